This design comes from an exercise in tuning for small area on the open sky130 flow, not from production work.
At most, simulation tests tie the RTL to the original design; equivalence was not proved.
Runs are listed by start time; runs that overlapped did not see each other's results, and the first one shown may already differ from the original design.
Some runs may be left out. An edit can pass the tests and still lose a function that they never use.
No functional check of the RTL was part of run 13.
No driver is modelled on the clock port, so clocking that relies on it looks cheaper here than on a real chip.
Power figures rest on the tool's default switching activity, not on a simulated workload.

==> flow/design.v <==
module counter_and_display(clk,rst,SEC_low,SEC_high,MIN_low,MIN_high,HOUR_low,HOUR_high,key0,key1,key2,key3);
input clk;
input rst;
integer count;
input key0,key1,key2,key3;
output reg[6:0] SEC_low;
output reg[6:0] SEC_high;
output reg[6:0] MIN_low;
output reg[6:0] MIN_high;
output reg[6:0] HOUR_low;
output reg[6:0] HOUR_high;
reg[6:0] second;
reg[6:0] min;
reg[6:0] hour;
reg key0_r0;
reg key0_r1;
reg key1_r0;
reg key1_r1;
reg key2_r0;
reg key2_r1;
reg key3_r0;
reg key3_r1;
always@(posedge clk)begin
	if(rst)begin
		count<=0;
		second<=0;
		min<=0;
		hour<=0;
		key0_r0<=1;
		key0_r1<=1;
		key1_r0<=1;
		key1_r1<=1;
		key2_r0<=1;
		key2_r1<=1;
		key3_r0<=1;
		key3_r1<=1;
	end
	else begin
	if(count==1000-1)begin
		count<=0;
		if(second<59)begin
			second<= second + 1;
		end
		else
			begin
			second <= 0;
			if(min<59)begin
				min <= min +1;
			end
			else
				begin
				min<=0;
				if(hour<23)begin
					hour<=hour + 1;
					end
				else
					hour<=0;
				end
			end
		end
	else
		count=count+1;
	key0_r0<= key0;
	key0_r1<= key0_r0;
	key1_r0<= key1;
	key1_r1<= key1_r0;
	key2_r0<= key2;
	key2_r1<= key2_r0;
	key3_r0<= key3;
	key3_r1<= key3_r0;
	if(key0_r0==0 && key0_r1==1)begin
		if(min==59)begin
			min<=0;
			if(hour ==23)begin
				hour<= 0;
				end
			else
				hour<=hour+1;
			end
		else
			min<= min + 1;
	end
	if(key1_r0==0 && key1_r1==1)begin
		if(min == 0)begin
			if(hour==0)begin
				hour<=23;
				end
			else
				hour<= hour -1;
			min<=59;
			end
		else
			min <= min - 1;
	end
	if(key2_r0==0 && key2_r1==1)begin
		if(hour == 23)begin
			hour<=0;
			end
		else
			hour<= hour +1;
	end
	if(key3_r0==0 && key3_r1==1)begin
		if(hour==00)begin
				hour<=23;
			end
		else
			hour<= hour - 1;
	end
	end
end
always@(second)begin
	SEC_low=second%10;
	case(SEC_low)
	4'd0:SEC_low=7'b1000000;
	4'd1:SEC_low=7'b1111001;
	4'd2:SEC_low=7'b0100100;
	4'd3:SEC_low=7'b0110000;
	4'd4:SEC_low=7'b0011001;
	4'd5:SEC_low=7'b0010010;
	4'd6:SEC_low=7'b0000010;
	4'd7:SEC_low=7'b1111000;
	4'd8:SEC_low=7'b0000000;
	4'd9:SEC_low=7'b0010000;
	default: SEC_low=7'b1001000;
	endcase
end
always@(second)begin
	SEC_high=second/10;
	case(SEC_high)
	4'd0:SEC_high=7'b1000000;
	4'd1:SEC_high=7'b1111001;
	4'd2:SEC_high=7'b0100100;
	4'd3:SEC_high=7'b0110000;
	4'd4:SEC_high=7'b0011001;
	4'd5:SEC_high=7'b0010010;
	4'd6:SEC_high=7'b0000010;
	4'd7:SEC_high=7'b1111000;
	4'd8:SEC_high=7'b0000000;
	4'd9:SEC_high=7'b0010000;
	default: SEC_high=7'b1001000;
	endcase
end
always@(min)begin
	MIN_low=min%10;
	case(MIN_low)
	4'd0:MIN_low=7'b1000000;
	4'd1:MIN_low=7'b1111001;
	4'd2:MIN_low=7'b0100100;
	4'd3:MIN_low=7'b0110000;
	4'd4:MIN_low=7'b0011001;
	4'd5:MIN_low=7'b0010010;
	4'd6:MIN_low=7'b0000010;
	4'd7:MIN_low=7'b1111000;
	4'd8:MIN_low=7'b0000000;
	4'd9:MIN_low=7'b0010000;
	default: MIN_low=7'b1001000;
	endcase
	end
always@(min)begin
	MIN_high=min/10;
	case(MIN_high)
	4'd0:MIN_high=7'b1000000;
	4'd1:MIN_high=7'b1111001;
	4'd2:MIN_high=7'b0100100;
	4'd3:MIN_high=7'b0110000;
	4'd4:MIN_high=7'b0011001;
	4'd5:MIN_high=7'b0010010;
	4'd6:MIN_high=7'b0000010;
	4'd7:MIN_high=7'b1111000;
	4'd8:MIN_high=7'b0000000;
	4'd9:MIN_high=7'b0010000;
	default: MIN_high=7'b1001000;
	endcase
end
always@(hour)begin
	HOUR_low=hour%10;
	case(HOUR_low)
	4'd0:HOUR_low=7'b1000000;
	4'd1:HOUR_low=7'b1111001;
	4'd2:HOUR_low=7'b0100100;
	4'd3:HOUR_low=7'b0110000;
	4'd4:HOUR_low=7'b0011001;
	4'd5:HOUR_low=7'b0010010;
	4'd6:HOUR_low=7'b0000010;
	4'd7:HOUR_low=7'b1111000;
	4'd8:HOUR_low=7'b0000000;
	4'd9:HOUR_low=7'b0010000;
	default: HOUR_low=7'b1001000;
	endcase
end
always@(hour)begin
	HOUR_high=hour/10;
	case(HOUR_high)
	4'd0:HOUR_high=7'b1000000;
	4'd1:HOUR_high=7'b1111001;
	4'd2:HOUR_high=7'b0100100;
	4'd3:HOUR_high=7'b0110000;
	4'd4:HOUR_high=7'b0011001;
	4'd5:HOUR_high=7'b0010010;
	4'd6:HOUR_high=7'b0000010;
	4'd7:HOUR_high=7'b1111000;
	4'd8:HOUR_high=7'b0000000;
	4'd9:HOUR_high=7'b0010000;
	default: HOUR_high=7'b1001000;
	endcase
end
endmodule
==> flow/run.sh <==
#!/bin/bash
# synth_recipe.tcl (not shown) runs the flow's synth.tcl, then flattens the netlist and writes it again
# the make line also repeats each setting of config.mk as NAME=value (left out here)
make -C /OpenROAD-flow-scripts/flow DESIGN_CONFIG=/design/flow/config.mk WORK_HOME=/design/flow/orfs CLKGATE_MAP_FILE= SYNTH_SCRIPT=/design/flow/synth_recipe.tcl finish
==> flow/config.mk <==
export PLATFORM = sky130hd
export DESIGN_NAME = counter_and_display
export DESIGN_NICKNAME = counter_and_display
export VERILOG_FILES = /design/flow/design.v
export SDC_FILE = /design/flow/constraint.sdc
export NUM_CORES = 4
export LEC_CHECK = 0
export CAP_MARGIN = 20
export CORE_MARGIN = 2
export CORE_UTILIZATION = 40
export SLEW_MARGIN = 20
==> flow/constraint.sdc <==
create_clock -name core_clock -period 10.0 [get_ports {clk}]
set_input_delay 2.0000 -clock core_clock [delete_from_list [all_inputs] [get_ports {clk}]]
set_output_delay 2.0000 -clock core_clock [all_outputs]
set_load 0.01 [all_outputs]
==> impl_metrics.ini, run 1 <==
[critical_path]
critPathSlowestCell = dfxtp_1
timing.rr.start = min[3]
r2r-end = hour[1]
reg2regPathDepth = 8
arrival_ns = 6.04
worstPathMaxFanout = 19
start_kind = flop
cp_cell_sequence = nor2_1 -> inv_1 -> ha_1 -> nand2b_1 -> o21ai_1 -> a21boi_1 -> mux2_2 -> a211oi_2 -> nand2_1 -> nor2b_1 -> nand2_1 -> xnor2_1 -> ha_1 -> inv_1 -> o31ai_1 -> nand2_1 -> nand4_1 -> a21bo_2 -> clkdlybuf4s50_1
cp_common_cell = nand2_1
critPathBufInv = 3
crit_type = reg -> out
required_ns = 8.00
cp_slowest_stage_delay_ns = 0.69
cp-end-kind = primary output
rrSetupSlack_ns = 6.40
cp_top_family = simple AND/OR/NAND/NOR gates

[pwr]
worst_ir_drop_vdd_mv = 0.115
power_density_nw_per_um2 = 149
p_leak_uw = 0.00278

[route]
drc = 0
drt_first_iter_violations = 488
wl_um = 16300
drt_pass1_iterations = 5
ant_nets = 0
wl_per_cell_um = 14.2
routed_via_density = 5.72
detailroute.via_count = 6570

[clock_tree]
cts_buffers = 9
cts_sinks = 61
cts_tree = done
htreeDepth = 3
path_clk_slew_ns = 0.06
hold_buffers = 0
post-cts-setup-buffer-count = 0
root_buffer = clkbuf_16
ctsResizeCount = 0
clock_path_buffers = 2
clk_latency_ns = 0.33

[min_path]
whs_path_depth = 1
min_to = key0_r1
hold_start = key0_r0
hold_class = reg -> reg

[synthesis]
synthAdderAreaFrac_pct = 10.2
synthFlopType = dfxtp_1
synthSimpleGateAreaFrac_pct = 29.3
synth_compound_area_share_pct = 26.6
synthXorXnorAreaFrac_pct = 6.71
avgSynthCellArea_sq_um = 7.28
ys_seq_area_share_pct = 18.4
ys_types = 97
synth_top_family_by_area = simple AND/OR/NAND/NOR gates
synth_top_area_cell = dfxtp_1
netlist_area_sq_um = 6620
ys_warn_count = 1
synth_edf_count = 0
syn_nets = 964
synth_top_area_share_pct = 18.4
synthCells = 909
ys_async_sr_fraction_pct = 0
synthTopCellsByArea = dfxtp_1 18%, ha_1 9.3%, nor2_1 6.0%
synth.area.mux_share_pct = 2.76
ys_ff_latch = 61

[finish]
seq_area_sq_um = 1220
syn_to_final_growth_pct = 12.6
postLayoutCoreUtil_pct = 45.6
stdcell_count = 1148
multi_input_area_sq_um = 5000
drive_above_1_share_pct = 6.90
insertedDiodeCount = 0
nets = 978
fill_cells = 1744

[sta]
rsz0062_at_grt = false
fin_skew_ns = 0.00502
finalHoldViolations = 0
tns_ns = 0
tightest_slew_ns = 0.944
setup_viol = 0
fin_crit_sh_pct = 80.4
min_period_ns = 8.04
finalMaxSlewViolations = 0
fmax_mhz = 124
slew_headroom_pct = 37.0

[floorplan]
die_x_um = 133
die_h_um = 133
ios = 48
rows = 47
die_area_sq_um = 17600
start_util_pct = 40.5
core_area_sq_um = 16300

[job]
drv_cap = 0

[grt]
antenna_found_initial = 0
grt_pass1_wl_um = 28000
grt_use_total_pct = 18.3
grt_max_degree = 34
overflow = 0
grt_pass1_vias = 5867

[placed_design]
portBuffers = 47
finalWeightedCongestion = 0.864
dp_hpwl_um = 11900
dpl.cell_count = 1132

[outcome]
outcome = complete, no violations
## per-layer routing
metal	up-vias	part of all wire, %	GRT usage, %
li1	3320	-	-
met5	-	0	0
met3	20	5.0	3.03
met1	3050	49	26.3
met2	180	45	28.7
met4	0	1.3	3.76
## flip-flops by register name, summed over array words and instances (netlist names)
name     cells
count       32
hour         7
key0_r0      1
key0_r1      1
key1_r0      1
key1_r1      1
key2_r0      1
key2_r1      1
key3_r0      1
key3_r1      1
min          7
second       7
## metrics by stage
| step | hold slack [ns] | worst slack, ns | power, uW | area, sq um |
|---|---|---|---|---|
| detailed placement | 0.423 | 2.35 | 797 | 7150 |
| global placement | 0.417 | 2.52 | 800 | 7150 |
| finish | 0.435 | 1.96 | 1110 | 7450 |
| CTS | 0.438 | 1.98 | 1120 | 7450 |
| global route | 0.468 | 1.25 | 1190 | 7450 |
| floorplan | 0.408 | 3.95 | 637 | 6620 |
## layout by cell type (no fill, tap or decap), types with 5 or more instances in the layout
cell type / instances
nand2b_1: 18
a31oi_1: 11
a22oi_1: 5
xor2_1: 20
nor2b_1: 17
or3_1: 9
clkbuf_16: 9
a21o_1: 5
o211ai_1: 7
and3_1: 11
inv_1: 40
o22ai_1: 9
nor2_1: 106
dfxtp_1: 61
nor3b_1: 6
a21oi_1: 71
nand3_1: 35
o31ai_1: 8
a211oi_1: 12
o21ai_1: 6
mux2i_1: 10
maj3_1: 5
nor3_1: 31
or2_2: 12
nand4_1: 16
ha_1: 49
a22o_1: 5
nand2_1: 79
xnor2_1: 27
and2_1: 6
o21a_1: 9
o221ai_1: 8
clkdlybuf4s50_1: 47
o21ai_0: 47
nor4_1: 8
## cell usage after synthesis, types with 6 or more instances
master and n:
o221ai_1 8, xnor2_1 27, nand3_1 35, nor4_1 8
buf_4 7, nor3b_1 6, o21ai_1 6, nand2_1 79
nand2b_1 18, o31ai_1 8, nor3_1 31, and2_1 6
inv_1 40, dfxtp_1 61, mux2i_1 10, a211oi_1 12
a21oi_1 71, o21a_1 9, ha_1 49, nor2b_1 17
o22ai_1 9, o211ai_1 7, a31oi_1 11, buf_2 12
xor2_1 20, nor2_1 106, nand4_1 16, or3_1 9
o21ai_0 47, and3_1 11, clkbuf_1 20, or2_2 12
## worst register-to-register path, cell delays in order (launching register included)
cell	delay [ns]
dfxtp_1	0.83
clkinv_1	0.51
o41ai_1	0.78
nand3_1	0.34
nor2_1	0.28
a31oi_1	0.17
o221ai_1	0.20
o211ai_1	0.11
a221oi_1	0.28
## layout make-up
cell class              instances  share of cell area [%]
multi-input cells             758                    67.1
clock buffers                   9                    3.02
flip-flops and latches         61                    16.4
well taps                     220                    3.69
inverters                      45                    2.27
repair buffers                 48                    6.41
clock inverters                 7                    1.11
## worst max-delay path by stage
stage / from / endpoint / slack, ns / cells after the start
global route: hour[4] / HOUR_low[6] / 1.25 / 19
CTS: hour[4] / HOUR_low[6] / 1.98 / 19
finish: hour[4] / HOUR_low[6] / 1.96 / 19
detailed placement: hour[4] / HOUR_low[6] / 2.35 / 19
global placement: min[4] / MIN_low[4] / 2.52 / 19
floorplan: min[0] / MIN_low[4] / 3.95 / 20
## cells by family after synthesis
family / after synthesis
AO/OA/AOI/OAI: 256
XOR/XNOR: 49
adder cells (fa/ha/maj): 55
buffers and inverters: 90
flip-flops: 61
multiplexers: 17
AND/OR/NAND/NOR: 381
## power breakdown
part | internal [uW] | switching (uW)
Clock | 197 | 122
Combinational | 241 | 273
Sequential | 251 | 27.7
Total | 689 | 423
==> inputs of run 2 (changes only) <==
==> flow/design.v (replaced) <==
module counter_and_display(clk,rst,SEC_low,SEC_high,MIN_low,MIN_high,HOUR_low,HOUR_high,key0,key1,key2,key3);
input clk;
input rst;
input key0,key1,key2,key3;
output [6:0] SEC_low;
output [6:0] SEC_high;
output [6:0] MIN_low;
output [6:0] MIN_high;
output [6:0] HOUR_low;
output [6:0] HOUR_high;
reg [9:0] pre;
reg [3:0] ks;
reg [3:0] kp;
reg [3:0] s_lo;
reg [2:0] s_hi;
reg [3:0] m_lo;
reg [2:0] m_hi;
reg [3:0] h_lo;
reg [1:0] h_hi;
wire [3:0] s_lo_d; wire [2:0] s_hi_d; wire [3:0] m_lo_d; wire [2:0] m_hi_d; wire [3:0] h_lo_d; wire [1:0] h_hi_d;
wire tc, s9, s5, sc, m9, m0, m5, mh0, mz, m59, mdn, mup, mcu, mcd, hdn, hup, hz, h23, hl9, hl0, hcu, hcd, h2, hh0;
wire s_hi_en;
assign tc = (~pre[0] & pre[1] & ~pre[2] & ~pre[3] & pre[4] & pre[5] & ~pre[6] & pre[7] & ~pre[8] & pre[9]);
assign s9 = (s_lo[0] & s_lo[3]);
assign s5 = (s_hi[0] & s_hi[2]);
assign sc = tc & s9 & s5;
assign m9 = (m_lo[0] & m_lo[3]);
assign m0 = (~m_lo[0] & ~m_lo[1] & ~m_lo[2] & ~m_lo[3]);
assign m5 = (m_hi[0] & m_hi[2]);
assign mh0 = (~m_hi[0] & ~m_hi[1] & ~m_hi[2]);
assign mz = m0 & mh0;
assign m59 = m9 & m5;
assign mdn = kp[1];
assign mup = kp[0] | sc;
assign hdn = kp[3] | (~kp[2] & kp[1] & mz);
assign hup = ~kp[3] & (kp[2] | (mup & m59));
assign mcd = mdn & m0;
assign mcu = ~mdn & mup & m9;
assign s_lo_d[0] = (~s_lo[0] & ~rst & tc) | (s_lo[0] & ~rst & ~tc);
assign s_lo_d[1] = ~((~s_lo[1] & ~tc) | (rst) | (~s_lo[0] & ~s_lo[1]) | (s_lo[3]) | (s_lo[0] & s_lo[1] & tc));
assign s_lo_d[2] = ~((~s_lo[2] & ~tc) | (rst) | (~s_lo[1] & ~s_lo[2]) | (~s_lo[0] & ~s_lo[2]) | (s_lo[0] & s_lo[1] & s_lo[2] & tc));
assign s_lo_d[3] = (s_lo[3] & ~rst & ~tc) | (~s_lo[0] & s_lo[3] & ~rst) | (s_lo[0] & s_lo[1] & s_lo[2] & ~rst & tc);
assign s_hi_en = tc & s9;
assign s_hi_d[0] = (~s_hi[0] & ~rst & s_hi_en) | (s_hi[0] & ~rst & ~s_hi_en);
assign s_hi_d[1] = ~((~s_hi[1] & ~s_hi_en) | (rst) | (~s_hi[0] & ~s_hi[1]) | (s_hi[0] & s_hi[1] & s_hi_en) | (s_hi[2]));
assign s_hi_d[2] = ~((rst) | (~s_hi[2] & ~s_hi_en) | (~s_hi[0] & ~s_hi[2]) | (s_hi[0] & ~s_hi[1] & s_hi_en));
assign m_lo_d[0] = ~((~m_lo[0] & ~mdn & ~mup) | (rst) | (m_lo[0] & mdn) | (m_lo[0] & mup));
assign m_lo_d[1] = ~((rst) | (~m_lo[0] & m_lo[1] & mdn) | (m_lo[0] & m_lo[1] & ~mdn & mup) | (~m_lo[0] & ~m_lo[1] & ~mdn) | (m_lo[0] & ~m_lo[1] & mdn) | (~m_lo[1] & ~mdn & ~mup) | (~m_lo[0] & ~m_lo[2] & ~m_lo[3] & mdn) | (m_lo[0] & m_lo[3]));
assign m_lo_d[2] = ~((rst) | (m_lo[0] & m_lo[1] & m_lo[2] & ~mdn & mup) | (~m_lo[1] & ~m_lo[2] & ~mdn) | (~m_lo[2] & ~m_lo[3] & mdn) | (m_lo[0] & m_lo[3]) | (~m_lo[0] & ~m_lo[2] & ~mdn) | (~m_lo[0] & ~m_lo[1] & m_lo[2] & mdn) | (m_lo[0] & ~m_lo[2] & ~mup));
assign m_lo_d[3] = ~((rst) | (~m_lo[0] & m_lo[3] & mdn) | (m_lo[2] & ~mup) | (m_lo[1] & ~m_lo[2]) | (m_lo[0] & ~m_lo[1] & ~m_lo[3]) | (~m_lo[0] & m_lo[2]) | (~m_lo[0] & ~m_lo[3] & ~mdn) | (m_lo[2] & mdn) | (m_lo[0] & ~m_lo[2] & ~mdn & mup));
assign m_hi_d[0] = ~((~m_hi[0] & ~mcd & ~mcu) | (rst) | (m_hi[0] & mcu) | (m_hi[0] & mcd));
assign m_hi_d[1] = ~((rst) | (m_hi[0] & m_hi[1] & ~mcd & mcu) | (m_hi[0] & m_hi[2]) | (~m_hi[0] & ~m_hi[2] & mcd) | (~m_hi[0] & ~m_hi[1] & ~mcd) | (m_hi[0] & ~m_hi[1] & mcd) | (~m_hi[1] & ~m_hi[2] & ~mcu));
assign m_hi_d[2] = ~((rst) | (~m_hi[0] & m_hi[2] & mcd) | (m_hi[1] & mcd) | (m_hi[0] & ~m_hi[1] & ~m_hi[2]) | (~m_hi[0] & ~m_hi[2] & ~mcd) | (m_hi[1] & ~mcu) | (m_hi[0] & ~m_hi[1] & ~mcd & mcu));
assign h_lo_d[0] = ~((~h_lo[0] & ~hdn & ~hup) | (rst) | (h_lo[0] & hdn) | (h_lo[0] & hup));
assign h_lo_d[1] = ~((rst) | (~h_lo[0] & h_lo[1] & hdn) | (~h_lo[0] & ~h_lo[1] & ~hdn) | (h_lo[0] & h_lo[1] & ~hdn & hup) | (h_lo[0] & ~h_lo[1] & hdn) | (h_lo[0] & ~h_lo[1] & ~hup) | (h_lo[3] & ~hdn) | (~h_lo[0] & h_hi[1] & hdn) | (~h_lo[0] & ~h_lo[2] & ~h_lo[3] & h_hi[0] & hdn));
assign h_lo_d[2] = ~((rst) | (h_lo[0] & h_lo[1] & h_lo[2] & ~hdn & hup) | (h_hi[1]) | (~h_lo[1] & ~h_lo[2] & ~hdn) | (~h_lo[2] & ~h_lo[3] & hdn) | (h_lo[0] & h_lo[3]) | (~h_lo[2] & ~hdn & ~hup) | (~h_lo[0] & ~h_lo[1] & h_lo[2] & hdn) | (~h_lo[0] & ~h_lo[2] & ~h_lo[3]));
assign h_lo_d[3] = ~((rst) | (~h_lo[0] & h_lo[3] & hdn) | (h_lo[1] & ~h_lo[2]) | (~h_lo[1] & ~h_lo[3] & ~hdn) | (h_lo[2] & hdn) | (h_lo[0] & ~h_lo[3] & hdn) | (~h_lo[0] & h_lo[2]) | (h_lo[2] & ~hup) | (~h_lo[3] & ~h_hi[0] & ~h_hi[1] & hdn) | (h_lo[0] & h_lo[3] & ~hdn & hup));
assign h_hi_d[0] = ~((rst) | (h_lo[0] & h_lo[3] & h_hi[0] & ~hdn & hup) | (~h_lo[3] & ~h_hi[0] & ~h_hi[1]) | (h_hi[1] & ~hdn) | (h_lo[0] & ~h_hi[0] & hdn) | (~h_lo[0] & ~h_hi[0] & ~h_hi[1]) | (h_lo[1] & h_hi[1]) | (~h_lo[0] & ~h_lo[1] & ~h_lo[2] & ~h_lo[3] & h_hi[0] & hdn) | (~h_hi[0] & ~hdn & ~hup));
assign h_hi_d[1] = ~((rst) | (h_lo[1] & ~h_hi[1]) | (h_lo[2]) | (~h_lo[0] & ~h_lo[1] & h_hi[1] & hdn) | (h_lo[0] & h_lo[1] & ~hdn & hup) | (h_hi[0] & ~hup) | (h_lo[3] & ~h_hi[0]) | (h_lo[0] & ~h_lo[3] & ~h_hi[1]) | (~h_lo[0] & h_hi[0]) | (~h_lo[0] & ~h_hi[1] & ~hdn) | (h_hi[0] & hdn));
assign SEC_low[0] = (s_lo[0] & ~s_lo[1] & ~s_lo[2] & ~s_lo[3]) | (~s_lo[0] & ~s_lo[1] & s_lo[2]);
assign SEC_low[1] = (s_lo[0] & ~s_lo[1] & s_lo[2]) | (~s_lo[0] & s_lo[1] & s_lo[2]);
assign SEC_low[2] = (~s_lo[0] & s_lo[1] & ~s_lo[2]);
assign SEC_low[3] = (s_lo[0] & ~s_lo[1] & ~s_lo[2] & ~s_lo[3]) | (~s_lo[0] & ~s_lo[1] & s_lo[2]) | (s_lo[0] & s_lo[1] & s_lo[2]);
assign SEC_low[4] = (s_lo[0]) | (~s_lo[1] & s_lo[2]);
assign SEC_low[5] = (s_lo[0] & ~s_lo[2] & ~s_lo[3]) | (s_lo[1] & ~s_lo[2]) | (s_lo[0] & s_lo[1]);
assign SEC_low[6] = (~s_lo[1] & ~s_lo[2] & ~s_lo[3]) | (s_lo[0] & s_lo[1] & s_lo[2]);
assign SEC_high[0] = (s_hi[0] & ~s_hi[1] & ~s_hi[2]) | (~s_hi[0] & s_hi[2]);
assign SEC_high[1] = (s_hi[0] & s_hi[2]);
assign SEC_high[2] = (~s_hi[0] & s_hi[1]);
assign SEC_high[3] = (s_hi[0] & ~s_hi[1] & ~s_hi[2]) | (~s_hi[0] & s_hi[2]);
assign SEC_high[4] = (s_hi[0]) | (s_hi[2]);
assign SEC_high[5] = (s_hi[0] & ~s_hi[2]) | (s_hi[1]);
assign SEC_high[6] = (~s_hi[1] & ~s_hi[2]);
assign MIN_low[0] = (m_lo[0] & ~m_lo[1] & ~m_lo[2] & ~m_lo[3]) | (~m_lo[0] & ~m_lo[1] & m_lo[2]);
assign MIN_low[1] = (m_lo[0] & ~m_lo[1] & m_lo[2]) | (~m_lo[0] & m_lo[1] & m_lo[2]);
assign MIN_low[2] = (~m_lo[0] & m_lo[1] & ~m_lo[2]);
assign MIN_low[3] = (m_lo[0] & ~m_lo[1] & ~m_lo[2] & ~m_lo[3]) | (~m_lo[0] & ~m_lo[1] & m_lo[2]) | (m_lo[0] & m_lo[1] & m_lo[2]);
assign MIN_low[4] = (m_lo[0]) | (~m_lo[1] & m_lo[2]);
assign MIN_low[5] = (m_lo[0] & ~m_lo[2] & ~m_lo[3]) | (m_lo[1] & ~m_lo[2]) | (m_lo[0] & m_lo[1]);
assign MIN_low[6] = (~m_lo[1] & ~m_lo[2] & ~m_lo[3]) | (m_lo[0] & m_lo[1] & m_lo[2]);
assign MIN_high[0] = (m_hi[0] & ~m_hi[1] & ~m_hi[2]) | (~m_hi[0] & m_hi[2]);
assign MIN_high[1] = (m_hi[0] & m_hi[2]);
assign MIN_high[2] = (~m_hi[0] & m_hi[1]);
assign MIN_high[3] = (m_hi[0] & ~m_hi[1] & ~m_hi[2]) | (~m_hi[0] & m_hi[2]);
assign MIN_high[4] = (m_hi[0]) | (m_hi[2]);
assign MIN_high[5] = (m_hi[0] & ~m_hi[2]) | (m_hi[1]);
assign MIN_high[6] = (~m_hi[1] & ~m_hi[2]);
assign HOUR_low[0] = (h_lo[0] & ~h_lo[1] & ~h_lo[2] & ~h_lo[3]) | (~h_lo[0] & ~h_lo[1] & h_lo[2]);
assign HOUR_low[1] = (h_lo[0] & ~h_lo[1] & h_lo[2]) | (~h_lo[0] & h_lo[1] & h_lo[2]);
assign HOUR_low[2] = (~h_lo[0] & h_lo[1] & ~h_lo[2]);
assign HOUR_low[3] = (h_lo[0] & ~h_lo[1] & ~h_lo[2] & ~h_lo[3]) | (~h_lo[0] & ~h_lo[1] & h_lo[2]) | (h_lo[0] & h_lo[1] & h_lo[2]);
assign HOUR_low[4] = (h_lo[0]) | (~h_lo[1] & h_lo[2]);
assign HOUR_low[5] = (h_lo[0] & ~h_lo[2] & ~h_lo[3]) | (h_lo[1] & ~h_lo[2]) | (h_lo[0] & h_lo[1]);
assign HOUR_low[6] = (~h_lo[1] & ~h_lo[2] & ~h_lo[3]) | (h_lo[0] & h_lo[1] & h_lo[2]);
assign HOUR_high[0] = (h_hi[0]);
assign HOUR_high[1] = 1'b0;
assign HOUR_high[2] = (h_hi[1]);
assign HOUR_high[3] = (h_hi[0]);
assign HOUR_high[4] = (h_hi[0]);
assign HOUR_high[5] = (h_hi[0]) | (h_hi[1]);
assign HOUR_high[6] = (~h_hi[1]);
always @(posedge clk) begin
	if (rst | tc) pre <= 10'd0;
	else pre <= {pre[8:0], ~(pre[9] ^ pre[6])};
	if (rst) begin
		ks <= 4'hf;
		kp <= 4'h0;
	end else begin
		ks <= {key3,key2,key1,key0};
		kp <= ~{key3,key2,key1,key0} & ks;
	end
	s_lo <= s_lo_d; s_hi <= s_hi_d;
	m_lo <= m_lo_d; m_hi <= m_hi_d;
	h_lo <= h_lo_d; h_hi <= h_hi_d;
end
endmodule
==> impl_metrics.ini, run 2 <==
[finish]
largest_register_ffs = 10
drive_above_1_share_pct = 9.18
stdcell_count = 377
layout_common_cells = 46 x clkdlybuf4s50_1, 38 x dfxtp_1, 28 x nor2_1
final_common_cell = clkdlybuf4s50_1
postLayoutCoreUtil_pct = 49.9
nets = 310
syn_to_final_growth_pct = 21.1
largest_register = pre
insertedDiodeCount = 0

[sta]
slew_headroom_pct = 60.4
finalMaxSlewViolations = 0
fin_crit_sh_pct = 42.6
fin_skew_ns = 0.00585
finalHoldViolations = 0
fmax_mhz = 235
setup_viol = 0
tns_ns = 0
tightest_slew_ns = 0.579
fin_hold_ws_ns = 0.409
min_period_ns = 4.26
rsz0062_at_grt = false

[floorplan]
ios = 48
die_area_sq_um = 6290
die_h_um = 79.3
die_x_um = 79.3
core_area_sq_um = 5510
start_util_pct = 41.2
rows = 27

[critical_path]
cp-end-kind = primary output
critPathSlowestCell = clkdlybuf4s50_1
cp_cell_sequence = clkinv_1 -> or3_1 -> mux2i_1 -> clkdlybuf4s50_1
crit_path_start = m_lo[0]
critPathBufInv = 2
timing.rr.start = s_lo[0]
required_ns = 8.00
start_kind = flop
crit_type = reg -> out
cp_top_family = buffers and inverters
arrival_ns = 2.26
cp_slowest_stage_delay_ns = 0.55
worstPathMaxFanout = 9

[route]
ant_nets = 0
routed_via_density = 5.10
wl_per_cell_um = 12.0
wl_um = 4540
drt_first_iter_violations = 180
drt_pass1_iterations = 4
detailroute.via_count = 1923
drc = 0

[pwr]
p_total_uw = 387
p_leak_uw = 0.00109
power_density_nw_per_um2 = 141
worst_ir_drop_vdd_mv = 0.0843

[synthesis]
synth_top_area_cell = dfxtp_1
synth_most_common_cell = dfxtp_1
synth_edf_count = 0
yosys-top-cells-count = 38 x dfxtp_1, 28 x nor2_1, 18 x nand2_1
avgSynthCellArea_sq_um = 8.25
syn_nets = 281
ys_warn_count = 1
synthCells = 275
synthFlopType = dfxtp_1
ys_seq_area_share_pct = 33.5
netlist_area_sq_um = 2270
ys_types = 54
ys_ff_latch = 38
ys_async_sr_fraction_pct = 0
synthTopCellsByArea = dfxtp_1 34%, nor2_1 4.6%, mux2i_1 3.1%
synth_top_area_share_pct = 33.5

[grt]
grt_pass1_vias = 1663
overflow = 0
grt_pass1_wl_um = 7620
grt_max_degree = 34
grt_use_total_pct = 15.1
antenna_found_initial = 0

[min_path]
hold_start = ks[0]
hold_class = reg -> reg

[clock_tree]
clock_path_buffers = 2
cts_tree = done
path_clk_slew_ns = 0.07
root_buffer = clkbuf_8
clk_latency_ns = 0.28
hold_buffers = 0
post-cts-setup-buffer-count = 0
ctsResizeCount = 0
cts_buffers = 5
htreeDepth = 2
cts_sinks = 38

[placed_design]
portBuffers = 46
dp_hpwl_um = 3150
dpl.cell_count = 369
finalWeightedCongestion = 0.832

[job]
drv_cap = 0

[outcome]
outcome = complete, no violations
-- run 2: cell types whose count changed after synthesis, sizes merged, moves of 12 or more --
| cell | previous run | this run |
|---|---|---|
| a21oi | 75 | 13 |
| clkbuf | 20 | 8 |
| dfxtp | 61 | 38 |
| ha | 49 | 0 |
| inv | 42 | 17 |
| nand2 | 79 | 18 |
| nand2b | 18 | 6 |
| nand3 | 36 | 4 |
| nor2 | 106 | 28 |
| nor3 | 32 | 14 |
| o21ai | 55 | 11 |
| xnor2 | 28 | 5 |
| xor2 | 21 | 7 |
-- run 2: power breakdown --
group	switching, uW	internal, uW	leakage (uW)	total, uW
Sequential	18.4	159	0.000311	178
Clock	52.5	55.6	0.0000482	108
Combinational	46.8	54.6	0.000735	101
Total	118	270	0.00109	387
-- run 2: final timing paths --
kind | end | slack, ns | cells past startpoint
max | MIN_low[3] | 5.74 | 4
max reg2reg | h_hi[0] | 7.96 | 5
min reg2reg | kp[0] | 0.41 | 2
min | kp[0] | 0.41 | 2
-- run 2: worst min-delay path, cell delays in order (launching register included) --
cell     delay [ns]
dfxtp_1        0.30
inv_1          0.04
nor2_1         0.03
-- run 2: cell type report --
type | count | area, sq um
tap | 72 | 90.1
multi-input combinational | 194 | 1270
sequential | 38 | 761
timing repair buffer | 47 | 468
clock buffer | 7 | 86.3
clock inverter | 1 | 5.00
fill | 538 | 2760
inverter | 18 | 67.6
-- run 2: through the flow --
step	area, sq um	worst slack (ns)
floorplan	2270	6.75
global placement	2660	6.09
detailed placement	2660	6.05
CTS	2750	5.73
global route	2750	5.61
finish	2750	5.74
-- run 2: cells by family after synthesis --
logic type,count (synthesis),synth area share (%)
compound gates,58,19.3
xor+xnor,12,4.63
buf+inv,43,10.5
flops,38,33.5
mux,7,3.09
other cells,1,0.165
simple gates,116,28.7
-- run 2: metal layers --
metal / global-route usage, % / part of all wire (%) / vias up
met4: 5.34 / 0.93 / 0
met2: 22.6 / 46 / 37
met3: 3.07 / 3.6 / 4
li1: - / - / 999
met1: 21.5 / 50 / 883
met5: 0 / 0 / -
==> inputs of run 3 (changes only) <==
--- a/flow/config.mk
+++ b/flow/config.mk
@@ -6,6 +6,8 @@
 export NUM_CORES = 4
 export LEC_CHECK = 0
+export ABC_AREA = 1
 export CAP_MARGIN = 20
 export CORE_MARGIN = 2
 export CORE_UTILIZATION = 40
+export CTS_BUF_LIST = sky130_fd_sc_hd__clkbuf_4
 export SLEW_MARGIN = 20
==> impl_metrics.ini, run 3 <==
[outcome]
outcome = complete, no violations

[synthesis]
syn_nets = 351
synth_most_common_cell = nor2_1
ys_async_sr_fraction_pct = 0
synth_top_area_cell = dfxtp_1
netlist_area_sq_um = 2160
ys_warn_count = 1
avgSynthCellArea_sq_um = 6.26
ys_seq_area_share_pct = 35.2
ys_types = 34
synth_edf_count = 0
synthTopCellsByArea = dfxtp_1 35%, nor2_1 13%, nand2_1 12%
yosys-top-cells-count = 74 x nor2_1, 68 x nand2_1, 53 x inv_1
synth_top_area_share_pct = 35.2
ys_ff_latch = 38
synthCells = 345
synthFlopType = dfxtp_1

[sta]
tns_ns = 0
fmax_mhz = 249
fin_crit_sh_pct = 40.2
min_period_ns = 4.02
finalHoldViolations = 0
setup_ws_ns = 5.98
rsz0062_at_grt = false
setup_viol = 0
tightest_slew_ns = 0.507
fin_skew_ns = 0.0118
finalMaxSlewViolations = 0
slew_headroom_pct = 66.1

[placed_design]
dp_hpwl_um = 3650
pre_cts_slack_ns = 6.10
finalWeightedCongestion = 0.864
portBuffers = 46

[clock_tree]
cts_tree = done
hold_buffers = 0
clk_latency_ns = 0.34
root_buffer = clkbuf_4
post-cts-setup-buffer-count = 0
clock_path_buffers = 2
cts_sinks = 38
ctsResizeCount = 0
htreeDepth = 2
cts_buffers = 5
path_clk_slew_ns = 0.12

[grt]
overflow = 0
grt_pass1_wl_um = 8660
grt_max_degree = 16
grt_pass1_vias = 1995
grt_use_total_pct = 17.3
antenna_found_initial = 0

[finish]
fill_cells = 544
final_common_cell = nor2_1
largest_register = pre
largest_register_ffs = 10
syn_to_final_growth_pct = 23.9
nets = 391
seq_area_sq_um = 761
layout_common_cells = 74 x nor2_1, 68 x nand2_1, 53 x inv_1
drive_above_1_share_pct = 6.99
insertedDiodeCount = 0
multi_input_area_sq_um = 1090

[route]
routed_via_density = 4.81
drc = 0
ant_nets = 0
wl_um = 4940
detailroute.via_count = 2193
drt_first_iter_violations = 122
drt_pass1_iterations = 4
wl_per_cell_um = 10.8

[critical_path]
timing.rr.start = m_lo[0]
required_ns = 8.00
cp_cell_sequence = nand2_1 -> o22ai_1 -> o21bai_1 -> clkdlybuf4s50_1
rrSetupSlack_ns = 8.34
crit_type = reg -> out
cp-end-kind = primary output
reg2regPathDepth = 11
cp_slowest_stage_delay_ns = 0.65
arrival_ns = 2.02
worstPathMaxFanout = 15
start_kind = flop
r2r-end = h_hi[1]
critPathSlowestCell = dfxtp_1

[pwr]
worst_ir_drop_vdd_mv = 0.0711
power_frac_seq_pct = 49.2
p_leak_uw = 0.00116
p_sw_share_pct = 33.2
pwr-share-clk_pct = 22.5
power.internal_uw = 232
power_density_nw_per_um2 = 130
comb_power_share_pct = 28.3
p_switching_uw = 115

[floorplan]
rows = 26
die_area_sq_um = 6000
die_x_um = 77.5
ios = 48
start_util_pct = 41.7
die_h_um = 77.5
core_area_sq_um = 5170

[job]
drv_cap = 0

[min_path]
whs_path_depth = 2
hold_start = ks[0]
hold_class = reg -> reg
min_to = kp[0]
run 3: power groups by stage:
stage	registers [uW]	logic, uW	clock network [uW]
final	171	98.1	78.1
after global routing	172	110	87.8
after CTS	170	98.6	82.9
after detailed placement	174	98.0	0
after global placement	174	98.1	0
after floorplan	169	64.4	0
run 3: how the worst max path moves through the flow:
stage / start / to / slack (ns) / cells after the start
floorplan: h_lo[0] / HOUR_low[3] / 6.77 / 4
global route: h_lo[0] / HOUR_low[3] / 5.85 / 4
CTS: h_lo[0] / HOUR_low[3] / 5.98 / 4
finish: h_lo[0] / HOUR_low[3] / 5.98 / 4
global placement: rst / h_hi[1] / 6.12 / 8
detailed placement: rst / h_hi[1] / 6.10 / 8
run 3: cell families (layout without fill, tap and decap cells):
logic type / count (synthesis) / in the layout / synth area share (%)
AO/OA/AOI/OAI: 45 / 45 / 12.5
flip-flops: 38 / 38 / 35.2
buffers and inverters: 70 / 111 / 14.0
other: 1 / 1 / 0.174
AND/OR/NAND/NOR: 191 / 191 / 38.0
run 3: layout make-up:
class	count	area share, %
Multi-Input combinational cell	237	40.9
Sequential cell	38	28.5
Timing Repair Buffer	46	17.2
Inverter	57	8.10
Tap cell	70	3.28
Clock buffer	5	1.40
Clock inverter	3	0.608
run 3: layer usage:
layer	up-vias	global-route usage, %	share of wire, %
li1	1156	-	-
met1	974	22.3	47
met2	55	27.9	47
met3	8	4.53	4.6
met4	0	5.89	1.3
met5	-	0	0
run 3: worst max-delay path: cells and delay by family (launching register included):
family	cells	cell delay, ns
AO/OA/AOI/OAI	2	0.31
buffers and inverters	1	0.55
flip-flops	1	0.65
AND/OR/NAND/NOR	1	0.17
run 3: per-stage QoR:
| stage | util (%) | area (sq um) | std cells | power [uW] | hold WS [ns] |
|---|---|---|---|---|---|
| floorplan | - | 2160 | 345 | 233 | 0.392 |
| global placement | 50.7 | 2620 | 448 | 272 | 0.396 |
| detailed placement | 50.7 | 2620 | 448 | 272 | 0.400 |
| CTS | 51.7 | 2670 | 456 | 352 | 0.402 |
| global route | 51.7 | 2670 | 456 | 370 | 0.424 |
| finish | 51.7 | 2670 | 456 | 347 | 0.401 |
==> inputs of run 4 (changes only) <==
==> flow/flow/run.sh (new file) <==
#!/bin/bash
set -o pipefail
export BUFFER_PORTS_ARGS="-buffer_cell sky130_fd_sc_hd__buf_1"
export CTS_ARGS="-sink_clustering_enable -repair_clock_nets -dont_use_dummy_load -buf_list {sky130_fd_sc_hd__clkbuf_4}"
bash standard.sh > standard.log 2>&1
==> flow/standard.sh (new file) <==
#!/bin/bash
# synth_recipe.tcl (not shown) runs the flow's synth.tcl, then flattens the netlist and writes it again
# the make line also repeats each setting of config.mk as NAME=value (left out here)
make -C /OpenROAD-flow-scripts/flow DESIGN_CONFIG=/design/flow/config.mk WORK_HOME=/design/flow/orfs CLKGATE_MAP_FILE= SYNTH_SCRIPT=/design/flow/synth_recipe.tcl "${@:-finish}"
--- a/flow/config.mk
+++ b/flow/config.mk
@@ -10,4 +10,3 @@
 export CORE_MARGIN = 2
 export CORE_UTILIZATION = 40
-export CTS_BUF_LIST = sky130_fd_sc_hd__clkbuf_4
 export SLEW_MARGIN = 20
removed: flow/run.sh
==> impl_metrics.ini, run 4 <==
[outcome]
outcome = complete, no violations

[synthesis]
netlist_area_sq_um = 2160
synthAdderAreaFrac_pct = 0
synth_compound_area_share_pct = 12.5
syn_nets = 351
ys_warn_count = 1
synth_top_area_share_pct = 35.2
synth_top_family_by_area = simple AND/OR/NAND/NOR gates
synth_most_common_cell = nor2_1
synthFlopType = dfxtp_1
synth_edf_count = 0
synth_top_area_cell = dfxtp_1
synthTopCellsByArea = dfxtp_1 35%, nor2_1 13%, nand2_1 12%
synth.area.mux_share_pct = 0
synthXorXnorAreaFrac_pct = 0
ys_types = 34
ys_ff_latch = 38
avgSynthCellArea_sq_um = 6.26
synthSimpleGateAreaFrac_pct = 38.0
ys_async_sr_fraction_pct = 0
yosys-top-cells-count = 74 x nor2_1, 68 x nand2_1, 53 x inv_1
ys_seq_area_share_pct = 35.2
synthCells = 345

[clock_tree]
post-cts-setup-buffer-count = 0
cts_buffers = 5
root_buffer = clkbuf_4
hold_buffers = 0
ctsResizeCount = 0
cts_sinks = 38
clk_latency_ns = 0.35
cts_tree = done
path_clk_slew_ns = 0.10
clock_path_buffers = 2
htreeDepth = 2

[pwr]
pwr-share-clk_pct = 21.8
p_switching_uw = 109
power_density_nw_per_um2 = 135
p_leak_uw = 0.00105
p_total_uw = 319
comb_power_share_pct = 24.7
power.internal_uw = 210
worst_ir_drop_vdd_mv = 0.0906
power_frac_seq_pct = 53.5
p_sw_share_pct = 34.2

[critical_path]
cp_cell_sequence = nand2_1 -> o22ai_1 -> o21bai_1 -> buf_1
critPathBufInv = 1
cp_top_family = flip-flops
arrival_ns = 1.64
cp_slowest_stage_delay_ns = 0.63
crit_type = reg -> out
cp-end-kind = primary output
required_ns = 8.00
worstPathMaxFanout = 15
start_kind = flop
critPathSlowestCell = dfxtp_1

[finish]
drive_above_1_share_pct = 6.53
stdcell_count = 453
largest_register = pre
nets = 391
syn_to_final_growth_pct = 9.80
fill_cells = 597
fin_area_sq_um = 2370
final_common_cell = nor2_1
largest_register_ffs = 10
layout_common_cells = 74 x nor2_1, 68 x nand2_1, 53 x inv_1
insertedDiodeCount = 0

[floorplan]
die_area_sq_um = 6000
core_area_sq_um = 5170
rows = 26
start_util_pct = 41.7
die_h_um = 77.5
die_x_um = 77.5
ios = 48

[grt]
grt_max_degree = 16
grt_pass1_vias = 1980
grt_pass1_wl_um = 8700
grt_use_total_pct = 17.4
overflow = 0
antenna_found_initial = 0

[sta]
fin_crit_sh_pct = 36.4
rsz0062_at_grt = false
fmax_mhz = 275
tns_ns = 0
min_period_ns = 3.64
fin_hold_ws_ns = 0.405
finalHoldViolations = 0
setup_viol = 0
fin_skew_ns = 0.0282
slew_headroom_pct = 58.4
tightest_slew_ns = 0.624
finalMaxSlewViolations = 0

[route]
detailroute.via_count = 2201
wl_um = 4820
drt_pass1_iterations = 4
drt_first_iter_violations = 110
routed_via_density = 4.86
ant_nets = 0
wl_per_cell_um = 10.6
drc = 0

[placed_design]
placed_area_sq_um = 2330
dp_hpwl_um = 3650
finalWeightedCongestion = 0.847
dpl.cell_count = 448
portBuffers = 46

[min_path]
hold_class = reg -> reg

[job]
drv_cap = 0
## run 4: cell count changes in the layout (fill, tap and decap cells not counted), sizes merged
cell           before  now
clkinv              2    0
buf                 0   46
clkdlybuf4s50      46    0
clkinvlp            1    0
## run 4: worst paths after layout
check,from,end,slack [ns],depth (start not counted)
worst min-delay path,ks[0],kp[0],0.41,2
worst max-delay path,h_lo[0],HOUR_low[3],6.36,4
worst min register to register,ks[0],kp[0],0.41,2
worst max register to register,m_hi[0],h_hi[1],8.36,11
## run 4: layout make-up
type | instances | area [sq um] | area share, %
Timing Repair Buffer | 46 | 173 | 7.29
Tap cell | 70 | 87.6 | 3.70
Multi-Input combinational cell | 237 | 1090 | 46.2
Sequential cell | 38 | 761 | 32.1
Inverter | 57 | 216 | 9.13
Clock buffer | 5 | 37.5 | 1.58
## run 4: worst register-to-register path: stages (launching register included)
cell and delay [ns]:
dfxtp_1 0.39, inv_2 0.11, nand2_1 0.08, nor2_1 0.15, nand3_2 0.12, nand2_2 0.22, inv_1 0.15, nand2_1 0.08
nand2_1 0.05, nor2_1 0.08, nand2_1 0.05, nor2_1 0.08
## run 4: logic make-up (layout without fill, tap and decap cells)
kind of cell / count (synthesis) / count (layout)
AO/OA/AOI/OAI: 45 / 45
other: 1 / 1
buffers and inverters: 70 / 108
flip-flops: 38 / 38
AND/OR/NAND/NOR: 191 / 191
## run 4: metal layers
metal	vias to the layer above	routed length (um)	part of all wire, %	track usage (%)
met2	51	2250	47	28.6
met4	0	61	1.3	3.75
met5	-	0	0	0
met3	6	262	5.4	5.23
li1	1163	-	-	-
met1	981	2250	47	22.5
## run 4: metrics by stage
stage | setup slack (ns) | util [%]
global route | 6.16 | 45.8
CTS | 6.37 | 45.8
floorplan | 6.77 | -
detailed placement | 6.57 | 45.1
finish | 6.36 | 45.8
global placement | 6.57 | 45.1
## run 4: power by group through the flow
stage	sequential [uW]	combinational [uW]	clock, uW
floorplan	169	64.4	0
global route	172	91.5	78.3
detailed placement	174	78.7	0
finish	171	78.8	69.6
CTS	170	79.2	73.7
global placement	174	78.7	0
==> inputs of run 5 (changes only) <==
==> flow/flow/run.sh (replaced) <==
#!/bin/bash
set -o pipefail
export BUFFER_PORTS_ARGS="-buffer_cell sky130_fd_sc_hd__buf_1"
export CTS_ARGS="-sink_clustering_enable -repair_clock_nets -dont_use_dummy_load -buf_list {sky130_fd_sc_hd__clkbuf_8}"
bash standard.sh > standard.log 2>&1
==> impl_metrics.ini, run 5 <==
[outcome]
outcome = complete, no violations

[clock_tree]
clock_path_buffers = 2
hold_buffers = 0
path_clk_slew_ns = 0.07
root_buffer = clkbuf_8
cts_buffers = 5
htreeDepth = 2
cts_sinks = 38
cts_tree = done
ctsResizeCount = 0
post-cts-setup-buffer-count = 0
clk_latency_ns = 0.29

[route]
drt_first_iter_violations = 125
detailroute.via_count = 2194
routed_via_density = 4.84
ant_nets = 0
drt_pass1_iterations = 4
wl_um = 4850
drc = 0
wl_per_cell_um = 10.7

[critical_path]
timing.rr.start = m_hi[0]
crit_path_start = h_lo[0]
worstPathMaxFanout = 15
rrSetupSlack_ns = 8.37
crit_type = reg -> out
reg2regPathDepth = 11
cp-end-kind = primary output
r2r-end = h_hi[1]
required_ns = 8.00
start_kind = flop
arrival_ns = 1.57

[pwr]
worst_ir_drop_vdd_mv = 0.108
power_density_nw_per_um2 = 143
p_leak_uw = 0.00106

[finish]
insertedDiodeCount = 0
final_common_cell = nor2_1
syn_to_final_growth_pct = 11.2
drive_above_1_share_pct = 6.53
fill_cells = 594
largest_register = pre
fin_area_sq_um = 2400
layout_common_cells = 74 x nor2_1, 68 x nand2_1, 53 x inv_1
largest_register_ffs = 10
nets = 391

[grt]
grt_pass1_vias = 1984
grt_max_degree = 16
overflow = 0
grt_pass1_wl_um = 8710
grt_use_total_pct = 17.5
antenna_found_initial = 0

[sta]
min_period_ns = 3.57
tightest_slew_ns = 0.621
fmax_mhz = 280
tns_ns = 0
fin_skew_ns = 0.0181
slew_headroom_pct = 58.6
finalHoldViolations = 0
fin_crit_sh_pct = 35.7
setup_viol = 0
finalMaxSlewViolations = 0
fin_hold_ws_ns = 0.403
setup_ws_ns = 6.43
rsz0062_at_grt = false

[synthesis]
synth_top_area_share_pct = 35.2
yosys-top-cells-count = 74 x nor2_1, 68 x nand2_1, 53 x inv_1
avgSynthCellArea_sq_um = 6.26
synth_edf_count = 0
ys_warn_count = 1
netlist_area_sq_um = 2160
ys_ff_latch = 38
ys_types = 34
synth_most_common_cell = nor2_1
synthFlopType = dfxtp_1
synth_top_area_cell = dfxtp_1
synthTopCellsByArea = dfxtp_1 35%, nor2_1 13%, nand2_1 12%
syn_nets = 351
synthCells = 345
ys_async_sr_fraction_pct = 0
ys_seq_area_share_pct = 35.2

[placed_design]
portBuffers = 46
finalWeightedCongestion = 0.847
dp_hpwl_um = 3650
pre_cts_slack_ns = 6.57
placed_area_sq_um = 2330

[min_path]
hold_start = ks[0]
hold_class = reg -> reg
min_to = kp[0]
whs_path_depth = 2

[floorplan]
rows = 26
die_x_um = 77.5
die_h_um = 77.5
start_util_pct = 41.7
core_area_sq_um = 5170
ios = 48
die_area_sq_um = 6000

[job]
drv_cap = 0
run 5: cell counts after synthesis:
No cell type changed its count.
run 5: cell families (layout without fill, tap and decap cells):
kind of cell | after synthesis | in the layout | synth area share [%]
AND/OR/NAND/NOR | 191 | 191 | 38.0
buffers and inverters | 70 | 108 | 14.0
AO/OA/AOI/OAI | 45 | 45 | 12.5
flip-flops | 38 | 38 | 35.2
other | 1 | 1 | 0.174
run 5: metrics by stage:
stage / power [uW] / util [%] / std cells
6_report: 344 / 46.4 / 453
5_1_grt: 367 / 46.4 / 453
4_1_cts: 347 / 46.4 / 453
2_1_floorplan: 233 / - / 345
3_5_place_dp: 253 / 45.1 / 448
3_3_place_gp: 253 / 45.1 / 448
run 5: worst max-delay path, stage by stage, from the launching register on:
cell and delay [ns]:
dfxtp_1 0.62, nand2_1 0.18, o22ai_1 0.19, o21bai_1 0.13
buf_1 0.16
run 5: final cells by class:
| cell class | count | area, sq um | share of cell area [%] |
|---|---|---|---|
| clock buffers | 5 | 68.8 | 2.87 |
| inverters | 57 | 216 | 9.02 |
| multi-input cells | 237 | 1090 | 45.6 |
| flip-flops and latches | 38 | 761 | 31.7 |
| well taps | 70 | 87.6 | 3.65 |
| repair buffers | 46 | 173 | 7.19 |
run 5: how the worst max path moves through the flow:
stage | endpoint | slack, ns
6_report | HOUR_low[3] | 6.43
5_1_grt | HOUR_low[3] | 6.23
4_1_cts | HOUR_low[3] | 6.44
3_5_place_dp | h_hi[1] | 6.57
3_3_place_gp | h_hi[1] | 6.57
2_1_floorplan | HOUR_low[3] | 6.77
run 5: power breakdown:
group	switching, uW	total [uW]	internal, uW
sequential	11.6	171	159
combinational	51.6	78.9	27.3
clock	49.5	94.5	45.0
run 5: layer usage:
metal | share of wire (%) | up-vias | GRT usage, %
met3 | 5.3 | 6 | 5.23
met4 | 1.3 | 0 | 4.29
met5 | 0 | - | 0
li1 | - | 1159 | -
met1 | 47 | 981 | 22.5
met2 | 46 | 48 | 28.8
==> inputs of run 6 (changes only) <==
==> flow/flow/run.sh (replaced) <==
#!/bin/bash
set -o pipefail
export BUFFER_PORTS_ARGS="-buffer_cell sky130_fd_sc_hd__buf_1"
export CTS_ARGS="-sink_clustering_enable -repair_clock_nets -dont_use_dummy_load -buf_list {sky130_fd_sc_hd__clkbuf_2 sky130_fd_sc_hd__clkbuf_4 sky130_fd_sc_hd__clkbuf_8}"
bash standard.sh > standard.log 2>&1
==> impl_metrics.ini, run 6 <==
[outcome]
outcome = complete, no violations

[route]
routed_via_density = 4.84
wl_um = 4850
drt_first_iter_violations = 125
drc = 0
wl_per_cell_um = 10.7
drt_pass1_iterations = 4
ant_nets = 0
detailroute.via_count = 2194

[clock_tree]
cts_buffers = 5
cts_sinks = 38
path_clk_slew_ns = 0.07
post-cts-setup-buffer-count = 0
cts_tree = done
htreeDepth = 2
hold_buffers = 0
ctsResizeCount = 0
clk_latency_ns = 0.29
root_buffer = clkbuf_8
clock_path_buffers = 2

[finish]
layout_common_cells = 74 x nor2_1, 68 x nand2_1, 53 x inv_1
stdcell_count = 453
postLayoutCoreUtil_pct = 46.4
fill_cells = 594
final_common_cell = nor2_1
largest_register_ffs = 10
drive_above_1_share_pct = 6.53
multi_input_area_sq_um = 1090
insertedDiodeCount = 0
seq_area_sq_um = 761
largest_register = pre
syn_to_final_growth_pct = 11.2
nets = 391

[grt]
grt_use_total_pct = 17.5
grt_pass1_vias = 1984
grt_pass1_wl_um = 8710
antenna_found_initial = 0
grt_max_degree = 16
overflow = 0

[pwr]
p_total_uw = 344
p_leak_uw = 0.00106
power_density_nw_per_um2 = 143
worst_ir_drop_vdd_mv = 0.108

[synthesis]
synth_top_area_share_pct = 35.2
synth_most_common_cell = nor2_1
synthCells = 345
synthTopCellsByArea = dfxtp_1 35%, nor2_1 13%, nand2_1 12%
synthFlopType = dfxtp_1
syn_nets = 351
ys_async_sr_fraction_pct = 0
avgSynthCellArea_sq_um = 6.26
yosys-top-cells-count = 74 x nor2_1, 68 x nand2_1, 53 x inv_1
netlist_area_sq_um = 2160
ys_types = 34
ys_ff_latch = 38
synth_top_area_cell = dfxtp_1
ys_seq_area_share_pct = 35.2
synth_edf_count = 0
ys_warn_count = 1

[critical_path]
start_kind = flop
r2r-end = h_hi[1]
timing.rr.start = m_hi[0]
arrival_ns = 1.57
cp-end-kind = primary output
required_ns = 8.00
rrSetupSlack_ns = 8.37
crit_type = reg -> out
worstPathMaxFanout = 15
reg2regPathDepth = 11

[job]
drv_cap = 0

[floorplan]
die_x_um = 77.5
die_area_sq_um = 6000
start_util_pct = 41.7
core_area_sq_um = 5170
rows = 26
die_h_um = 77.5
ios = 48

[min_path]
whs_path_depth = 2
hold_start = ks[0]
hold_class = reg -> reg
min_to = kp[0]

[sta]
rsz0062_at_grt = false
slew_headroom_pct = 58.6
fin_skew_ns = 0.0181
tightest_slew_ns = 0.621
tns_ns = 0
finalMaxSlewViolations = 0
fin_crit_sh_pct = 35.7
finalHoldViolations = 0
min_period_ns = 3.57
fmax_mhz = 280
setup_viol = 0

[placed_design]
dpl.cell_count = 448
portBuffers = 46
dp_hpwl_um = 3650
finalWeightedCongestion = 0.847
run 6: cell counts after synthesis:
No cell type changed its count.
run 6: cell families after synthesis:
group | count (synthesis) | share of synthesized area [%]
flip-flops | 38 | 35.2
AND/OR/NAND/NOR | 191 | 38.0
AO/OA/AOI/OAI | 45 | 12.5
buffers and inverters | 70 | 14.0
other | 1 | 0.174
run 6: through the flow:
step	setup slack [ns]	area, sq um	hold WS, ns
CTS	6.44	2400	0.405
detailed placement	6.57	2330	0.400
finish	6.43	2400	0.403
floorplan	6.77	2160	0.392
global placement	6.57	2330	0.396
global route	6.23	2400	0.422
run 6: worst max path at each step:
stage | startpoint | to | slack [ns] | cells past startpoint
floorplan | h_lo[0] | HOUR_low[3] | 6.77 | 4
global placement | rst | h_hi[1] | 6.57 | 8
detailed placement | rst | h_hi[1] | 6.57 | 8
CTS | h_lo[0] | HOUR_low[3] | 6.44 | 4
global route | h_lo[0] | HOUR_low[3] | 6.23 | 4
finish | h_lo[0] | HOUR_low[3] | 6.43 | 4
run 6: report_power, final:
group | switching (uW) | leakage, uW | internal, uW
Sequential | 11.6 | 0.000311 | 159
Combinational | 51.6 | 0.000711 | 27.3
Clock | 49.5 | 0.0000359 | 45.0
run 6: routing by layer:
layer	vias to the layer above	share of wire [%]	GRT usage, %
met2	48	46	28.8
li1	1159	-	-
met5	-	0	0
met1	981	47	22.5
met4	0	1.3	4.29
met3	6	5.3	5.23
run 6: area by class of cell:
| class | instances | area share, % |
|---|---|---|
| Timing Repair Buffer | 46 | 7.19 |
| Clock buffer | 5 | 2.87 |
| Tap cell | 70 | 3.65 |
| Multi-Input combinational cell | 237 | 45.6 |
| Inverter | 57 | 9.02 |
| Sequential cell | 38 | 31.7 |
run 6: worst max-delay path: stages, from the launching register on:
cell and delay (ns):
dfxtp_1 0.62, nand2_1 0.18, o22ai_1 0.19, o21bai_1 0.13
buf_1 0.16
==> inputs of run 7 (changes only) <==
==> flow/flow/run.sh (replaced) <==
#!/bin/bash
set -o pipefail
export BUFFER_PORTS_ARGS="-buffer_cell sky130_fd_sc_hd__buf_1"
export CTS_ARGS="-sink_clustering_enable -sink_clustering_size 40 -sink_clustering_max_diameter 500 -repair_clock_nets -dont_use_dummy_load -buf_list {sky130_fd_sc_hd__clkbuf_16}"
bash standard.sh > standard.log 2>&1
==> impl_metrics.ini, run 7 <==
[outcome]
outcome = complete, no violations

[pwr]
p_switching_uw = 116
worst_ir_drop_vdd_mv = 0.0963
p_sw_share_pct = 29.7
p_leak_uw = 0.00108
power_density_nw_per_um2 = 159
power.internal_uw = 275
pwr-share-clk_pct = 36.1
comb_power_share_pct = 20.2
power_frac_seq_pct = 43.8

[synthesis]
synth_top_family_by_area = simple AND/OR/NAND/NOR gates
synth_edf_count = 0
netlist_area_sq_um = 2160
synth_most_common_cell = nor2_1
synth_top_area_share_pct = 35.2
ys_warn_count = 1
synth_compound_area_share_pct = 12.5
synth.area.mux_share_pct = 0
synthAdderAreaFrac_pct = 0
ys_types = 34
avgSynthCellArea_sq_um = 6.26
synth_top_area_cell = dfxtp_1
synthCells = 345
ys_async_sr_fraction_pct = 0
synthSimpleGateAreaFrac_pct = 38.0
synthXorXnorAreaFrac_pct = 0
ys_ff_latch = 38
synthTopCellsByArea = dfxtp_1 35%, nor2_1 13%, nand2_1 12%
yosys-top-cells-count = 74 x nor2_1, 68 x nand2_1, 53 x inv_1
ys_seq_area_share_pct = 35.2
synthFlopType = dfxtp_1
syn_nets = 351

[min_path]
hold_class = reg -> reg

[route]
detailroute.via_count = 2184
drc = 0
dr_wl_met2_um = 2240
drt-met1-wl_um = 2330
routed.top_layer = met4
routed_via_density = 4.82
drt_first_iter_violations = 83
wl_um = 4860
ant_nets = 0
drt_pass1_iterations = 4
wl_per_cell_um = 10.7
met3WireLength_um = 232

[sta]
fin_crit_sh_pct = 35.7
rsz0062_at_grt = false
tightest_slew_ns = 0.621
finalMaxSlewViolations = 0
min_period_ns = 3.57
fin_hold_ws_ns = 0.405
fmax_mhz = 280
fin_skew_ns = 0.00893
slew_headroom_pct = 58.6
tns_ns = 0
finalHoldViolations = 0
setup_viol = 0

[clock_tree]
clk_latency_ns = 0.28
root_buffer = clkbuf_16
clock_path_buffers = 2
post-cts-setup-buffer-count = 0
cts_buffers = 5
htreeDepth = 2
cts_sinks = 38
cts_tree = done
hold_buffers = 0
path_clk_slew_ns = 0.05
ctsResizeCount = 0

[finish]
seq_area_sq_um = 761
multi_input_area_sq_um = 1090
fin_area_sq_um = 2460
largest_register_ffs = 10
insertedDiodeCount = 0
drive_above_1_share_pct = 6.53
fill_cells = 584
layout_common_cells = 74 x nor2_1, 68 x nand2_1, 53 x inv_1
largest_register = pre
nets = 391
final_common_cell = nor2_1
syn_to_final_growth_pct = 13.9

[floorplan]
rows = 26
die_area_sq_um = 6000
start_util_pct = 41.7
die_h_um = 77.5
ios = 48
core_area_sq_um = 5170
die_x_um = 77.5

[critical_path]
required_ns = 8.00
worstPathMaxFanout = 15
start_kind = flop
cp-end-kind = primary output
crit_type = reg -> out
arrival_ns = 1.57

[job]
drv_cap = 0

[placed_design]
finalWeightedCongestion = 0.847
portBuffers = 46
dp_hpwl_um = 3650
placed_area_sq_um = 2330

[grt]
grt_pass1_wl_um = 8720
grt_max_degree = 16
overflow = 0
antenna_found_initial = 0
grt_pass1_vias = 1974
grt_use_total_pct = 17.7
[run 7: power by group through the flow]
stage	combinational, uW	clock [uW]	sequential (uW)
global placement	78.7	0	174
global route	91.5	152	172
detailed placement	78.7	0	174
floorplan	64.4	0	169
finish	78.8	141	171
CTS	79.3	146	171
[run 7: layer usage]
| layer | track usage, % | vias to the layer above |
|---|---|---|
| met3 | 5.23 | 6 |
| li1 | - | 1169 |
| met2 | 28.8 | 41 |
| met5 | 0 | - |
| met4 | 5.36 | 0 |
| met1 | 22.6 | 968 |
[run 7: critical path, stage by stage (launching register included)]
cell and delay [ns]:
dfxtp_1 0.62, nand2_1 0.18, o22ai_1 0.19, o21bai_1 0.13, buf_1 0.16
[run 7: cell type report]
type	count	area share (%)
multi-input combinational	237	44.6
sequential	38	31.0
inverter	57	8.81
timing repair buffer	46	7.03
clock buffer	5	5.09
tap	70	3.56
[run 7: per-stage QoR]
stage / setup WS, ns / instances / total power [uW] / util (%)
after floorplan: 6.77 / 345 / 233 / -
after global placement: 6.57 / 448 / 253 / 45.1
after detailed placement: 6.57 / 448 / 253 / 45.1
after CTS: 6.46 / 453 / 396 / 47.5
after global routing: 6.25 / 453 / 416 / 47.5
final: 6.43 / 453 / 391 / 47.5
[run 7: logic make-up (layout without fill, tap and decap cells)]
family          Yosys count  count (layout)
other cells               1               1
buf+inv                  70             108
flops                    38              38
compound gates           45              45
simple gates            191             191
[run 7: path summary, 6_finish.rpt]
kind | depth (start not counted) | slack, ns | to | startpoint
worst max-delay path | 4 | 6.43 | HOUR_low[3] | h_lo[0]
worst min-delay path | 2 | 0.41 | kp[0] | ks[0]
worst max register to register | 11 | 8.39 | h_hi[1] | m_hi[0]
worst min register to register | 2 | 0.41 | kp[0] | ks[0]
==> inputs of run 8 (changes only) <==
==> flow/design.v (replaced) <==
module counter_and_display(clk,rst,SEC_low,SEC_high,MIN_low,MIN_high,HOUR_low,HOUR_high,key0,key1,key2,key3);
input clk;
input rst;
input key0,key1,key2,key3;
output [6:0] SEC_low;
output [6:0] SEC_high;
output [6:0] MIN_low;
output [6:0] MIN_high;
output [6:0] HOUR_low;
output [6:0] HOUR_high;
reg [9:0] pre;
reg [3:0] ks;
reg [3:0] kp;
reg [3:0] s_lo;
reg [2:0] s_hi;
reg [3:0] m_lo;
reg [2:0] m_hi;
reg [5:0] h;
wire [3:0] s_lo_d; wire [2:0] s_hi_d; wire [3:0] m_lo_d; wire [2:0] m_hi_d; wire [5:0] h_d;
wire tc, s9, s5, sc, s_hi_en, m9, m0, m5, mh0, mz, m59, mdn, mup, mcu, mcd, hdn, hup;
wire [9:0] prel = pre ^ 10'd0;
wire [3:0] ksl = ks ^ 4'd0;
wire [3:0] kpl = kp ^ 4'd0;
assign tc = (~pre[0] & ~pre[1] & pre[2] & ~pre[3] & ~pre[4] & pre[5] & ~pre[6] & pre[7] & ~pre[8] & pre[9]);
assign s9 = (s_lo[0] & ~s_lo[1] & ~s_lo[3]);
assign s5 = (~s_hi[0] & ~s_hi[1]);
assign sc = tc & s9 & s5;
assign s_hi_en = tc & s9;
assign m9 = (~m_lo[0] & m_lo[3]);
assign m0 = (~m_lo[2] & m_lo[3]);
assign m5 = (m_hi[0] & ~m_hi[2]);
assign mh0 = (~m_hi[0] & m_hi[1]);
assign mz = m0 & mh0;
assign m59 = m9 & m5;
assign mdn = kpl[1];
assign mup = kpl[0] | sc;
assign hdn = kpl[3] | (~kpl[2] & kpl[1] & mz);
assign hup = ~kpl[3] & (kpl[2] | (mup & m59));
assign mcd = mdn & m0;
assign mcu = ~mdn & mup & m9;
assign s_lo_d[0] = (s_lo[0] & ~tc) | (rst) | (s_lo[0] & ~s_lo[2]) | (~s_lo[0] & s_lo[2] & tc);
assign s_lo_d[1] = (~s_lo[0] & ~rst & tc) | (s_lo[1] & ~s_lo[2] & ~s_lo[3] & ~rst) | (s_lo[1] & ~rst & ~tc);
assign s_lo_d[2] = (s_lo[2] & ~tc) | (rst) | (~s_lo[2] & ~s_lo[3] & tc) | (~s_lo[1] & s_lo[3]) | (s_lo[0] & s_lo[2] & s_lo[3]);
assign s_lo_d[3] = (s_lo[3] & ~tc) | (rst) | (~s_lo[2] & ~s_lo[3] & tc) | (s_lo[0] & ~s_lo[1] & tc) | (~s_lo[1] & ~s_lo[3] & tc);
assign s_hi_d[0] = (rst) | (~s_hi[1] & s_hi_en) | (s_hi[0] & s_hi[2]) | (~s_hi[2] & ~s_hi_en);
assign s_hi_d[1] = ~((~s_hi[1] & ~s_hi_en) | (rst) | (s_hi[1] & s_hi[2] & s_hi_en) | (~s_hi[0] & s_hi_en));
assign s_hi_d[2] = (s_hi[2] & ~s_hi_en) | (rst) | (s_hi[1] & ~s_hi[2] & s_hi_en) | (~s_hi[1] & s_hi[2]) | (~s_hi[0]);
assign m_lo_d[0] = (m_lo[0] & ~mdn & ~mup) | (rst) | (~m_lo[0] & mdn) | (~m_lo[0] & mup);
assign m_lo_d[1] = (rst) | (m_lo[0] & ~m_lo[1] & mdn) | (~m_lo[0] & ~m_lo[1] & ~mdn & mup) | (m_lo[0] & m_lo[1] & ~m_lo[3] & ~mdn) | (~m_lo[0] & m_lo[1] & mdn) | (m_lo[1] & ~mdn & ~mup) | (~m_lo[0] & m_lo[2] & ~m_lo[3] & mdn);
assign m_lo_d[2] = ~((~m_lo[2] & ~mdn & ~mup) | (rst) | (~m_lo[0] & ~m_lo[1] & ~m_lo[2] & ~mdn) | (m_lo[0] & m_lo[1] & ~m_lo[2] & ~m_lo[3] & mdn) | (~m_lo[0] & m_lo[2] & mdn) | (m_lo[2] & m_lo[3] & mup) | (m_lo[1] & m_lo[2] & ~mdn & mup) | (~m_lo[1] & m_lo[3] & mdn));
assign m_lo_d[3] = (rst) | (~m_lo[0] & m_lo[1] & ~m_lo[2] & ~mdn & mup) | (~m_lo[0] & m_lo[3] & ~mdn) | (~m_lo[0] & ~m_lo[1] & ~m_lo[3] & mdn) | (~m_lo[2] & m_lo[3] & ~mup) | (~m_lo[2] & m_lo[3] & mdn) | (m_lo[3] & ~mdn & ~mup) | (m_lo[0] & ~m_lo[1] & ~m_lo[2] & ~mdn & mup);
assign m_hi_d[0] = ~((~m_hi[0] & ~mcd & ~mcu) | (rst) | (m_hi[0] & mcu) | (m_hi[0] & mcd));
assign m_hi_d[1] = (rst) | (~m_hi[2] & ~mcd & mcu) | (~m_hi[0] & m_hi[1]) | (~m_hi[0] & m_hi[2] & mcd) | (m_hi[1] & m_hi[2] & mcd) | (m_hi[1] & ~mcd & ~mcu);
assign m_hi_d[2] = ~((rst) | (~m_hi[1] & ~m_hi[2] & ~mcd) | (m_hi[0] & ~m_hi[2]) | (m_hi[0] & ~m_hi[1] & ~mcd & mcu) | (m_hi[1] & mcd) | (~m_hi[2] & ~mcd & ~mcu));
assign h_d[0] = ~((~h[0] & ~hdn & ~hup) | (rst) | (h[0] & hdn) | (h[0] & hup));
assign h_d[1] = (rst) | (h[0] & ~h[1] & ~hdn & hup) | (~h[0] & ~h[1] & hdn) | (~h[0] & h[1] & ~h[3] & ~hdn) | (h[0] & h[1] & hdn) | (h[1] & ~hdn & ~hup) | (h[1] & ~h[5] & hdn) | (h[0] & h[3] & hdn) | (h[3] & h[4] & ~hdn);
assign h_d[2] = (rst) | (~h[5]) | (h[0] & ~h[1] & ~h[2] & ~hdn & hup) | (~h[0] & h[2] & ~h[3]) | (h[0] & h[2] & hdn) | (h[1] & h[2] & ~hdn) | (~h[0] & h[1] & ~h[3] & hdn) | (~h[1] & h[2] & ~hup) | (~h[1] & h[3]);
assign h_d[3] = ~((rst) | (~h[0] & h[3] & hdn) | (~h[1] & h[2] & ~h[3]) | (h[1] & ~h[3] & ~hdn) | (~h[2] & hdn) | (h[0] & h[2] & ~h[3]) | (~h[0] & ~h[1]) | (~h[2] & ~hup) | (h[1] & ~h[3] & ~h[4] & h[5]) | (h[0] & h[3] & ~hdn & hup));
assign h_d[4] = ~((rst) | (~h[3] & ~h[4] & h[5]) | (~h[5] & ~hdn) | (h[0] & ~h[4] & hdn) | (~h[0] & ~h[4] & h[5]) | (~h[1] & ~h[5]) | (~h[0] & h[1] & h[2] & ~h[3] & h[4] & hdn) | (~h[4] & ~hdn & ~hup) | (h[0] & h[1] & h[3] & ~hdn & hup));
assign h_d[5] = (rst) | (~h[0] & h[1] & ~h[5] & hdn) | (~h[2]) | (h[0] & ~h[1] & ~hdn & hup) | (~h[1] & h[5]) | (h[4] & ~hup) | (~h[0] & h[3]) | (h[0] & ~h[3] & h[5]) | (~h[0] & h[5] & ~hdn) | (h[4] & hdn);
assign SEC_low[0] = (~s_lo[0] & s_lo[3]);
assign SEC_low[1] = (s_lo[1] & ~s_lo[2] & ~s_lo[3]) | (s_lo[0] & s_lo[1] & s_lo[2] & s_lo[3]);
assign SEC_low[2] = (s_lo[1] & s_lo[2] & ~s_lo[3]);
assign SEC_low[3] = (~s_lo[0] & s_lo[2]);
assign SEC_low[4] = (~s_lo[2] & ~s_lo[3]) | (~s_lo[0]);
assign SEC_low[5] = (~s_lo[0] & ~s_lo[1]) | (s_lo[2] & ~s_lo[3]);
assign SEC_low[6] = (~s_lo[1] & s_lo[2]);
assign SEC_high[0] = (s_hi[1] & s_hi[2]);
assign SEC_high[1] = (~s_hi[0] & ~s_hi[1]);
assign SEC_high[2] = (~s_hi[1] & ~s_hi[2]);
assign SEC_high[3] = (s_hi[1] & s_hi[2]);
assign SEC_high[4] = (s_hi[1]) | (~s_hi[0]);
assign SEC_high[5] = (~s_hi[2]) | (s_hi[0] & s_hi[1]);
assign SEC_high[6] = (s_hi[0] & s_hi[2]);
assign MIN_low[0] = ~((~m_lo[2]) | (~m_lo[0] & m_lo[3]) | (m_lo[1]));
assign MIN_low[1] = (~m_lo[0] & ~m_lo[1] & ~m_lo[2]) | (m_lo[0] & m_lo[1] & ~m_lo[2] & ~m_lo[3]);
assign MIN_low[2] = (m_lo[0] & m_lo[1] & m_lo[2]);
assign MIN_low[3] = (~m_lo[0] & m_lo[2] & ~m_lo[3]) | (m_lo[0] & ~m_lo[1] & m_lo[3]);
assign MIN_low[4] = (~m_lo[0]) | (m_lo[2] & m_lo[3]);
assign MIN_low[5] = (~m_lo[0] & m_lo[1]) | (m_lo[2] & ~m_lo[3]);
assign MIN_low[6] = (~m_lo[0] & m_lo[2] & ~m_lo[3]) | (m_lo[1] & m_lo[3]);
assign MIN_high[0] = (~m_hi[1] & ~m_hi[2]) | (m_hi[1] & m_hi[2]);
assign MIN_high[1] = (m_hi[0] & ~m_hi[2]);
assign MIN_high[2] = (~m_hi[0] & m_hi[2]);
assign MIN_high[3] = (~m_hi[1] & ~m_hi[2]) | (m_hi[1] & m_hi[2]);
assign MIN_high[4] = (~m_hi[1] & ~m_hi[2]) | (m_hi[0]);
assign MIN_high[5] = (m_hi[2]);
assign MIN_high[6] = (~m_hi[0] & m_hi[1]) | (m_hi[1] & m_hi[2]);
assign HOUR_low[0] = (~h[0] & h[1] & ~h[2]) | (h[0] & h[1] & h[2] & ~h[3]);
assign HOUR_low[1] = (~h[0] & ~h[1] & ~h[2]) | (h[0] & h[1] & ~h[2]);
assign HOUR_low[2] = (~h[0] & ~h[1] & h[2]);
assign HOUR_low[3] = (h[0] & ~h[1] & ~h[2]) | (~h[0] & h[1] & ~h[2]) | (h[0] & h[1] & h[2] & ~h[3]);
assign HOUR_low[4] = (h[0]) | (h[1] & ~h[2]);
assign HOUR_low[5] = ~((~h[0] & ~h[2]) | (h[1] & ~h[2]) | (~h[0] & h[1]) | (h[3]));
assign HOUR_low[6] = (h[0] & ~h[1] & ~h[2]) | (h[1] & h[2] & ~h[3]);
assign HOUR_high[0] = (h[4]);
assign HOUR_high[1] = 1'b0;
assign HOUR_high[2] = (~h[5]);
assign HOUR_high[3] = (h[4]);
assign HOUR_high[4] = (h[4]);
assign HOUR_high[5] = (~h[5]) | (h[4]);
assign HOUR_high[6] = (h[5]);
always @(posedge clk) begin
	if (rst | tc) pre <= 10'd453;
	else pre <= {prel[8:0], ~(prel[6] ^ prel[9])} ^ 10'd0;
	if (rst) begin
		ks <= 4'd15;
		kp <= 4'd0;
	end else begin
		ks <= {key3,key2,key1,key0} ^ 4'd0;
		kp <= (~{key3,key2,key1,key0} & ksl) ^ 4'd0;
	end
	s_lo <= s_lo_d; s_hi <= s_hi_d;
	m_lo <= m_lo_d; m_hi <= m_hi_d;
	h <= h_d;
end
endmodule
==> flow/flow/run.sh (replaced) <==
#!/bin/bash
set -o pipefail
export BUFFER_PORTS_ARGS="-buffer_cell sky130_fd_sc_hd__buf_1"
export CTS_ARGS="-sink_clustering_enable -repair_clock_nets -dont_use_dummy_load -buf_list {sky130_fd_sc_hd__clkbuf_8}"
bash standard.sh > standard.log 2>&1
==> impl_metrics.ini, run 8 <==
[outcome]
outcome = complete, no violations

[clock_tree]
htreeDepth = 2
root_buffer = clkbuf_8
path_clk_slew_ns = 0.07
cts_sinks = 38
clk_latency_ns = 0.28
clock_path_buffers = 2
cts_buffers = 5
cts_tree = done
ctsResizeCount = 0
hold_buffers = 0
post-cts-setup-buffer-count = 0

[grt]
antenna_found_initial = 0
grt_pass1_vias = 1748
grt_use_total_pct = 16.4
grt_max_degree = 18
overflow = 0
grt_pass1_wl_um = 7860

[route]
ant_nets = 0
detailroute.via_count = 2049
routed_via_density = 4.88
wl_um = 4640
wl_per_cell_um = 11.1
drc = 0
drt_pass1_iterations = 4
drt_first_iter_violations = 114

[pwr]
power.internal_uw = 233
p_switching_uw = 110
p_leak_uw = 0.00111
p_total_uw = 343
power_density_nw_per_um2 = 146
worst_ir_drop_vdd_mv = 0.0746
comb_power_share_pct = 22.8
power_frac_seq_pct = 50.1
p_sw_share_pct = 32.0
pwr-share-clk_pct = 27.1

[critical_path]
arrival_ns = 1.49
required_ns = 8.00
cp-end-kind = primary output
worstPathMaxFanout = 10
crit_type = reg -> out
start_kind = flop

[synthesis]
syn_nets = 322
synth_top_area_share_pct = 36.0
synthTopCellsByArea = dfxtp_1 36%, nand2_1 9.4%, nor2_1 8.3%
netlist_area_sq_um = 2110
synthCells = 314
yosys-top-cells-count = 53 x nand2_1, 47 x nor2_1, 41 x inv_1
ys_warn_count = 1
ys_types = 38
avgSynthCellArea_sq_um = 6.73
synth_most_common_cell = nand2_1
synth_edf_count = 0
synth_top_area_cell = dfxtp_1
ys_ff_latch = 38
synthFlopType = dfxtp_1
ys_seq_area_share_pct = 36.0
ys_async_sr_fraction_pct = 0

[sta]
rsz0062_at_grt = false
fin_hold_ws_ns = 0.399
finalHoldViolations = 0
setup_viol = 0
min_period_ns = 3.49
fin_crit_sh_pct = 34.9
tns_ns = 0
fmax_mhz = 286
fin_skew_ns = 0.0126
finalMaxSlewViolations = 0

[placed_design]
placed_area_sq_um = 2270
portBuffers = 46
dp_hpwl_um = 3460
finalWeightedCongestion = 0.838

[finish]
reg.largest.list = pre: 10 flops, h: 6 flops
postLayoutCoreUtil_pct = 45.8
largest_register = pre
fin_area_sq_um = 2340
nets = 360
drive_above_1_share_pct = 9.71
syn_to_final_growth_pct = 10.7
layout_common_cells = 53 x nand2_1, 47 x nor2_1, 46 x buf_1
insertedDiodeCount = 0
final_common_cell = nand2_1
largest_register_ffs = 10

[min_path]
hold_class = reg -> reg

[floorplan]
core_area_sq_um = 5110
start_util_pct = 41.4
ios = 48
die_x_um = 76.7
rows = 26
die_h_um = 76.7
die_area_sq_um = 5880

[job]
drv_cap = 0
==> run 8: cell types whose count changed after synthesis, sizes merged, moves of 4 or more <==
cell	change
nor3	+9
a21oi	+7
or2	+5
nand3	-13
inv	-11
a211oi	-4
o21ai	+7
nor2	-27
nand2	-14
==> run 8: power groups by stage <==
stage	combinational, uW	clock [uW]	sequential [uW]
floorplan	65.9	0	170
global placement	77.9	0	175
detailed placement	77.6	0	175
CTS	78.1	97.2	171
global route	89.1	105	174
finish	78.3	92.8	172
==> run 8: cell families (layout without fill, tap and decap cells) <==
logic type	Yosys count	in the layout	synth area share [%]
AO/OA/AOI/OAI	57	57	15.0
adder cells (fa/ha/maj)	2	2	1.18
buffers and inverters	63	99	13.6
flip-flops	38	38	36.0
other	1	1	0.177
AND/OR/NAND/NOR	152	152	33.7
XOR/XNOR	1	1	0.414
==> run 8: metrics by stage <==
| step | cells | setup slack [ns] |
|---|---|---|
| 6_report | 420 | 6.51 |
| 5_1_grt | 420 | 6.42 |
| 4_1_cts | 420 | 6.53 |
| 3_5_place_dp | 415 | 6.79 |
| 3_3_place_gp | 415 | 6.83 |
| 2_1_floorplan | 314 | 6.96 |
==> run 8: layer usage <==
layer / vias to the layer above / wire length (um) / share of wire [%] / GRT usage, %
li1: 1080 / - / - / -
met1: 888 / 2210 / 48 / 23.1
met2: 74 / 2050 / 44 / 24.1
met3: 7 / 318 / 6.9 / 3.88
met4: 0 / 63 / 1.4 / 6.18
met5: - / 0 / 0 / 0
==> run 8: path summary, 6_finish.rpt <==
path / start / to / slack, ns / depth (start not counted)
setup reg to reg: m_lo[3] / h[3] / 8.34 / 9
hold / removal: ks[1] / kp[1] / 0.40 / 2
hold reg to reg: ks[1] / kp[1] / 0.40 / 2
setup / recovery: h[1] / HOUR_low[3] / 6.51 / 5
==> run 8: area by class of cell <==
| class | count | area [sq um] |
|---|---|---|
| multi-input cells | 213 | 1070 |
| clock buffers | 5 | 68.8 |
| flip-flops and latches | 38 | 761 |
| well taps | 70 | 87.6 |
| fillers | 540 | 2770 |
| inverters | 47 | 176 |
| repair buffers | 47 | 180 |
==> run 8: worst max-delay path, cell delays in order (launching register included) <==
cell and delay (ns):
dfxtp_1 0.53, inv_2 0.14, nor2_2 0.21, nand2_1 0.10, nand3_1 0.09, buf_1 0.15
==> inputs of run 9 (changes only) <==
==> flow/flow/run.sh (replaced) <==
#!/bin/bash
set -o pipefail
export BUFFER_PORTS_ARGS="-buffer_cell sky130_fd_sc_hd__buf_1"
export CLK_TREE_N=2
export CLK_TREE_BUF=sky130_fd_sc_hd__clkbuf_8
export PRE_CTS_TCL=$PWD/flow/clk_tree.tcl
export CTS_ARGS="-clk_nets clk -dont_use_dummy_load -buf_list {sky130_fd_sc_hd__clkbuf_8}"
bash standard.sh > standard.log 2>&1
==> flow/flow/clk_tree.tcl (new file) <==
# Drive the register clock pins from CLK_TREE_N clock buffers (each placed at the
# centre of its group of registers), all fed from the clock port. Runs before
# clock_tree_synthesis, which then finds the clock already buffered.
set block [ord::get_db_block]
set dbu [$block getDbUnitsPerMicron]
set k $::env(CLK_TREE_N)
set pins {}
foreach pin [get_pins -of_objects [get_nets clk]] {
  if {[get_property $pin direction] ne "input"} { continue }
  set inst [[sta::sta_to_db_pin $pin] getInst]
  set bb [$inst getBBox]
  lappend pins [list $pin [expr {([$bb xMin] + [$bb xMax]) / 2.0 / $dbu}] [expr {([$bb yMin] + [$bb yMax]) / 2.0 / $dbu}]]
}
set n [llength $pins]
# k-means on the pin locations, seeded along x
set sorted [lsort -real -index 1 $pins]
set cent {}
for {set i 0} {$i < $k} {incr i} {
  set p [lindex $sorted [expr {int(($i + 0.5) * $n / $k)}]]
  lappend cent [list [lindex $p 1] [lindex $p 2]]
}
for {set iter 0} {$iter < 50} {incr iter} {
  set groups [lrepeat $k {}]
  foreach p $pins {
    set best 0; set bd 1e30
    for {set i 0} {$i < $k} {incr i} {
      set c [lindex $cent $i]
      set d [expr {pow([lindex $p 1] - [lindex $c 0], 2) + pow([lindex $p 2] - [lindex $c 1], 2)}]
      if {$d < $bd} { set bd $d; set best $i }
    }
    lset groups $best [concat [lindex $groups $best] [list $p]]
  }
  set cent {}
  foreach g $groups {
    set sx 0; set sy 0
    foreach p $g { set sx [expr {$sx + [lindex $p 1]}]; set sy [expr {$sy + [lindex $p 2]}] }
    set m [llength $g]
    if {$m == 0} { set m 1 }
    lappend cent [list [expr {$sx / $m}] [expr {$sy / $m}]]
  }
}
set i 0
foreach g $groups c $cent {
  if {[llength $g] == 0} { continue }
  set loads {}
  foreach p $g { lappend loads [lindex $p 0] }
  puts "clk_tree: buffer $i drives [llength $g] clock pins at ($c)"
  insert_buffer -buffer_cell $::env(CLK_TREE_BUF) -net clk -load_pins $loads -location $c -buffer_name clkleaf_buf$i -net_name clknet_leaf$i
  incr i
}
==> impl_metrics.ini, run 9 <==
[critical_path]
cp_slowest_stage_delay_ns = 0.55
rrSetupSlack_ns = 8.36
cp-end-kind = primary output
cp_cell_sequence = inv_2 -> nor2_2 -> nand2_1 -> nand3_1 -> buf_1
critPathSlowestCell = dfxtp_1
reg2regPathDepth = 9
cp_top_family = flip-flops
critPathBufInv = 2
r2r-end = h[3]
timing.rr.start = m_lo[3]
worstPathMaxFanout = 10
start_kind = flop
crit_type = reg -> out
required_ns = 8.00
arrival_ns = 1.39

[sta]
min_period_ns = 3.39
setup_ws_ns = 6.61
finalMaxSlewViolations = 0
fin_crit_sh_pct = 33.9
tns_ns = 0
fin_skew_ns = 0.00134
fmax_mhz = 295
setup_viol = 0
finalHoldViolations = 0
rsz0062_at_grt = false

[synthesis]
avgSynthCellArea_sq_um = 6.73
ys_warn_count = 1
syn_nets = 322
synth_most_common_cell = nand2_1
synthFlopType = dfxtp_1
synthCells = 314
synthSimpleGateAreaFrac_pct = 33.7
synthXorXnorAreaFrac_pct = 0.414
synthTopCellsByArea = dfxtp_1 36%, nand2_1 9.4%, nor2_1 8.3%
synth_top_family_by_area = simple AND/OR/NAND/NOR gates
ys_types = 38
synthAdderAreaFrac_pct = 1.18
yosys-top-cells-count = 53 x nand2_1, 47 x nor2_1, 41 x inv_1
synth_edf_count = 0
netlist_area_sq_um = 2110
ys_async_sr_fraction_pct = 0
synth_top_area_share_pct = 36.0
synth_top_area_cell = dfxtp_1
synth_compound_area_share_pct = 15.0
synth.area.mux_share_pct = 0
ys_ff_latch = 38
ys_seq_area_share_pct = 36.0

[pwr]
power_density_nw_per_um2 = 133
power_frac_seq_pct = 56.2
p_total_uw = 305
p_switching_uw = 98.4
p_sw_share_pct = 32.2
p_leak_uw = 0.00109
worst_ir_drop_vdd_mv = 0.0860
power.internal_uw = 207
comb_power_share_pct = 25.4
pwr-share-clk_pct = 18.4

[clock_tree]
hold_buffers = 0
path_clk_slew_ns = 0.11
post-cts-setup-buffer-count = 0
ctsResizeCount = 0
clk_latency_ns = 0.16

[floorplan]
rows = 26
die_h_um = 76.7
ios = 48
die_area_sq_um = 5880
core_area_sq_um = 5110
die_x_um = 76.7
start_util_pct = 41.4

[finish]
largest_register_ffs = 10
layout_common_cells = 53 x nand2_1, 47 x nor2_1, 46 x buf_1
reg.largest.list = pre: 10 flops, h: 6 flops
nets = 357
postLayoutCoreUtil_pct = 45.0
final_common_cell = nand2_1
syn_to_final_growth_pct = 8.76
largest_register = pre
insertedDiodeCount = 0
drive_above_1_share_pct = 8.93

[route]
wl_um = 4490
ant_nets = 0
wl_per_cell_um = 10.8
drc = 0
detailroute.via_count = 2004
routed_via_density = 4.81
drt_pass1_iterations = 4
drt_first_iter_violations = 94

[outcome]
outcome = complete, no violations

[grt]
grt_use_total_pct = 15.0
grt_pass1_vias = 1725
overflow = 0
antenna_found_initial = 0
grt_pass1_wl_um = 7670
grt_max_degree = 21

[min_path]
min_to = kp[3]
hold_class = reg -> reg
hold_start = ks[3]
whs_path_depth = 2

[placed_design]
dp_hpwl_um = 3460
finalWeightedCongestion = 0.838
pre_cts_slack_ns = 6.79
portBuffers = 46

[job]
drv_cap = 0
[run 9: tightest hold or removal path: cells and delay by family, from the launching register on]
kind                   cells  cell delay, ns
flip-flops                 1            0.31
AND/OR/NAND/NOR            1            0.03
buffers and inverters      1            0.04
[run 9: cell type report, without the clock buffers]
type | instances | area, sq um
fillers | 541 | 2810
inverters | 47 | 176
repair buffers | 47 | 180
well taps | 70 | 87.6
flip-flops and latches | 38 | 761
multi-input cells | 213 | 1070
[run 9: worst max-delay path by stage]
stage	end	start	cells after the start	slack [ns]
2_1_floorplan	HOUR_low[5]	h[0]	3	6.96
3_3_place_gp	h[3]	rst	9	6.83
3_5_place_dp	h[3]	rst	9	6.79
4_1_cts	h[3]	rst	9	6.78
5_1_grt	HOUR_low[3]	h[1]	5	6.50
6_report	HOUR_low[3]	h[1]	5	6.61
[run 9: power by group through the flow]
stage | logic [uW] | clock network, uW | registers (uW)
CTS | 77.9 | 41.4 | 175
global placement | 77.9 | 0 | 175
global route | 88.9 | 65.1 | 174
detailed placement | 77.6 | 0 | 175
floorplan | 65.9 | 0 | 170
finish | 77.7 | 56.1 | 172
[run 9: metal layers]
layer  GRT usage [%]  routed length (um)
met3            1.29                 263
met2            24.7                2000
met4            1.64                  40
met5               0                   0
met1            22.0                2190
[run 9: cell families after synthesis]
family                   Yosys count
flip-flops                        38
adder cells (fa/ha/maj)            2
XOR/XNOR                           1
AND/OR/NAND/NOR                  152
buffers and inverters             63
other                              1
AO/OA/AOI/OAI                     57
[run 9: through the flow]
| step | cells | cell area (sq um) | hold WS, ns |
|---|---|---|---|
| 2_1_floorplan | 314 | 2110 | 0.392 |
| 3_3_place_gp | 415 | 2270 | 0.395 |
| 3_5_place_dp | 415 | 2270 | 0.397 |
| 4_1_cts | 417 | 2300 | 0.397 |
| 5_1_grt | 417 | 2300 | 0.437 |
| 6_report | 417 | 2300 | 0.412 |
==> inputs of run 10 (changes only) <==
==> flow/flow/run.sh (replaced) <==
#!/bin/bash
set -o pipefail
export BUFFER_PORTS_ARGS="-buffer_cell sky130_fd_sc_hd__buf_1"
export CLK_TREE_N=4
export CLK_TREE_BUF=sky130_fd_sc_hd__clkbuf_4
export PRE_CTS_TCL=$PWD/flow/clk_tree.tcl
export CTS_ARGS="-clk_nets clk -dont_use_dummy_load -buf_list {sky130_fd_sc_hd__clkbuf_4}"
bash standard.sh > standard.log 2>&1
==> impl_metrics.ini, run 10 <==
[outcome]
outcome = complete, no violations

[finish]
syn_to_final_growth_pct = 8.88
largest_register = pre
drive_above_1_share_pct = 9.46
nets = 359
layout_common_cells = 53 x nand2_1, 47 x nor2_1, 46 x buf_1
reg.largest.list = pre: 10 flops, h: 6 flops
fill_cells = 542
largest_register_ffs = 10
stdcell_count = 419
insertedDiodeCount = 0
final_common_cell = nand2_1

[synthesis]
synthFlopType = dfxtp_1
synth_most_common_cell = nand2_1
avgSynthCellArea_sq_um = 6.73
syn_nets = 322
synth_top_area_share_pct = 36.0
synth_edf_count = 0
yosys-top-cells-count = 53 x nand2_1, 47 x nor2_1, 41 x inv_1
ys_seq_area_share_pct = 36.0
ys_ff_latch = 38
synthTopCellsByArea = dfxtp_1 36%, nand2_1 9.4%, nor2_1 8.3%
ys_types = 38
synthCells = 314
synth_top_area_cell = dfxtp_1
netlist_area_sq_um = 2110
ys_warn_count = 1
ys_async_sr_fraction_pct = 0

[pwr]
p_sw_share_pct = 32.3
power_frac_seq_pct = 56.1
pwr-share-clk_pct = 18.6
p_leak_uw = 0.00109
comb_power_share_pct = 25.4
power_density_nw_per_um2 = 133
power.internal_uw = 207
p_switching_uw = 98.8
worst_ir_drop_vdd_mv = 0.0796
p_total_uw = 306

[sta]
fin_skew_ns = 0.0243
tns_ns = 0
fin_hold_ws_ns = 0.410
rsz0062_at_grt = false
fmax_mhz = 293
fin_crit_sh_pct = 34.2
setup_viol = 0
finalHoldViolations = 0
min_period_ns = 3.42
finalMaxSlewViolations = 0

[placed_design]
dp_hpwl_um = 3460
dpl.cell_count = 415
portBuffers = 46
finalWeightedCongestion = 0.838

[floorplan]
die_h_um = 76.7
rows = 26
ios = 48
die_area_sq_um = 5880
start_util_pct = 41.4
core_area_sq_um = 5110
die_x_um = 76.7

[clock_tree]
post-cts-setup-buffer-count = 0
clk_latency_ns = 0.17
path_clk_slew_ns = 0.12
hold_buffers = 0
ctsResizeCount = 0

[critical_path]
r2r-end = h[3]
crit_path_end = HOUR_low[3]
reg2regPathDepth = 9
crit_type = reg -> out
arrival_ns = 1.42
start_kind = flop
worstPathMaxFanout = 10
cp-end-kind = primary output
required_ns = 8.00
timing.rr.start = kp[1]
rrSetupSlack_ns = 8.36
crit_path_start = h[1]

[grt]
top_usage_layer = met2
grt_pass1_wl_um = 7730
grt_max_degree = 18
antenna_found_initial = 0
overflow = 0
met1_usage_pct = 22.3
grt_pass1_vias = 1732
grt_use_met3_pct = 1.88
globalRouteMet2Util_pct = 24.4
grt_use_total_pct = 15.2

[job]
drv_cap = 0

[route]
ant_nets = 0
drt_pass1_iterations = 4
routed_via_density = 4.84
wl_per_cell_um = 10.9
drt_first_iter_violations = 106
detailroute.via_count = 2027
wl_um = 4560
drc = 0

[min_path]
hold_class = reg -> reg
==> run 10: cell count changes in the layout (fill, tap and decap cells not counted) <==
cell      delta
clkbuf_4     +4
clkbuf_8     -2
==> run 10: area by class of cell, without the clock buffers <==
cell class	count	area, sq um	area share (%)
inverters	47	176	7.66
well taps	70	87.6	3.80
repair buffers	47	180	7.83
multi-input cells	213	1070	46.4
flip-flops and latches	38	761	33.0
==> run 10: layer usage <==
layer | share of wire, % | vias to the layer above
li1 | - | 1079
met1 | 49 | 884
met2 | 44 | 59
met3 | 5.8 | 5
met4 | 1.3 | 0
met5 | 0 | -
==> run 10: how the worst min path moves through the flow <==
stage | cells after the start | slack, ns | endpoint | from
2_1_floorplan | 2 | 0.39 | kp[1] | ks[1]
3_3_place_gp | 2 | 0.40 | kp[3] | ks[3]
3_5_place_dp | 2 | 0.40 | kp[3] | ks[3]
4_1_cts | 2 | 0.40 | kp[3] | ks[3]
5_1_grt | 2 | 0.44 | kp[1] | ks[1]
6_report | 2 | 0.41 | kp[3] | ks[3]
==> run 10: cell families after synthesis <==
family | after synthesis | share of synthesized area, %
simple gates | 152 | 33.7
buf+inv | 63 | 13.6
compound gates | 57 | 15.0
flops | 38 | 36.0
fa+ha+maj | 2 | 1.18
xor+xnor | 1 | 0.414
other cells | 1 | 0.177
==> run 10: power by group through the flow <==
stage	Combinational, uW	Sequential [uW]	Clock [uW]
floorplan	65.9	170	0
global placement	77.9	175	0
detailed placement	77.6	175	0
CTS	77.9	175	42.1
global route	88.9	174	66.2
finish	77.7	172	56.9
==> run 10: stage by stage <==
stage | instance area, sq um | setup slack [ns] | util, %
2_1_floorplan | 2110 | 6.96 | -
3_3_place_gp | 2270 | 6.83 | 44.5
3_5_place_dp | 2270 | 6.79 | 44.5
4_1_cts | 2300 | 6.78 | 45.1
5_1_grt | 2300 | 6.49 | 45.1
6_report | 2300 | 6.58 | 45.1
==> run 10: critical path, stage by stage, from the launching register on <==
cell     delay, ns
dfxtp_1       0.56
inv_2         0.14
nor2_2        0.20
nand2_1       0.10
nand3_1       0.09
buf_1         0.15
==> inputs of run 11 (changes only) <==
==> flow/flow/run.sh (replaced) <==
#!/bin/bash
# The standard layout (standard.sh: standard synthesis, floorplan, placement,
# routing) with three changes, made through ORFS's own hooks:
#  - the port buffers are the smallest buffer cell (buf_1);
#  - after floorplan, logic cells are swapped for the smallest drive strength of
#    their family (flow/downsize.tcl);
#  - the clock port drives 2 clock buffers, each feeding the registers of one half
#    of the core (flow/clk_tree.tcl, run just before clock tree synthesis, which
#    then finds the clock already buffered).
# Each tool's output goes to standard.log here and to ORFS's logs under orfs/.
set -o pipefail
export BUFFER_PORTS_ARGS="-buffer_cell sky130_fd_sc_hd__buf_1"
export POST_FLOORPLAN_TCL=$PWD/flow/downsize.tcl
export CLK_TREE_N=2
export CLK_TREE_BUF=sky130_fd_sc_hd__clkbuf_8
export PRE_CTS_TCL=$PWD/flow/clk_tree.tcl
export CTS_ARGS="-clk_nets clk -dont_use_dummy_load -buf_list {sky130_fd_sc_hd__clkbuf_8}"
bash standard.sh > standard.log 2>&1
==> flow/flow/downsize.tcl (new file) <==
# Swap every logic cell for the smallest cell of its family (same function, other
# drive strength): synthesis upsizes gates for a speed the 10 ns clock does not need.
# Registers, buffers, tie cells and physical cells are left alone.
set block [ord::get_db_block]
set db [ord::get_db]
set area {}
foreach lib [$db getLibs] {
  foreach m [$lib getMasters] {
    set name [$m getName]
    if {[regexp {^(sky130_fd_sc_hd__[a-z0-9]+)_([0-9]+)$} $name -> fam drive]} {
      if {[llength [get_lib_cells -quiet $name]] == 0} { continue }
      if {[get_property [get_lib_cells $name] dont_use]} { continue }
      dict lappend area $fam [list $name [expr {[$m getWidth] * [$m getHeight]}]]
    }
  }
}
set n 0
foreach inst [$block getInsts] {
  set name [[$inst getMaster] getName]
  if {![regexp {^(sky130_fd_sc_hd__([a-z0-9]+))_([0-9]+)$} $name -> fam base drive]} { continue }
  if {[regexp {^(df|sdf|edf|dl|buf|clkbuf|clkdly|dlygate|dlymetal|conb|tap|fill|decap|diode|probe|lpflow|macro|bufbuf|bufinv)} $base]} { continue }
  if {![dict exists $area $fam]} { continue }
  set best [lindex [lsort -integer -index 1 [dict get $area $fam]] 0]
  set cur [expr {[[$inst getMaster] getWidth] * [[$inst getMaster] getHeight]}]
  if {[lindex $best 1] < $cur} {
    replace_cell [$inst getName] [lindex $best 0]
    incr n
  }
}
puts "downsize: $n cells swapped for a smaller drive strength"
==> impl_metrics.ini, run 11 <==
[outcome]
outcome = complete, no violations

[sta]
tns_ns = 0
fin_crit_sh_pct = 34.7
rsz0062_at_grt = false
finalHoldViolations = 0
min_period_ns = 3.47
fin_skew_ns = 0.0114
fmax_mhz = 289
setup_viol = 0
finalMaxSlewViolations = 0
setup_ws_ns = 6.53

[route]
drc = 0
drt_first_iter_violations = 96
wl_um = 4390
ant_nets = 0
drt_pass1_iterations = 4
wl_per_cell_um = 10.5
detailroute.via_count = 2029
routed_via_density = 4.87

[critical_path]
timing.rr.start = s_lo[0]
cp-end-kind = primary output
rrSetupSlack_ns = 8.13
start_kind = flop
reg2regPathDepth = 9
r2r-end = h[5]
required_ns = 8.00
crit_type = reg -> out
arrival_ns = 1.47
worstPathMaxFanout = 10

[placed_design]
pre_cts_slack_ns = 6.76
portBuffers = 46
placed_area_sq_um = 2200
dp_hpwl_um = 3350
finalWeightedCongestion = 0.861

[synthesis]
netlist_area_sq_um = 2110
synthFlopType = dfxtp_1
synth_compound_area_share_pct = 15.0
avgSynthCellArea_sq_um = 6.73
ys_warn_count = 1
synth_top_area_cell = dfxtp_1
synth_most_common_cell = nand2_1
yosys-top-cells-count = 53 x nand2_1, 47 x nor2_1, 41 x inv_1
synthTopCellsByArea = dfxtp_1 36%, nand2_1 9.4%, nor2_1 8.3%
ys_types = 38
synthXorXnorAreaFrac_pct = 0.414
syn_nets = 322
ys_seq_area_share_pct = 36.0
synth_edf_count = 0
synth_top_family_by_area = simple AND/OR/NAND/NOR gates
synthAdderAreaFrac_pct = 1.18
ys_ff_latch = 38
synthCells = 314
synthSimpleGateAreaFrac_pct = 33.7
synth_top_area_share_pct = 36.0
synth.area.mux_share_pct = 0
ys_async_sr_fraction_pct = 0

[finish]
final_common_cell = nand2_1
syn_to_final_growth_pct = 5.33
insertedDiodeCount = 0
multi_input_area_sq_um = 995
largest_register = pre
layout_common_cells = 59 x nand2_1, 50 x nor2_1, 46 x buf_1
seq_area_sq_um = 761
drive_above_1_share_pct = 4.61
nets = 357
reg.largest.list = pre: 10 flops, h: 6 flops
largest_register_ffs = 10
fin_area_sq_um = 2230
fill_cells = 542

[pwr]
p_total_uw = 302
p_sw_share_pct = 32.0
pwr-share-clk_pct = 18.6
worst_ir_drop_vdd_mv = 0.0833
power_density_nw_per_um2 = 136
comb_power_share_pct = 24.7
p_switching_uw = 96.8
p_leak_uw = 0.00106
power_frac_seq_pct = 56.7
power.internal_uw = 206

[grt]
grt_use_total_pct = 14.2
grt_max_degree = 21
grt_use_met3_pct = 0.824
grt_pass1_vias = 1681
antenna_found_initial = 0
globalRouteMet2Util_pct = 23.4
top_usage_layer = met2
overflow = 0
met1_usage_pct = 20.9
grt_pass1_wl_um = 7400

[clock_tree]
path_clk_slew_ns = 0.12
ctsResizeCount = 0
clk_latency_ns = 0.17
hold_buffers = 0
post-cts-setup-buffer-count = 0

[floorplan]
die_area_sq_um = 5880
start_util_pct = 41.4
ios = 48
die_x_um = 76.7
rows = 26
die_h_um = 76.7
core_area_sq_um = 5110

[job]
drv_cap = 0

[min_path]
whs_path_depth = 2
hold_start = ks[2]
min_to = kp[2]
hold_class = reg -> reg
-- run 11: cell count changes in the layout (fill, tap and decap cells not counted), sizes merged --
cell,previous run,this run
clkbuf,4,2
-- run 11: power by group through the flow --
stage                     Clock (uW)  Sequential (uW)  Combinational [uW]
after global routing            64.6              173                85.8
after floorplan                    0              170                65.9
after CTS                       41.4              175                74.9
after global placement             0              175                75.0
final                           56.2              172                74.7
after detailed placement           0              175                74.5
-- run 11: critical path: stages (launching register included) --
cell and delay (ns):
dfxtp_1 0.54, inv_2 0.13, nor2_1 0.26, nand2_1 0.11
nand3_1 0.09, buf_1 0.15
-- run 11: logic make-up (layout without fill, tap and decap cells) --
kind of cell | count (synthesis) | after routing
other cells | 1 | 1
simple gates | 152 | 152
flops | 38 | 38
compound gates | 57 | 57
fa+ha+maj | 2 | 2
xor+xnor | 1 | 1
buf+inv | 63 | 96
-- run 11: cell type report, without the clock buffers --
class / count / share of cell area (%)
Timing Repair Buffer: 47 / 8.09
Inverter: 47 / 7.92
Multi-Input combinational cell: 213 / 44.7
Sequential cell: 38 / 34.2
Tap cell: 70 / 3.93
-- run 11: metal layers --
layer,part of all wire [%],wire [um],vias up
met4,0.80,35,0
met2,44,1920,71
li1,-,-,1073
met3,7.0,306,4
met1,48,2130,881
met5,0,0,-
-- run 11: per-stage QoR --
stage	hold slack, ns	util [%]	cells
2_1_floorplan	0.392	-	314
3_3_place_gp	0.396	43.1	415
3_5_place_dp	0.401	43.1	415
4_1_cts	0.401	43.6	417
5_1_grt	0.419	43.6	417
6_report	0.404	43.6	417
-- run 11: worst max-delay path by stage --
stage / depth (start not counted) / start / endpoint
after floorplan: 3 / h[0] / HOUR_low[5]
after global placement: 5 / h[1] / HOUR_low[3]
after detailed placement: 9 / rst / h[3]
after CTS: 9 / rst / h[3]
after global routing: 5 / h[1] / HOUR_low[3]
final: 5 / h[1] / HOUR_low[3]
==> inputs of run 12 (changes only) <==
==> flow/design.v (replaced) <==
module counter_and_display(clk,rst,SEC_low,SEC_high,MIN_low,MIN_high,HOUR_low,HOUR_high,key0,key1,key2,key3);
input clk;
input rst;
input key0,key1,key2,key3;
output [6:0] SEC_low;
output [6:0] SEC_high;
output [6:0] MIN_low;
output [6:0] MIN_high;
output [6:0] HOUR_low;
output [6:0] HOUR_high;
reg [9:0] pre;
reg [3:0] ks;
reg [3:0] kp;
reg [3:0] s_lo;
reg [2:0] s_hi;
reg [3:0] m_lo;
reg [2:0] m_hi;
reg [5:0] h;
wire [3:0] s_lo_d; wire [2:0] s_hi_d; wire [3:0] m_lo_d; wire [2:0] m_hi_d; wire [5:0] h_d;
wire tc, s9, s5, sc, s_hi_en, m9, m0, m5, mh0, mz, m59, mdn, mup, mcu, mcd, hdn, hup;
wire [9:0] prel = pre ^ 10'd64;
wire [3:0] ksl = ks ^ 4'd0;
wire [3:0] kpl = kp ^ 4'd7;
assign tc = (~pre[0] & ~pre[1] & pre[2] & pre[3] & pre[4] & pre[6] & ~pre[7] & ~pre[8] & ~pre[9]);
assign s9 = (s_lo[1] & s_lo[2] & ~s_lo[3]);
assign s5 = (s_hi[0] & ~s_hi[1] & s_hi[2]);
assign sc = tc & s9 & s5;
assign s_hi_en = tc & s9;
assign m9 = (~m_lo[0] & m_lo[3]);
assign m0 = (m_lo[0] & m_lo[2] & ~m_lo[3]);
assign m5 = (m_hi[0] & m_hi[1] & m_hi[2]);
assign mh0 = (~m_hi[0] & ~m_hi[1]);
assign mz = m0 & mh0;
assign m59 = m9 & m5;
assign mdn = kpl[1];
assign mup = kpl[0] | sc;
assign hdn = kpl[3] | (~kpl[2] & kpl[1] & mz);
assign hup = ~kpl[3] & (kpl[2] | (mup & m59));
assign mcd = mdn & m0;
assign mcu = ~mdn & mup & m9;
assign s_lo_d[0] = (s_lo[0] & ~rst & ~tc) | (~s_lo[0] & s_lo[1] & ~rst & tc) | (~s_lo[1] & s_lo[2] & ~rst & tc);
assign s_lo_d[1] = ~((~s_lo[1] & ~tc) | (rst) | (~s_lo[0] & ~s_lo[1]) | (s_lo[0] & s_lo[1] & ~s_lo[3] & tc));
assign s_lo_d[2] = ~((~s_lo[2] & ~tc) | (rst) | (~s_lo[0] & s_lo[3] & tc) | (s_lo[1] & s_lo[2] & tc) | (s_lo[0] & ~s_lo[1] & ~s_lo[3]));
assign s_lo_d[3] = (~s_lo[0] & ~s_lo[3] & ~rst & tc) | (s_lo[3] & ~rst & ~tc) | (s_lo[1] & s_lo[2] & s_lo[3] & ~rst);
assign s_hi_d[0] = (s_hi[0] & ~s_hi_en) | (rst) | (s_hi[1] & ~s_hi[2]) | (~s_hi[0] & s_hi_en) | (s_hi[0] & ~s_hi[1] & s_hi[2]);
assign s_hi_d[1] = ~((~s_hi[1] & ~s_hi_en) | (rst) | (s_hi[0] & ~s_hi[1]) | (~s_hi[0] & s_hi[1] & s_hi_en));
assign s_hi_d[2] = ~((~s_hi[2] & ~s_hi_en) | (rst) | (~s_hi[1] & s_hi[2] & s_hi_en));
assign m_lo_d[0] = (m_lo[0] & ~mdn & ~mup) | (rst) | (~m_lo[0] & mdn) | (~m_lo[0] & mup);
assign m_lo_d[1] = (m_lo[1] & ~mdn & ~mup) | (rst) | (~m_lo[1] & ~m_lo[3] & mdn) | (~m_lo[0] & m_lo[1] & ~m_lo[2]) | (~m_lo[2] & mdn) | (m_lo[3] & ~mdn & mup) | (~m_lo[1] & m_lo[2] & ~m_lo[3] & mup);
assign m_lo_d[2] = (rst) | (~m_lo[0] & m_lo[1] & mdn) | (~m_lo[1] & ~mdn & mup) | (m_lo[0] & m_lo[2] & ~m_lo[3]) | (m_lo[2] & ~mdn & ~mup) | (m_lo[2] & ~m_lo[3] & mdn) | (m_lo[1] & m_lo[2] & mdn) | (m_lo[0] & ~m_lo[1] & ~m_lo[2] & mdn);
assign m_lo_d[3] = ~((rst) | (m_lo[3] & mdn) | (m_lo[3] & mup) | (~m_lo[1] & mdn) | (m_lo[1] & ~m_lo[3] & ~mdn) | (~m_lo[3] & ~mdn & ~mup) | (m_lo[0] & m_lo[1] & ~m_lo[2]));
assign m_hi_d[0] = ~((~m_hi[0] & ~mcd & ~mcu) | (rst) | (m_hi[0] & mcu) | (m_hi[0] & mcd));
assign m_hi_d[1] = ~((~m_hi[1] & ~mcd & ~mcu) | (rst) | (m_hi[1] & m_hi[2] & ~mcd & mcu) | (~m_hi[2] & mcd));
assign m_hi_d[2] = (rst) | (~m_hi[2] & mcd) | (~m_hi[1] & mcd) | (m_hi[2] & ~mcd & ~mcu) | (m_hi[1] & ~mcd & mcu);
assign h_d[0] = (h[0] & ~hdn & ~hup) | (rst) | (~h[0] & hdn) | (~h[0] & hup);
assign h_d[1] = (rst) | (~h[0] & ~h[1] & ~hdn & hup) | (h[0] & ~h[1] & hdn) | (h[0] & h[1] & ~hdn) | (~h[0] & h[1] & hdn) | (h[1] & ~hdn & ~hup) | (~h[4] & h[5]) | (h[0] & ~h[2] & ~h[3] & ~h[4] & hdn) | (~h[0] & h[3]);
assign h_d[2] = ~((rst) | (~h[0] & ~h[1] & h[2] & ~hdn & hup) | (h[5]) | (h[0] & ~h[2] & ~h[3]) | (~h[0] & h[1] & ~h[2]) | (h[3] & ~hdn) | (~h[1] & ~h[2] & hdn) | (h[0] & h[1] & ~h[3] & hdn) | (~h[2] & ~hdn & ~hup));
assign h_d[3] = (h[0] & h[1] & ~h[2] & ~h[3] & ~h[4] & ~rst & hdn) | (~h[0] & ~h[1] & h[2] & ~rst & ~hdn & hup) | (h[3] & ~h[5] & ~rst & ~hdn) | (h[1] & h[5] & ~rst & hdn) | (~h[0] & h[3] & ~rst & hdn) | (h[3] & h[5] & ~rst & ~hup);
assign h_d[4] = (rst) | (h[0] & h[5] & ~hdn & hup) | (~h[3] & h[4] & ~h[5]) | (~h[1] & h[4]) | (h[4] & h[5] & ~hdn) | (h[0] & h[4] & ~hup) | (~h[0] & h[3] & h[5] & hdn) | (h[4] & ~h[5] & hdn);
assign h_d[5] = ~((rst) | (~h[1] & ~h[5]) | (h[2]) | (h[3] & hdn) | (~h[0] & ~h[1] & ~hdn & hup) | (~h[0] & ~h[3] & ~h[5]) | (~h[5] & ~hdn & ~hup) | (~h[3] & ~h[5] & ~hdn) | (h[0] & ~h[4] & ~h[5] & ~hdn) | (~h[0] & h[3] & h[5] & hup));
assign SEC_low[0] = ~((~s_lo[3]) | (s_lo[0] & ~s_lo[1]) | (~s_lo[2]));
assign SEC_low[1] = (s_lo[0] & s_lo[1] & ~s_lo[2]) | (~s_lo[2] & s_lo[3]);
assign SEC_low[2] = (s_lo[0] & ~s_lo[1] & ~s_lo[3]);
assign SEC_low[3] = (~s_lo[0] & s_lo[2]) | (s_lo[1] & s_lo[2] & s_lo[3]);
assign SEC_low[4] = ~((~s_lo[1] & ~s_lo[2]) | (s_lo[0] & ~s_lo[2]) | (s_lo[0] & ~s_lo[1]));
assign SEC_low[5] = (~s_lo[0] & s_lo[1] & ~s_lo[3]) | (~s_lo[0] & s_lo[2]) | (s_lo[0] & ~s_lo[1] & ~s_lo[3]);
assign SEC_low[6] = (~s_lo[0] & ~s_lo[1]);
assign SEC_high[0] = (~s_hi[0]);
assign SEC_high[1] = (s_hi[0] & ~s_hi[1] & s_hi[2]);
assign SEC_high[2] = (s_hi[1] & ~s_hi[2]);
assign SEC_high[3] = (~s_hi[0]);
assign SEC_high[4] = (s_hi[2]);
assign SEC_high[5] = (~s_hi[0] & ~s_hi[1]) | (s_hi[0] & s_hi[1]);
assign SEC_high[6] = (~s_hi[1] & ~s_hi[2]) | (~s_hi[0] & ~s_hi[1]);
assign MIN_low[0] = (m_lo[0] & m_lo[1] & ~m_lo[2]) | (~m_lo[1] & m_lo[2] & ~m_lo[3]);
assign MIN_low[1] = (~m_lo[0] & ~m_lo[1] & ~m_lo[2]) | (m_lo[0] & ~m_lo[1] & m_lo[2]);
assign MIN_low[2] = (m_lo[1] & m_lo[3]);
assign MIN_low[3] = (m_lo[0] & m_lo[1] & ~m_lo[2]) | (~m_lo[0] & m_lo[2] & ~m_lo[3]);
assign MIN_low[4] = (~m_lo[0]) | (m_lo[1] & ~m_lo[2]);
assign MIN_low[5] = (~m_lo[0] & m_lo[1]) | (m_lo[1] & m_lo[3]) | (~m_lo[0] & m_lo[2] & ~m_lo[3]);
assign MIN_low[6] = (m_lo[2] & ~m_lo[3]);
assign MIN_high[0] = (~m_hi[2]);
assign MIN_high[1] = (m_hi[0] & m_hi[1] & m_hi[2]);
assign MIN_high[2] = (~m_hi[0] & m_hi[1] & m_hi[2]);
assign MIN_high[3] = (~m_hi[2]);
assign MIN_high[4] = (~m_hi[2]) | (m_hi[0]);
assign MIN_high[5] = (m_hi[0] & ~m_hi[2]) | (m_hi[0] & ~m_hi[1]) | (~m_hi[0] & m_hi[1] & m_hi[2]);
assign MIN_high[6] = (m_hi[0] & ~m_hi[2]) | (~m_hi[0] & ~m_hi[1]);
assign HOUR_low[0] = (~h[0] & h[1] & ~h[2] & ~h[3]) | (h[0] & h[1] & h[2]);
assign HOUR_low[1] = (h[0] & ~h[1] & h[2]) | (~h[0] & h[1] & h[2]);
assign HOUR_low[2] = (h[0] & ~h[1] & ~h[2]);
assign HOUR_low[3] = (~h[0] & h[1] & ~h[2] & ~h[3]) | (h[0] & h[1] & h[2]) | (~h[0] & ~h[1] & h[2]);
assign HOUR_low[4] = (~h[0]) | (h[1] & h[2]);
assign HOUR_low[5] = (~h[1] & ~h[2]) | (~h[0] & ~h[2] & ~h[3]) | (~h[0] & ~h[1]);
assign HOUR_low[6] = (h[1] & ~h[2] & ~h[3]) | (~h[0] & ~h[1] & h[2]) | (h[0] & h[1] & h[5]);
assign HOUR_high[0] = (~h[4] & ~h[5]);
assign HOUR_high[1] = 1'b0;
assign HOUR_high[2] = (h[0] & h[5]) | (~h[3] & h[5]);
assign HOUR_high[3] = (~h[4] & ~h[5]);
assign HOUR_high[4] = (~h[4] & ~h[5]);
assign HOUR_high[5] = (~h[4] & ~h[5]) | (~h[3] & h[5]) | (h[0] & ~h[4]);
assign HOUR_high[6] = (~h[5]) | (~h[0] & ~h[4]);
always @(posedge clk) begin
	if (rst | tc) pre <= 10'd120;
	else pre <= {prel[8:0], ~(prel[2] ^ prel[9])} ^ 10'd64;
	if (rst) begin
		ks <= 4'd15;
		kp <= 4'd7;
	end else begin
		ks <= {key3,key2,key1,key0} ^ 4'd0;
		kp <= (~{key3,key2,key1,key0} & ksl) ^ 4'd7;
	end
	s_lo <= s_lo_d; s_hi <= s_hi_d;
	m_lo <= m_lo_d; m_hi <= m_hi_d;
	h <= h_d;
end
endmodule
==> impl_metrics.ini, run 12 <==
[sta]
fin_crit_sh_pct = 34.8
slew_headroom_pct = 64.5
tns_ns = 0
fmax_mhz = 287
tightest_slew_ns = 0.532
min_period_ns = 3.48
setup_viol = 0
fin_skew_ns = 0.00631
finalMaxSlewViolations = 0
rsz0062_at_grt = false
finalHoldViolations = 0

[finish]
largest_register = pre
reg.largest.list = pre: 10 flops, h: 6 flops
syn_to_final_growth_pct = 6.36
nets = 351
final_common_cell = nand2_1
largest_register_ffs = 10
multi_input_area_sq_um = 975
layout_common_cells = 53 x nand2_1, 51 x nor2_1, 50 x inv_1
drive_above_1_share_pct = 2.06
insertedDiodeCount = 0
postLayoutCoreUtil_pct = 43.7
seq_area_sq_um = 761
fill_cells = 584

[synthesis]
avgSynthCellArea_sq_um = 6.79
ys_types = 38
synth_top_area_share_pct = 36.5
synth_most_common_cell = inv_1
ys_ff_latch = 38
synth_edf_count = 0
ys_warn_count = 1
synth.area.mux_share_pct = 0
netlist_area_sq_um = 2090
synthTopCellsByArea = dfxtp_1 36%, inv_1 8.8%, nand2_1 8.6%
synthSimpleGateAreaFrac_pct = 30.1
synth_top_family_by_area = simple AND/OR/NAND/NOR gates
synthFlopType = dfxtp_1
ys_seq_area_share_pct = 36.5
synth_compound_area_share_pct = 17.2
ys_async_sr_fraction_pct = 0
synthAdderAreaFrac_pct = 1.80
synth_top_area_cell = dfxtp_1
syn_nets = 316
yosys-top-cells-count = 49 x inv_1, 48 x nand2_1, 48 x nor2_1
synthCells = 307
synthXorXnorAreaFrac_pct = 0

[grt]
top_usage_layer = met2
grt_max_degree = 21
grt_pass1_vias = 1786
globalRouteMet2Util_pct = 26.9
grt_use_total_pct = 14.8
grt_use_met3_pct = 1.07
antenna_found_initial = 0
grt_pass1_wl_um = 7690
met1_usage_pct = 20.1
overflow = 0

[floorplan]
ios = 48
die_x_um = 76.2
die_area_sq_um = 5810
start_util_pct = 41.1
core_area_sq_um = 5070
die_h_um = 76.2
rows = 26

[min_path]
whs_path_depth = 1
min_to = pre[6]
hold_start = pre[5]
hold_class = reg -> reg

[placed_design]
finalWeightedCongestion = 0.861
portBuffers = 46
dp_hpwl_um = 3400

[critical_path]
arrival_ns = 1.48
worstPathMaxFanout = 12
rrSetupSlack_ns = 7.97
cp-end-kind = primary output
timing.rr.start = m_lo[2]
start_kind = flop
crit_type = reg -> out
required_ns = 8.00
reg2regPathDepth = 12
r2r-end = h[2]

[route]
drt_pass1_iterations = 4
drt_first_iter_violations = 98
wl_um = 4410
drc = 0
wl_per_cell_um = 10.8
ant_nets = 0
routed_via_density = 4.82
detailroute.via_count = 1977

[clock_tree]
post-cts-setup-buffer-count = 0
clk_latency_ns = 0.17
hold_buffers = 0
ctsResizeCount = 0
path_clk_slew_ns = 0.12

[outcome]
outcome = complete, no violations

[pwr]
power_density_nw_per_um2 = 128
worst_ir_drop_vdd_mv = 0.0708
p_leak_uw = 0.00109

[job]
drv_cap = 0
-- run 12: changes by cell type in the layout (fill, tap and decap cells not counted), sizes merged, moves of 5 or more --
| cell | before | now |
|---|---|---|
| a21oi | 20 | 15 |
| nor3 | 13 | 6 |
| nand2 | 59 | 53 |
| nand3 | 14 | 21 |
| or2 | 9 | 4 |
| inv | 46 | 51 |
-- run 12: cells by family (layout without fill, tap and decap cells) --
logic type	Yosys count	in the layout
adders and majority gates	3	3
other	1	1
and+or+nand+nor	139	139
AOI/OAI and AO/OA	59	59
buffers and inverters	67	100
DFF	38	38
-- run 12: through the flow --
stage | area (sq um) | hold slack, ns | std cells | setup WS (ns) | total power, uW
2_1_floorplan | 2090 | 0.351 | 307 | 6.77 | 218
3_3_place_gp | 2190 | 0.364 | 408 | 6.50 | 230
3_5_place_dp | 2190 | 0.363 | 408 | 6.49 | 230
4_1_cts | 2220 | 0.365 | 410 | 6.48 | 272
5_1_grt | 2220 | 0.416 | 410 | 6.38 | 303
6_report | 2220 | 0.390 | 410 | 6.52 | 283
-- run 12: layer usage --
layer / wire [um] / share of wire, % / vias up
met3: 188 / 4.3 / 2
met2: 2080 / 47 / 36
met1: 2120 / 48 / 886
met5: 0 / 0 / -
met4: 27 / 0.61 / 0
li1: - / - / 1053
-- run 12: critical path, cell delays in order, from the launching register on --
cell and delay, ns:
dfxtp_1 0.56, nor2_1 0.15, inv_1 0.13, nor2_1 0.07, or2_2 0.29, buf_1 0.13
-- run 12: area by class of cell, without the clock buffers --
| type | count | area share, % |
|---|---|---|
| Inverter | 52 | 8.80 |
| Timing Repair Buffer | 46 | 7.78 |
| Sequential cell | 38 | 34.3 |
| Multi-Input combinational cell | 202 | 43.9 |
| Tap cell | 70 | 3.95 |
-- run 12: worst max path at each step --
stage	startpoint	endpoint	slack (ns)	cells after the start
2_1_floorplan	h[0]	HOUR_low[3]	6.77	4
3_3_place_gp	rst	m_lo[2]	6.50	4
3_5_place_dp	rst	s_lo[2]	6.49	4
4_1_cts	rst	s_lo[2]	6.48	4
5_1_grt	h[0]	HOUR_low[3]	6.38	5
6_report	h[0]	HOUR_low[3]	6.52	5
-- run 12: where the power goes --
part	switching, uW	internal (uW)	total [uW]
clock	38.7	18.8	57.4
sequential	7.90	159	167
combinational	38.9	20.0	58.9
==> inputs of run 13 (changes only) <==
==> flow/design.v (replaced) <==
module counter_and_display(clk,rst,SEC_low,SEC_high,MIN_low,MIN_high,HOUR_low,HOUR_high,key0,key1,key2,key3);
input clk;
input rst;
input key0,key1,key2,key3;
output [6:0] SEC_low;
output [6:0] SEC_high;
output [6:0] MIN_low;
output [6:0] MIN_high;
output [6:0] HOUR_low;
output [6:0] HOUR_high;
reg [9:0] pre;
reg [3:0] ks;
reg [3:0] kp;
reg [3:0] s_lo;
reg [2:0] s_hi;
reg [3:0] m_lo;
reg [2:0] m_hi;
wire [3:0] s_lo_d; wire [2:0] s_hi_d; wire [3:0] m_lo_d; wire [2:0] m_hi_d; reg [3:0] h_lo; reg [1:0] h_hi; wire [3:0] h_lo_d; wire [1:0] h_hi_d; wire hl9, hl0, hl3, hh2, hh0, hcu, hcd;
wire tc, s9, s5, sc, s_hi_en, m9, m0, m5, mh0, mz, m59, mdn, mup, mcu, mcd, hdn, hup;
wire [9:0] prel = pre ^ 10'd64;
wire [3:0] ksl = ks ^ 4'd0;
wire [3:0] kpl = kp ^ 4'd15;
assign tc = (~pre[0] & ~pre[1] & pre[2] & pre[3] & pre[4] & pre[6] & ~pre[7] & ~pre[8] & ~pre[9]);
assign s9 = (s_lo[1] & s_lo[2] & ~s_lo[3]);
assign s5 = (s_hi[1] & ~s_hi[2]);
assign sc = tc & s9 & s5;
assign s_hi_en = tc & s9;
assign m9 = (~m_lo[0] & m_lo[3]);
assign m0 = (m_lo[0] & m_lo[2] & ~m_lo[3]);
assign m5 = (m_hi[0] & m_hi[1] & m_hi[2]);
assign mh0 = (~m_hi[0] & ~m_hi[1]);
assign mz = m0 & mh0;
assign m59 = m9 & m5;
assign mdn = kpl[1];
assign mup = kpl[0] | sc;
assign hdn = kpl[3] | (~kpl[2] & kpl[1] & mz);
assign hup = ~kpl[3] & (kpl[2] | (mup & m59));
assign mcd = mdn & m0;
assign mcu = ~mdn & mup & m9;
assign s_lo_d[0] = (s_lo[0] & ~rst & ~tc) | (~s_lo[0] & s_lo[1] & ~rst & tc) | (~s_lo[1] & s_lo[2] & ~rst & tc);
assign s_lo_d[1] = ~((~s_lo[1] & ~tc) | (rst) | (~s_lo[0] & ~s_lo[1]) | (s_lo[0] & s_lo[1] & ~s_lo[3] & tc));
assign s_lo_d[2] = ~((~s_lo[2] & ~tc) | (rst) | (~s_lo[0] & s_lo[3] & tc) | (s_lo[1] & s_lo[2] & tc) | (s_lo[0] & ~s_lo[1] & ~s_lo[3]));
assign s_lo_d[3] = (~s_lo[0] & ~s_lo[3] & ~rst & tc) | (s_lo[3] & ~rst & ~tc) | (s_lo[1] & s_lo[2] & s_lo[3] & ~rst);
assign s_hi_d[0] = (s_hi[0] & ~s_hi_en) | (rst) | (s_hi[1] & ~s_hi[2]) | (~s_hi[0] & s_hi_en) | (s_hi[0] & ~s_hi[1] & s_hi[2]);
assign s_hi_d[1] = ~((~s_hi[1] & ~s_hi_en) | (rst) | (~s_hi[2] & s_hi_en) | (~s_hi[0] & ~s_hi[1]));
assign s_hi_d[2] = (~s_hi[1] & ~rst & s_hi_en) | (s_hi[0] & s_hi[2] & ~rst) | (~s_hi[0] & ~rst & ~s_hi_en);
assign m_lo_d[0] = (m_lo[0] & ~mdn & ~mup) | (rst) | (~m_lo[0] & mdn) | (~m_lo[0] & mup);
assign m_lo_d[1] = (m_lo[1] & ~mdn & ~mup) | (rst) | (~m_lo[1] & ~m_lo[3] & mdn) | (~m_lo[0] & m_lo[1] & ~m_lo[2]) | (~m_lo[2] & mdn) | (m_lo[3] & ~mdn & mup) | (~m_lo[1] & m_lo[2] & ~m_lo[3] & mup);
assign m_lo_d[2] = (rst) | (~m_lo[0] & m_lo[1] & mdn) | (~m_lo[1] & ~mdn & mup) | (m_lo[0] & m_lo[2] & ~m_lo[3]) | (m_lo[2] & ~mdn & ~mup) | (m_lo[2] & ~m_lo[3] & mdn) | (m_lo[1] & m_lo[2] & mdn) | (m_lo[0] & ~m_lo[1] & ~m_lo[2] & mdn);
assign m_lo_d[3] = ~((rst) | (m_lo[3] & mdn) | (m_lo[3] & mup) | (~m_lo[1] & mdn) | (m_lo[1] & ~m_lo[3] & ~mdn) | (~m_lo[3] & ~mdn & ~mup) | (m_lo[0] & m_lo[1] & ~m_lo[2]));
assign m_hi_d[0] = ~((~m_hi[0] & ~mcd & ~mcu) | (rst) | (m_hi[0] & mcu) | (m_hi[0] & mcd));
assign m_hi_d[1] = ~((~m_hi[1] & ~mcd & ~mcu) | (rst) | (m_hi[1] & m_hi[2] & ~mcd & mcu) | (~m_hi[2] & mcd));
assign m_hi_d[2] = (rst) | (~m_hi[2] & mcd) | (~m_hi[1] & mcd) | (m_hi[2] & ~mcd & ~mcu) | (m_hi[1] & ~mcd & mcu);
assign hl9 = (h_lo[0] & ~h_lo[2] & h_lo[3]);
assign hl0 = (~h_lo[0] & ~h_lo[1] & ~h_lo[2] & ~h_lo[3]);
assign hl3 = (h_lo[2] & h_lo[3]);
assign hh2 = (~h_hi[1]);
assign hh0 = (~h_hi[0] & h_hi[1]);
assign hcu = hup & (hl9 | (hh2 & hl3));
assign hcd = hdn & hl0;
assign h_hi_d[0] = ~rst & (hcd ? ((~h_hi[1])) : (hcu ? ((~h_hi[0] & h_hi[1])) : h_hi[0]));
assign h_hi_d[1] = rst | (hcd ? ((~h_hi[1]) | (h_hi[0])) : (hcu ? ((~h_hi[0])) : h_hi[1]));
assign h_lo_d[0] = ~((~h_lo[0] & ~hdn & ~hup) | (rst) | (h_lo[0] & hdn) | (h_lo[0] & hup));
assign h_lo_d[1] = ~((rst) | (h_lo[0] & h_lo[1] & hup) | (~h_lo[1] & ~h_lo[3] & ~hup) | (h_lo[3] & ~hdn) | (~h_lo[0] & ~h_lo[2] & hup) | (~h_lo[0] & ~h_lo[3] & hdn) | (h_lo[0] & ~h_lo[2] & ~hup) | (~h_lo[0] & ~h_lo[1] & h_lo[2]));
assign h_lo_d[2] = ~((rst) | (h_lo[0] & ~h_lo[2]) | (h_lo[0] & h_lo[1] & hup) | (~h_lo[1] & ~h_lo[2] & ~hdn) | (h_lo[1] & ~h_lo[2] & ~hup) | (h_lo[2] & h_lo[3] & hdn) | (~h_lo[2] & ~h_lo[3] & hdn & ~hh0) | (h_lo[3] & hup & hh2));
assign h_lo_d[3] = ~((rst) | (~h_lo[0] & h_lo[3] & hdn) | (~h_lo[1] & ~h_lo[3] & ~hdn) | (h_lo[1] & ~hup) | (h_lo[0] & ~h_lo[1] & hup) | (h_lo[0] & ~h_lo[3] & ~hup) | (h_lo[2] & h_lo[3] & hdn) | (~h_lo[0] & h_lo[2] & hup));
assign SEC_low[0] = ~((~s_lo[3]) | (s_lo[0] & ~s_lo[1]) | (~s_lo[2]));
assign SEC_low[1] = (s_lo[0] & s_lo[1] & ~s_lo[2]) | (~s_lo[2] & s_lo[3]);
assign SEC_low[2] = (s_lo[0] & ~s_lo[1] & ~s_lo[3]);
assign SEC_low[3] = (~s_lo[0] & s_lo[2]) | (s_lo[1] & s_lo[2] & s_lo[3]);
assign SEC_low[4] = ~((~s_lo[1] & ~s_lo[2]) | (s_lo[0] & ~s_lo[2]) | (s_lo[0] & ~s_lo[1]));
assign SEC_low[5] = (~s_lo[0] & s_lo[1] & ~s_lo[3]) | (~s_lo[0] & s_lo[2]) | (s_lo[0] & ~s_lo[1] & ~s_lo[3]);
assign SEC_low[6] = (~s_lo[0] & ~s_lo[1]);
assign SEC_high[0] = (~s_hi[0]);
assign SEC_high[1] = (s_hi[1] & ~s_hi[2]);
assign SEC_high[2] = (s_hi[0] & ~s_hi[1] & s_hi[2]);
assign SEC_high[3] = (~s_hi[0]);
assign SEC_high[4] = (s_hi[1]) | (~s_hi[0]);
assign SEC_high[5] = (s_hi[0] & s_hi[2]) | (~s_hi[1] & s_hi[2]);
assign SEC_high[6] = (~s_hi[1] & ~s_hi[2]) | (~s_hi[0] & ~s_hi[1]);
assign MIN_low[0] = (m_lo[0] & m_lo[1] & ~m_lo[2]) | (~m_lo[1] & m_lo[2] & ~m_lo[3]);
assign MIN_low[1] = (~m_lo[0] & ~m_lo[1] & ~m_lo[2]) | (m_lo[0] & ~m_lo[1] & m_lo[2]);
assign MIN_low[2] = (m_lo[1] & m_lo[3]);
assign MIN_low[3] = (m_lo[0] & m_lo[1] & ~m_lo[2]) | (~m_lo[0] & m_lo[2] & ~m_lo[3]);
assign MIN_low[4] = (~m_lo[0]) | (m_lo[1] & ~m_lo[2]);
assign MIN_low[5] = (~m_lo[0] & m_lo[1]) | (m_lo[1] & m_lo[3]) | (~m_lo[0] & m_lo[2] & ~m_lo[3]);
assign MIN_low[6] = (m_lo[2] & ~m_lo[3]);
assign MIN_high[0] = (~m_hi[2]);
assign MIN_high[1] = (m_hi[0] & m_hi[1] & m_hi[2]);
assign MIN_high[2] = (~m_hi[0] & m_hi[1] & m_hi[2]);
assign MIN_high[3] = (~m_hi[2]);
assign MIN_high[4] = (~m_hi[2]) | (m_hi[0]);
assign MIN_high[5] = (m_hi[0] & ~m_hi[2]) | (m_hi[0] & ~m_hi[1]) | (~m_hi[0] & m_hi[1] & m_hi[2]);
assign MIN_high[6] = (m_hi[0] & ~m_hi[2]) | (~m_hi[0] & ~m_hi[1]);
assign HOUR_low[0] = (h_lo[0] & ~h_lo[2] & ~h_lo[3]) | (~h_lo[0] & ~h_lo[1] & h_lo[2]);
assign HOUR_low[1] = (h_lo[0] & ~h_lo[1] & h_lo[2] & ~h_lo[3]) | (~h_lo[0] & h_lo[1] & h_lo[2]);
assign HOUR_low[2] = (h_lo[1] & ~h_lo[2]);
assign HOUR_low[3] = (h_lo[0] & ~h_lo[2] & ~h_lo[3]) | (~h_lo[0] & ~h_lo[1] & h_lo[2]) | (h_lo[0] & h_lo[1]);
assign HOUR_low[4] = (h_lo[0]) | (~h_lo[1] & h_lo[2]);
assign HOUR_low[5] = (h_lo[0] & ~h_lo[2] & ~h_lo[3]) | (h_lo[1] & ~h_lo[2]) | (h_lo[2] & h_lo[3]) | (h_lo[0] & h_lo[1]);
assign HOUR_low[6] = (~h_lo[1] & ~h_lo[2] & ~h_lo[3]) | (h_lo[0] & h_lo[1]);
assign HOUR_high[0] = (h_hi[0]);
assign HOUR_high[1] = 1'b0;
assign HOUR_high[2] = (~h_hi[1]);
assign HOUR_high[3] = (h_hi[0]);
assign HOUR_high[4] = (h_hi[0]);
assign HOUR_high[5] = (~h_hi[1]) | (h_hi[0]);
assign HOUR_high[6] = (h_hi[1]);
always @(posedge clk) begin
	if (rst | tc) pre <= 10'd120;
	else pre <= {prel[8:0], ~(prel[2] ^ prel[9])} ^ 10'd64;
	if (rst) begin
		ks <= 4'd15;
		kp <= 4'd15;
	end else begin
		ks <= {key3,key2,key1,key0} ^ 4'd0;
		kp <= (~{key3,key2,key1,key0} & ksl) ^ 4'd15;
	end
	s_lo <= s_lo_d; s_hi <= s_hi_d;
	m_lo <= m_lo_d; m_hi <= m_hi_d;
	h_lo <= h_lo_d; h_hi <= h_hi_d;
end
endmodule
==> flow/flow/run.sh (replaced) <==
#!/bin/bash
# The standard layout (standard.sh) with these changes, made through ORFS's hooks:
#  - synthesis is the standard one except that ABC maps the logic with
#    flow/abc_area.script (flow/synth_abc.tcl wraps synth_recipe.tcl);
#  - the port buffers are the smallest buffer cell (buf_1);
#  - after floorplan, logic cells are swapped for the smallest drive strength of
#    their family (flow/downsize.tcl);
#  - the clock port drives 2 clock buffers, each feeding the registers of one half
#    of the core (flow/clk_tree.tcl, run just before clock tree synthesis, which
#    then finds the clock already buffered).
# The tools' output goes to standard.log here and to ORFS's logs under orfs/.
set -o pipefail
export FLOW_STD_SYNTH=$PWD/synth_recipe.tcl
export FLOW_ABC_SCRIPT=$PWD/flow/abc_area.script
sed "s#SYNTH_SCRIPT=[^ ]*#SYNTH_SCRIPT=$PWD/flow/synth_abc.tcl#" standard.sh > standard_abc.sh
grep -q "SYNTH_SCRIPT=$PWD/flow/synth_abc.tcl" standard_abc.sh || { echo "could not set SYNTH_SCRIPT" >&2; exit 1; }
export BUFFER_PORTS_ARGS="-buffer_cell sky130_fd_sc_hd__buf_1"
export POST_FLOORPLAN_TCL=$PWD/flow/downsize.tcl
export CLK_TREE_N=2
export CLK_TREE_BUF=sky130_fd_sc_hd__clkbuf_8
export PRE_CTS_TCL=$PWD/flow/clk_tree.tcl
export CTS_ARGS="-clk_nets clk -dont_use_dummy_load -buf_list {sky130_fd_sc_hd__clkbuf_8}"
bash standard_abc.sh > standard.log 2>&1
==> flow/flow/abc_area.script (new file) <==
strash
&get -n
&deepsyn -T 60
&put
dch -f
map -a
topo
dnsize -c
==> flow/flow/synth_abc.tcl (new file) <==
# The standard synthesis (synth_recipe.tcl, which sources ORFS's synth.tcl) with one
# change: the combinational logic is mapped by ABC with flow/abc_area.script, an
# area-only mapping, instead of ORFS's abc_area.script. Registers are untouched: they
# are mapped by dfflibmap before ABC runs, exactly as in the standard synthesis.
proc abc {args} {
  set i [lsearch -exact $args -script]
  if {$i >= 0} { lset args [expr {$i + 1}] $::env(FLOW_ABC_SCRIPT) }
  yosys abc {*}$args
}
source $::env(FLOW_STD_SYNTH)
==> impl_metrics.ini, run 13 <==
[critical_path]
cp_slowest_stage_delay_ns = 0.42
reg2regPathDepth = 15
worstPathMaxFanout = 6
cp_cell_sequence = clkinv_1 -> nor3_1 -> clkinv_1 -> o21ai_0 -> buf_1
crit_type = reg -> out
arrival_ns = 1.57
cp-end-kind = primary output
start_kind = flop
critPathBufInv = 3
cp_top_family = buffers and inverters
cp_common_cell = clkinv_1
required_ns = 8.00
crit_cells = 5
critPathSlowestCell = dfxtp_1

[pwr]
p_leak_uw = 0.000763
power.internal_uw = 205
p_sw_share_pct = 31.2
comb_power_share_pct = 23.9
worst_ir_drop_vdd_mv = 0.125
p_switching_uw = 92.9
pwr-share-clk_pct = 19.0
power_frac_seq_pct = 57.1
p_total_uw = 298
power_density_nw_per_um2 = 149

[clock_tree]
path_clk_slew_ns = 0.12
ctsResizeCount = 0
clk_latency_ns = 0.17
hold_buffers = 0
post-cts-setup-buffer-count = 0

[placed_design]
dp_hpwl_um = 2860
portBuffers = 46
finalWeightedCongestion = 0.858

[route]
detailroute.via_count = 1716
drt_first_iter_violations = 59
wl_um = 3700
drt_pass1_iterations = 4
ant_nets = 0
wl_per_cell_um = 10.7
routed_via_density = 4.96
drc = 0

[synthesis]
avgSynthCellArea_sq_um = 7.05
synthTopCellsByArea = dfxtp_1 43%, clkinv_1 9.5%, nor2_1 8.2%
yosys-top-cells-count = 45 x clkinv_1, 39 x nor2_1, 38 x dfxtp_1
ys_warn_count = 1
syn_nets = 259
ys_ff_latch = 38
synth_top_area_cell = dfxtp_1
synth_most_common_cell = clkinv_1
synthCells = 253
synth_edf_count = 0
ys_types = 26
netlist_area_sq_um = 1780
ys_seq_area_share_pct = 42.7
synthFlopType = dfxtp_1
synth_top_area_share_pct = 42.7
ys_async_sr_fraction_pct = 0

[sta]
finalMaxSlewViolations = 0
fin_skew_ns = 0.0186
slew_headroom_pct = 58.7
tightest_slew_ns = 0.618
tns_ns = 0
min_period_ns = 3.57
fin_crit_sh_pct = 35.7
finalHoldViolations = 0
fmax_mhz = 280
setup_viol = 0
rsz0062_at_grt = false

[grt]
grt_max_degree = 21
antenna_found_initial = 0
grt_use_total_pct = 14.2
grt_pass1_wl_um = 6240
overflow = 0
grt_pass1_vias = 1483

[floorplan]
die_area_sq_um = 5010
rows = 24
core_area_sq_um = 4320
die_h_um = 70.8
ios = 48
die_x_um = 70.8
start_util_pct = 41.2

[finish]
largest_register_ffs = 10
postLayoutCoreUtil_pct = 46.2
insertedDiodeCount = 0
final_common_cell = buf_1
layout_common_cells = 46 x buf_1, 45 x clkinv_1, 39 x nor2_1
largest_register = pre
nets = 302
syn_to_final_growth_pct = 11.9
drive_above_1_share_pct = 2.72

[outcome]
outcome = complete, no violations

[min_path]
hold_class = reg -> reg
whs_path_depth = 1

[job]
drv_cap = 0
-- run 13: routing by layer --
metal	vias up	track usage (%)	share of wire, %
met5	-	0	0
met4	0	0.839	0.73
met3	2	1.14	4.3
met2	25	25.9	48
met1	772	19.3	47
li1	917	-	-
-- run 13: worst paths after layout --
check | from | slack [ns] | endpoint
max reg2reg | pre[7] | 6.82 | h_hi[0]
min | ks[1] | 0.38 | kp[1]
min reg2reg | ks[1] | 0.38 | kp[1]
max | m_lo[0] | 6.43 | MIN_low[0]
-- run 13: final cells by class, without the clock buffers --
type	instances	area, sq um
multi-input cells	162	793
repair buffers	47	180
fillers	477	2330
flip-flops and latches	38	761
inverters	45	169
well taps	52	65.1
-- run 13: cell families (layout without fill, tap and decap cells) --
logic type      Yosys count  after routing  share of synthesized area [%]
flops                    38             38                           42.7
simple gates             94             94                           22.2
compound gates           66             66                           21.6
xor+xnor                  1              1                          0.491
buf+inv                  53             94                           12.8
other cells               1              1                          0.210
-- run 13: stage by stage --
| stage | hold WS (ns) | setup WS [ns] | instances | instance area (sq um) |
|---|---|---|---|---|
| final | 0.376 | 6.43 | 346 | 2000 |
| after global routing | 0.391 | 6.25 | 346 | 2000 |
| after CTS | 0.374 | 6.57 | 346 | 2000 |
| after detailed placement | 0.374 | 6.57 | 344 | 1970 |
| after global placement | 0.369 | 6.59 | 344 | 1970 |
| after floorplan | 0.367 | 6.84 | 253 | 1780 |
-- run 13: power by group through the flow --
stage | clock, uW | combinational [uW] | sequential, uW
after floorplan | 0 | 52.9 | 172
after global placement | 0 | 71.8 | 173
after detailed placement | 0 | 71.4 | 174
after CTS | 41.4 | 71.6 | 174
after global routing | 63.9 | 81.4 | 172
final | 56.6 | 71.0 | 170
==> inputs of run 14 (changes only) <==
==> flow/design.v (replaced) <==
module counter_and_display(clk,rst,SEC_low,SEC_high,MIN_low,MIN_high,HOUR_low,HOUR_high,key0,key1,key2,key3);
input clk;
input rst;
input key0,key1,key2,key3;
output [6:0] SEC_low;
output [6:0] SEC_high;
output [6:0] MIN_low;
output [6:0] MIN_high;
output [6:0] HOUR_low;
output [6:0] HOUR_high;
reg [9:0] pre;
reg [3:0] ks;
reg [3:0] kp;
reg [3:0] s_lo;
reg [2:0] s_hi;
reg [3:0] m_lo;
reg [2:0] m_hi;
wire [3:0] s_lo_d; wire [2:0] s_hi_d; wire [3:0] m_lo_d; wire [2:0] m_hi_d; reg [3:0] h_lo; reg [1:0] h_hi; wire [3:0] h_lo_d; wire [1:0] h_hi_d; wire hl9, hl0, hl3, hh2, hh0, hcu, hcd;
wire tc, s9, s5, sc, s_hi_en, m9, m0, m5, mh0, mz, m59, mdn, mup, mcu, mcd, hdn, hup;
wire [9:0] prel = pre ^ 10'd341;
wire [3:0] ksl = ks ^ 4'd15;
wire [3:0] kpl = kp ^ 4'd0;
assign tc = (pre[0] & pre[1] & pre[2] & pre[3] & pre[4] & pre[5] & ~pre[6] & ~pre[7] & ~pre[8] & ~pre[9]);
assign s9 = (s_lo[0] & s_lo[1] & s_lo[2] & s_lo[3]);
assign s5 = (s_hi[1] & ~s_hi[2]);
assign sc = tc & s9 & s5;
assign s_hi_en = tc & s9;
assign m9 = (~m_lo[0] & m_lo[3]);
assign m0 = (m_lo[1] & m_lo[3]);
assign m5 = (~m_hi[0] & m_hi[1] & m_hi[2]);
assign mh0 = (m_hi[0] & ~m_hi[1]);
assign mz = m0 & mh0;
assign m59 = m9 & m5;
assign mdn = kpl[1];
assign mup = kpl[0] | sc;
assign hdn = kpl[3] | (~kpl[2] & kpl[1] & mz);
assign hup = ~kpl[3] & (kpl[2] | (mup & m59));
assign mcd = mdn & m0;
assign mcu = ~mdn & mup & m9;
assign s_lo_d[0] = ~rst & (s_lo[0] ^ ((~s_lo[1] & tc) | (s_lo[3] & tc)));
assign s_lo_d[1] = ~rst & (s_lo[1] ^ (~((~tc) | (~s_lo[2] & s_lo[3]) | (~s_lo[1] & ~s_lo[2]) | (s_lo[1] & s_lo[2] & ~s_lo[3]))));
assign s_lo_d[2] = ~rst & (s_lo[2] ^ ((~s_lo[2] & tc) | (s_lo[0] & tc)));
assign s_lo_d[3] = ~rst & (s_lo[3] ^ ((~s_lo[3] & tc) | (s_lo[2] & tc)));
assign s_hi_d[0] = (s_hi[0] & ~s_hi_en) | (rst) | (s_hi[1] & ~s_hi[2] & s_hi_en) | (s_hi[0] & s_hi[2]);
assign s_hi_d[1] = (rst) | (~s_hi[0] & ~s_hi[2] & s_hi_en) | (~s_hi[0] & s_hi[1]) | (s_hi[1] & ~s_hi_en);
assign s_hi_d[2] = (s_hi[2] & ~s_hi_en) | (rst) | (~s_hi[2] & s_hi_en);
assign m_lo_d[0] = (m_lo[0] & ~mdn & ~mup) | (rst) | (~m_lo[0] & mdn) | (~m_lo[0] & mup);
assign m_lo_d[1] = (m_lo[1] & ~mdn & ~mup) | (rst) | (~m_lo[1] & ~m_lo[3] & mdn) | (~m_lo[0] & m_lo[1] & ~m_lo[2]) | (~m_lo[2] & mdn) | (m_lo[0] & m_lo[2] & ~m_lo[3] & ~mdn) | (~m_lo[1] & m_lo[2] & ~mdn & mup);
assign m_lo_d[2] = (rst) | (~m_lo[0] & m_lo[1] & mdn) | (~m_lo[1] & ~mdn & mup) | (m_lo[2] & ~mdn & ~mup) | (m_lo[2] & ~m_lo[3] & mdn) | (m_lo[1] & m_lo[3]) | (m_lo[0] & ~m_lo[1] & ~m_lo[3] & mdn);
assign m_lo_d[3] = (rst) | (~m_lo[1] & ~m_lo[2] & ~mdn & mup) | (~m_lo[0] & m_lo[3] & ~mdn) | (m_lo[1] & m_lo[3] & mdn) | (~m_lo[0] & m_lo[2] & ~m_lo[3] & mdn) | (m_lo[3] & ~mdn & ~mup);
assign m_hi_d[0] = (m_hi[0] & ~mcd & ~mcu) | (rst) | (~m_hi[0] & mcu) | (~m_hi[0] & mcd);
assign m_hi_d[1] = ~((~m_hi[1] & ~mcd & ~mcu) | (rst) | (m_hi[1] & m_hi[2] & ~mcd & mcu) | (~m_hi[2] & mcd));
assign m_hi_d[2] = (rst) | (~m_hi[2] & mcd) | (~m_hi[1] & mcd) | (m_hi[2] & ~mcd & ~mcu) | (m_hi[1] & ~mcd & mcu);
assign hl9 = (h_lo[0] & h_lo[1] & h_lo[2]);
assign hl0 = (~h_lo[0] & ~h_lo[1] & ~h_lo[2] & h_lo[3]);
assign hl3 = (h_lo[2] & ~h_lo[3]);
assign hh2 = (~h_hi[0] & h_hi[1]);
assign hh0 = (~h_hi[1]);
assign hcu = hup & (hl9 | (hh2 & hl3));
assign hcd = hdn & hl0;
assign h_hi_d[0] = ~rst & (hcd ? ((~h_hi[0] & h_hi[1])) : (hcu ? ((~h_hi[1])) : h_hi[0]));
assign h_hi_d[1] = ~rst & (hcd ? ((~h_hi[0])) : (hcu ? ((~h_hi[1]) | (h_hi[0])) : h_hi[1]));
assign h_lo_d[0] = ~((~h_lo[0] & ~hdn & ~hup) | (rst) | (h_lo[0] & hdn) | (h_lo[0] & hup));
assign h_lo_d[1] = ~((rst) | (~h_lo[1] & ~hdn & ~hup) | (h_lo[2] & h_lo[3] & hdn) | (h_lo[1] & h_lo[2] & hup) | (h_lo[0] & ~h_lo[3] & hup) | (h_lo[0] & h_lo[3] & hdn) | (~h_lo[0] & ~h_lo[2] & h_lo[3] & hup) | (~h_lo[0] & ~h_lo[3] & hdn) | (~h_lo[0] & ~h_lo[1] & ~hup & hh0));
assign h_lo_d[2] = ~((rst) | (h_lo[0] & ~h_lo[2] & ~hup) | (~h_lo[0] & ~h_lo[2] & ~hdn) | (~h_lo[0] & h_lo[2] & hdn) | (h_lo[0] & h_lo[2] & hup) | (h_lo[1] & ~h_lo[2]));
assign h_lo_d[3] = (rst) | (h_lo[3] & ~hdn & ~hup) | (~h_lo[1] & ~h_lo[2] & hup) | (h_lo[0] & ~h_lo[1] & hdn) | (h_lo[1] & h_lo[2] & ~hup) | (h_lo[0] & h_lo[3] & ~hdn) | (~h_lo[0] & ~h_lo[2] & h_lo[3] & ~hup & ~hh0) | (~h_lo[1] & h_lo[3] & ~hdn) | (~h_lo[1] & hup & hh2) | (~h_lo[0] & h_lo[1] & ~hup);
assign SEC_low[0] = (s_lo[0] & ~s_lo[1] & s_lo[3]) | (s_lo[1] & s_lo[2] & ~s_lo[3]);
assign SEC_low[1] = (s_lo[0] & ~s_lo[2]) | (~s_lo[0] & s_lo[1] & s_lo[2]);
assign SEC_low[2] = (~s_lo[0] & s_lo[1] & ~s_lo[3]);
assign SEC_low[3] = (s_lo[0] & ~s_lo[1]) | (s_lo[2] & ~s_lo[3]);
assign SEC_low[4] = (s_lo[0]) | (~s_lo[1] & s_lo[2]);
assign SEC_low[5] = (~s_lo[1] & s_lo[2]) | (~s_lo[0] & s_lo[1] & ~s_lo[3]);
assign SEC_low[6] = (s_lo[0] & ~s_lo[1]) | (~s_lo[1] & ~s_lo[3]);
assign SEC_high[0] = (~s_hi[0] & s_hi[1] & s_hi[2]) | (s_hi[0] & ~s_hi[1]);
assign SEC_high[1] = (s_hi[1] & ~s_hi[2]);
assign SEC_high[2] = (~s_hi[1] & s_hi[2]);
assign SEC_high[3] = (~s_hi[0] & s_hi[1] & s_hi[2]) | (s_hi[0] & ~s_hi[1]);
assign SEC_high[4] = (~s_hi[2]) | (~s_hi[0] & s_hi[1]);
assign SEC_high[5] = (~s_hi[1]);
assign SEC_high[6] = (s_hi[0]);
assign MIN_low[0] = (m_lo[0] & m_lo[1] & ~m_lo[2]) | (~m_lo[1] & m_lo[2] & ~m_lo[3]);
assign MIN_low[1] = (~m_lo[0] & ~m_lo[1] & ~m_lo[2]) | (m_lo[0] & ~m_lo[1] & m_lo[2]);
assign MIN_low[2] = (m_lo[0] & m_lo[2] & ~m_lo[3]);
assign MIN_low[3] = (m_lo[0] & m_lo[1] & ~m_lo[2]) | (~m_lo[0] & m_lo[2] & ~m_lo[3]);
assign MIN_low[4] = (~m_lo[0]) | (m_lo[1] & ~m_lo[2]);
assign MIN_low[5] = (~m_lo[0] & m_lo[1]) | (m_lo[2] & ~m_lo[3]);
assign MIN_low[6] = (m_lo[1] & m_lo[3]) | (~m_lo[0] & m_lo[2] & ~m_lo[3]);
assign MIN_high[0] = (~m_hi[2]);
assign MIN_high[1] = (~m_hi[0] & m_hi[1] & m_hi[2]);
assign MIN_high[2] = (m_hi[0] & m_hi[1] & m_hi[2]);
assign MIN_high[3] = (~m_hi[2]);
assign MIN_high[4] = (~m_hi[2]) | (~m_hi[0]);
assign MIN_high[5] = (~m_hi[0] & ~m_hi[2]) | (~m_hi[0] & ~m_hi[1]) | (m_hi[0] & m_hi[1] & m_hi[2]);
assign MIN_high[6] = (~m_hi[0] & ~m_hi[2]) | (m_hi[0] & ~m_hi[1]);
assign HOUR_low[0] = (~h_lo[0] & ~h_lo[3]) | (h_lo[0] & ~h_lo[1] & h_lo[3]);
assign HOUR_low[1] = (h_lo[1] & ~h_lo[2]);
assign HOUR_low[2] = (~h_lo[0] & h_lo[1] & h_lo[2]);
assign HOUR_low[3] = (~h_lo[2] & ~h_lo[3]) | (h_lo[0] & ~h_lo[1] & ~h_lo[2]);
assign HOUR_low[4] = (~h_lo[3]) | (h_lo[0]);
assign HOUR_low[5] = (h_lo[0] & ~h_lo[1]) | (~h_lo[0] & h_lo[1] & h_lo[2]);
assign HOUR_low[6] = ~((~h_lo[0] & ~h_lo[3]) | (h_lo[2]) | (h_lo[1]));
assign HOUR_high[0] = (h_hi[0]);
assign HOUR_high[1] = 1'b0;
assign HOUR_high[2] = (~h_hi[0] & h_hi[1]);
assign HOUR_high[3] = (h_hi[0]);
assign HOUR_high[4] = (h_hi[0]);
assign HOUR_high[5] = (h_hi[1]);
assign HOUR_high[6] = (~h_hi[1]) | (h_hi[0]);
always @(posedge clk) begin
	if (rst | tc) pre <= 10'd0;
	else pre <= {prel[8:0], ~(prel[2] ^ prel[9])} ^ 10'd341;
	if (rst) begin
		ks <= 4'd0;
		kp <= 4'd0;
	end else begin
		ks <= {key3,key2,key1,key0} ^ 4'd15;
		kp <= (~{key3,key2,key1,key0} & ksl) ^ 4'd0;
	end
	s_lo <= s_lo_d; s_hi <= s_hi_d;
	m_lo <= m_lo_d; m_hi <= m_hi_d;
	h_lo <= h_lo_d; h_hi <= h_hi_d;
end
endmodule
--- a/flow/flow/run.sh
+++ b/flow/flow/run.sh
@@ -6,5 +6,5 @@
 #  - after floorplan, logic cells are swapped for the smallest drive strength of
 #    their family (flow/downsize.tcl);
-#  - the clock port drives 2 clock buffers, each feeding the registers of one half
+#  - the clock port drives 3 clock buffers, each feeding the registers of one part
 #    of the core (flow/clk_tree.tcl, run just before clock tree synthesis, which
 #    then finds the clock already buffered).
@@ -17,5 +17,5 @@
 export BUFFER_PORTS_ARGS="-buffer_cell sky130_fd_sc_hd__buf_1"
 export POST_FLOORPLAN_TCL=$PWD/flow/downsize.tcl
-export CLK_TREE_N=2
+export CLK_TREE_N=3
 export CLK_TREE_BUF=sky130_fd_sc_hd__clkbuf_8
 export PRE_CTS_TCL=$PWD/flow/clk_tree.tcl
==> impl_metrics.ini, run 14 <==
[pwr]
worst_ir_drop_vdd_mv = 0.107
p_total_uw = 302
power_frac_seq_pct = 57.6
comb_power_share_pct = 20.9
power.internal_uw = 211
pwr-share-clk_pct = 21.6
p_leak_uw = 0.000717
p_sw_share_pct = 30.0
power_density_nw_per_um2 = 154
p_switching_uw = 90.5

[min_path]
hold_class = reg -> reg
min_to = kp[2]
whs_path_depth = 1
hold_start = ks[2]

[critical_path]
cp_cell_sequence = clkinv_1 -> o22ai_1 -> clkinv_1 -> a21oi_1 -> buf_1
required_ns = 8.00
start_kind = flop
rrSetupSlack_ns = 7.30
cp_common_cell = clkinv_1
reg2regPathDepth = 13
cp_top_family = buffers and inverters
critPathBufInv = 3
timing.rr.start = pre[4]
arrival_ns = 1.49
r2r-end = h_hi[1]
cp-end-kind = primary output
crit_path_start = s_lo[0]
critPathSlowestCell = dfxtp_1
worstPathMaxFanout = 7
cp_slowest_stage_delay_ns = 0.41
crit_type = reg -> out

[finish]
final_common_cell = nor2_1
largest_register = pre
largest_register_ffs = 10
fill_cells = 445
seq_area_sq_um = 761
nets = 294
drive_above_1_share_pct = 1.75
insertedDiodeCount = 0
layout_common_cells = 47 x nor2_1, 46 x buf_1, 43 x clkinv_1
multi_input_area_sq_um = 749
syn_to_final_growth_pct = 12.4

[clock_tree]
path_clk_slew_ns = 0.09
clk_latency_ns = 0.15
ctsResizeCount = 0
hold_buffers = 0
post-cts-setup-buffer-count = 0

[placed_design]
portBuffers = 46
dp_hpwl_um = 2760
finalWeightedCongestion = 0.899

[synthesis]
avgSynthCellArea_sq_um = 7.10
ys_async_sr_fraction_pct = 0
synth_top_area_cell = dfxtp_1
synthFlopType = dfxtp_1
netlist_area_sq_um = 1740
synth_top_area_share_pct = 43.7
ys_seq_area_share_pct = 43.7
synth_edf_count = 0
yosys-top-cells-count = 47 x nor2_1, 43 x clkinv_1, 38 x dfxtp_1
ys_types = 25
syn_nets = 251
ys_warn_count = 1
synthTopCellsByArea = dfxtp_1 44%, nor2_1 10%, clkinv_1 9.3%
ys_ff_latch = 38
synth_most_common_cell = nor2_1
synthCells = 245

[sta]
fin_crit_sh_pct = 34.9
fin_skew_ns = 0.0134
finalHoldViolations = 0
fmax_mhz = 286
tns_ns = 0
setup_viol = 0
min_period_ns = 3.49
rsz0062_at_grt = false
finalMaxSlewViolations = 0

[grt]
antenna_found_initial = 0
grt_max_degree = 28
grt_pass1_vias = 1435
grt_use_total_pct = 14.0
grt_pass1_wl_um = 6080
overflow = 0

[floorplan]
die_x_um = 69.9
die_h_um = 69.9
ios = 48
core_area_sq_um = 4090
die_area_sq_um = 4890
rows = 23
start_util_pct = 42.6

[route]
detailroute.via_count = 1699
drt_first_iter_violations = 74
routed_via_density = 5.06
ant_nets = 0
drc = 0
drt_pass1_iterations = 4
wl_um = 3660
wl_per_cell_um = 10.9

[outcome]
outcome = complete, no violations

[job]
drv_cap = 0
run 14: cell families (layout without fill, tap and decap cells):
kind of cell | count (synthesis) | in the layout | synth area share [%]
XOR/XNOR | 1 | 1 | 0.504
other | 1 | 1 | 0.216
flip-flops | 38 | 38 | 43.7
buffers and inverters | 52 | 93 | 13.2
AND/OR/NAND/NOR | 89 | 89 | 21.2
AO/OA/AOI/OAI | 64 | 64 | 21.2
run 14: power groups by stage:
stage	clock [uW]	combinational (uW)	sequential, uW
finish	65.1	62.9	174
global route	72.7	72.1	175
CTS	50.2	63.6	177
detailed placement	0	63.4	177
global placement	0	63.7	177
floorplan	0	46.2	174
run 14: worst reg2reg max path: cells and delay by family (launching register included):
kind / cells / cell delay [ns]
compound gates: 4 / 0.81
simple gates: 7 / 1.31
flops: 1 / 0.34
buf+inv: 2 / 0.16
run 14: per-stage QoR:
stage | instance area (sq um) | instances | hold slack, ns | util, % | worst slack (ns)
2_1_floorplan | 1740 | 245 | 0.367 | - | 6.78
3_3_place_gp | 1910 | 333 | 0.375 | 46.8 | 6.77
3_5_place_dp | 1910 | 333 | 0.377 | 46.8 | 6.71
4_1_cts | 1960 | 336 | 0.377 | 47.9 | 6.70
5_1_grt | 1960 | 336 | 0.407 | 47.9 | 6.34
6_report | 1960 | 336 | 0.388 | 47.9 | 6.51
run 14: layout make-up, without the clock buffers:
class                   count  area share [%]
well taps                  50            3.20
multi-input cells         155            38.3
flip-flops and latches     38            38.9
repair buffers             47            9.21
inverters                  43            8.25
run 14: routing by layer:
metal	wire (um)	vias to the layer above	GRT usage, %
met5	0	-	0
met4	43	0	1.50
met3	179	5	1.01
met2	1580	39	22.9
met1	1860	754	20.9
li1	-	901	-
run 14: worst max-delay path by stage:
stage                   to  slack, ns  cells after the start
3_3_place_gp   HOUR_low[3]       6.77                      5
4_1_cts         SEC_low[0]       6.70                      5
3_5_place_dp    SEC_low[0]       6.71                      5
6_report        SEC_low[0]       6.51                      5
2_1_floorplan   SEC_low[0]       6.78                      4
5_1_grt         SEC_low[0]       6.34                      5
==> inputs of run 15 (changes only) <==
==> flow/flow/abc_area.script (replaced) <==
strash
dch -f
amap
mfs -a
strash
dch -f
amap
topo
==> impl_metrics.ini, run 15 <==
[outcome]
outcome = complete, no violations

[synthesis]
ys_types = 27
ys_async_sr_fraction_pct = 0
synthXorXnorAreaFrac_pct = 0
ys_ff_latch = 38
ys_warn_count = 1
synth_most_common_cell = nor2_1
netlist_area_sq_um = 1720
synth_compound_area_share_pct = 20.8
synth_edf_count = 0
synthSimpleGateAreaFrac_pct = 23.3
avgSynthCellArea_sq_um = 7.40
synthCells = 232
synth_top_family_by_area = simple AND/OR/NAND/NOR gates
ys_seq_area_share_pct = 44.3
synth_top_area_cell = dfxtp_1
synthFlopType = dfxtp_1
synthTopCellsByArea = dfxtp_1 44%, nor2_1 13%, clkinv_1 7.4%
synth_top_area_share_pct = 44.3
syn_nets = 238
synth.area.mux_share_pct = 0
synthAdderAreaFrac_pct = 0
yosys-top-cells-count = 61 x nor2_1, 38 x dfxtp_1, 34 x clkinv_1

[finish]
postLayoutCoreUtil_pct = 47.6
largest_register_ffs = 10
multi_input_area_sq_um = 761
drive_above_1_share_pct = 1.47
final_common_cell = nor2_1
largest_register = pre
fill_cells = 438
insertedDiodeCount = 0
syn_to_final_growth_pct = 12.6
seq_area_sq_um = 761
layout_common_cells = 61 x nor2_1, 46 x buf_1, 38 x dfxtp_1
fin_area_sq_um = 1930
nets = 281

[floorplan]
start_util_pct = 42.3
core_area_sq_um = 4060
die_h_um = 69.5
rows = 23
die_x_um = 69.5
ios = 48
die_area_sq_um = 4830

[route]
detailroute.via_count = 1622
wl_per_cell_um = 10.8
routed_via_density = 5.02
drt_first_iter_violations = 40
drc = 0
drt_pass1_iterations = 4
ant_nets = 0
wl_um = 3500

[critical_path]
worstPathMaxFanout = 10
cp_slowest_stage_delay_ns = 0.52
cp_common_cell = clkinv_1
crit_type = reg -> out
required_ns = 8.00
critPathSlowestCell = dfxtp_1
cp_cell_sequence = clkinv_1 -> nor2_1 -> clkinv_1 -> a21oi_1 -> buf_1
start_kind = flop
arrival_ns = 1.49
cp-end-kind = primary output

[grt]
grt_use_total_pct = 13.8
grt_pass1_vias = 1370
grt_pass1_wl_um = 5960
overflow = 0
antenna_found_initial = 0
grt_max_degree = 21

[pwr]
p_total_uw = 299
p_leak_uw = 0.000718
power_density_nw_per_um2 = 155
worst_ir_drop_vdd_mv = 0.0918

[sta]
fin_crit_sh_pct = 34.9
setup_viol = 0
min_period_ns = 3.49
finalMaxSlewViolations = 0
fmax_mhz = 286
finalHoldViolations = 0
rsz0062_at_grt = false
fin_skew_ns = 0.0103
tns_ns = 0

[job]
drv_cap = 0

[placed_design]
finalWeightedCongestion = 0.885
placed_area_sq_um = 1890
dp_hpwl_um = 2670
portBuffers = 46

[clock_tree]
path_clk_slew_ns = 0.08
hold_buffers = 0
clk_latency_ns = 0.14
ctsResizeCount = 0
post-cts-setup-buffer-count = 0

[min_path]
hold_class = reg -> reg
[run 15: cell count changes after synthesis, sizes merged, moves of 3 or more]
cell / previous run / this run
a211oi: 4 / 9
a21oi: 21 / 6
a22oi: 0 / 3
clkinv: 43 / 34
nand2: 20 / 14
nor2: 47 / 61
o2111ai: 0 / 3
o21ai: 25 / 11
o22ai: 4 / 9
[run 15: logic make-up after synthesis]
| logic type | after synthesis |
|---|---|
| AO/OA/AOI/OAI | 53 |
| buffers and inverters | 43 |
| flip-flops | 38 |
| other | 1 |
| AND/OR/NAND/NOR | 97 |
[run 15: layout make-up, without the clock buffers]
| class | instances | area share [%] |
|---|---|---|
| Inverter | 34 | 6.60 |
| Tap cell | 50 | 3.24 |
| Multi-Input combinational cell | 151 | 39.4 |
| Sequential cell | 38 | 39.4 |
| Timing Repair Buffer | 47 | 9.32 |
[run 15: worst max-delay path, delay by kind of cell, from the launching register on]
family | cells | cell delay [ns]
AND/OR/NAND/NOR | 1 | 0.18
AO/OA/AOI/OAI | 1 | 0.15
buffers and inverters | 3 | 0.51
flip-flops | 1 | 0.52
[run 15: worst paths after layout]
path | slack (ns) | startpoint | cells past startpoint | end
hold reg to reg | 0.38 | ks[1] | 1 | kp[1]
setup / recovery | 6.51 | h_lo[0] | 5 | HOUR_low[3]
setup reg to reg | 6.95 | pre[2] | 15 | h_hi[0]
hold / removal | 0.38 | ks[1] | 1 | kp[1]
[run 15: stage by stage]
| stage | cells | hold WS, ns | setup WS, ns |
|---|---|---|---|
| floorplan | 232 | 0.371 | 6.86 |
| global placement | 320 | 0.374 | 6.72 |
| detailed placement | 320 | 0.379 | 6.69 |
| CTS | 323 | 0.379 | 6.67 |
| global route | 323 | 0.398 | 6.27 |
| finish | 323 | 0.382 | 6.51 |
[run 15: power by group]
| group | switching [uW] | leakage [uW] | internal (uW) |
|---|---|---|---|
| logic | 40.5 | 0.000382 | 22.0 |
| clock network | 36.1 | 0.0000216 | 27.5 |
| registers | 11.0 | 0.000314 | 162 |
| total | 87.5 | 0.000718 | 211 |
[run 15: per-layer routing]
metal	wire length, um	vias to the layer above	GRT usage [%]
met2	1520	39	23.6
met1	1760	701	19.9
met4	31	0	0.871
met3	187	4	1.02
met5	0	-	0
li1	-	878	-
==> inputs of run 16 (changes only) <==
==> flow/design.v (replaced) <==
module counter_and_display(clk,rst,SEC_low,SEC_high,MIN_low,MIN_high,HOUR_low,HOUR_high,key0,key1,key2,key3);
input clk;
input rst;
input key0,key1,key2,key3;
output [6:0] SEC_low;
output [6:0] SEC_high;
output [6:0] MIN_low;
output [6:0] MIN_high;
output [6:0] HOUR_low;
output [6:0] HOUR_high;
reg [9:0] pre;
reg [3:0] ks;
reg [3:0] kp;
reg [3:0] s_lo;
reg [2:0] s_hi;
reg [3:0] m_lo;
reg [2:0] m_hi;
wire [3:0] s_lo_d; wire [2:0] s_hi_d; wire [3:0] m_lo_d; wire [2:0] m_hi_d; reg [3:0] h_lo; reg [1:0] h_hi; wire [3:0] h_lo_d; wire [1:0] h_hi_d; wire hl9, hl0, hl3, hh2, hh0, hcu, hcd;
wire tc, s9, s5, sc, s_hi_en, m9, m0, m5, mh0, mz, m59, mdn, mup, mcu, mcd, hdn, hup;
wire [9:0] prel = pre ^ 10'd597;
wire [3:0] ksl = ks ^ 4'd15;
wire [3:0] kpl = kp ^ 4'd8;
assign tc = (~pre[0] & ~pre[1] & pre[2] & pre[3] & pre[4] & ~pre[5] & pre[6] & ~pre[7] & ~pre[8] & ~pre[9]);
assign s9 = (~s_lo[0] & s_lo[2]);
assign s5 = (~s_hi[0] & s_hi[2]);
assign sc = tc & s9 & s5;
assign s_hi_en = tc & s9;
assign m9 = (m_lo[0] & m_lo[3]);
assign m0 = (~m_lo[1] & m_lo[3]);
assign m5 = (m_hi[0] & m_hi[1] & m_hi[2]);
assign mh0 = (~m_hi[0] & ~m_hi[1]);
assign mz = m0 & mh0;
assign m59 = m9 & m5;
assign mdn = kpl[1];
assign mup = kpl[0] | sc;
assign hdn = kpl[3] | (~kpl[2] & kpl[1] & mz);
assign hup = ~kpl[3] & (kpl[2] | (mup & m59));
assign mcd = mdn & m0;
assign mcu = ~mdn & mup & m9;
assign s_lo_d[0] = rst | (tc ? ((~s_lo[2] & ~s_lo[3]) | (~s_lo[0]) | (s_lo[2] & s_lo[3])) : s_lo[0]);
assign s_lo_d[1] = ~rst & (tc ? ((s_lo[0] & s_lo[1]) | (s_lo[0] & ~s_lo[2] & ~s_lo[3])) : s_lo[1]);
assign s_lo_d[2] = ~rst & (tc ? ((s_lo[1] & ~s_lo[3]) | (s_lo[2] & ~s_lo[3]) | (~s_lo[0] & ~s_lo[2])) : s_lo[2]);
assign s_lo_d[3] = ~rst & (tc ? ((s_lo[1]) | (s_lo[0] & s_lo[2])) : s_lo[3]);
assign s_hi_d[0] = rst | (s_hi_en ? ((s_hi[2])) : s_hi[0]);
assign s_hi_d[1] = ~rst & (s_hi_en ? ((~s_hi[0] & ~s_hi[1] & ~s_hi[2]) | (s_hi[0] & ~s_hi[1] & s_hi[2])) : s_hi[1]);
assign s_hi_d[2] = rst | (s_hi_en ? ((~s_hi[1] & s_hi[2]) | (s_hi[1] & ~s_hi[2])) : s_hi[2]);
assign m_lo_d[0] = ~rst & (mdn ? ((~m_lo[0])) : (mup ? ((~m_lo[0])) : m_lo[0]));
assign m_lo_d[1] = ~rst & (mdn ? ((m_lo[1] & ~m_lo[2]) | (m_lo[3])) : (mup ? ((m_lo[1] & ~m_lo[3]) | (~m_lo[0] & m_lo[1]) | (~m_lo[0] & m_lo[2])) : m_lo[1]));
assign m_lo_d[2] = ~rst & (mdn ? ((m_lo[1] & ~m_lo[3]) | (~m_lo[0] & m_lo[2])) : (mup ? ((~m_lo[0] & ~m_lo[3]) | (m_lo[2] & ~m_lo[3])) : m_lo[2]));
assign m_lo_d[3] = rst | (mdn ? ((~m_lo[1] & m_lo[3]) | (m_lo[0] & ~m_lo[2])) : (mup ? ((m_lo[1] & ~m_lo[2]) | (m_lo[0] & m_lo[1])) : m_lo[3]));
assign m_hi_d[0] = ~((~m_hi[0] & ~mcd & ~mcu) | (rst) | (m_hi[0] & mcu) | (m_hi[0] & mcd));
assign m_hi_d[1] = ~((~m_hi[1] & ~mcd & ~mcu) | (rst) | (m_hi[1] & m_hi[2] & ~mcd & mcu) | (~m_hi[2] & mcd));
assign m_hi_d[2] = (rst) | (~m_hi[2] & mcd) | (~m_hi[1] & mcd) | (m_hi[2] & ~mcd & ~mcu) | (m_hi[1] & ~mcd & mcu);
assign hl9 = (~h_lo[0] & h_lo[1]);
assign hl0 = (h_lo[0] & ~h_lo[2] & ~h_lo[3]);
assign hl3 = (~h_lo[0] & ~h_lo[1] & ~h_lo[2]);
assign hh2 = (h_hi[0] & h_hi[1]);
assign hh0 = (~h_hi[1]);
assign hcu = hup & (hl9 | (hh2 & hl3));
assign hcd = hdn & hl0;
assign h_hi_d[0] = rst | (hcd ? ((~h_hi[1]) | (~h_hi[0])) : (hcu ? ((h_hi[1])) : h_hi[0]));
assign h_hi_d[1] = ~rst & (hcd ? ((h_hi[0])) : (hcu ? ((~h_hi[1]) | (~h_hi[0])) : h_hi[1]));
assign h_lo_d[0] = (h_lo[0] & ~hdn & ~hup) | (rst) | (~h_lo[0] & hdn) | (~h_lo[0] & hup) | (~h_lo[1] & h_lo[2] & hup) | (h_lo[2] & h_lo[3] & hdn);
assign h_lo_d[1] = (~h_lo[1] & h_lo[3] & ~rst & hup) | (~h_lo[2] & ~h_lo[3] & ~rst & hdn & ~hh0) | (~h_lo[0] & ~h_lo[3] & ~rst & hdn) | (h_lo[1] & ~rst & ~hdn & ~hup);
assign h_lo_d[2] = ~((rst) | (h_lo[0] & ~h_lo[3] & hdn) | (~h_lo[0] & h_lo[3] & hdn) | (~h_lo[0] & h_lo[2] & hup) | (~h_lo[2] & h_lo[3] & ~hdn) | (~h_lo[2] & ~h_lo[3] & ~hup) | (~h_lo[0] & ~h_lo[2] & hh2));
assign h_lo_d[3] = ~((~h_lo[3] & ~hdn & ~hup) | (rst) | (~h_lo[1] & h_lo[3] & hdn) | (h_lo[1] & hup) | (~h_lo[0] & ~h_lo[2] & hup) | (h_lo[0] & h_lo[2] & ~h_lo[3] & ~hup) | (h_lo[0] & ~h_lo[3] & ~hup & hh0));
assign SEC_low[0] = (s_lo[1] & ~s_lo[3]) | (~s_lo[0] & s_lo[1]);
assign SEC_low[1] = (s_lo[0] & ~s_lo[1] & s_lo[3]);
assign SEC_low[2] = (s_lo[1] & s_lo[2]);
assign SEC_low[3] = (s_lo[1] & ~s_lo[3]) | (~s_lo[0] & ~s_lo[2]);
assign SEC_low[4] = (~s_lo[0]) | (s_lo[1] & ~s_lo[2]) | (~s_lo[1] & s_lo[2] & s_lo[3]);
assign SEC_low[5] = (s_lo[0] & s_lo[1]) | (~s_lo[0] & ~s_lo[3]);
assign SEC_low[6] = (~s_lo[2] & ~s_lo[3]);
assign SEC_high[0] = (s_hi[1]);
assign SEC_high[1] = (~s_hi[0] & s_hi[2]);
assign SEC_high[2] = (s_hi[0] & ~s_hi[2]);
assign SEC_high[3] = (s_hi[1]);
assign SEC_high[4] = (~s_hi[0]) | (s_hi[1]);
assign SEC_high[5] = (~s_hi[1] & ~s_hi[2]) | (s_hi[1] & s_hi[2]);
assign SEC_high[6] = (s_hi[0] & s_hi[2]);
assign MIN_low[0] = (m_lo[0] & ~m_lo[1] & ~m_lo[2]) | (~m_lo[0] & ~m_lo[1] & m_lo[2]);
assign MIN_low[1] = (m_lo[1] & m_lo[2]);
assign MIN_low[2] = (~m_lo[0] & ~m_lo[2] & ~m_lo[3]);
assign MIN_low[3] = (m_lo[0] & ~m_lo[2] & ~m_lo[3]) | (~m_lo[0] & ~m_lo[1] & m_lo[2]);
assign MIN_low[4] = (m_lo[0]) | (m_lo[2] & ~m_lo[3]);
assign MIN_low[5] = (~m_lo[2] & ~m_lo[3]) | (m_lo[0] & ~m_lo[1]);
assign MIN_low[6] = (~m_lo[1] & m_lo[3]) | (m_lo[0] & ~m_lo[2] & ~m_lo[3]);
assign MIN_high[0] = (~m_hi[2]);
assign MIN_high[1] = (m_hi[0] & m_hi[1] & m_hi[2]);
assign MIN_high[2] = (~m_hi[0] & m_hi[1] & m_hi[2]);
assign MIN_high[3] = (~m_hi[2]);
assign MIN_high[4] = (~m_hi[2]) | (m_hi[0]);
assign MIN_high[5] = (m_hi[0] & ~m_hi[2]) | (m_hi[0] & ~m_hi[1]) | (~m_hi[0] & m_hi[1] & m_hi[2]);
assign MIN_high[6] = (m_hi[0] & ~m_hi[2]) | (~m_hi[0] & ~m_hi[1]);
assign HOUR_low[0] = (h_lo[0] & h_lo[2] & ~h_lo[3]) | (~h_lo[0] & h_lo[2] & h_lo[3]);
assign HOUR_low[1] = (h_lo[0] & h_lo[2] & h_lo[3]);
assign HOUR_low[2] = (h_lo[0] & h_lo[1] & ~h_lo[2]);
assign HOUR_low[3] = (h_lo[2] & ~h_lo[3]) | (~h_lo[0] & h_lo[2]);
assign HOUR_low[4] = (~h_lo[0]) | (~h_lo[1] & h_lo[2]);
assign HOUR_low[5] = (h_lo[0] & h_lo[1] & ~h_lo[2]) | (~h_lo[0] & ~h_lo[1]);
assign HOUR_low[6] = (h_lo[0] & ~h_lo[2] & ~h_lo[3]) | (~h_lo[0] & h_lo[2]);
assign HOUR_high[0] = (~h_hi[0]);
assign HOUR_high[1] = 1'b0;
assign HOUR_high[2] = (h_hi[0] & h_hi[1]);
assign HOUR_high[3] = (~h_hi[0]);
assign HOUR_high[4] = (~h_hi[0]);
assign HOUR_high[5] = (h_hi[1]);
assign HOUR_high[6] = (~h_hi[1]) | (~h_hi[0]);
always @(posedge clk) begin
	if (rst | tc) pre <= 10'd129;
	else pre <= {prel[8:0], ~(prel[6] ^ prel[9])} ^ 10'd597;
	if (rst) begin
		ks <= 4'd0;
		kp <= 4'd8;
	end else begin
		ks <= {key3,key2,key1,key0} ^ 4'd15;
		kp <= (~{key3,key2,key1,key0} & ksl) ^ 4'd8;
	end
	s_lo <= s_lo_d; s_hi <= s_hi_d;
	m_lo <= m_lo_d; m_hi <= m_hi_d;
	h_lo <= h_lo_d; h_hi <= h_hi_d;
end
endmodule
==> impl_metrics.ini, run 16 <==
[synthesis]
ys_ff_latch = 38
yosys-top-cells-count = 41 x nor2_1, 38 x dfxtp_1, 29 x clkinv_1
ys_types = 30
synth_top_area_cell = dfxtp_1
ys_async_sr_fraction_pct = 0
synthTopCellsByArea = dfxtp_1 45%, nor2_1 9.2%, clkinv_1 6.5%
ys_seq_area_share_pct = 45.3
ys_warn_count = 1
synthCells = 217
netlist_area_sq_um = 1680
synth_top_area_share_pct = 45.3
synth_edf_count = 0
synthFlopType = dfxtp_1
syn_nets = 223
avgSynthCellArea_sq_um = 7.73
synth_most_common_cell = nor2_1

[critical_path]
start_kind = flop
required_ns = 10.03
timing.rr.start = pre[8]
crit_path_start = pre[8]
crit_type = reg -> reg
cp-end-kind = flop
arrival_ns = 4.07
worstPathMaxFanout = 7

[sta]
finalMaxSlewViolations = 0
setup_viol = 0
fin_crit_sh_pct = 40.3
fin_skew_ns = 0.0332
slew_headroom_pct = 43.7
rsz0062_at_grt = false
fmax_mhz = 248
fin_hold_ws_ns = 0.389
min_period_ns = 4.03
tns_ns = 0
finalHoldViolations = 0
tightest_slew_ns = 0.836

[grt]
grt_use_total_pct = 14.3
grt_pass1_wl_um = 5520
grt_pass1_vias = 1293
antenna_found_initial = 0
overflow = 0
grt_max_degree = 24

[clock_tree]
path_clk_slew_ns = 0.10
ctsResizeCount = 0
post-cts-setup-buffer-count = 0
hold_buffers = 0
clk_latency_ns = 0.16

[floorplan]
start_util_pct = 41.6
ios = 48
die_x_um = 68.8
rows = 23
die_h_um = 68.8
die_area_sq_um = 4730
core_area_sq_um = 4030

[finish]
largest_register = pre
layout_common_cells = 46 x buf_1, 41 x nor2_1, 38 x dfxtp_1
largest_register_ffs = 10
final_common_cell = buf_1
fin_area_sq_um = 1890
fill_cells = 434
drive_above_1_share_pct = 1.56
insertedDiodeCount = 0
nets = 265
syn_to_final_growth_pct = 12.5

[route]
drt_first_iter_violations = 95
wl_um = 3420
ant_nets = 0
detailroute.via_count = 1580
drc = 0
routed_via_density = 5.15
wl_per_cell_um = 11.1
drt_pass1_iterations = 4

[pwr]
p_leak_uw = 0.000691
power_density_nw_per_um2 = 153
worst_ir_drop_vdd_mv = 0.0901

[placed_design]
placed_area_sq_um = 1850
portBuffers = 46
dp_hpwl_um = 2610
finalWeightedCongestion = 0.902

[job]
drv_cap = 0

[min_path]
hold_start = ks[1]
hold_class = reg -> reg

[outcome]
outcome = complete, no violations
## run 16: area by class of cell, without the clock buffers
class	count	area, sq um	share of cell area (%)
Timing Repair Buffer	47	180	9.55
Inverter	29	109	5.77
Tap cell	50	62.6	3.32
Multi-Input combinational cell	140	733	38.9
Sequential cell	38	761	40.3
## run 16: metrics by stage
stage	utilization [%]	total power [uW]	worst slack, ns	instances
2_1_floorplan	-	212	6.59	217
3_3_place_gp	45.8	228	6.20	304
3_5_place_dp	45.8	228	6.00	304
4_1_cts	46.8	278	5.98	307
5_1_grt	46.8	310	5.62	307
6_report	46.8	288	5.97	307
## run 16: where the power goes
group          internal, uW  leakage, uW  total, uW  switching, uW
sequential              161     0.000314        171           9.59
combinational          18.9     0.000355       53.5           34.6
clock                  27.5    0.0000216       64.3           36.8
total                   207     0.000691        288           81.0
## run 16: layer usage
metal  vias to the layer above  global-route usage (%)  routed length [um]
met5                         -                       0                   0
met4                         0                   0.980                  31
met3                         4                    1.14                 140
met2                        33                    26.0                1600
met1                       705                    19.4                1640
li1                        838                       -                   -
## run 16: worst max-delay path: stages (launching register included)
cell and delay (ns):
dfxtp_1 0.32, or4_1 0.51, nor4_1 0.70, clkinv_1 0.39, nor3_1 0.55, a21oi_1 0.23, nor3_1 0.29, a21o_1 0.20
nand2_1 0.15, nor2_1 0.22, clkinv_1 0.12, nor2_1 0.09, o221ai_1 0.13
## run 16: cells by family (layout without fill, tap and decap cells)
logic type | count (synthesis) | in the layout | synth area share, %
other | 1 | 1 | 0.223
buffers and inverters | 39 | 79 | 11.0
AO/OA/AOI/OAI | 60 | 60 | 23.6
flip-flops | 38 | 38 | 45.3
AND/OR/NAND/NOR | 79 | 79 | 19.8
## run 16: final timing paths
path,end,slack [ns],cells past startpoint
setup / recovery,h_hi[0],5.97,12
hold / removal,kp[1],0.39,1
setup reg to reg,h_hi[0],5.97,12
hold reg to reg,kp[1],0.39,1
==> inputs of run 17 (changes only) <==
--- a/flow/flow/run.sh
+++ b/flow/flow/run.sh
@@ -7,4 +7,5 @@
 #    their family (flow/downsize.tcl);
 #  - the clock port drives 3 clock buffers, each feeding the registers of one part
+#    (clkbuf_8, or clkbuf_4 for a group of at most 10 registers)
 #    of the core (flow/clk_tree.tcl, run just before clock tree synthesis, which
 #    then finds the clock already buffered).
@@ -19,5 +20,7 @@
 export CLK_TREE_N=3
 export CLK_TREE_BUF=sky130_fd_sc_hd__clkbuf_8
+export CLK_TREE_SMALL_BUF=sky130_fd_sc_hd__clkbuf_4
+export CLK_TREE_SMALL_MAX=10
 export PRE_CTS_TCL=$PWD/flow/clk_tree.tcl
-export CTS_ARGS="-clk_nets clk -dont_use_dummy_load -buf_list {sky130_fd_sc_hd__clkbuf_8}"
+export CTS_ARGS="-clk_nets clk -dont_use_dummy_load -buf_list {sky130_fd_sc_hd__clkbuf_8 sky130_fd_sc_hd__clkbuf_4}"
 bash standard_abc.sh > standard.log 2>&1
--- a/flow/flow/clk_tree.tcl
+++ b/flow/flow/clk_tree.tcl
@@ -1,4 +1,5 @@
 # Drive the register clock pins from CLK_TREE_N clock buffers (each placed at the
-# centre of its group of registers), all fed from the clock port. Runs before
+# centre of its group of registers), all fed from the clock port. A group of at most
+# CLK_TREE_SMALL_MAX registers gets the smaller CLK_TREE_SMALL_BUF, if that is set. Runs before
 # clock_tree_synthesis, which then finds the clock already buffered.
 set block [ord::get_db_block]
@@ -45,6 +46,10 @@
   set loads {}
   foreach p $g { lappend loads [lindex $p 0] }
-  puts "clk_tree: buffer $i drives [llength $g] clock pins at ($c)"
-  insert_buffer -buffer_cell $::env(CLK_TREE_BUF) -net clk -load_pins $loads -location $c -buffer_name clkleaf_buf$i -net_name clknet_leaf$i
+  set cell $::env(CLK_TREE_BUF)
+  if {[info exists ::env(CLK_TREE_SMALL_BUF)] && [llength $g] <= $::env(CLK_TREE_SMALL_MAX)} {
+    set cell $::env(CLK_TREE_SMALL_BUF)
+  }
+  puts "clk_tree: buffer $i ($cell) drives [llength $g] clock pins at ($c)"
+  insert_buffer -buffer_cell $cell -net clk -load_pins $loads -location $c -buffer_name clkleaf_buf$i -net_name clknet_leaf$i
   incr i
 }
==> impl_metrics.ini, run 17 <==
[outcome]
outcome = complete, no violations

[finish]
final_common_cell = buf_1
drive_above_1_share_pct = 1.56
syn_to_final_growth_pct = 12.1
insertedDiodeCount = 0
nets = 265
layout_common_cells = 46 x buf_1, 41 x nor2_1, 38 x dfxtp_1
largest_register = pre
largest_register_ffs = 10

[synthesis]
synthFlopType = dfxtp_1
synthCells = 217
yosys-top-cells-count = 41 x nor2_1, 38 x dfxtp_1, 29 x clkinv_1
ys_async_sr_fraction_pct = 0
ys_seq_area_share_pct = 45.3
synth_most_common_cell = nor2_1
ys_types = 30
avgSynthCellArea_sq_um = 7.73
synth_edf_count = 0
synth_top_area_cell = dfxtp_1
netlist_area_sq_um = 1680
syn_nets = 223
synth_top_area_share_pct = 45.3
ys_warn_count = 1
ys_ff_latch = 38
synthTopCellsByArea = dfxtp_1 45%, nor2_1 9.2%, clkinv_1 6.5%

[grt]
grt_use_total_pct = 14.3
grt_max_degree = 24
grt_pass1_vias = 1293
overflow = 0
grt_pass1_wl_um = 5520
antenna_found_initial = 0

[sta]
fmax_mhz = 248
tightest_slew_ns = 0.836
finalMaxSlewViolations = 0
min_period_ns = 4.03
fin_skew_ns = 0.0159
setup_ws_ns = 5.97
setup_viol = 0
slew_headroom_pct = 43.7
rsz0062_at_grt = false
tns_ns = 0
finalHoldViolations = 0
fin_crit_sh_pct = 40.3

[floorplan]
die_x_um = 68.8
start_util_pct = 41.6
die_h_um = 68.8
die_area_sq_um = 4730
core_area_sq_um = 4030
ios = 48
rows = 23

[route]
drc = 0
detailroute.via_count = 1578
drt_first_iter_violations = 95
wl_per_cell_um = 11.1
ant_nets = 0
drt_pass1_iterations = 4
routed_via_density = 5.14
wl_um = 3410

[clock_tree]
post-cts-setup-buffer-count = 0
hold_buffers = 0
path_clk_slew_ns = 0.10
clk_latency_ns = 0.16
ctsResizeCount = 0

[min_path]
hold_start = ks[1]
hold_class = reg -> reg

[critical_path]
cp-end-kind = flop
required_ns = 10.03
worstPathMaxFanout = 7
timing.rr.start = pre[8]
crit_type = reg -> reg
start_kind = flop
arrival_ns = 4.07
critPathSlowestCell = nor4_1
cp_top_family = simple AND/OR/NAND/NOR gates
rrSetupSlack_ns = 5.97
cp_cell_sequence = or4_1 -> nor4_1 -> clkinv_1 -> nor3_1 -> a21oi_1 -> nor3_1 -> a21o_1 -> nand2_1 -> nor2_1 -> clkinv_1 -> nor2_1 -> o221ai_1
crit_path_start = pre[8]
critPathBufInv = 2
cp_slowest_stage_delay_ns = 0.70

[placed_design]
pre_cts_slack_ns = 6.00
portBuffers = 46
finalWeightedCongestion = 0.902
dp_hpwl_um = 2610

[pwr]
p_leak_uw = 0.000688
worst_ir_drop_vdd_mv = 0.0900
power_density_nw_per_um2 = 151

[job]
drv_cap = 0
==> run 17: cell counts after synthesis <==
Identical to the previous run, type by type.
==> run 17: cell type report, without the clock buffers <==
cell class              instances  area, sq um
flip-flops and latches         38          761
well taps                      50         62.6
fillers                       435         2150
inverters                      29          109
multi-input cells             140          733
repair buffers                 47          180
==> run 17: metal layers <==
layer  global-route usage, %  part of all wire [%]
met1                    19.4                    48
met2                    26.0                    47
met3                    1.14                   4.1
met4                   0.980                  0.91
met5                       0                     0
==> run 17: kinds of logic after synthesis <==
| kind of cell | Yosys count | share of synthesized area (%) |
|---|---|---|
| compound gates | 60 | 23.6 |
| buf+inv | 39 | 11.0 |
| flops | 38 | 45.3 |
| other cells | 1 | 0.223 |
| simple gates | 79 | 19.8 |
==> run 17: stage by stage <==
stage / util [%] / cells / hold slack, ns / cell area, sq um / total power (uW)
final: 46.7 / 307 / 0.389 / 1880 / 284
after global routing: 46.7 / 307 / 0.407 / 1880 / 306
after CTS: 46.7 / 307 / 0.383 / 1880 / 274
after detailed placement: 45.8 / 304 / 0.382 / 1850 / 228
after global placement: 45.8 / 304 / 0.377 / 1850 / 228
after floorplan: - / 217 / 0.371 / 1680 / 212
==> run 17: worst paths after layout <==
| path | endpoint | cells after the start |
|---|---|---|
| max reg2reg | h_hi[0] | 12 |
| min reg2reg | kp[1] | 1 |
| max | h_hi[0] | 12 |
| min | kp[1] | 1 |
==> run 17: report_power, final <==
group          switching [uW]  internal [uW]
registers                9.58            161
clock network            36.5           23.2
logic                    34.6           18.9
==> inputs of run 18 (changes only) <==
==> flow/design.v (replaced) <==
module counter_and_display(clk,rst,SEC_low,SEC_high,MIN_low,MIN_high,HOUR_low,HOUR_high,key0,key1,key2,key3);
input clk;
input rst;
input key0,key1,key2,key3;
output [6:0] SEC_low;
output [6:0] SEC_high;
output [6:0] MIN_low;
output [6:0] MIN_high;
output [6:0] HOUR_low;
output [6:0] HOUR_high;
reg [9:0] pre;
reg [3:0] ks;
reg [3:0] kp;
reg [3:0] s_lo;
reg [2:0] s_hi;
reg [3:0] m_lo;
reg [2:0] m_hi;
wire [3:0] s_lo_d; wire [2:0] s_hi_d; wire [3:0] m_lo_d; wire [2:0] m_hi_d; reg [3:0] h_lo; reg [1:0] h_hi; wire [3:0] h_lo_d; wire [1:0] h_hi_d; wire hl9, hl0, hl3, hh2, hh0, hcu, hcd;
wire tc, s9, s5, sc, s_hi_en, m9, m0, m5, mh0, mz, m59, mdn, mup, mcu, mcd, hdn, hup;
wire [9:0] prel = pre ^ 10'd597;
wire [3:0] ksl = ks ^ 4'd15;
wire [3:0] kpl = kp ^ 4'd8;
assign tc = (~pre[0] & ~pre[1] & ~pre[2] & pre[3] & ~pre[4] & pre[5] & ~pre[6] & ~pre[7] & pre[8] & pre[9]);
assign s9 = (~s_lo[0] & s_lo[2]);
assign s5 = (~s_hi[0] & s_hi[2]);
assign sc = tc & s9 & s5;
assign s_hi_en = tc & s9;
assign m9 = (m_lo[0] & m_lo[3]);
assign m0 = (~m_lo[1] & m_lo[3]);
assign m5 = (~m_hi[0] & ~m_hi[1] & m_hi[2]);
assign mh0 = (m_hi[0] & m_hi[1]);
assign mz = m0 & mh0;
assign m59 = m9 & m5;
assign mdn = kpl[1];
assign mup = kpl[0] | sc;
assign hdn = kpl[3] | (~kpl[2] & kpl[1] & mz);
assign hup = ~kpl[3] & (kpl[2] | (mup & m59));
assign mcd = mdn & m0;
assign mcu = ~mdn & mup & m9;
assign s_lo_d[0] = rst | (tc ? ((~s_lo[2] & ~s_lo[3]) | (~s_lo[0]) | (s_lo[2] & s_lo[3])) : s_lo[0]);
assign s_lo_d[1] = ~rst & (tc ? ((s_lo[0] & s_lo[1]) | (s_lo[0] & ~s_lo[2] & ~s_lo[3])) : s_lo[1]);
assign s_lo_d[2] = ~rst & (tc ? ((~s_lo[0] & ~s_lo[2]) | (s_lo[1] & ~s_lo[3]) | (s_lo[0] & s_lo[2] & ~s_lo[3])) : s_lo[2]);
assign s_lo_d[3] = ~rst & (tc ? ((s_lo[1]) | (s_lo[2] & s_lo[3])) : s_lo[3]);
assign s_hi_d[0] = rst | (s_hi_en ? ((s_hi[2])) : s_hi[0]);
assign s_hi_d[1] = rst | (s_hi_en ? ((~s_hi[1]) | (s_hi[0] & ~s_hi[2]) | (~s_hi[0] & s_hi[2])) : s_hi[1]);
assign s_hi_d[2] = rst | (s_hi_en ? ((s_hi[1] & s_hi[2]) | (~s_hi[0] & ~s_hi[1])) : s_hi[2]);
assign m_lo_d[0] = ~rst & (mdn ? ((~m_lo[0])) : (mup ? ((~m_lo[0])) : m_lo[0]));
assign m_lo_d[1] = ~rst & (mdn ? ((m_lo[1] & ~m_lo[2]) | (m_lo[3])) : (mup ? ((m_lo[1] & ~m_lo[3]) | (~m_lo[0] & m_lo[1]) | (~m_lo[0] & m_lo[2])) : m_lo[1]));
assign m_lo_d[2] = ~rst & (mdn ? ((m_lo[1] & ~m_lo[3]) | (~m_lo[0] & m_lo[2])) : (mup ? ((~m_lo[0] & ~m_lo[3]) | (m_lo[2] & ~m_lo[3])) : m_lo[2]));
assign m_lo_d[3] = rst | (mdn ? ((~m_lo[1] & m_lo[3]) | (m_lo[0] & ~m_lo[2])) : (mup ? ((m_lo[1] & ~m_lo[2]) | (m_lo[0] & m_lo[1])) : m_lo[3]));
assign m_hi_d[0] = (m_hi[0] & ~mcd & ~mcu) | (rst) | (~m_hi[0] & mcu) | (~m_hi[0] & mcd);
assign m_hi_d[1] = (m_hi[1] & ~mcd & ~mcu) | (rst) | (~m_hi[1] & m_hi[2] & ~mcd & mcu) | (~m_hi[2] & mcd);
assign m_hi_d[2] = (rst) | (~m_hi[2] & mcd) | (m_hi[1] & mcd) | (m_hi[2] & ~mcd & ~mcu) | (~m_hi[1] & ~mcd & mcu);
assign hl9 = (~h_lo[0] & h_lo[1]);
assign hl0 = (h_lo[0] & ~h_lo[2] & ~h_lo[3]);
assign hl3 = (~h_lo[0] & ~h_lo[1] & ~h_lo[2]);
assign hh2 = (h_hi[0] & h_hi[1]);
assign hh0 = (~h_hi[0]);
assign hcu = hup & (hl9 | (hh2 & hl3));
assign hcd = hdn & hl0;
assign h_hi_d[0] = ~rst & (hcd ? ((h_hi[1])) : (hcu ? ((~h_hi[1]) | (~h_hi[0])) : h_hi[0]));
assign h_hi_d[1] = rst | (hcd ? ((~h_hi[1]) | (~h_hi[0])) : (hcu ? ((h_hi[0])) : h_hi[1]));
assign h_lo_d[0] = (h_lo[0] & ~hdn & ~hup) | (rst) | (~h_lo[0] & hdn) | (~h_lo[0] & hup) | (~h_lo[1] & h_lo[2] & hup) | (h_lo[2] & h_lo[3] & hdn);
assign h_lo_d[1] = (~h_lo[1] & h_lo[3] & ~rst & hup) | (~h_lo[2] & ~h_lo[3] & ~rst & hdn & ~hh0) | (~h_lo[0] & ~h_lo[3] & ~rst & hdn) | (h_lo[1] & ~rst & ~hdn & ~hup);
assign h_lo_d[2] = ~((rst) | (h_lo[0] & ~h_lo[3] & hdn) | (~h_lo[0] & h_lo[3] & hdn) | (~h_lo[0] & h_lo[2] & hup) | (~h_lo[2] & h_lo[3] & ~hdn) | (~h_lo[2] & ~h_lo[3] & ~hup) | (~h_lo[0] & ~h_lo[2] & hh2));
assign h_lo_d[3] = ~((~h_lo[3] & ~hdn & ~hup) | (rst) | (~h_lo[1] & h_lo[3] & hdn) | (h_lo[1] & hup) | (~h_lo[0] & ~h_lo[2] & hup) | (h_lo[0] & h_lo[2] & ~h_lo[3] & ~hup) | (h_lo[0] & ~h_lo[3] & ~hup & hh0));
assign SEC_low[0] = (s_lo[1] & ~s_lo[3]) | (~s_lo[0] & s_lo[1]);
assign SEC_low[1] = (~s_lo[1] & s_lo[3]);
assign SEC_low[2] = (s_lo[1] & s_lo[2]);
assign SEC_low[3] = (~s_lo[0] & ~s_lo[2]) | (s_lo[1] & ~s_lo[3]);
assign SEC_low[4] = (~s_lo[0]) | (s_lo[1] & ~s_lo[2]) | (~s_lo[1] & s_lo[2] & s_lo[3]);
assign SEC_low[5] = (s_lo[0] & s_lo[1]) | (~s_lo[0] & ~s_lo[1] & ~s_lo[2]);
assign SEC_low[6] = (~s_lo[2] & ~s_lo[3]);
assign SEC_high[0] = (~s_hi[1]);
assign SEC_high[1] = (~s_hi[0] & s_hi[2]);
assign SEC_high[2] = (s_hi[0] & ~s_hi[2]);
assign SEC_high[3] = (~s_hi[1]);
assign SEC_high[4] = (~s_hi[0]) | (~s_hi[1]);
assign SEC_high[5] = (s_hi[1] & ~s_hi[2]) | (s_hi[0] & ~s_hi[1]);
assign SEC_high[6] = (s_hi[0] & s_hi[2]);
assign MIN_low[0] = (m_lo[0] & ~m_lo[1] & ~m_lo[2]) | (~m_lo[0] & ~m_lo[1] & m_lo[2]);
assign MIN_low[1] = (m_lo[1] & m_lo[2]);
assign MIN_low[2] = (~m_lo[0] & ~m_lo[2] & ~m_lo[3]);
assign MIN_low[3] = (m_lo[0] & ~m_lo[2] & ~m_lo[3]) | (~m_lo[0] & ~m_lo[1] & m_lo[2]);
assign MIN_low[4] = (m_lo[0]) | (m_lo[2] & ~m_lo[3]);
assign MIN_low[5] = (~m_lo[2] & ~m_lo[3]) | (m_lo[0] & ~m_lo[1]);
assign MIN_low[6] = (~m_lo[1] & m_lo[3]) | (m_lo[0] & ~m_lo[2] & ~m_lo[3]);
assign MIN_high[0] = (~m_hi[2]);
assign MIN_high[1] = (~m_hi[0] & ~m_hi[1] & m_hi[2]);
assign MIN_high[2] = (m_hi[0] & ~m_hi[1] & m_hi[2]);
assign MIN_high[3] = (~m_hi[2]);
assign MIN_high[4] = (~m_hi[2]) | (~m_hi[0]);
assign MIN_high[5] = (~m_hi[0] & ~m_hi[2]) | (m_hi[0] & ~m_hi[1] & m_hi[2]) | (~m_hi[0] & m_hi[1]);
assign MIN_high[6] = (~m_hi[0] & ~m_hi[2]) | (m_hi[0] & m_hi[1]);
assign HOUR_low[0] = (h_lo[0] & h_lo[2] & ~h_lo[3]) | (~h_lo[0] & h_lo[2] & h_lo[3]);
assign HOUR_low[1] = (h_lo[0] & h_lo[2] & h_lo[3]);
assign HOUR_low[2] = (h_lo[0] & h_lo[1] & ~h_lo[2]);
assign HOUR_low[3] = (h_lo[2] & ~h_lo[3]) | (~h_lo[0] & h_lo[2]);
assign HOUR_low[4] = (~h_lo[0]) | (~h_lo[1] & h_lo[2]);
assign HOUR_low[5] = (h_lo[0] & h_lo[1] & ~h_lo[2]) | (~h_lo[0] & ~h_lo[1]);
assign HOUR_low[6] = (h_lo[0] & ~h_lo[2] & ~h_lo[3]) | (~h_lo[0] & h_lo[2]);
assign HOUR_high[0] = (~h_hi[1]);
assign HOUR_high[1] = 1'b0;
assign HOUR_high[2] = (h_hi[0] & h_hi[1]);
assign HOUR_high[3] = (~h_hi[1]);
assign HOUR_high[4] = (~h_hi[1]);
assign HOUR_high[5] = (h_hi[0]);
assign HOUR_high[6] = (~h_hi[1]) | (~h_hi[0]);
always @(posedge clk) begin
	if (rst | tc) pre <= 10'd208;
	else pre <= {prel[8:0], ~(prel[2] ^ prel[9])} ^ 10'd597;
	if (rst) begin
		ks <= 4'd0;
		kp <= 4'd8;
	end else begin
		ks <= {key3,key2,key1,key0} ^ 4'd15;
		kp <= (~{key3,key2,key1,key0} & ksl) ^ 4'd8;
	end
	s_lo <= s_lo_d; s_hi <= s_hi_d;
	m_lo <= m_lo_d; m_hi <= m_hi_d;
	h_lo <= h_lo_d; h_hi <= h_hi_d;
end
endmodule
==> impl_metrics.ini, run 18 <==
[outcome]
outcome = complete, no violations

[critical_path]
crit_type = reg -> out
timing.rr.start = pre[6]
rrSetupSlack_ns = 6.94
required_ns = 8.00
reg2regPathDepth = 14
r2r-end = h_hi[0]
cp-end-kind = primary output
arrival_ns = 1.44
start_kind = flop
worstPathMaxFanout = 11

[synthesis]
synthTopCellsByArea = dfxtp_1 45%, nor2_1 8.8%, clkinv_1 7.1%
synthXorXnorAreaFrac_pct = 0
synthCells = 223
synth_compound_area_share_pct = 23.2
ys_types = 33
synthAdderAreaFrac_pct = 0
netlist_area_sq_um = 1700
synthFlopType = dfxtp_1
synth_most_common_cell = nor2_1
synth_top_family_by_area = compound AO/OA/AOI/OAI gates
avgSynthCellArea_sq_um = 7.63
ys_ff_latch = 38
synth_top_area_cell = dfxtp_1
synthSimpleGateAreaFrac_pct = 20.8
ys_warn_count = 1
ys_seq_area_share_pct = 44.7
syn_nets = 229
yosys-top-cells-count = 40 x nor2_1, 38 x dfxtp_1, 32 x clkinv_1
synth_top_area_share_pct = 44.7
ys_async_sr_fraction_pct = 0
synth_edf_count = 0
synth.area.mux_share_pct = 0

[sta]
slew_headroom_pct = 59.3
finalHoldViolations = 0
rsz0062_at_grt = false
finalMaxSlewViolations = 0
fin_crit_sh_pct = 34.4
tightest_slew_ns = 0.606
min_period_ns = 3.44
fin_skew_ns = 0.0313
tns_ns = 0
setup_viol = 0
fmax_mhz = 291

[placed_design]
portBuffers = 46
finalWeightedCongestion = 0.855
dp_hpwl_um = 2640

[grt]
grt_pass1_wl_um = 5910
met1_usage_pct = 19.7
globalRouteMet2Util_pct = 23.6
antenna_found_initial = 0
grt_pass1_vias = 1352
grt_max_degree = 24
overflow = 0
top_usage_layer = met2
grt_use_met3_pct = 1.02
grt_use_total_pct = 13.8

[floorplan]
die_area_sq_um = 4790
core_area_sq_um = 4060
rows = 23
die_h_um = 69.2
start_util_pct = 41.9
die_x_um = 69.2
ios = 48

[min_path]
whs_path_depth = 1
min_to = kp[2]
hold_start = ks[2]
hold_class = reg -> reg

[finish]
nets = 272
layout_common_cells = 46 x buf_1, 40 x nor2_1, 38 x dfxtp_1
drive_above_1_share_pct = 1.52
largest_register_ffs = 10
insertedDiodeCount = 0
largest_register = pre
final_common_cell = buf_1
postLayoutCoreUtil_pct = 47.1
syn_to_final_growth_pct = 12.4
fill_cells = 448

[route]
drt_pass1_iterations = 5
detailroute.via_count = 1633
drc = 0
routed_via_density = 5.20
wl_um = 3470
wl_per_cell_um = 11.0
drt_first_iter_violations = 78
ant_nets = 0

[pwr]
worst_ir_drop_vdd_mv = 0.105
power_density_nw_per_um2 = 148
p_leak_uw = 0.000694

[clock_tree]
path_clk_slew_ns = 0.11
hold_buffers = 0
ctsResizeCount = 0
post-cts-setup-buffer-count = 0
clk_latency_ns = 0.17

[job]
drv_cap = 0
[run 18: worst max-delay path, stage by stage, from the launching register on]
cell and delay [ns]:
dfxtp_1 0.54, clkinv_1 0.20, nor3_1 0.24, o21bai_1 0.13, buf_1 0.16
[run 18: worst max path at each step]
stage	depth (start not counted)	from	endpoint
CTS	4	h_lo[0]	HOUR_low[5]
finish	4	h_lo[0]	HOUR_low[5]
floorplan	3	h_lo[0]	HOUR_low[5]
detailed placement	4	h_lo[0]	HOUR_low[5]
global placement	4	h_lo[0]	HOUR_low[5]
global route	4	h_lo[0]	HOUR_low[5]
[run 18: through the flow]
step           instances  hold WS (ns)  setup slack (ns)  power, uW  instance area [sq um]
2_1_floorplan        223         0.371              6.81        212                   1700
6_report             314         0.381              6.56        283                   1910
3_5_place_dp         311         0.381              6.76        227                   1880
4_1_cts              314         0.381              6.75        274                   1910
5_1_grt              314         0.388              6.35        302                   1910
3_3_place_gp         311         0.377              6.78        228                   1880
[run 18: cells by family after synthesis]
group                  count (synthesis)
buffers and inverters                 41
AOI/OAI and AO/OA                     59
DFF                                   38
other                                  1
and+or+nand+nor                       84
[run 18: layer usage]
| layer | part of all wire, % | vias up |
|---|---|---|
| li1 | - | 858 |
| met1 | 50 | 717 |
| met2 | 43 | 53 |
| met3 | 5.4 | 5 |
| met4 | 1.2 | 0 |
| met5 | 0 | - |
[run 18: final cells by class, without the clock buffers]
class                   count  area, sq um  area share (%)
repair buffers             47          180            9.42
inverters                  32          120            6.28
multi-input cells         144          753            39.4
flip-flops and latches     38          761            39.8
well taps                  50         62.6            3.27
[run 18: power breakdown]
part | internal [uW] | switching [uW] | leakage, uW
registers | 161 | 9.27 | 0.000313
logic | 19.1 | 34.4 | 0.000362
clock network | 23.2 | 36.7 | 0.0000190
total | 203 | 80.4 | 0.000694
==> inputs of run 19 (changes only) <==
--- a/flow/design.v
+++ b/flow/design.v
@@ -18,8 +18,8 @@
 wire [3:0] s_lo_d; wire [2:0] s_hi_d; wire [3:0] m_lo_d; wire [2:0] m_hi_d; reg [3:0] h_lo; reg [1:0] h_hi; wire [3:0] h_lo_d; wire [1:0] h_hi_d; wire hl9, hl0, hl3, hh2, hh0, hcu, hcd;
 wire tc, s9, s5, sc, s_hi_en, m9, m0, m5, mh0, mz, m59, mdn, mup, mcu, mcd, hdn, hup;
-wire [9:0] prel = pre ^ 10'd597;
+wire [9:0] prel = pre ^ 10'd725;
 wire [3:0] ksl = ks ^ 4'd15;
-wire [3:0] kpl = kp ^ 4'd8;
-assign tc = (~pre[0] & ~pre[1] & ~pre[2] & pre[3] & ~pre[4] & pre[5] & ~pre[6] & ~pre[7] & pre[8] & pre[9]);
+wire [3:0] kpl = kp ^ 4'd0;
+assign tc = (pre[0] & pre[1] & pre[2] & pre[3] & ~pre[4] & ~pre[5] & ~pre[6] & ~pre[7] & pre[8] & pre[9]);
 assign s9 = (~s_lo[0] & s_lo[2]);
 assign s5 = (~s_hi[0] & s_hi[2]);
@@ -28,6 +28,6 @@
 assign m9 = (m_lo[0] & m_lo[3]);
 assign m0 = (~m_lo[1] & m_lo[3]);
-assign m5 = (~m_hi[0] & ~m_hi[1] & m_hi[2]);
-assign mh0 = (m_hi[0] & m_hi[1]);
+assign m5 = (m_hi[0] & m_hi[1] & ~m_hi[2]);
+assign mh0 = (~m_hi[0] & ~m_hi[1]);
 assign mz = m0 & mh0;
 assign m59 = m9 & m5;
@@ -49,7 +49,7 @@
 assign m_lo_d[2] = ~rst & (mdn ? ((m_lo[1] & ~m_lo[3]) | (~m_lo[0] & m_lo[2])) : (mup ? ((~m_lo[0] & ~m_lo[3]) | (m_lo[2] & ~m_lo[3])) : m_lo[2]));
 assign m_lo_d[3] = rst | (mdn ? ((~m_lo[1] & m_lo[3]) | (m_lo[0] & ~m_lo[2])) : (mup ? ((m_lo[1] & ~m_lo[2]) | (m_lo[0] & m_lo[1])) : m_lo[3]));
-assign m_hi_d[0] = (m_hi[0] & ~mcd & ~mcu) | (rst) | (~m_hi[0] & mcu) | (~m_hi[0] & mcd);
-assign m_hi_d[1] = (m_hi[1] & ~mcd & ~mcu) | (rst) | (~m_hi[1] & m_hi[2] & ~mcd & mcu) | (~m_hi[2] & mcd);
-assign m_hi_d[2] = (rst) | (~m_hi[2] & mcd) | (m_hi[1] & mcd) | (m_hi[2] & ~mcd & ~mcu) | (~m_hi[1] & ~mcd & mcu);
+assign m_hi_d[0] = ~((~m_hi[0] & ~mcd & ~mcu) | (rst) | (m_hi[0] & mcu) | (m_hi[0] & mcd));
+assign m_hi_d[1] = ~((~m_hi[1] & ~mcd & ~mcu) | (rst) | (m_hi[1] & ~m_hi[2] & ~mcd & mcu) | (m_hi[2] & mcd));
+assign m_hi_d[2] = (~m_hi[1] & ~rst & ~mcd & mcu) | (m_hi[2] & ~rst & ~mcd & ~mcu) | (m_hi[1] & ~m_hi[2] & ~rst & mcd);
 assign hl9 = (~h_lo[0] & h_lo[1]);
 assign hl0 = (h_lo[0] & ~h_lo[2] & ~h_lo[3]);
@@ -86,11 +86,11 @@
 assign MIN_low[5] = (~m_lo[2] & ~m_lo[3]) | (m_lo[0] & ~m_lo[1]);
 assign MIN_low[6] = (~m_lo[1] & m_lo[3]) | (m_lo[0] & ~m_lo[2] & ~m_lo[3]);
-assign MIN_high[0] = (~m_hi[2]);
-assign MIN_high[1] = (~m_hi[0] & ~m_hi[1] & m_hi[2]);
-assign MIN_high[2] = (m_hi[0] & ~m_hi[1] & m_hi[2]);
-assign MIN_high[3] = (~m_hi[2]);
-assign MIN_high[4] = (~m_hi[2]) | (~m_hi[0]);
-assign MIN_high[5] = (~m_hi[0] & ~m_hi[2]) | (m_hi[0] & ~m_hi[1] & m_hi[2]) | (~m_hi[0] & m_hi[1]);
-assign MIN_high[6] = (~m_hi[0] & ~m_hi[2]) | (m_hi[0] & m_hi[1]);
+assign MIN_high[0] = (m_hi[2]);
+assign MIN_high[1] = (m_hi[0] & m_hi[1] & ~m_hi[2]);
+assign MIN_high[2] = (~m_hi[0] & m_hi[1] & ~m_hi[2]);
+assign MIN_high[3] = (m_hi[2]);
+assign MIN_high[4] = (m_hi[0]) | (m_hi[2]);
+assign MIN_high[5] = (m_hi[0] & ~m_hi[1]) | (~m_hi[0] & m_hi[1] & ~m_hi[2]) | (m_hi[0] & m_hi[2]);
+assign MIN_high[6] = (~m_hi[0] & ~m_hi[1]) | (m_hi[0] & m_hi[2]);
 assign HOUR_low[0] = (h_lo[0] & h_lo[2] & ~h_lo[3]) | (~h_lo[0] & h_lo[2] & h_lo[3]);
 assign HOUR_low[1] = (h_lo[0] & h_lo[2] & h_lo[3]);
@@ -108,12 +108,12 @@
 assign HOUR_high[6] = (~h_hi[1]) | (~h_hi[0]);
 always @(posedge clk) begin
-	if (rst | tc) pre <= 10'd208;
-	else pre <= {prel[8:0], ~(prel[2] ^ prel[9])} ^ 10'd597;
+	if (rst | tc) pre <= 10'd60;
+	else pre <= {prel[8:0], ~(prel[2] ^ prel[9])} ^ 10'd725;
 	if (rst) begin
 		ks <= 4'd0;
-		kp <= 4'd8;
+		kp <= 4'd0;
 	end else begin
 		ks <= {key3,key2,key1,key0} ^ 4'd15;
-		kp <= (~{key3,key2,key1,key0} & ksl) ^ 4'd8;
+		kp <= (~{key3,key2,key1,key0} & ksl) ^ 4'd0;
 	end
 	s_lo <= s_lo_d; s_hi <= s_hi_d;
==> impl_metrics.ini, run 19 <==
[min_path]
whs_path_depth = 1
hold_class = reg -> reg

[synthesis]
ys_warn_count = 1
ys_ff_latch = 38
ys_seq_area_share_pct = 45.6
synthTopCellsByArea = dfxtp_1 46%, nor2_1 8.1%, clkinv_1 7.0%
synthCells = 217
yosys-top-cells-count = 38 x dfxtp_1, 36 x nor2_1, 31 x clkinv_1
synth_top_area_share_pct = 45.6
synthFlopType = dfxtp_1
synth_most_common_cell = dfxtp_1
syn_nets = 223
ys_async_sr_fraction_pct = 0
avgSynthCellArea_sq_um = 7.68
synth_top_area_cell = dfxtp_1
netlist_area_sq_um = 1670
ys_types = 24
synth_edf_count = 0

[grt]
overflow = 0
grt_pass1_wl_um = 5490
grt_use_total_pct = 14.3
grt_max_degree = 22
grt_pass1_vias = 1278
antenna_found_initial = 0

[critical_path]
timing.rr.start = pre[9]
rrSetupSlack_ns = 6.75
worstPathMaxFanout = 21
cp_cell_sequence = buf_1 -> clkinv_1 -> nand2_1 -> nor3_1 -> a31oi_1 -> o31ai_1
crit_path_start = rst
crit_path_end = m_hi[2]
arrival_ns = 3.68
required_ns = 10.04
reg2regPathDepth = 13
r2r-end = h_hi[0]
crit_type = in -> reg
cp-end-kind = flop
critPathSlowestCell = buf_1
start_kind = input port
cp_slowest_stage_delay_ns = 0.63

[outcome]
outcome = complete, no violations

[sta]
tightest_slew_ns = 0.870
fin_crit_sh_pct = 36.4
min_period_ns = 3.64
tns_ns = 0
fmax_mhz = 275
fin_skew_ns = 0.0372
slew_headroom_pct = 42.0
finalHoldViolations = 0
rsz0062_at_grt = false
finalMaxSlewViolations = 0
setup_viol = 0

[finish]
seq_area_sq_um = 761
multi_input_area_sq_um = 714
postLayoutCoreUtil_pct = 46.5
final_common_cell = buf_1
insertedDiodeCount = 0
layout_common_cells = 46 x buf_1, 38 x dfxtp_1, 36 x nor2_1
largest_register_ffs = 10
fill_cells = 435
nets = 264
drive_above_1_share_pct = 1.17
largest_register = pre
syn_to_final_growth_pct = 11.7

[clock_tree]
post-cts-setup-buffer-count = 0
ctsResizeCount = 0
hold_buffers = 0
path_clk_slew_ns = 0.11
clk_latency_ns = 0.17

[placed_design]
finalWeightedCongestion = 0.788
portBuffers = 46
dp_hpwl_um = 2530

[pwr]
p_total_uw = 283
p_leak_uw = 0.000661
power_density_nw_per_um2 = 152
worst_ir_drop_vdd_mv = 0.129

[floorplan]
die_area_sq_um = 4700
start_util_pct = 41.7
die_h_um = 68.6
ios = 48
rows = 23
die_x_um = 68.6
core_area_sq_um = 4000

[route]
ant_nets = 0
drt_first_iter_violations = 86
detailroute.via_count = 1575
drc = 0
wl_um = 3370
routed_via_density = 5.15
wl_per_cell_um = 11.0
drt_pass1_iterations = 4

[job]
drv_cap = 0
## run 19: changes by cell type in the layout (fill, tap and decap cells not counted), sizes merged, moves of 2 or more
cell and delta:
o21a -2, a31oi +3, o221ai +3, a22oi -2
or3 -2, a21oi +4, nand3 -4, o22ai +3
nor2 -4, nor3 +4, o21ai -4
## run 19: cell type report, without the clock buffers
cell class,count,area share [%]
Sequential cell,38,40.9
Multi-Input combinational cell,138,38.4
Timing Repair Buffer,46,9.27
Inverter,31,6.25
Tap cell,50,3.36
## run 19: metrics by stage
stage	worst slack (ns)	instances	area [sq um]	hold slack, ns
floorplan	6.79	217	1670	0.358
global placement	6.13	303	1830	0.373
detailed placement	6.11	303	1830	0.375
CTS	6.11	306	1860	0.370
global route	6.03	306	1860	0.405
finish	6.36	306	1860	0.388
## run 19: report_power, final
group	internal (uW)	switching [uW]
Combinational	18.2	33.7
Clock	23.2	37.9
Sequential	161	9.57
Total	202	81.2
## run 19: kinds of logic (layout without fill, tap and decap cells)
logic type / count (synthesis) / after routing / share of synthesized area, %
buffers and inverters: 41 / 80 / 11.5
other: 1 / 1 / 0.225
flip-flops: 38 / 38 / 45.6
AO/OA/AOI/OAI: 59 / 59 / 23.2
AND/OR/NAND/NOR: 78 / 78 / 19.4
## run 19: routing by layer
metal | routed length, um | vias to the layer above | track usage (%)
met5 | 0 | - | 0
met4 | 45 | 0 | 1.25
met3 | 168 | 5 | 1.95
met2 | 1470 | 32 | 23.4
met1 | 1690 | 701 | 20.9
li1 | - | 837 | -
## run 19: how the worst min path moves through the flow
stage	start	endpoint	slack, ns
after floorplan	pre[4]	pre[5]	0.36
after global placement	pre[3]	pre[4]	0.37
after detailed placement	pre[3]	pre[4]	0.38
after CTS	pre[3]	pre[4]	0.37
after global routing	ks[2]	kp[2]	0.41
final	ks[0]	kp[0]	0.39
## run 19: worst max-delay path: cells and delay by family
family	cells	cell delay, ns
AO/OA/AOI/OAI	2	0.23
buffers and inverters	2	1.17
AND/OR/NAND/NOR	2	0.27

static timing again, ports no longer ideal:
The results above use ideal ports. As a check the final layouts listed here were re-extracted and re-timed, cells and wires unchanged. Step 1: set_driving_cell puts a clkbuf_16 on clk and a buf_2 on each other input, an assumption about the parent block. Step 2 moves the port delays by t, midway between the first and last clock arrival at a register: inputs arrive t later, outputs are due t later. That takes back most of the time a late clock gives input paths. a / b / c = ideal ports / drivers / drivers and shift; a / b = the first two.
run | t (ns) | setup WS [ns] | worst hold slack (ns) | worst slew at a driven data input, ns | cell pins on the clock port's net
run 1 | 0.369 | 1.958 / 1.918 / 2.288 | 0.435 / 0.435 / 0.435 | 0.05 | 1
run 2 | 0.309 | 5.741 / 5.713 / 6.022 | 0.409 / 0.409 / 0.409 | 0.04 | 1
run 3 | 0.364 | 5.977 / 5.953 / 6.109 | 0.401 / 0.401 / 0.401 | 0.03 | 1
run 4 | 0.359 | 6.362 / 6.338 / 6.546 | 0.405 / 0.405 / 0.405 | 0.03 | 1
run 5 | 0.309 | 6.426 / 6.399 / 6.534 | 0.403 / 0.403 / 0.403 | 0.03 | 1
run 6 | 0.309 | 6.426 / 6.399 / 6.534 | 0.403 / 0.403 / 0.403 | 0.03 | 1
run 7 | 0.304 | 6.430 / 6.399 / 6.535 | 0.405 / 0.405 / 0.405 | 0.03 | 1
run 8 | 0.306 | 6.507 / 6.477 / 6.763 | 0.399 / 0.399 / 0.399 | 0.03 | 1
run 9 | 0.200 | 6.615 / 6.579 / 6.778 | 0.412 / 0.412 / 0.412 | 0.03 | 2
run 10 | 0.211 | 6.582 / 6.532 / 6.743 | 0.410 / 0.410 / 0.410 | 0.03 | 4
run 11 | 0.198 | 6.534 / 6.500 / 6.698 | 0.404 / 0.404 / 0.404 | 0.03 | 2
run 12 | 0.201 | 6.515 / 6.480 / 6.548 | 0.390 / 0.390 / 0.390 | 0.03 | 2
run 13 | 0.200 | 6.434 / 6.400 / 6.599 | 0.376 / 0.376 / 0.376 | 0.03 | 2
run 14 | 0.188 | 6.507 / 6.459 / 6.647 | 0.388 / 0.388 / 0.388 | 0.03 | 3
run 15 | 0.178 | 6.505 / 6.464 / 6.642 | 0.382 / 0.382 / 0.382 | 0.03 | 3
run 16 | 0.183 | 5.966 / 5.966 / 5.966 | 0.389 / 0.389 / 0.389 | 0.03 | 3
run 17 | 0.189 | 5.966 / 5.966 / 5.966 | 0.389 / 0.389 / 0.389 | 0.03 | 3
run 18 | 0.191 | 6.563 / 6.522 / 6.713 | 0.381 / 0.381 / 0.381 | 0.03 | 3
run 19 | 0.191 | 6.359 / 6.371 / 6.180 | 0.388 / 0.388 / 0.388 | 0.03 | 3
After both steps every run listed still meets setup and hold. For run 19, which loses most, drivers alone change the setup slack by +0.012 ns; drivers and shift together by -0.179 ns.
